This is an optimization exercise on Yosys and OpenROAD, whose aim is small area, not a production implementation. Function was checked by simulation only, so behaviour that the tests miss may differ from the original. The runs stand in the order in which they began. Some may have run side by side, so a run need not build on the results above it, and the first need not be the original design. Not every run is shown, and edits may drop behaviour that the tests do not exercise. The flow treats the clock pin as an ideal source, which a real chip does not have.

--- flow/config.mk ---
export PLATFORM = sky130hd
export DESIGN_NAME = i2c_wrapper
export DESIGN_NICKNAME = i2c_wrapper
export VERILOG_FILES = /design/flow/design.v
export SDC_FILE = /design/flow/constraint.sdc
export NUM_CORES = 4
export LEC_CHECK = 0
export CAP_MARGIN = 20
export CORE_MARGIN = 2
export CORE_UTILIZATION = 40
export SLEW_MARGIN = 20
--- flow/constraint.sdc ---
create_clock -name core_clock -period 10.0 [get_ports {pclk}]
set_input_delay 2.0000 -clock core_clock [delete_from_list [all_inputs] [get_ports {pclk}]]
set_output_delay 2.0000 -clock core_clock [all_outputs]
set_load 0.01 [all_outputs]
--- flow/design.v ---
module i2c_master (
    input   clk,
    input   rst,
    input   newd,
    input  [6:0]  addr,
    input   op,          
    input   mode_sel,    
    input  [7:0]  reg_addr,    
    input  sda_in,
    output sda_out,
    output  scl,
    input  [31:0] din,
    output [31:0] dout,
    output reg busy,
    output reg ack_err,
    output reg done
);
    parameter  CLK_DIV1 = (40_000_000 / 100_000) / 4;   
parameter  [8:0] CLK1 = CLK_DIV1 - 1;    
parameter  [8:0] CLK2 = (CLK_DIV1 * 2) - 1;   
parameter  [8:0] CLK3 = (CLK_DIV1 * 3) - 1;   
parameter  [8:0] CLK4 = (CLK_DIV1 * 4) - 1;   
    reg [8:0] count1;
    reg [1:0] pulse;
    always @(posedge clk) begin
        if (rst || !busy) begin
            pulse  <= 2'd0;
            count1 <= 9'd0;
        end else begin
            if      (count1 == CLK1) begin pulse <= 2'd1; count1 <= count1 + 9'd1; end
            else if (count1 == CLK2) begin pulse <= 2'd2; count1 <= count1 + 9'd1; end
            else if (count1 == CLK3) begin pulse <= 2'd3; count1 <= count1 + 9'd1; end
            else if (count1 == CLK4) begin pulse <= 2'd0; count1 <= 9'd0;          end
            else                          count1 <= count1 + 9'd1;
        end
    end
parameter [3:0] IDLE       = 4'd0;
parameter [3:0] START      = 4'd1;
parameter [3:0] WR_SLVADDR = 4'd2;
parameter [3:0] ACK_SA     = 4'd3;
parameter [3:0] WR_REGADDR = 4'd4;
parameter [3:0] ACK_RA     = 4'd5;
parameter [3:0] WR_DATA    = 4'd6;
parameter [3:0] ACK_WR     = 4'd7;
parameter [3:0] RD_DATA    = 4'd8;
parameter [3:0] MSTR_ACK   = 4'd9;
parameter [3:0] MSTR_NACK  = 4'd10;
parameter [3:0] STOP       = 4'd11;
reg [3:0] state;
    reg        scl_t;
    reg        sda_t;
    reg        sda_en;
    reg [3:0]  bitcount;
    reg [1:0]  byte_idx;
    reg [7:0]  sh_addr_w;    
    reg [7:0]  sh_addr_r;    
    reg [7:0]  sh_regaddr;
    reg [31:0] sh_tx;
    reg [31:0] rx_data;
    reg [31:0] dout_r;       
    reg        r_ack;
    wire [7:0] tx_byte;
    assign tx_byte = (mode_sel == 1'b0) ? sh_tx[31:24]   :
                     (byte_idx == 2'd0) ? sh_tx[31:24]  :
                     (byte_idx == 2'd1) ? sh_tx[23:16]  :
                     (byte_idx == 2'd2) ? sh_tx[15:8]   :
                                          sh_tx[7:0];
    wire last_byte;
    assign last_byte = (mode_sel == 1'b0) ? (byte_idx == 2'd0)
                                          : (byte_idx == 2'd3);
    always @(posedge clk) begin
        if (rst) begin
            state      <= IDLE;
            scl_t      <= 1'b1;
            sda_t      <= 1'b1;
            sda_en     <= 1'b0;
            bitcount   <= 4'd0;
            byte_idx   <= 2'd0;
            sh_addr_w  <= 8'd0;
            sh_addr_r  <= 8'd0;
            sh_regaddr <= 8'd0;
            sh_tx      <= 32'd0;
            rx_data    <= 32'd0;
            dout_r     <= 32'd0;
            r_ack      <= 1'b0;
            busy       <= 1'b0;
            ack_err    <= 1'b0;
            done       <= 1'b0;
        end else begin
            case (state)
                IDLE: begin
                    ack_err <= 1'b0;
                    scl_t   <= 1'b1;
                    sda_t   <= 1'b1;
                    sda_en  <= 1'b0;
                    if (newd) begin
                        sh_addr_w  <= {addr, 1'b0};
                        sh_addr_r  <= {addr, 1'b1};
                        sh_regaddr <= reg_addr;
                        sh_tx      <= din;
                        rx_data    <= 32'd0;
                        byte_idx   <= 2'd0;
                        bitcount   <= 4'd0;
                        done    <= 1'b0;
                        busy       <= 1'b1;
                        state      <= START;
                    end else begin
                        busy <= 1'b0;
                    end
                end
                START: begin
                    sda_en <= 1'b1;
                    case (pulse)
                        2'd0: begin scl_t <= 1'b1; sda_t <= 1'b1; end
                        2'd1: begin scl_t <= 1'b1; sda_t <= 1'b1; end
                        2'd2: begin scl_t <= 1'b1; sda_t <= 1'b0; end   
                        2'd3: begin scl_t <= 1'b1; sda_t <= 1'b0; end
                        default: ;
                    endcase
                    if (count1 == CLK4) begin
                        scl_t    <= 1'b0;
                        bitcount <= 4'd0;
                        state    <= WR_SLVADDR;
                    end
                end
                WR_SLVADDR: begin
                    sda_en <= 1'b1;
                    if (bitcount <= 4'd7) begin
                        case (pulse)
                            2'd0: begin scl_t <= 1'b0; end
                            2'd1: begin
                                scl_t <= 1'b0;
                                sda_t <= (op == 1'b0)
       ? sh_addr_w[3'd7 - bitcount[2:0]]
       : sh_addr_r[3'd7 - bitcount[2:0]];
                            end
                            2'd2: begin scl_t <= 1'b1; end
                            2'd3: begin scl_t <= 1'b1; end
                            default: ;
                        endcase
                        if (count1 == CLK4) begin
                            scl_t    <= 1'b0;
                            bitcount <= bitcount + 4'd1;
                        end
                    end else begin
                        bitcount <= 4'd0;
                        sda_en   <= 1'b0;    
                        state    <= ACK_SA;
                    end
                end
                ACK_SA: begin
                    sda_en <= 1'b0;
                    case (pulse)
                        2'd0: begin scl_t <= 1'b0; end
                        2'd1: begin scl_t <= 1'b0; end
                        2'd2: begin scl_t <= 1'b1; r_ack <= sda_in; end   
                        2'd3: begin scl_t <= 1'b1; end
                        default: ;
                    endcase
                    if (count1 == CLK4) begin
                        scl_t <= 1'b0;
                        if (r_ack == 1'b0) begin         
                            bitcount <= 4'd0;
                            sda_en   <= 1'b1;
                            state    <= WR_REGADDR;
                        end else begin                   
                            ack_err <= 1'b1;
                            sda_en  <= 1'b1;
                            state   <= STOP;
                        end
                    end
                end
                WR_REGADDR: begin
                    sda_en <= 1'b1;
                    if (bitcount <= 4'd7) begin
                        case (pulse)
                            2'd0: begin scl_t <= 1'b0; end
                            2'd1: begin
                                scl_t <= 1'b0;
                                sda_t <= sh_regaddr[3'd7 - bitcount[2:0]];
                            end
                            2'd2: begin scl_t <= 1'b1; end
                            2'd3: begin scl_t <= 1'b1; end
                            default: ;
                        endcase
                        if (count1 == CLK4) begin
                            scl_t    <= 1'b0;
                            bitcount <= bitcount + 4'd1;
                        end
                    end else begin
                        bitcount <= 4'd0;
                        sda_en   <= 1'b0;    
                        state    <= ACK_RA;
                    end
                end
                ACK_RA: begin
                    sda_en <= 1'b0;
                    case (pulse)
                        2'd0: begin scl_t <= 1'b0; end
                        2'd1: begin scl_t <= 1'b0; end
                        2'd2: begin scl_t <= 1'b1; r_ack <= sda_in; end   
                        2'd3: begin scl_t <= 1'b1; end
                        default: ;
                    endcase
                    if (count1 == CLK4) begin
                        scl_t    <= 1'b0;
                        bitcount <= 4'd0;
                        if (r_ack == 1'b0) begin
                            if (op == 1'b0) begin
                                sda_en <= 1'b1;
                                state  <= WR_DATA;    
                            end else begin
                                sda_en <= 1'b0;       
                                state  <= RD_DATA;    
                            end
                        end else begin
                            ack_err <= 1'b1;
                            sda_en  <= 1'b1;
                            state   <= STOP;
                        end
                    end
                end
                WR_DATA: begin
                    sda_en <= 1'b1;
                    if (bitcount <= 4'd7) begin
                        case (pulse)
                            2'd0: begin scl_t <= 1'b0; end
                            2'd1: begin
                                scl_t <= 1'b0;
                                sda_t <= tx_byte[3'd7 - bitcount[2:0]];
                            end
                            2'd2: begin scl_t <= 1'b1; end
                            2'd3: begin scl_t <= 1'b1; end
                            default: ;
                        endcase
                        if (count1 == CLK4) begin
                            scl_t    <= 1'b0;
                            bitcount <= bitcount + 4'd1;
                        end
                    end else begin
                        bitcount <= 4'd0;
                        sda_en   <= 1'b0;    
                        state    <= ACK_WR;
                    end
                end
                ACK_WR: begin
                    sda_en <= 1'b0;
                    case (pulse)
                        2'd0: begin scl_t <= 1'b0; end
                        2'd1: begin scl_t <= 1'b0; end
                        2'd2: begin scl_t <= 1'b1; r_ack <= sda_in; end   
                        2'd3: begin scl_t <= 1'b1; end
                        default: ;
                    endcase
                    if (count1 == CLK4) begin
                        scl_t <= 1'b0;
                        if (r_ack == 1'b0) begin
                            if (last_byte) begin
                                sda_en <= 1'b1;
                                state  <= STOP;          
                            end else begin
                                byte_idx <= byte_idx + 2'd1;
                                bitcount <= 4'd0;
                                sda_en   <= 1'b1;
                                state    <= WR_DATA;     
                            end
                        end else begin
                            ack_err <= 1'b1;
                            sda_en  <= 1'b1;
                            state   <= STOP;
                        end
                    end
                end
                RD_DATA: begin
                    sda_en <= 1'b0;      
                    if (bitcount <= 4'd7) begin
                        case (pulse)
                            2'd0: begin scl_t <= 1'b0; end
                            2'd1: begin scl_t <= 1'b0; end
                            2'd2: begin
    scl_t <= 1'b1;
    if (count1 == CLK3) begin
        if(mode_sel == 1'b0)
            rx_data[7:0] <= {rx_data[6:0], sda_in};
        else begin
            case(byte_idx)
                2'd0: rx_data[31:24] <= {rx_data[30:24], sda_in};
                2'd1: rx_data[23:16] <= {rx_data[22:16], sda_in};
                2'd2: rx_data[15:8]  <= {rx_data[14:8],  sda_in};
                2'd3: rx_data[7:0]   <= {rx_data[6:0],   sda_in};
                default: ;
            endcase
        end
    end
end
                                                       2'd3: begin scl_t <= 1'b1; end
                            default: ;
                        endcase
                        if (count1 == CLK4) begin
                            scl_t    <= 1'b0;
                            bitcount <= bitcount + 4'd1;
                        end
                    end else begin
                        bitcount <= 4'd0;
                        sda_en   <= 1'b1;
                        state    <= last_byte ? MSTR_NACK : MSTR_ACK;
                    end
                end
                MSTR_ACK: begin
                    sda_en <= 1'b1;
                    case (pulse)
                        2'd0: begin scl_t <= 1'b0; sda_t <= 1'b0; end
                        2'd1: begin scl_t <= 1'b0; sda_t <= 1'b0; end
                        2'd2: begin scl_t <= 1'b1; sda_t <= 1'b0; end
                        2'd3: begin scl_t <= 1'b1; sda_t <= 1'b0; end
                        default: ;
                    endcase
                    if (count1 == CLK4) begin
                        scl_t    <= 1'b0;
                        byte_idx <= byte_idx + 2'd1;
                        bitcount <= 4'd0;
                        sda_en   <= 1'b0;
                        state    <= RD_DATA;
                    end
                end
                MSTR_NACK: begin
                    sda_en <= 1'b1;
                    case (pulse)
                        2'd0: begin scl_t <= 1'b0; sda_t <= 1'b1; end
                        2'd1: begin scl_t <= 1'b0; sda_t <= 1'b1; end
                        2'd2: begin scl_t <= 1'b1; sda_t <= 1'b1; end
                        2'd3: begin scl_t <= 1'b1; sda_t <= 1'b1; end
                        default: ;
                    endcase
                    if (count1 == CLK4) begin
                        dout_r <= rx_data;
                        scl_t  <= 1'b0;
                        sda_t  <= 1'b0;    
                        sda_en <= 1'b1;
                        state  <= STOP;
                    end
                end
                STOP: begin
                    sda_en <= 1'b1;
                    case (pulse)
                        2'd0: begin scl_t <= 1'b0; sda_t <= 1'b0; end
                        2'd1: begin scl_t <= 1'b1; sda_t <= 1'b0; end   
                        2'd2: begin scl_t <= 1'b1; sda_t <= 1'b1; end   
                        2'd3: begin scl_t <= 1'b1; sda_t <= 1'b1; end
                        default: ;
                    endcase
                    if (count1 == CLK4) begin
                        scl_t  <= 1'b1;
                        sda_t  <= 1'b1;
                        sda_en <= 1'b0;
                        busy   <= 1'b0;
                        done   <= 1'b1;
                       state  <= IDLE;
                    end
                end
                default: state <= IDLE;
            endcase
        end
    end
    assign sda_out  = (sda_en && (sda_t == 1'b0)) ? 1'b0 : 1'b1;
    assign scl  = scl_t;
    assign dout = dout_r;
endmodule
module i2c_register #(
parameter ADDR_WIDTH = 8,
parameter DATA_WIDTH = 32
)(
input  logic                    pclk,
input  logic                    presetn,
input  logic [ADDR_WIDTH-1:0]   paddr,
input  logic                    psel,
input  logic                    penable,
input  logic                    pwrite,
input  logic [DATA_WIDTH-1:0]   pwdata,
output logic [DATA_WIDTH-1:0]   prdata,
output logic                    pready,
output logic                    pslverr,
output logic [3:0]              control_reg,
output logic [6:0]              addr_reg,
output logic [31:0]             reg_addr_out,
output logic [31:0]             data_in_reg,
input  logic                    i2c_busy,
input  logic                    i2c_done,
input  logic                    i2c_ack_err,
input  logic [31:0]             i2c_rx_data
);
localparam CONTROL  = 8'h00;    
localparam ADDR     = 8'h04;    
localparam REG_ADDR = 8'h08;    
localparam DATA_IN  = 8'h0C;    
localparam DATA_OUT = 8'h10;    
localparam STATUS   = 8'h14;    
logic [31:0] slave_addr_reg;
logic [31:0] reg_addr_reg;
logic [31:0] data_reg;
logic [31:0] status_reg;
logic write_en;
logic read_en;
logic access_en;
logic addr_valid;
logic write_to_ro;
assign write_en  = psel & penable & pwrite;
assign read_en   = psel & penable & ~pwrite;
assign access_en = psel & penable;
assign pready = psel & penable;
always_comb begin
    case (paddr)
        CONTROL,
        ADDR,
        REG_ADDR,
        DATA_IN,
        DATA_OUT,
        STATUS : addr_valid = 1'b1;
        default  : addr_valid = 1'b0;
    endcase
end
assign write_to_ro =
    write_en &&
    ((paddr == STATUS) || (paddr == DATA_OUT));
assign pslverr =
    access_en &&
    (~addr_valid || write_to_ro);
always_ff @(posedge pclk or negedge presetn) begin
    if (!presetn) begin
        control_reg    <= 4'b0000;
        slave_addr_reg <= 32'd0;
        reg_addr_reg   <= 32'd0;
        data_reg       <= 32'd0;
        status_reg <= 32'd0;
    end
    else begin
        if (addr_valid ) begin 
            if( write_en) begin
            case (paddr)
                CONTROL  : control_reg    <= pwdata[3:0];
                ADDR     : slave_addr_reg <= pwdata;
                REG_ADDR : reg_addr_reg   <= pwdata;
                DATA_IN  : data_reg       <= pwdata;
                               default  : ;
            endcase
        end
            else begin
                status_reg <= {29'd0, i2c_ack_err,i2c_busy};
            end
        end
        if (control_reg[0])
            control_reg[0] <= 1'b0;
    end
end
assign addr_reg       = slave_addr_reg[6:0];
assign reg_addr_out   = reg_addr_reg;
assign data_in_reg    = data_reg;
logic [31:0] prdata_int;
always_comb begin
    prdata_int = 32'd0;
    if (addr_valid && penable && psel) begin
        case (paddr)
            CONTROL :
                prdata_int = {28'd0, control_reg};
            ADDR :
                prdata_int = slave_addr_reg;
            REG_ADDR :
                prdata_int = reg_addr_reg;
            DATA_IN :
                prdata_int = data_reg;
            DATA_OUT :
                prdata_int = i2c_rx_data;
            STATUS :
                prdata_int = status_reg; 
            default: prdata_int=32'h0;
        endcase
    end
end
assign prdata = (pwrite==0)?prdata_int:'h0;
endmodule
module i2c_wrapper #(
    parameter ADDR_WIDTH = 8,
    parameter DATA_WIDTH = 32
)(
    input  logic                    pclk,
    input  logic                    presetn,
    input  logic [ADDR_WIDTH-1:0]   paddr,
    input  logic                    psel,
    input  logic                    penable,
    input  logic                    pwrite,
    input  logic [DATA_WIDTH-1:0]   pwdata,
    output logic [DATA_WIDTH-1:0]   prdata,
    output logic                    pready,
    output logic                    pslverr,
    input  logic                     sda_in,
    output logic                     sda_out,
    output wire                     scl
);
wire [3:0]  control_reg_wire;
wire mode_sel;
assign mode_sel = control_reg_wire[2];
wire [6:0]  wire_addr;
wire [31:0] wire_reg_addr;
wire [31:0] wire_tx_data;
wire [31:0] wire_rx_data;
wire         wire_busy;
wire         wire_done;
wire         wire_error;
i2c_register #(
    .ADDR_WIDTH (ADDR_WIDTH),
    .DATA_WIDTH (DATA_WIDTH)
) i2c_reg (
    .pclk           (pclk),
    .presetn        (presetn),
    .paddr          (paddr),
    .psel           (psel),
    .penable        (penable),
    .pwrite         (pwrite),
    .pwdata         (pwdata),
    .prdata         (prdata),
    .pready         (pready),
    .pslverr        (pslverr),
    .control_reg    (control_reg_wire),
    .addr_reg       (wire_addr),
    .reg_addr_out   (wire_reg_addr),
    .data_in_reg    (wire_tx_data),
    .i2c_busy       (wire_busy),
    .i2c_done       (wire_done),
    .i2c_ack_err    (wire_error),
    .i2c_rx_data    (wire_rx_data)
);
i2c_master i2c (
    .clk            (pclk),
    .rst            (~presetn),
    .newd           (control_reg_wire[0]),
    .op             (control_reg_wire[1]),
    .mode_sel(mode_sel),
    .addr           (wire_addr),
    .reg_addr (wire_reg_addr[7:0]),
    .din       (wire_tx_data),
    .dout         (wire_rx_data),
    .sda_in           (sda_in),
    .sda_out           (sda_out),
    .scl            (scl),
    .busy           (wire_busy),
    .done           (wire_done),
    .ack_err        (wire_error)
);
endmodule
--- flow/run.sh ---
#!/bin/bash
# synth_recipe.tcl (not shown) runs the flow's synth.tcl, then flattens the netlist and writes it again
# the make line also repeats each setting of config.mk as NAME=value (left out here)
make -C /OpenROAD-flow-scripts/flow DESIGN_CONFIG=/design/flow/config.mk WORK_HOME=/design/flow/orfs CLKGATE_MAP_FILE= SYNTH_SCRIPT=/design/flow/synth_recipe.tcl finish
==> impl_metrics.env, run 1 <==
export IMPL_status="finished clean"
export IMPL_cp_cell_sequence="clkdlybuf4s50_1, or4_4, nor2_2, nand3b_2, nor2_2, buf_4, a22oi_1, a21oi_1, clkdlybuf4s50_1"
export IMPL_grt_pass1_vias=8234
export IMPL_grt_pass1_wl_microns=47300
export IMPL_drv_slew=0
export IMPL_core_area_sq_mm=0.0270
export IMPL_slew_headroom=0.377
export IMPL_synth_distinct_cells=68
export IMPL_finalSetupViolCount=0
export IMPL_syn_area_per_cell_sq_um=9.76
export IMPL_grt_max_degree=69
export IMPL_setup_tns_ps=0
export IMPL_crit_path_max_fanout=32
export IMPL_route_detailed_drc=0
export IMPL_cts_sinks=241
export IMPL_clock_skew_ps=25.8
export IMPL_synthFlopType="dfxtp_1"
export IMPL_clock_latency_ps=550
export IMPL_gp_congestion=0.858
export IMPL_yosysMostFrequentCell="nand2_1"
export IMPL_postCtsSetupRepairBufs=0
export IMPL_cap_viol_max_count=0
export IMPL_cts_buffers=27
export IMPL_netlist_instances=1128
export IMPL_fp_dieW_microns=170
export IMPL_syn_area_sq_mm=0.0110
export IMPL_drt_first_pass_iters=7
export IMPL_cp_buffers_inverters=3
export IMPL_initial_core_util=0.408
export IMPL_io_buffers=81
export IMPL_fmax_mhz=145
export IMPL_rows=60
export IMPL_grt_overflow=0
export IMPL_fin_crit_sh=0.690
export IMPL_cp_required_ps=8000
export IMPL_die_area_sq_mm=0.0289
export IMPL_syn_nets=1180
export IMPL_clkTransAtPathRegs_ps=60
export IMPL_end_kind="output port"
export IMPL_root_buffer="clkbuf_16"
export IMPL_ys_warn_count=2
export IMPL_place_hpwl_microns=20400
export IMPL_grt_setup_unrepaired="no"
export IMPL_ys_top_cells_by_count="nand2_1, dfxtp_1, a21oi_1"
export IMPL_crit_arrival_ps=4900
export IMPL_seq_area_frac_synth=0.485
export IMPL_regToRegSetupSlack_ps=7350
export IMPL_grtUsageTotal=0.207
export IMPL_ys_async_sr_fraction=0.423
export IMPL_syn_to_final_growth_pct=17.0
export IMPL_max_stage_delay_ps=630
export IMPL_finalNetCount=1227
export IMPL_synth_edf_count=0
export IMPL_synth_seq_cells=241
export IMPL_worstMarginPinSlew_ps=935
export IMPL_routedWlPerCell_microns=19.3
export IMPL_antenna_cells=0
export IMPL_drt_wl_total_microns=29600
export IMPL_worst_setup_path_start_kind="input port"
export IMPL_worst_hold_path_type="flip-flop to flip-flop"
export IMPL_synth_top_area_frac=0.253
export IMPL_vias=8599
export IMPL_drive_gt1_frac=0.159
export IMPL_htree_levels=1
export IMPL_ant_nets=0
export IMPL_yosys_area_top_type="dfxtp_1"
export IMPL_period_needed_ps=6900
export IMPL_synthTopCellsByArea="dfxtp_1, dfrtp_1, mux2_2"
export IMPL_cts_path_max_buffers=3
export IMPL_grt_antenna_before_repair=0
export IMPL_die_h_microns=170
export IMPL_slowest_stage="clkdlybuf4s50_1"
export IMPL_cts_repair_resized=0
export IMPL_cts_tree="yes"
export IMPL_hold_violations=0
export IMPL_viasPerCell=5.60
export IMPL_path_delay_family="buffers and inverters"
export IMPL_io_pins=82
export IMPL_path_class="input port to output port"
export IMPL_ctsHoldBuffers=0
export IMPL_drtIter0Drc=632
==> per-layer routing <==
| metal | wire, microns | part of all wire | up-vias | track usage |
|---|---|---|---|---|
| met2 | 13200 | 0.44 | 297 | 0.320 |
| li1 | - | - | 4100 | - |
| met4 | 309 | 0.010 | 0 | 0.0412 |
| met3 | 2030 | 0.068 | 31 | 0.0356 |
| met1 | 14100 | 0.48 | 4171 | 0.307 |
| met5 | 0 | 0 | - | 0 |
==> cells in the final DEF, fill, tap and decap left out, drive strengths merged, types with 3 or more instances in the layout <==
cell type,n
nand2,164
dfxtp,139
a21oi,125
mux2,109
dfrtp,102
nor2,83
clkdlybuf4s50,80
mux2i,48
clkbuf,40
nand2b,36
nand3,35
a222oi,28
o21ai,27
buf,19
inv,17
nor3,12
and3,11
a31oi,9
or3,9
clkinv,9
o211ai,8
a211oi,7
ha,6
a22oi,5
nor2b,5
xnor2,4
nand4,3
o22ai,3
o31ai,3
a211o,3
a2111oi,3
xor2,3
nor3b,3
or4,3
nor4,3
a21boi,3
==> cell families (layout without fill, tap and decap cells) <==
logic type      after synthesis  count (layout)  synth area share
xor+xnor                      7               7           0.00557
simple gates                381             381             0.169
flops                       241             241             0.485
compound gates              235             235             0.134
buf+inv                      99             166            0.0408
mux                         159             159             0.159
fa+ha+maj                     6               6           0.00682
==> path summary, 6_finish.rpt <==
path                                             from                                to  cells past startpoint
setup / recovery                             paddr[0]                         prdata[0]                      9
hold / removal             i2c.sh_tx[11]$_SDFFE_PN0P_        i2c.sh_tx[11]$_SDFFE_PN0P_                      2
setup reg to reg            i2c.state[0]$_SDFFE_PN0P_      i2c.byte_idx[0]$_SDFFE_PN0P_                      6
hold reg to reg            i2c.sh_tx[11]$_SDFFE_PN0P_        i2c.sh_tx[11]$_SDFFE_PN0P_                      2
max in group asynchronous                     presetn  i2c_reg.control_reg[0]$_DFF_PN0_                      3
min in group asynchronous                     presetn  i2c_reg.data_reg[18]$_DFFE_PN0P_                      2
==> area by class of cell <==
class                   count  area [sq um]
inverters                  18          68.8
fillers                  2543         14100
clock inverters             9          85.1
multi-input cells         788          5250
flip-flops and latches    241          5340
well taps                 341           427
repair buffers             99           963
clock buffers              40           756
==> worst register-to-register path: cells and delay by family, from the launching register on <==
| family | cells | cell delay (ps) |
|---|---|---|
| AND/OR/NAND/NOR | 3 | 1680 |
| AO/OA/AOI/OAI | 2 | 370 |
| flip-flops | 1 | 290 |
| buffers and inverters | 1 | 220 |
==> stage by stage <==
step / instance area, sq um / worst slack, ps / hold WS, ps / std cells / utilization
after floorplan: 11000 / 4340 / 430 / 1128 / -
after global placement: 12000 / 2790 / 442 / 1486 / 0.446
after detailed placement: 12000 / 3080 / 450 / 1486 / 0.446
after CTS: 12900 / 3070 / 458 / 1535 / 0.477
after global routing: 12900 / 2970 / 475 / 1536 / 0.478
final: 12900 / 3100 / 457 / 1536 / 0.478
Power of run 1 is not shown: the default activity estimate is doubtful for this run.
==> run 2, diff against run 1 <==
==> flow/design.v (replaced) <==
module i2c_wrapper #(
    parameter ADDR_WIDTH = 8,
    parameter DATA_WIDTH = 32
)(
    input  logic                    pclk,
    input  logic                    presetn,
    input  logic [ADDR_WIDTH-1:0]   paddr,
    input  logic                    psel,
    input  logic                    penable,
    input  logic                    pwrite,
    input  logic [DATA_WIDTH-1:0]   pwdata,
    output logic [DATA_WIDTH-1:0]   prdata,
    output logic                    pready,
    output logic                    pslverr,
    input  logic                    sda_in,
    output logic                    sda_out,
    output wire                     scl
);
    wire a_ctl = (paddr == 8'h00);
    wire a_adr = (paddr == 8'h04);
    wire a_reg = (paddr == 8'h08);
    wire a_din = (paddr == 8'h0C);
    wire a_out = (paddr == 8'h10);
    wire a_sts = (paddr == 8'h14);
    wire a_ok  = a_ctl | a_adr | a_reg | a_din | a_out | a_sts;
    wire acc = psel & penable;
    wire wr  = acc & pwrite;
    assign pready  = acc;
    assign pslverr = acc & (~a_ok | (pwrite & (a_out | a_sts)));
    reg  [3:0]  ctrl;                  
    reg  [31:0] r_adr, r_reg, r_din;   
    reg  [31:0] r_out;                 
    reg         v_adr, v_reg, v_din, v_out;
    reg         st_busy, st_err;       
    wire op   = ctrl[1];
    wire mode = ctrl[2];
    always @(posedge pclk or negedge presetn) begin
        if (!presetn) begin
            ctrl  <= 4'd0;
            v_adr <= 1'b0;
            v_reg <= 1'b0;
            v_din <= 1'b0;
        end else begin
            if (wr & a_ctl) ctrl[3:1] <= pwdata[3:1];
            ctrl[0] <= ~ctrl[0] & wr & a_ctl & pwdata[0];
            if (wr & a_adr) v_adr <= 1'b1;
            if (wr & a_reg) v_reg <= 1'b1;
            if (wr & a_din) v_din <= 1'b1;
        end
    end
    always @(posedge pclk) begin
        if (wr & a_adr) r_adr <= pwdata;
        if (wr & a_reg) r_reg <= pwdata;
        if (wr & a_din) r_din <= pwdata;
    end
    localparam [3:0] IDLE = 4'd0,  START = 4'd1,  SLV  = 4'd2,  ACK_SA = 4'd3,
                     REG  = 4'd4,  ACK_RA = 4'd5, WRD  = 4'd6,  ACK_WR = 4'd7,
                     RDD  = 4'd8,  MACK = 4'd9,   MNACK = 4'd10, STOP = 4'd11;
    reg [3:0] state;
    reg [3:0] bitcnt;
    reg [1:0] byte_idx;
    reg [1:0] q;           
    reg [6:0] s;           
    reg       scl_t, sda_t, sda_en;
    reg       r_ack, ack_err;
    reg [6:0] sa;          
    reg [7:0] sr;          
    reg [31:0] buf_q;      
    reg       sa_v, sr_v, tx_v;
    wire busy = (state != IDLE);
    wire term = s[6] & ~s[5] & s[4] & s[2] & s[0];    
    wire clk3 = (q == 2'd2) & term;
    wire clk4 = (q == 2'd3) & term;
    wire bit_last = bitcnt[3];
    always @(posedge pclk) begin
        if (!busy | term) s <= 7'd1;
        else              s <= {s[5:0], s[6] ^ s[5]};
        if (!busy)        q <= 2'd0;
        else if (term)    q <= q + 2'd1;
    end
    wire last_byte = mode ? (byte_idx == 2'd3) : (byte_idx == 2'd0);
    wire [1:0] tsel   = mode ? byte_idx : 2'd0;
    wire [2:0] bsel   = 3'd7 - bitcnt[2:0];
    wire [31:0] bufsw = buf_q;
    wire tx_bit  = bufsw[{~tsel, bsel}] & tx_v;
    wire sa_bit  = (bitcnt[2:0] == 3'd7) ? op : (sa[bsel - 3'd1] & sa_v);
    wire sr_bit  = sr[bsel] & sr_v;
    wire sample = (state == RDD) & ~bit_last & clk3;
    wire [3:0] sh;
    assign sh[0] = sample & (~mode | (byte_idx == 2'd3));    
    assign sh[1] = sample & mode & (byte_idx == 2'd2);
    assign sh[2] = sample & mode & (byte_idx == 2'd1);
    assign sh[3] = sample & mode & (byte_idx == 2'd0);
    wire rd_enter = (state == ACK_RA) & clk4 & ~r_ack & op;
    integer i;
    always @(posedge pclk) begin
        if (!busy) begin
            sa    <= r_adr[6:0];
            sr    <= r_reg[7:0];
            buf_q <= r_din;
            sa_v  <= v_adr;
            sr_v  <= v_reg;
            tx_v  <= v_din;
        end else if (rd_enter) begin
            buf_q <= 32'd0;
        end else begin
            for (i = 0; i < 4; i = i + 1)
                if (sh[i]) buf_q[8*i +: 8] <= {buf_q[8*i +: 7], sda_in};
        end
    end
    always @(posedge pclk or negedge presetn) begin
        if (!presetn) begin
            state    <= IDLE;
            scl_t    <= 1'b1;
            sda_t    <= 1'b1;
            sda_en   <= 1'b0;
            bitcnt   <= 4'd0;
            byte_idx <= 2'd0;
            r_ack    <= 1'b0;
            ack_err  <= 1'b0;
            v_out    <= 1'b0;
        end else begin
            case (state)
            IDLE: begin
                ack_err <= 1'b0;
                scl_t   <= 1'b1;
                sda_t   <= 1'b1;
                sda_en  <= 1'b0;
                bitcnt  <= 4'd0;
                byte_idx <= 2'd0;
                if (ctrl[0]) state <= START;
            end
            START: begin
                sda_en <= 1'b1;
                scl_t  <= ~clk4;
                sda_t  <= ~q[1];
                if (clk4) state <= SLV;
            end
            SLV, REG, WRD: begin
                if (!bit_last) begin
                    sda_en <= 1'b1;
                    scl_t  <= q[1] & ~clk4;
                    if (q == 2'd1)
                        sda_t <= (state == SLV) ? sa_bit : (state == REG) ? sr_bit : tx_bit;
                    if (clk4) bitcnt <= bitcnt + 4'd1;
                end else begin
                    bitcnt <= 4'd0;
                    sda_en <= 1'b0;
                    state  <= state + 4'd1;
                end
            end
            ACK_SA, ACK_RA, ACK_WR: begin
                sda_en <= 1'b0;
                scl_t  <= q[1] & ~clk4;
                if (clk3) r_ack <= sda_in;
                if (clk4) begin
                    sda_en <= 1'b1;
                    if (r_ack) begin
                        ack_err <= 1'b1;
                        state   <= STOP;
                    end else if (state == ACK_SA) begin
                        state <= REG;
                    end else if (state == ACK_RA) begin
                        if (op) begin sda_en <= 1'b0; state <= RDD; end
                        else state <= WRD;
                    end else begin
                        if (last_byte) state <= STOP;
                        else begin byte_idx <= byte_idx + 2'd1; state <= WRD; end
                    end
                end
            end
            RDD: begin
                if (!bit_last) begin
                    sda_en <= 1'b0;
                    scl_t  <= q[1] & ~clk4;
                    if (clk4) bitcnt <= bitcnt + 4'd1;
                end else begin
                    bitcnt <= 4'd0;
                    sda_en <= 1'b1;
                    state  <= last_byte ? MNACK : MACK;
                end
            end
            MACK: begin
                sda_en <= 1'b1;
                scl_t  <= q[1] & ~clk4;
                sda_t  <= 1'b0;
                if (clk4) begin
                    byte_idx <= byte_idx + 2'd1;
                    sda_en   <= 1'b0;
                    state    <= RDD;
                end
            end
            MNACK: begin
                sda_en <= 1'b1;
                scl_t  <= q[1] & ~clk4;
                sda_t  <= ~clk4;
                if (clk4) begin
                    v_out <= 1'b1;
                    state <= STOP;
                end
            end
            STOP: begin
                sda_en <= ~clk4;
                scl_t  <= (q != 2'd0);
                sda_t  <= q[1];
                if (clk4) state <= IDLE;
            end
            default: state <= IDLE;
            endcase
        end
    end
    always @(posedge pclk) begin
        if ((state == MNACK) & clk4) r_out <= buf_q;
        st_busy <= busy;
        st_err  <= ack_err;
    end
    assign scl     = scl_t;
    assign sda_out = ~sda_en | sda_t;
    always @(*) begin
        prdata = 32'd0;
        if (a_ctl) prdata = {28'd0, ctrl};
        if (a_adr & v_adr) prdata = r_adr;
        if (a_reg & v_reg) prdata = r_reg;
        if (a_din & v_din) prdata = r_din;
        if (a_out & v_out) prdata = r_out;
        if (a_sts) prdata = {30'd0, st_err, st_busy};
    end
endmodule
==> run 2 against run 1 <==
Against the previous run: count of clock-buffer cells in the layout decreased by 11; clock skew fell by 12 ps; critical path depth down 1; synthesized area decreased by 17%; still clean on timing, DRC and antenna; fmax is 0.21% lower; sequential share of layout area grew 14 points; wire length shrank 25%; register-to-register slack got worse by 400 ps; final area is 15% lower; sequential cell count decreased by 29; core utilization grew 0.94 points.
==> impl_metrics.env, run 2 <==
export IMPL_status="finished clean"
export IMPL_yosysMostFrequentCell="edfxtp_1"
export IMPL_finalNetCount=795
export IMPL_grt_antenna_before_repair=0
export IMPL_cp_required_ps=8000
export IMPL_fin_util=0.487
export IMPL_worst_setup_path_start_kind="input port"
export IMPL_viasPerCell=5.81
export IMPL_gp_congestion=0.826
export IMPL_route_detailed_drc=0
export IMPL_syn_nets=718
export IMPL_cts_sinks=212
export IMPL_fmax_mhz=145
export IMPL_rows=55
export IMPL_drtIter0Drc=637
export IMPL_fin_cells=1035
export IMPL_synthFlopType="edfxtp_1"
export IMPL_die_area_sq_mm=0.0241
export IMPL_grt_setup_unrepaired="no"
export IMPL_synth_distinct_cells=72
export IMPL_synth_seq_cells=212
export IMPL_cts_repair_resized=0
export IMPL_initial_core_util=0.405
export IMPL_grt_max_degree=54
export IMPL_fin_hold_ws_ps=375
export IMPL_reg2reg_depth=5
export IMPL_die_h_microns=155
export IMPL_ys_top_cells_by_count="edfxtp_1, nand2_1, a22o_1"
export IMPL_crit_path_max_fanout=16
export IMPL_hold_violations=0
export IMPL_ctsHoldBuffers=0
export IMPL_drt_wl_total_microns=22200
export IMPL_routedWlPerCell_microns=21.4
export IMPL_core_area_sq_mm=0.0226
export IMPL_grtUsageTotal=0.185
export IMPL_io_buffers=81
export IMPL_reg2reg_from="state[0]$_DFFE_PN0P_"
export IMPL_cts_buffers=23
export IMPL_ant_nets=0
export IMPL_layout_common_cells="edfxtp_1, nand2_1, clkdlybuf4s50_1, a22o_1, a222oi_1"
export IMPL_synth_top_area_frac=0.584
export IMPL_finalSetupViolCount=0
export IMPL_r2r_end="buf_q[8]$_DFFE_PP_"
export IMPL_clock_latency_ps=510
export IMPL_crit_arrival_ps=4910
export IMPL_grt_pass1_wl_microns=35000
export IMPL_hold_depth=0
export IMPL_worstHoldEndpoint="st_err$_DFF_P_"
export IMPL_hp_start="ack_err$_DFFE_PN0P_"
export IMPL_worst_hold_path_type="flip-flop to flip-flop"
export IMPL_period_needed_ps=6910
export IMPL_path_class="input port to output port"
export IMPL_placed_cells=992
export IMPL_seq_area_frac_synth=0.671
export IMPL_crit_start="paddr[0]"
export IMPL_slew_headroom=0.429
export IMPL_place_hpwl_microns=14000
export IMPL_setup_tns_ps=0
export IMPL_ys_async_sr_fraction=0.108
export IMPL_ys_warn_count=1
export IMPL_grt_overflow=0
export IMPL_end_kind="output port"
export IMPL_postCtsSetupRepairBufs=0
export IMPL_drv_slew=0
export IMPL_worstMarginPinSlew_ps=851
export IMPL_cts_tree="yes"
export IMPL_syn_area_per_cell_sq_um=13.9
export IMPL_synth_edf_count=178
export IMPL_fin_crit_sh=0.691
export IMPL_fp_dieW_microns=155
export IMPL_vias=6014
export IMPL_yosys_area_top_type="edfxtp_1"
export IMPL_synthTopCellsByArea="edfxtp_1, dfrtp_1, a22o_1"
export IMPL_final_common_cell="edfxtp_1"
export IMPL_cts_path_max_buffers=3
export IMPL_root_buffer="clkbuf_16"
export IMPL_cap_viol_max_count=0
export IMPL_syn_to_final_growth_pct=20.3
export IMPL_netlist_instances=656
export IMPL_clkTransAtPathRegs_ps=60
export IMPL_clock_skew_ps=13.4
export IMPL_htree_levels=1
export IMPL_regToRegSetupSlack_ps=6950
export IMPL_antenna_cells=0
export IMPL_syn_area_sq_mm=0.00915
export IMPL_drive_gt1_frac=0.116
export IMPL_grt_pass1_vias=6186
export IMPL_io_pins=82
export IMPL_drt_first_pass_iters=6
[run 2: cell count changes in the layout (fill, tap and decap cells not counted), moves of 37 or more]
cell      change
mux2_2       -92
dfxtp_1     -128
nand2_1      -79
mux2i_1      -41
nor2_1       -67
a22o_1       +37
edfxtp_1    +178
dfrtp_1      -81
a21oi_1     -109
[run 2: critical path, cell delays in order]
cell,delay (ps)
clkdlybuf4s50_1,410
nor4_2,400
nor4b_4,450
and3_1,610
buf_4,340
nand2_1,80
nand2_1,60
clkdlybuf4s50_1,550
[run 2: cell families (layout without fill, tap and decap cells)]
group / count (synthesis) / after routing / synth area share
multiplexers: 26 / 26 / 0.0360
AND/OR/NAND/NOR: 186 / 186 / 0.106
buffers and inverters: 63 / 157 / 0.0320
adder cells (fa/ha/maj): 16 / 16 / 0.0219
AO/OA/AOI/OAI: 152 / 152 / 0.132
flip-flops: 212 / 212 / 0.671
XOR/XNOR: 1 / 1 / 0.000958
[run 2: final cells by class]
class | instances | area [sq um]
fill | 1974 | 11600
sequential | 212 | 6140
multi-input combinational | 381 | 2740
timing repair buffer | 95 | 936
clock buffer | 29 | 651
tap | 285 | 357
clock inverter | 13 | 100
inverter | 20 | 75.1
[run 2: worst max-delay path by stage]
stage	slack, ps	to	cells past startpoint
floorplan	3800	r_adr[0]$_DFFE_PP_	3
global placement	3120	prdata[15]	8
detailed placement	3030	prdata[17]	8
CTS	3030	prdata[17]	8
global route	2820	prdata[19]	8
finish	3090	prdata[6]	8
[run 2: layer usage]
metal  GRT usage  wire length [microns]  part of all wire  vias up
met1       0.254                   9640              0.43     3027
met4      0.0419                    354             0.016        0
met5           0                      0                 0        -
met2       0.311                  10800              0.49      204
li1            -                      -                 -     2755
met3      0.0337                   1340             0.060       28
[run 2: through the flow]
step           worst slack, ps  cell area, sq um
2_1_floorplan             3800              9150
3_3_place_gp              3120             10200
3_5_place_dp              3030             10200
4_1_cts                   3030             11000
5_1_grt                   2820             11000
6_report                  3090             11000
Power of run 2 is not shown: the default activity estimate is doubtful for this run.
==> run 3, diff against run 2 <==
--- a/flow/config.mk
+++ b/flow/config.mk
@@ -5,6 +5,7 @@
 export SDC_FILE = /design/flow/constraint.sdc
 export NUM_CORES = 4
 export LEC_CHECK = 0
+export ABC_AREA = 1
 export CAP_MARGIN = 20
 export CORE_MARGIN = 2
 export CORE_UTILIZATION = 40
==> run 3 against run 2 <==
Against the previous run: still clean on timing, DRC and antenna; wire length rose by 0.65%; setup slack got worse by 140 ps; cell count grew 21%; synthesized cell count increased by 32%; clock skew fell by 3.8 ps; global-route usage rose by 0.068 points; count of clock-buffer cells in the layout stayed put; critical path type unchanged; critical endpoint is now prdata[3]; largest cell class unchanged.
==> impl_metrics.env, run 3 <==
export IMPL_netlist_instances=865
export IMPL_syn_to_final_growth_pct=21.4
export IMPL_routedWlPerCell_microns=17.8
export IMPL_grtUsageTotal=0.186
export IMPL_ys_async_sr_fraction=0.108
export IMPL_die_area_sq_mm=0.0244
export IMPL_ctsHoldBuffers=0
export IMPL_reg2reg_depth=7
export IMPL_cts_sinks=212
export IMPL_route_detailed_drc=0
export IMPL_fp_dieW_microns=156
export IMPL_crit_path_max_fanout=28
export IMPL_synthFlopType="edfxtp_1"
export IMPL_placed_cells=1211
export IMPL_vias=6571
export IMPL_cts_repair_resized=0
export IMPL_die_h_microns=156
export IMPL_yosysMostFrequentCell="nand2_1"
export IMPL_clock_latency_ps=500
export IMPL_synth_seq_cells=212
export IMPL_final_area_sq_mm=0.0112
export IMPL_end_kind="output port"
export IMPL_worstMarginPinSlew_ps=910
export IMPL_synth_distinct_cells=39
export IMPL_crit_arrival_ps=5050
export IMPL_cts_buffers=23
export IMPL_drt_wl_total_microns=22300
export IMPL_syn_area_sq_mm=0.00926
export IMPL_grt_overflow=0
export IMPL_finalSetupViolCount=0
export IMPL_worstHoldEndpoint="st_err$_DFF_P_"
export IMPL_worst_hold_path_type="flip-flop to flip-flop"
export IMPL_path_class="input port to output port"
export IMPL_grt_setup_unrepaired="no"
export IMPL_clkTransAtPathRegs_ps=60
export IMPL_syn_area_per_cell_sq_um=10.7
export IMPL_drive_gt1_frac=0.0804
export IMPL_antenna_cells=0
export IMPL_core_area_sq_mm=0.0227
export IMPL_grt_max_degree=60
export IMPL_slowest_stage="nor2_4"
export IMPL_ys_warn_count=1
export IMPL_max_stage_delay_ps=690
export IMPL_cts_path_max_buffers=3
export IMPL_synthTopCellsByArea="edfxtp_1, nand2_1, dfrtp_1"
export IMPL_cp_required_ps=8000
export IMPL_cts_tree="yes"
export IMPL_r2r_end="buf_q[22]$_DFFE_PP_"
export IMPL_drv_slew=0
export IMPL_io_buffers=81
export IMPL_layout_common_cells="nand2_1, edfxtp_1, inv_1, clkdlybuf4s50_1, nor2_1"
export IMPL_fmax_mhz=142
export IMPL_slew_headroom=0.392
export IMPL_reg2reg_from="state[3]$_DFFE_PN0P_"
export IMPL_grt_pass1_wl_microns=35100
export IMPL_worst_setup_path_start_kind="input port"
export IMPL_hold_depth=0
export IMPL_synth_edf_count=178
export IMPL_fin_crit_sh=0.705
export IMPL_yosys_area_top_type="edfxtp_1"
export IMPL_status="finished clean"
export IMPL_ant_nets=0
export IMPL_htree_levels=1
export IMPL_period_needed_ps=7050
export IMPL_clock_skew_ps=9.58
export IMPL_drt_first_pass_iters=5
export IMPL_place_hpwl_microns=14100
export IMPL_place_area_sq_mm=0.0104
export IMPL_grt_antenna_before_repair=0
export IMPL_hp_start="ack_err$_DFFE_PN0P_"
export IMPL_ys_top_cells_by_count="nand2_1, edfxtp_1, inv_1"
export IMPL_io_pins=82
export IMPL_drtIter0Drc=489
export IMPL_viasPerCell=5.24
export IMPL_root_buffer="clkbuf_16"
export IMPL_syn_nets=927
export IMPL_synth_top_area_frac=0.577
export IMPL_hold_violations=0
export IMPL_rows=55
export IMPL_finalNetCount=1016
export IMPL_initial_core_util=0.408
export IMPL_final_common_cell="nand2_1"
export IMPL_regToRegSetupSlack_ps=6870
export IMPL_setup_tns_ps=0
export IMPL_postCtsSetupRepairBufs=0
export IMPL_seq_area_frac_synth=0.663
export IMPL_gp_congestion=0.838
export IMPL_grt_pass1_vias=6303
export IMPL_cap_viol_max_count=0
export IMPL_cp_cell_sequence="clkdlybuf4s50_1, nor2_1, nand2_1, nor2_1, nand3_1, nor2_4, inv_1, o21ai_0, o22ai_1, inv_1, clkdlybuf4s50_1"
export IMPL_fin_cells=1255
==> run 3: cell count changes after synthesis, sizes merged, moves of 9 or more <==
cell	before	now
o21ai	20	61
nand3	10	39
a222oi	30	0
nor2b	9	0
nand2b	10	0
a22o	37	0
nand2	85	238
mux2	15	2
a41oi	0	27
inv	20	105
nor2	15	80
buf	30	17
==> run 3: layout make-up <==
cell class	count	area [sq um]
Clock buffer	29	629
Clock inverter	12	134
Fill cell	2045	11500
Inverter	105	394
Multi-Input combinational cell	520	2630
Sequential cell	212	6140
Tap cell	285	357
Timing Repair Buffer	92	953
==> run 3: cells by family (layout without fill, tap and decap cells) <==
logic type / after synthesis / after routing / share of synthesized area
and+or+nand+nor: 371 / 371 / 0.165
DFF: 212 / 212 / 0.663
buffers and inverters: 133 / 238 / 0.0559
AOI/OAI and AO/OA: 129 / 129 / 0.0893
adders and majority gates: 16 / 16 / 0.0216
xor gates and xnor gates: 2 / 2 / 0.00189
muxes: 2 / 2 / 0.00243
==> run 3: worst max-delay path: cells and delay by family <==
kind / cells / cell delay [ps]
AND/OR/NAND/NOR: 5 / 1310
AO/OA/AOI/OAI: 2 / 360
buffers and inverters: 4 / 1370
==> run 3: layer usage <==
metal / GRT usage / part of all wire / up-vias
li1: - / - / 3138
met1: 0.284 / 0.50 / 3211
met2: 0.283 / 0.44 / 194
met3: 0.0256 / 0.052 / 28
met4: 0.0415 / 0.016 / 0
met5: 0 / 0 / -
==> run 3: how the worst max path moves through the flow <==
stage | from | endpoint | slack (ps) | depth (start not counted)
finish | paddr[7] | prdata[3] | 2950 | 11
global route | paddr[1] | prdata[3] | 2690 | 11
CTS | paddr[7] | prdata[3] | 2950 | 11
detailed placement | paddr[6] | prdata[3] | 2950 | 11
global placement | paddr[7] | prdata[3] | 3030 | 11
floorplan | paddr[7] | prdata[17] | 4760 | 8
==> run 3: stage by stage <==
stage	hold slack (ps)	worst slack (ps)	util
3_5_place_dp	389	2950	0.458
2_1_floorplan	341	4760	-
5_1_grt	411	2690	0.495
3_3_place_gp	367	3030	0.458
4_1_cts	404	2950	0.491
6_report	387	2950	0.495
Power of run 3 is not shown: the default activity estimate is doubtful for this run.
==> run 4, diff against run 3 <==
--- a/flow/config.mk
+++ b/flow/config.mk
@@ -5,8 +5,8 @@
 export SDC_FILE = /design/flow/constraint.sdc
 export NUM_CORES = 4
 export LEC_CHECK = 0
-export ABC_AREA = 1
 export CAP_MARGIN = 20
 export CORE_MARGIN = 2
 export CORE_UTILIZATION = 40
+export CTS_BUF_LIST = sky130_fd_sc_hd__clkbuf_4
 export SLEW_MARGIN = 20
==> run 4 against run 3 <==
Against the previous run: hold slack lost 13 ps; wire length increased by 0.40%; via count decreased by 5.3%; register-to-register slack better by 50 ps; core utilization is 0.97 points lower; fmax increased by 2.0%; cell count down 13%; critical endpoint is now prdata[6]; largest cell class unchanged.
==> impl_metrics.env, run 4 <==
export IMPL_ys_top_cells_by_count="edfxtp_1, nand2_1, a22o_1"
export IMPL_clkTransAtPathRegs_ps=60
export IMPL_grtUsageTotal=0.190
export IMPL_finalSetupViolCount=0
export IMPL_cap_viol_max_count=0
export IMPL_ys_warn_count=1
export IMPL_grt_pass1_vias=6452
export IMPL_vias=6223
export IMPL_ant_nets=0
export IMPL_grt_overflow=0
export IMPL_layout_common_cells="edfxtp_1, nand2_1, clkbuf_4, clkdlybuf4s50_1, a22o_1"
export IMPL_status="finished clean"
export IMPL_cts_buffers=54
export IMPL_routedWlPerCell_microns=20.5
export IMPL_fmax_mhz=145
export IMPL_cts_repair_resized=0
export IMPL_slew_headroom=0.434
export IMPL_crit_path_max_fanout=16
export IMPL_fp_dieW_microns=155
export IMPL_yosys_area_top_type="edfxtp_1"
export IMPL_setup_tns_ps=0
export IMPL_io_pins=82
export IMPL_grt_antenna_before_repair=1
export IMPL_rows=55
export IMPL_final_area_sq_mm=0.0110
export IMPL_cts_sinks=212
export IMPL_io_buffers=81
export IMPL_grt_max_degree=54
export IMPL_ctsHoldBuffers=0
export IMPL_synth_top_area_frac=0.584
export IMPL_drt_first_pass_iters=5
export IMPL_worst_setup_path_start_kind="input port"
export IMPL_place_hpwl_microns=14000
export IMPL_grt_setup_unrepaired="no"
export IMPL_path_class="input port to output port"
export IMPL_drive_gt1_frac=0.170
export IMPL_cts_path_max_buffers=3
export IMPL_fin_cells=1091
export IMPL_seq_area_frac_synth=0.671
export IMPL_clock_latency_ps=640
export IMPL_postCtsSetupRepairBufs=0
export IMPL_drt_wl_total_microns=22400
export IMPL_pre_cts_slack_ps=3030
export IMPL_htree_levels=2
export IMPL_core_area_sq_mm=0.0226
export IMPL_cts_tree="yes"
export IMPL_syn_area_per_cell_sq_um=13.9
export IMPL_final_common_cell="edfxtp_1"
export IMPL_gp_congestion=0.826
export IMPL_syn_to_final_growth_pct=19.8
export IMPL_root_buffer="clkbuf_4"
export IMPL_synth_edf_count=178
export IMPL_clock_skew_ps=41.1
export IMPL_ys_async_sr_fraction=0.108
export IMPL_grt_pass1_wl_microns=35600
export IMPL_worstMarginPinSlew_ps=843
export IMPL_fin_crit_sh=0.691
export IMPL_route_detailed_drc=0
export IMPL_period_needed_ps=6910
export IMPL_initial_core_util=0.405
export IMPL_drv_slew=0
export IMPL_crit_arrival_ps=4910
export IMPL_syn_nets=718
export IMPL_syn_area_sq_mm=0.00915
export IMPL_die_h_microns=155
export IMPL_place_area_sq_mm=0.0102
export IMPL_end_kind="output port"
export IMPL_placed_cells=992
export IMPL_worst_hold_path_type="flip-flop to flip-flop"
export IMPL_synth_seq_cells=212
export IMPL_finalNetCount=826
export IMPL_cp_required_ps=8000
export IMPL_synthFlopType="edfxtp_1"
export IMPL_viasPerCell=5.70
export IMPL_die_area_sq_mm=0.0241
export IMPL_netlist_instances=656
export IMPL_setup_slack_ps=3090
export IMPL_n_fill_cell=2035
export IMPL_yosysMostFrequentCell="edfxtp_1"
export IMPL_synthTopCellsByArea="edfxtp_1, dfrtp_1, a22o_1"
export IMPL_hold_violations=0
export IMPL_drtIter0Drc=526
export IMPL_synth_distinct_cells=72
run 4: metal layers:
metal	share of wire	vias to the layer above	GRT usage	routed length [microns]
li1	-	2844	-	-
met1	0.44	3130	0.254	9810
met2	0.48	219	0.308	10900
met3	0.061	30	0.0487	1370
met4	0.017	0	0.0572	379
met5	0	-	0	0
run 4: final timing paths:
kind / cells past startpoint / to / slack, ps / from
setup / recovery: 8 / prdata[6] / 3090 / paddr[0]
hold / removal: 0 / st_err$_DFF_P_ / 370 / ack_err$_DFFE_PN0P_
setup reg to reg: 5 / buf_q[19]$_DFFE_PP_ / 6920 / state[0]$_DFFE_PN0P_
hold reg to reg: 0 / st_err$_DFF_P_ / 370 / ack_err$_DFFE_PN0P_
max in group asynchronous: 2 / sda_t$_DFFE_PN1P_ / 7950 / presetn
min in group asynchronous: 2 / r_ack$_DFFE_PN0P_ / 1750 / presetn
run 4: logic make-up (layout without fill, tap and decap cells):
| logic type | Yosys count | count (layout) | share of synthesized area |
|---|---|---|---|
| AO/OA/AOI/OAI | 152 | 152 | 0.132 |
| multiplexers | 26 | 26 | 0.0360 |
| buffers and inverters | 63 | 212 | 0.0320 |
| adder cells (fa/ha/maj) | 16 | 16 | 0.0219 |
| flip-flops | 212 | 212 | 0.671 |
| other | 0 | 1 | 0 |
| XOR/XNOR | 1 | 1 | 0.000958 |
| AND/OR/NAND/NOR | 186 | 186 | 0.106 |
run 4: critical path, stage by stage:
cell and delay, ps:
clkdlybuf4s50_1 410, nor4_2 400, nor4b_4 450, and3_1 620, buf_4 340, nand2_1 80
nand2_1 60, clkdlybuf4s50_1 540
run 4: metrics by stage:
step / hold slack [ps] / utilization
CTS: 380 / 0.484
detailed placement: 361 / 0.453
finish: 374 / 0.485
global placement: 365 / 0.453
floorplan: 341 / -
global route: 395 / 0.485
run 4: cell type report:
type | count | area, sq um | area share
Antenna cell | 1 | 2.50 | 0.000228
Clock inverter | 15 | 87.6 | 0.00799
Timing Repair Buffer | 95 | 936 | 0.0854
Clock buffer | 82 | 616 | 0.0562
Sequential cell | 212 | 6140 | 0.561
Inverter | 20 | 75.1 | 0.00685
Multi-Input combinational cell | 381 | 2740 | 0.250
Tap cell | 285 | 357 | 0.0325
Power of run 4 is not shown: the default activity estimate is doubtful for this run.
==> run 5, diff against run 4 <==
--- a/flow/config.mk
+++ b/flow/config.mk
@@ -8,5 +8,5 @@
 export CAP_MARGIN = 20
 export CORE_MARGIN = 2
 export CORE_UTILIZATION = 40
-export CTS_BUF_LIST = sky130_fd_sc_hd__clkbuf_4
+export CTS_BUF_LIST = sky130_fd_sc_hd__clkbuf_2
 export SLEW_MARGIN = 20
==> run 5 against run 4 <==
Against the previous run: count of clock-buffer cells in the layout increased by 1; largest cell class unchanged; critical path type unchanged; critical path depth unchanged; hold slack improved by 12 ps; still clean; sequential cell count unchanged; register-to-register slack about the same; wire length increased by 0.27%; die area unchanged; synthesized cell count unchanged.
==> impl_metrics.env, run 5 <==
export IMPL_status="finished clean"
export IMPL_drtIter0Drc=552
export IMPL_place_area_sq_mm=0.0102
export IMPL_synth_top_area_frac=0.584
export IMPL_cts_sinks=212
export IMPL_core_area_sq_mm=0.0226
export IMPL_gp_congestion=0.826
export IMPL_routedWlPerCell_microns=20.6
export IMPL_cp_required_ps=8000
export IMPL_syn_area_per_cell_sq_um=13.9
export IMPL_vias=6195
export IMPL_drt_first_pass_iters=5
export IMPL_clkTransAtPathRegs_ps=110
export IMPL_grt_overflow=0
export IMPL_path_class="input port to output port"
export IMPL_placed_cells=992
export IMPL_root_buffer="clkbuf_2"
export IMPL_syn_area_sq_mm=0.00915
export IMPL_fp_dieW_microns=155
export IMPL_finalNetCount=825
export IMPL_grt_pass1_wl_microns=35600
export IMPL_final_common_cell="edfxtp_1"
export IMPL_grt_setup_unrepaired="no"
export IMPL_end_kind="output port"
export IMPL_slew_headroom=0.429
export IMPL_postCtsSetupRepairBufs=0
export IMPL_clock_latency_ps=780
export IMPL_fin_crit_sh=0.690
export IMPL_grt_max_degree=54
export IMPL_setup_tns_ps=0
export IMPL_crit_arrival_ps=4900
export IMPL_rows=55
export IMPL_drive_gt1_frac=0.170
export IMPL_synth_edf_count=178
export IMPL_yosys_area_top_type="edfxtp_1"
export IMPL_seq_area_frac_synth=0.671
export IMPL_die_area_sq_mm=0.0241
export IMPL_syn_nets=718
export IMPL_fin_hold_ws_ps=386
export IMPL_worst_hold_path_type="flip-flop to flip-flop"
export IMPL_ys_async_sr_fraction=0.108
export IMPL_place_hpwl_microns=14000
export IMPL_fin_cells=1090
export IMPL_cts_buffers=53
export IMPL_cts_tree="yes"
export IMPL_synth_distinct_cells=72
export IMPL_cap_viol_max_count=0
export IMPL_clock_skew_ps=39.7
export IMPL_initial_core_util=0.405
export IMPL_synthFlopType="edfxtp_1"
export IMPL_drt_wl_total_microns=22500
export IMPL_fmax_mhz=145
export IMPL_synth_seq_cells=212
export IMPL_ys_top_cells_by_count="edfxtp_1, nand2_1, a22o_1"
export IMPL_synthTopCellsByArea="edfxtp_1, dfrtp_1, a22o_1"
export IMPL_worstMarginPinSlew_ps=851
export IMPL_viasPerCell=5.68
export IMPL_grt_pass1_vias=6428
export IMPL_layout_common_cells="edfxtp_1, nand2_1, clkbuf_2, clkdlybuf4s50_1, a22o_1"
export IMPL_crit_path_max_fanout=16
export IMPL_cts_path_max_buffers=3
export IMPL_yosysMostFrequentCell="edfxtp_1"
export IMPL_finalSetupViolCount=0
export IMPL_final_area_sq_mm=0.0107
export IMPL_die_h_microns=155
export IMPL_htree_levels=2
export IMPL_syn_to_final_growth_pct=17.2
export IMPL_n_fill_cell=2050
export IMPL_ctsHoldBuffers=0
export IMPL_io_buffers=81
export IMPL_cts_repair_resized=0
export IMPL_ant_nets=0
export IMPL_ys_warn_count=1
export IMPL_drv_slew=0
export IMPL_period_needed_ps=6900
export IMPL_io_pins=82
export IMPL_grt_antenna_before_repair=1
export IMPL_grtUsageTotal=0.190
export IMPL_route_detailed_drc=0
export IMPL_hold_violations=0
export IMPL_netlist_instances=656
export IMPL_worst_setup_path_start_kind="input port"
==> run 5: cell counts after synthesis <==
Identical to the previous run, type by type.
==> run 5: routing by layer <==
metal	GRT usage	vias up	routed length (microns)
met5	0	-	0
met4	0.0603	0	403
met3	0.0476	36	1440
met2	0.305	228	10800
met1	0.255	3081	9790
li1	-	2850	-
==> run 5: cell families after synthesis <==
kind of cell,after synthesis,share of synthesized area
AO/OA/AOI/OAI,152,0.132
buffers and inverters,63,0.0320
multiplexers,26,0.0360
AND/OR/NAND/NOR,186,0.106
flip-flops,212,0.671
XOR/XNOR,1,0.000958
adder cells (fa/ha/maj),16,0.0219
==> run 5: layout make-up <==
| class | instances | area (sq um) | share of cell area |
|---|---|---|---|
| diodes | 1 | 2.50 | 0.000233 |
| flip-flops and latches | 212 | 6140 | 0.573 |
| clock buffers | 83 | 415 | 0.0387 |
| multi-input cells | 381 | 2740 | 0.255 |
| repair buffers | 95 | 936 | 0.0873 |
| clock inverters | 13 | 56.3 | 0.00525 |
| inverters | 20 | 75.1 | 0.00700 |
| well taps | 285 | 357 | 0.0332 |
==> run 5: worst paths after layout <==
kind,startpoint,end,slack [ps],cells past startpoint
setup / recovery,paddr[0],prdata[6],3100,8
hold / removal,ack_err$_DFFE_PN0P_,st_err$_DFF_P_,390,0
setup reg to reg,state[0]$_DFFE_PN0P_,buf_q[13]$_DFFE_PP_,6920,5
hold reg to reg,ack_err$_DFFE_PN0P_,st_err$_DFF_P_,390,0
max in group asynchronous,presetn,sda_t$_DFFE_PN1P_,8060,2
min in group asynchronous,presetn,ctrl[0]$_DFF_PN0_,1600,2
==> run 5: worst max-delay path, cell delays in order <==
cell	delay [ps]
clkdlybuf4s50_1	410
nor4_2	400
nor4b_4	450
and3_1	600
buf_4	340
nand2_1	80
nand2_1	60
clkdlybuf4s50_1	540
==> run 5: stage by stage <==
step	util	setup WS [ps]
4_1_cts	0.474	3030
5_1_grt	0.475	2810
6_report	0.475	3100
3_3_place_gp	0.453	3120
2_1_floorplan	-	3800
3_5_place_dp	0.453	3030
Power of run 5 is not shown: the default activity estimate is doubtful for this run.
==> run 6, diff against run 5 <==
--- a/flow/design.v
+++ b/flow/design.v
@@ -61,7 +61,7 @@
     reg [1:0] byte_idx;
     reg [1:0] q;           
     reg [6:0] s;           
-    reg       scl_t, sda_t, sda_en;
+    reg       sda_t, sda_en;
     reg       r_ack, ack_err;
     reg [6:0] sa;          
     reg [7:0] sr;          
@@ -81,37 +81,44 @@
     wire last_byte = mode ? (byte_idx == 2'd3) : (byte_idx == 2'd0);
     wire [1:0] tsel   = mode ? byte_idx : 2'd0;
     wire [2:0] bsel   = 3'd7 - bitcnt[2:0];
-    wire [31:0] bufsw = buf_q;
-    wire tx_bit  = bufsw[{~tsel, bsel}] & tx_v;
+    wire tx_bit  = buf_q[{~tsel, 3'd7}] & tx_v;
     wire sa_bit  = (bitcnt[2:0] == 3'd7) ? op : (sa[bsel - 3'd1] & sa_v);
     wire sr_bit  = sr[bsel] & sr_v;
     wire sample = (state == RDD) & ~bit_last & clk3;
+    wire rot    = (state == WRD) & ~bit_last & clk4;
     wire [3:0] sh;
-    assign sh[0] = sample & (~mode | (byte_idx == 2'd3));    
-    assign sh[1] = sample & mode & (byte_idx == 2'd2);
-    assign sh[2] = sample & mode & (byte_idx == 2'd1);
-    assign sh[3] = sample & mode & (byte_idx == 2'd0);
+    assign sh[0] = rot | (sample & (~mode | (byte_idx == 2'd3)));    
+    assign sh[1] = rot | (sample & mode & (byte_idx == 2'd2));
+    assign sh[2] = rot | (sample & mode & (byte_idx == 2'd1));
+    assign sh[3] = rot | (sample & mode & (byte_idx == 2'd0));
     wire rd_enter = (state == ACK_RA) & clk4 & ~r_ack & op;
+    wire keep = busy & ~rd_enter;
+    wire [31:0] prev;
+    wire [31:0] buf_d;
+    wire [3:0]  buf_en;
+    genvar k;
+    generate
+        for (k = 0; k < 4; k = k + 1) begin : g_byte
+            assign prev[8*k +: 8] = {buf_q[8*k +: 7], rot ? buf_q[8*k+7] : sda_in};
+            assign buf_en[k] = ~busy | rd_enter | sh[k];
+        end
+    endgenerate
+    assign buf_d = ({32{keep}} & prev) | ({32{~busy}} & r_din);
     integer i;
     always @(posedge pclk) begin
+        for (i = 0; i < 4; i = i + 1)
+            if (buf_en[i]) buf_q[8*i +: 8] <= buf_d[8*i +: 8];
         if (!busy) begin
             sa    <= r_adr[6:0];
             sr    <= r_reg[7:0];
-            buf_q <= r_din;
             sa_v  <= v_adr;
             sr_v  <= v_reg;
             tx_v  <= v_din;
-        end else if (rd_enter) begin
-            buf_q <= 32'd0;
-        end else begin
-            for (i = 0; i < 4; i = i + 1)
-                if (sh[i]) buf_q[8*i +: 8] <= {buf_q[8*i +: 7], sda_in};
         end
     end
     always @(posedge pclk or negedge presetn) begin
         if (!presetn) begin
             state    <= IDLE;
-            scl_t    <= 1'b1;
             sda_t    <= 1'b1;
             sda_en   <= 1'b0;
             bitcnt   <= 4'd0;
@@ -123,7 +130,6 @@
             case (state)
             IDLE: begin
                 ack_err <= 1'b0;
-                scl_t   <= 1'b1;
                 sda_t   <= 1'b1;
                 sda_en  <= 1'b0;
                 bitcnt  <= 4'd0;
@@ -132,14 +138,12 @@
             end
             START: begin
                 sda_en <= 1'b1;
-                scl_t  <= ~clk4;
                 sda_t  <= ~q[1];
                 if (clk4) state <= SLV;
             end
             SLV, REG, WRD: begin
                 if (!bit_last) begin
                     sda_en <= 1'b1;
-                    scl_t  <= q[1] & ~clk4;
                     if (q == 2'd1)
                         sda_t <= (state == SLV) ? sa_bit : (state == REG) ? sr_bit : tx_bit;
                     if (clk4) bitcnt <= bitcnt + 4'd1;
@@ -151,7 +155,6 @@
             end
             ACK_SA, ACK_RA, ACK_WR: begin
                 sda_en <= 1'b0;
-                scl_t  <= q[1] & ~clk4;
                 if (clk3) r_ack <= sda_in;
                 if (clk4) begin
                     sda_en <= 1'b1;
@@ -172,7 +175,6 @@
             RDD: begin
                 if (!bit_last) begin
                     sda_en <= 1'b0;
-                    scl_t  <= q[1] & ~clk4;
                     if (clk4) bitcnt <= bitcnt + 4'd1;
                 end else begin
                     bitcnt <= 4'd0;
@@ -182,7 +184,6 @@
             end
             MACK: begin
                 sda_en <= 1'b1;
-                scl_t  <= q[1] & ~clk4;
                 sda_t  <= 1'b0;
                 if (clk4) begin
                     byte_idx <= byte_idx + 2'd1;
@@ -192,7 +193,6 @@
             end
             MNACK: begin
                 sda_en <= 1'b1;
-                scl_t  <= q[1] & ~clk4;
                 sda_t  <= ~clk4;
                 if (clk4) begin
                     v_out <= 1'b1;
@@ -201,7 +201,6 @@
             end
             STOP: begin
                 sda_en <= ~clk4;
-                scl_t  <= (q != 2'd0);
                 sda_t  <= q[1];
                 if (clk4) state <= IDLE;
             end
@@ -214,15 +213,16 @@
         st_busy <= busy;
         st_err  <= ack_err;
     end
-    assign scl     = scl_t;
+    wire s_first = (s == 7'd1);
+    assign scl = (state == IDLE) | (state == START) |
+                 ((state == STOP) ? (q[1] | (q[0] & ~s_first))
+                                  : (q[1] & (q[0] | ~s_first)));
     assign sda_out = ~sda_en | sda_t;
-    always @(*) begin
-        prdata = 32'd0;
-        if (a_ctl) prdata = {28'd0, ctrl};
-        if (a_adr & v_adr) prdata = r_adr;
-        if (a_reg & v_reg) prdata = r_reg;
-        if (a_din & v_din) prdata = r_din;
-        if (a_out & v_out) prdata = r_out;
-        if (a_sts) prdata = {30'd0, st_err, st_busy};
-    end
+    wire s_adr = a_adr & v_adr;
+    wire s_reg = a_reg & v_reg;
+    wire s_din = a_din & v_din;
+    wire s_out = a_out & v_out;
+    assign prdata = ({32{s_adr}} & r_adr) | ({32{s_reg}} & r_reg) |
+                    ({32{s_din}} & r_din) | ({32{s_out}} & r_out) |
+                    {28'd0, {4{a_ctl}} & ctrl} | {30'd0, {2{a_sts}} & {st_err, st_busy}};
 endmodule
==> flow/flow/run.sh (new file) <==
#!/bin/bash
set -euo pipefail
bash standard.sh 'BUFFER_PORTS_ARGS=-buffer_cell sky130_fd_sc_hd__buf_1' \
  'CTS_ARGS=-sink_clustering_enable -repair_clock_nets -dont_use_dummy_load -buf_list sky130_fd_sc_hd__clkbuf_2' finish > standard_flow.log 2>&1
==> flow/standard.sh (new file) <==
#!/bin/bash
# synth_recipe.tcl (not shown) runs the flow's synth.tcl, then flattens the netlist and writes it again
# the make line also repeats each setting of config.mk as NAME=value (left out here)
make -C /OpenROAD-flow-scripts/flow DESIGN_CONFIG=/design/flow/config.mk WORK_HOME=/design/flow/orfs CLKGATE_MAP_FILE= SYNTH_SCRIPT=/design/flow/synth_recipe.tcl "${@:-finish}"
--- a/flow/config.mk
+++ b/flow/config.mk
@@ -8,5 +8,4 @@
 export CAP_MARGIN = 20
 export CORE_MARGIN = 2
 export CORE_UTILIZATION = 40
-export CTS_BUF_LIST = sky130_fd_sc_hd__clkbuf_2
 export SLEW_MARGIN = 20
removed: flow/run.sh
==> run 6 against run 5 <==
Against the previous run: sequential cell count fell by 1; wire length fell by 4.7%; still clean on timing, DRC and antenna; setup slack improved by 460 ps; critical path depth fell by 1; largest cell class unchanged; die area fell by 3.1%; highest routed layer is now met5; hold slack improved by 35 ps; critical endpoint is now prdata[15]; fmax rose by 7.2%.
==> impl_metrics.env, run 6 <==
export IMPL_drt_wl_total_microns=21400
export IMPL_grt_antenna_before_repair=1
export IMPL_rows=54
export IMPL_clkTransAtPathRegs_ps=110
export IMPL_fp_dieW_microns=153
export IMPL_synth_edf_count=178
export IMPL_root_buffer="clkbuf_2"
export IMPL_synth_seq_cells=211
export IMPL_ctsHoldBuffers=0
export IMPL_r2r_end="state[0]$_DFFE_PN0P_"
export IMPL_antenna_cells=0
export IMPL_syn_nets=673
export IMPL_yosys_area_top_type="edfxtp_1"
export IMPL_crit_path_max_fanout=22
export IMPL_status="finished clean"
export IMPL_seq_area_frac_synth=0.691
export IMPL_slowest_stage="and4b_1"
export IMPL_crit_top_cell="buf_1"
export IMPL_netlist_instances=612
export IMPL_layout_common_cells="edfxtp_1, buf_1, clkbuf_2, nor2_1, a22oi_1"
export IMPL_io_buffers=81
export IMPL_clock_latency_ps=790
export IMPL_end_kind="output port"
export IMPL_routedWlPerCell_microns=21.5
export IMPL_synth_top_area_frac=0.604
export IMPL_grt_overflow=0
export IMPL_syn_to_final_growth_pct=9.69
export IMPL_setup_tns_ps=0
export IMPL_cap_viol_max_count=0
export IMPL_grt_max_degree=58
export IMPL_ys_async_sr_fraction=0.104
export IMPL_reg2reg_from="state[0]$_DFFE_PN0P_"
export IMPL_period_needed_ps=6430
export IMPL_cts_repair_resized=0
export IMPL_grt_pass1_vias=6082
export IMPL_drive_gt1_frac=0.130
export IMPL_synthFlopType="edfxtp_1"
export IMPL_vias=5764
export IMPL_crit_start="paddr[4]"
export IMPL_max_stage_delay_ps=650
export IMPL_core_area_sq_mm=0.0218
export IMPL_syn_area_per_cell_sq_um=14.5
export IMPL_ys_top_cells_by_count="edfxtp_1, nor2_1, a22oi_1"
export IMPL_htree_levels=2
export IMPL_drtIter0Drc=460
export IMPL_drv_slew=0
export IMPL_ys_warn_count=1
export IMPL_finalNetCount=778
export IMPL_drt_first_pass_iters=5
export IMPL_postCtsSetupRepairBufs=0
export IMPL_initial_core_util=0.407
export IMPL_place_hpwl_microns=13200
export IMPL_regToRegSetupSlack_ps=6840
export IMPL_grtUsageTotal=0.183
export IMPL_die_area_sq_mm=0.0233
export IMPL_gp_congestion=0.849
export IMPL_fin_crit_sh=0.643
export IMPL_worstMarginPinSlew_ps=1050
export IMPL_crit_arrival_ps=4430
export IMPL_cp_required_ps=8000
export IMPL_grt_pass1_wl_microns=33600
export IMPL_cts_sinks=211
export IMPL_cts_buffers=52
export IMPL_fmax_mhz=155
export IMPL_grt_setup_unrepaired="no"
export IMPL_worst_hold_path_type="flip-flop to flip-flop"
export IMPL_viasPerCell=5.79
export IMPL_worstSetupEndpoint="prdata[15]"
export IMPL_syn_area_sq_mm=0.00886
export IMPL_synthTopCellsByArea="edfxtp_1, dfrtp_1, a22o_1"
export IMPL_hold_violations=0
export IMPL_cp_cell_sequence="buf_1, nor4_4, nor3b_2, and4b_1, buf_4, a221o_1, buf_1"
export IMPL_cts_tree="yes"
export IMPL_synth_distinct_cells=62
export IMPL_reg2reg_depth=8
export IMPL_path_class="input port to output port"
export IMPL_die_h_microns=153
export IMPL_cts_path_max_buffers=3
export IMPL_io_pins=82
export IMPL_route_detailed_drc=0
export IMPL_finalSetupViolCount=0
export IMPL_slew_headroom=0.303
export IMPL_clock_skew_ps=128
export IMPL_ant_nets=0
export IMPL_worst_setup_path_start_kind="input port"
export IMPL_yosysMostFrequentCell="edfxtp_1"
export IMPL_final_common_cell="edfxtp_1"
-- run 6: cell types whose count changed after synthesis, sizes merged, moves of 16 or more --
cell and change:
nand2 -67, a221o +27, a222oi -29, buf -16
nor2 +38, a22oi +31
-- run 6: layout make-up --
type / count / area [sq um]
clock buffers: 52 / 260
fillers: 1998 / 12000
repair buffers: 92 / 399
well taps: 280 / 350
flip-flops and latches: 211 / 6120
inverters: 16 / 60.1
multi-input cells: 344 / 2530
-- run 6: kinds of logic after synthesis --
logic type	count (synthesis)	share of synthesized area
multiplexers	18	0.0263
flip-flops	211	0.691
AND/OR/NAND/NOR	143	0.0846
adder cells (fa/ha/maj)	15	0.0212
AO/OA/AOI/OAI	166	0.149
buffers and inverters	57	0.0264
XOR/XNOR	2	0.00198
-- run 6: metal layers --
layer / track usage / up-vias / routed length, microns / share of wire
met2: 0.292 / 244 / 9990 / 0.47
li1: - / 2606 / - / -
met4: 0.0564 / 2 / 348 / 0.016
met5: 0 / - / 13 / 0.00061
met3: 0.0455 / 37 / 1620 / 0.076
met1: 0.250 / 2875 / 9430 / 0.44
-- run 6: how the worst min path moves through the flow --
stage / to / startpoint / cells past startpoint
3_3_place_gp: st_err$_DFF_P_ / ack_err$_DFFE_PN0P_ / 0
6_report: r_out[26]$_DFFE_PP_ / buf_q[26]$_DFFE_PP_ / 0
3_5_place_dp: st_err$_DFF_P_ / ack_err$_DFFE_PN0P_ / 0
4_1_cts: r_out[26]$_DFFE_PP_ / buf_q[26]$_DFFE_PP_ / 0
5_1_grt: sr[6]$_DFFE_PP_ / r_reg[6]$_DFFE_PP_ / 0
2_1_floorplan: st_err$_DFF_P_ / ack_err$_DFFE_PN0P_ / 0
-- run 6: worst max-delay path: cells and delay by family --
kind	cells	cell delay, ps
compound gates	1	220
simple gates	3	1500
buf+inv	3	700
-- run 6: through the flow --
stage | instances | util | hold slack [ps] | setup slack, ps | cell area, sq um
floorplan | 612 | - | 347 | 4270 | 8860
global placement | 942 | 0.434 | 403 | 3690 | 9430
detailed placement | 942 | 0.434 | 403 | 3580 | 9430
CTS | 994 | 0.446 | 434 | 3580 | 9690
global route | 995 | 0.447 | 448 | 3390 | 9710
finish | 995 | 0.447 | 421 | 3570 | 9710
Power of run 6 is not shown: the default activity estimate is doubtful for this run.
==> run 7, diff against run 6 <==
==> flow/flow/run.sh (replaced) <==
#!/bin/bash
# Layout flow: the standard flow (standard.sh) with three changes.
#  1. After the standard synthesis, the combinational cells are mapped again
#     by ABC with an area-oriented script (flow/area.abc). The flip-flops
#     are black boxes in that step, so every register keeps its instance
#     name and cell type from the standard synthesis.
#  2. The ports are buffered with sky130_fd_sc_hd__buf_1.
#  3. Clock tree synthesis gets its own arguments (flow/cts_args.txt).
# Each tool's output goes to a log file of its own in this folder.
set -euo pipefail
LIB=$FLOW_HOME/platforms/sky130hd/lib/sky130_fd_sc_hd__tt_025C_1v80.lib
R=orfs/results/sky130hd/i2c_wrapper/base
DU=$(grep -A40 "DONT_USE_CELLS +=" $FLOW_HOME/platforms/sky130hd/config.mk | grep -oE "sky130_fd_sc_hd__[a-z0-9_]+" | sed 's/^/-dont_use /' | tr '\n' ' ')

bash standard.sh synth > 1_standard_synth.log 2>&1
cp $R/1_2_yosys.v std_synth.v
python3 flow/comb_lib.py $LIB comb.lib > 2_comb_lib.log 2>&1
yosys -p "read_liberty comb.lib; read_liberty -lib -nooverwrite $LIB; \
  read_verilog std_synth.v; hierarchy -check -top $FLOW_TOP; flatten; rename -hide w:*.*; hierarchy -top $FLOW_TOP; read_liberty -lib -nooverwrite $LIB; opt -purge; \
  abc -liberty $LIB $DU -script flow/area.abc; opt_clean -purge; \
  setundef -zero; \
  hilomap -singleton -hicell sky130_fd_sc_hd__conb_1 HI -locell sky130_fd_sc_hd__conb_1 LO; \
  insbuf -buf sky130_fd_sc_hd__buf_4 A X; opt_clean -purge; \
  check -assert -mapped; stat -liberty $LIB; \
  write_verilog -noattr -nohex -nodec reabc.v" > 3_reabc_yosys.log 2>&1
cp reabc.v $R/1_2_yosys.v
CTS=$(cat flow/cts_args.txt)
bash standard.sh 'BUFFER_PORTS_ARGS=-buffer_cell sky130_fd_sc_hd__buf_1' "CTS_ARGS=$CTS" finish > 4_standard_finish.log 2>&1
==> flow/flow/area.abc (new file) <==
&get -n
&st
&dc2
&dch -f
&nf -R 1000 -p -a
&put
topo
dnsize
==> flow/flow/comb_lib.py (new file) <==
# Writes a copy of a liberty file that keeps only the combinational cells
# (no ff, latch or statetable groups), so that yosys can read their functions
# while the sequential cells stay black boxes.
import re, sys
txt = open(sys.argv[1]).read()
starts = [m.start() for m in re.finditer(r'\n\s*cell \(', txt)]
head = txt[:starts[0]]
starts.append(txt.rindex('}'))
keep = []
for a, b in zip(starts, starts[1:]):
    seg = txt[a:b]
    if re.search(r'\b(ff|latch|statetable)\s*\(', seg):
        continue
    keep.append(seg)
open(sys.argv[2], 'w').write(head + ''.join(keep) + '\n}\n')
==> flow/flow/cts_args.txt (new file) <==
-sink_clustering_enable -repair_clock_nets -dont_use_dummy_load -buf_list sky130_fd_sc_hd__clkbuf_2
==> run 7 against run 6 <==
Against the previous run: still clean on timing, DRC and antenna; synthesized area shrank 7.1%; sequential cell count is the same; cell count shrank 1.7%; setup slack gained 350 ps; global-route usage grew 0.50 points; critical path depth grew 2; wire length shrank 5.6%; final area shrank 4.1%; die area shrank 6.9%; first-iteration DRC count grew 0.87%; synthesized cell count shrank 8.5%; sequential share of layout area grew 2.7 points.
==> impl_metrics.env, run 7 <==
export IMPL_reg2reg_from="s[5]$_SDFF_PP0_"
export IMPL_cp_required_ps=8000
export IMPL_final_common_cell="edfxtp_1"
export IMPL_cts_repair_resized=0
export IMPL_syn_nets=606
export IMPL_fp_dieW_microns=147
export IMPL_crit_path_max_fanout=32
export IMPL_ant_nets=0
export IMPL_clock_skew_ps=67.4
export IMPL_drt_first_pass_iters=6
export IMPL_syn_area_sq_mm=0.00823
export IMPL_hold_violations=0
export IMPL_io_pins=82
export IMPL_htree_levels=2
export IMPL_worstMarginPinSlew_ps=1050
export IMPL_netlist_instances=560
export IMPL_hp_start="ack_err$_DFFE_PN0P_"
export IMPL_routedWlPerCell_microns=20.7
export IMPL_clock_latency_ps=770
export IMPL_viasPerCell=5.69
export IMPL_grt_pass1_wl_microns=31900
export IMPL_drive_gt1_frac=0.106
export IMPL_cts_buffers=52
export IMPL_cts_path_max_buffers=3
export IMPL_grt_max_degree=56
export IMPL_place_area_sq_mm=0.00905
export IMPL_place_hpwl_microns=12400
export IMPL_root_buffer="clkbuf_2"
export IMPL_die_area_sq_mm=0.0217
export IMPL_end_kind="output port"
export IMPL_initial_core_util=0.407
export IMPL_worst_hold_path_type="flip-flop to flip-flop"
export IMPL_crit_arrival_ps=4090
export IMPL_final_area_sq_mm=0.00932
export IMPL_grt_antenna_before_repair=1
export IMPL_rows=52
export IMPL_grt_setup_unrepaired="no"
export IMPL_slew_headroom=0.301
export IMPL_fin_hold_ws_ps=383
export IMPL_worstHoldEndpoint="st_err$_DFF_P_"
export IMPL_fmax_mhz=164
export IMPL_regToRegSetupSlack_ps=6800
export IMPL_fin_crit_sh=0.609
export IMPL_grt_pass1_vias=5782
export IMPL_hold_depth=0
export IMPL_setup_tns_ps=0
export IMPL_drt_wl_total_microns=20200
export IMPL_drv_slew=0
export IMPL_layout_common_cells="edfxtp_1, buf_1, a22oi_1, o21ai_0, clkbuf_2"
export IMPL_cts_sinks=211
export IMPL_drtIter0Drc=464
export IMPL_grt_overflow=0
export IMPL_grtUsageTotal=0.188
export IMPL_ys_warn_count=1
export IMPL_syn_area_per_cell_sq_um=14.7
export IMPL_reg2reg_depth=7
export IMPL_clkTransAtPathRegs_ps=70
export IMPL_cts_tree="yes"
export IMPL_postCtsSetupRepairBufs=0
export IMPL_io_buffers=81
export IMPL_die_h_microns=147
export IMPL_finalSetupViolCount=0
export IMPL_status="finished clean"
export IMPL_route_detailed_drc=0
export IMPL_syn_to_final_growth_pct=13.3
export IMPL_vias=5560
export IMPL_gp_congestion=0.879
export IMPL_finalNetCount=754
export IMPL_worst_setup_path_start_kind="input port"
export IMPL_ctsHoldBuffers=0
export IMPL_core_area_sq_mm=0.0202
export IMPL_path_class="input port to output port"
export IMPL_cap_viol_max_count=0
export IMPL_r2r_end="buf_q[0]$_DFFE_PP_"
export IMPL_period_needed_ps=6090
## run 7: changes by cell type in the layout (fill, tap and decap cells not counted), moves of 7 or more
cell / before / now
nand2_1: 16 / 43
ha_1: 15 / 0
a221o_1: 28 / 2
and2_1: 11 / 1
a22o_1: 35 / 28
inv_1: 15 / 0
nand3_1: 9 / 17
nor2_1: 50 / 20
o21ai_0: 12 / 56
mux2_2: 7 / 0
a22oi_1: 37 / 65
a21oi_1: 10 / 19
## run 7: worst max path at each step
stage          cells past startpoint  slack [ps]                   to            startpoint
2_1_floorplan                      3        2570  buf_q[10]$_DFFE_PP_  state[0]$_DFFE_PN0P_
3_3_place_gp                       9        4000           prdata[31]              paddr[0]
3_5_place_dp                       9        3930           prdata[31]              paddr[0]
4_1_cts                            9        3900           prdata[31]              paddr[0]
5_1_grt                            9        3790           prdata[24]              paddr[0]
6_report                           9        3910           prdata[24]              paddr[0]
## run 7: area by class of cell
| type | count | area (sq um) |
|---|---|---|
| timing repair buffer | 94 | 434 |
| inverter | 5 | 18.8 |
| antenna | 2 | 5.00 |
| fill | 1825 | 10900 |
| tap | 270 | 338 |
| clock buffer | 52 | 260 |
| multi-input combinational | 344 | 2150 |
| sequential | 211 | 6120 |
## run 7: per-stage QoR
stage               instances  utilization  worst slack (ps)
floorplan                 560            -              2570
global placement          922        0.445              4000
detailed placement        924        0.448              3930
CTS                       976        0.460              3900
global route              978        0.461              3790
finish                    978        0.461              3910
## run 7: per-layer routing
metal	vias up	wire length, microns	track usage
met5	-	0	0
met4	0	523	0.0736
met3	43	1280	0.0410
met2	235	9770	0.312
met1	2723	8620	0.244
li1	2559	-	-
## run 7: critical path: stages
cell      delay, ps
buf_1            70
or3_1           450
nand2b_1        200
or2_0           300
nor2b_2         130
buf_4           410
a22oi_1         150
o21ai_0         170
buf_1           200
Power of run 7 is not shown: the default activity estimate is doubtful for this run.
==> run 8, diff against run 7 <==
==> flow/flow/cts_args.txt (replaced) <==
-sink_clustering_enable -repair_clock_nets -dont_use_dummy_load -buf_list sky130_fd_sc_hd__clkbuf_4 -sink_clustering_size 10 -sink_clustering_max_diameter 40
--- a/flow/config.mk
+++ b/flow/config.mk
@@ -5,7 +5,7 @@
 export SDC_FILE = /design/flow/constraint.sdc
 export NUM_CORES = 4
 export LEC_CHECK = 0
-export CAP_MARGIN = 20
+export CAP_MARGIN = 0
 export CORE_MARGIN = 2
 export CORE_UTILIZATION = 40
-export SLEW_MARGIN = 20
+export SLEW_MARGIN = 0
==> run 8 against run 7 <==
Against the previous run: still clean; sequential share of layout area is 0.60 points higher; first-iteration DRC count decreased by 17%; via count fell by 2.3%; die area unchanged; hold slack got worse by 12 ps; register-to-register slack gained 70 ps; synthesized cell count stayed put; cell count down 2.6%; fmax decreased by 0.14%; wire length is 1.4% lower; critical endpoint is now prdata[31].
==> impl_metrics.env, run 8 <==
export IMPL_finalSetupViolCount=0
export IMPL_end_kind="output port"
export IMPL_slowest_stage="or3_1"
export IMPL_syn_area_sq_mm=0.00823
export IMPL_ys_warn_count=1
export IMPL_layout_common_cells="edfxtp_1, buf_1, a22oi_1, o21ai_0, nand2_1"
export IMPL_cap_viol_max_count=0
export IMPL_period_needed_ps=6100
export IMPL_fin_crit_sh=0.610
export IMPL_die_h_microns=147
export IMPL_multi_input_area_sq_mm=0.00215
export IMPL_drt_wl_total_microns=19900
export IMPL_grt_pass1_wl_microns=31600
export IMPL_cts_buffers=30
export IMPL_syn_area_per_cell_sq_um=14.7
export IMPL_max_stage_delay_ps=440
export IMPL_worstMarginPinSlew_ps=1150
export IMPL_cp_cell_sequence="buf_1, or3_1, nand2b_1, or2_0, nor2b_2, buf_4, a22oi_1, o21ai_0, buf_1"
export IMPL_clock_latency_ps=660
export IMPL_cts_repair_resized=0
export IMPL_grt_pass1_vias=5628
export IMPL_drv_slew=0
export IMPL_fp_dieW_microns=147
export IMPL_crit_arrival_ps=4100
export IMPL_drtIter0Drc=384
export IMPL_io_buffers=81
export IMPL_regArea_sq_mm=0.00612
export IMPL_n_fill_cell=1831
export IMPL_hold_violations=0
export IMPL_final_common_cell="edfxtp_1"
export IMPL_io_pins=82
export IMPL_slew_headroom=0.230
export IMPL_path_class="input port to output port"
export IMPL_postCtsSetupRepairBufs=0
export IMPL_crit_top_cell="buf_1"
export IMPL_route_detailed_drc=0
export IMPL_root_buffer="clkbuf_4"
export IMPL_fmax_mhz=164
export IMPL_finalNetCount=730
export IMPL_vias=5432
export IMPL_place_area_sq_mm=0.00901
export IMPL_grt_setup_unrepaired="no"
export IMPL_clock_skew_ps=53.7
export IMPL_htree_levels=1
export IMPL_grt_overflow=0
export IMPL_cts_path_max_buffers=3
export IMPL_core_area_sq_mm=0.0202
export IMPL_clkTransAtPathRegs_ps=70
export IMPL_syn_nets=606
export IMPL_die_area_sq_mm=0.0217
export IMPL_gp_congestion=0.879
export IMPL_fin_cells=953
export IMPL_worst_hold_path_type="flip-flop to flip-flop"
export IMPL_netlist_instances=560
export IMPL_drive_gt1_frac=0.0748
export IMPL_setup_tns_ps=0
export IMPL_drt_first_pass_iters=6
export IMPL_place_hpwl_microns=12000
export IMPL_syn_to_final_growth_pct=12.3
export IMPL_grtUsageTotal=0.185
export IMPL_cts_sinks=211
export IMPL_status="finished clean"
export IMPL_fin_hold_ws_ps=371
export IMPL_grt_antenna_before_repair=1
export IMPL_rows=52
export IMPL_ant_nets=0
export IMPL_initial_core_util=0.407
export IMPL_placed_cells=922
export IMPL_final_area_sq_mm=0.00924
export IMPL_crit_path_max_fanout=32
export IMPL_routedWlPerCell_microns=20.9
export IMPL_grt_max_degree=56
export IMPL_viasPerCell=5.70
export IMPL_cp_required_ps=8000
export IMPL_cts_tree="yes"
export IMPL_ctsHoldBuffers=0
export IMPL_worst_setup_path_start_kind="input port"
[run 8: cell types whose count changed in the layout (fill, tap and decap cells not counted)]
cell | before | now
clkbuf_2 | 52 | 0
diode_2 | 2 | 1
buf_16 | 1 | 0
clkbuf_4 | 0 | 30
buf_12 | 1 | 0
[run 8: critical path: cells and delay by family]
family	cells	cell delay (ps)
simple gates	4	1060
buf+inv	3	680
compound gates	2	350
[run 8: worst paths after layout]
check,from,endpoint,slack [ps],depth (start not counted)
min,ack_err$_DFFE_PN0P_,st_err$_DFF_P_,370,0
min in group asynchronous,presetn,byte_idx[1]$_DFFE_PN0P_,1320,2
min reg2reg,ack_err$_DFFE_PN0P_,st_err$_DFF_P_,370,0
max,paddr[0],prdata[31],3900,9
max reg2reg,s[5]$_SDFF_PP0_,buf_q[6]$_DFFE_PP_,6870,7
max in group asynchronous,presetn,sda_t$_DFFE_PN1P_,8330,2
[run 8: metrics by stage]
step,util,worst slack [ps]
global route,0.456,3790
floorplan,-,2570
finish,0.456,3900
detailed placement,0.445,3920
global placement,0.445,4000
CTS,0.456,3910
[run 8: layer usage]
| layer | GRT usage | routed length (microns) | vias to the layer above |
|---|---|---|---|
| li1 | - | - | 2520 |
| met1 | 0.247 | 8710 | 2706 |
| met2 | 0.315 | 9720 | 175 |
| met3 | 0.0318 | 1120 | 31 |
| met4 | 0.0524 | 367 | 0 |
| met5 | 0 | 0 | - |
[run 8: cell type report]
type                    instances  area share
multi-input cells             344       0.232
diodes                          1    0.000271
well taps                     270      0.0366
flip-flops and latches        211       0.662
clock buffers                  30      0.0244
inverters                       5     0.00203
repair buffers                 92      0.0419
Power of run 8 is not shown: the default activity estimate is doubtful for this run.
==> run 9, diff against run 8 <==
==> flow/flow/cts_args.txt (replaced) <==
-sink_clustering_enable -repair_clock_nets -dont_use_dummy_load -buf_list sky130_fd_sc_hd__clkbuf_1 sky130_fd_sc_hd__clkbuf_2
==> flow/config.mk (replaced) <==
export PLATFORM = sky130hd
export DESIGN_NAME = i2c_wrapper
export DESIGN_NICKNAME = i2c_wrapper
export VERILOG_FILES = /design/flow/design.v
export SDC_FILE = /design/flow/constraint.sdc
export NUM_CORES = 4
export LEC_CHECK = 0
export CAP_MARGIN = 20
export CORE_MARGIN = 2
export CORE_UTILIZATION = 55
export SLEW_MARGIN = 20
==> run 9 against run 8 <==
Against the previous run: the flow now stops in clock tree synthesis (4_1_cts); synthesized area is the same; synthesized cell count is the same.
==> impl_metrics.env, run 9 <==
export IMPL_syn_area_per_cell_sq_um=14.7
export IMPL_stop_stage="clock tree synthesis (4_1_cts)"
export IMPL_syn_nets=606
export IMPL_gp_congestion=0.917
export IMPL_io_buffers=81
export IMPL_place_hpwl_microns=11300
export IMPL_die_h_microns=126
export IMPL_status="stopped before the end"
export IMPL_fp_dieW_microns=126
export IMPL_error="[ERROR STA-0564] clock_tree_synthesis positional arguments not supported."
export IMPL_initial_core_util=0.564
export IMPL_syn_area_sq_mm=0.00823
export IMPL_netlist_instances=560
export IMPL_io_pins=82
export IMPL_ys_warn_count=1
export IMPL_rows=44
## run 9: worst max-delay path by stage
stage	from	end	slack, ps	cells after the start
after detailed placement	paddr[0]	prdata[15]	3990	9
after global placement	paddr[0]	prdata[15]	4030	9
after floorplan	state[0]$_DFFE_PN0P_	buf_q[10]$_DFFE_PP_	2570	3
## run 9: per-stage QoR
step | utilization | hold WS, ps | setup slack (ps) | area, sq um | std cells
after detailed placement | 0.611 | 400 | 3990 | 8910 | 838
after global placement | 0.611 | 397 | 4030 | 8910 | 838
after floorplan | - | 347 | 2570 | 8230 | 560
==> run 10, diff against run 9 <==
==> flow/flow/cts_args.txt (replaced) <==
-sink_clustering_enable -repair_clock_nets -dont_use_dummy_load -buf_list sky130_fd_sc_hd__clkbuf_4 -sink_clustering_size 10 -sink_clustering_max_diameter 40
--- a/flow/config.mk
+++ b/flow/config.mk
@@ -5,7 +5,7 @@
 export SDC_FILE = /design/flow/constraint.sdc
 export NUM_CORES = 4
 export LEC_CHECK = 0
-export CAP_MARGIN = 20
+export CAP_MARGIN = 0
 export CORE_MARGIN = 2
 export CORE_UTILIZATION = 55
-export SLEW_MARGIN = 20
+export SLEW_MARGIN = 0
==> run 10 against run 9 <==
Against the previous run: the run now finishes clean; synthesized cell count unchanged; synthesized area is the same.
==> impl_metrics.env, run 10 <==
export IMPL_final_area_sq_mm=0.00913
export IMPL_drv_slew=0
export IMPL_end_kind="output port"
export IMPL_cp_cell_sequence="buf_1, or3_1, nand2b_1, or2_0, nor2b_2, buf_4, a22oi_1, o21ai_0, buf_1"
export IMPL_gp_congestion=0.917
export IMPL_cts_repair_resized=0
export IMPL_worst_hold_path_type="flip-flop to flip-flop"
export IMPL_grt_antenna_before_repair=0
export IMPL_drt_wl_total_microns=19400
export IMPL_ctsHoldBuffers=0
export IMPL_ant_nets=0
export IMPL_layout_common_cells="edfxtp_1, buf_1, a22oi_1, o21ai_0, nand2_1"
export IMPL_clkTransAtPathRegs_ps=100
export IMPL_crit_arrival_ps=4010
export IMPL_slew_headroom=0.295
export IMPL_worstHoldEndpoint="st_err$_DFF_P_"
export IMPL_antenna_cells=0
export IMPL_period_needed_ps=6010
export IMPL_ys_warn_count=1
export IMPL_drtIter0Drc=462
export IMPL_fin_hold_ws_ps=428
export IMPL_root_buffer="clkbuf_4"
export IMPL_final_common_cell="edfxtp_1"
export IMPL_finalNetCount=731
export IMPL_io_buffers=81
export IMPL_cp_required_ps=8000
export IMPL_cts_path_max_buffers=3
export IMPL_grtUsageTotal=0.245
export IMPL_r2r_end="buf_q[6]$_DFFE_PP_"
export IMPL_syn_area_per_cell_sq_um=14.7
export IMPL_cts_sinks=211
export IMPL_initial_core_util=0.564
export IMPL_die_h_microns=126
export IMPL_htree_levels=1
export IMPL_io_pins=82
export IMPL_postCtsSetupRepairBufs=0
export IMPL_fp_dieW_microns=126
export IMPL_die_area_sq_mm=0.0160
export IMPL_worst_setup_path_start_kind="input port"
export IMPL_cap_viol_max_count=0
export IMPL_fmax_mhz=166
export IMPL_hp_start="ack_err$_DFFE_PN0P_"
export IMPL_slowest_stage="or3_1"
export IMPL_grt_pass1_vias=5458
export IMPL_routedWlPerCell_microns=22.4
export IMPL_grt_max_degree=55
export IMPL_drt_first_pass_iters=5
export IMPL_netlist_instances=560
export IMPL_grt_pass1_wl_microns=30500
export IMPL_clock_skew_ps=80.0
export IMPL_rows=44
export IMPL_multi_input_area_sq_mm=0.00215
export IMPL_syn_nets=606
export IMPL_cts_buffers=29
export IMPL_grt_setup_unrepaired="no"
export IMPL_status="finished clean"
export IMPL_syn_to_final_growth_pct=11.0
export IMPL_fin_util=0.626
export IMPL_route_detailed_drc=0
export IMPL_path_class="input port to output port"
export IMPL_vias=5554
export IMPL_fin_crit_sh=0.601
export IMPL_drive_gt1_frac=0.0761
export IMPL_syn_area_sq_mm=0.00823
export IMPL_clock_latency_ps=670
export IMPL_regToRegSetupSlack_ps=7060
export IMPL_place_area_sq_mm=0.00891
export IMPL_crit_path_max_fanout=32
export IMPL_grt_overflow=0
export IMPL_reg2reg_depth=7
export IMPL_crit_top_cell="buf_1"
export IMPL_max_stage_delay_ps=430
export IMPL_viasPerCell=6.41
export IMPL_cts_tree="yes"
export IMPL_place_hpwl_microns=11300
export IMPL_reg2reg_from="s[5]$_SDFF_PP0_"
export IMPL_worstMarginPinSlew_ps=1060
export IMPL_regArea_sq_mm=0.00612
export IMPL_n_fill_cell=1155
export IMPL_core_area_sq_mm=0.0146
export IMPL_hold_depth=0
export IMPL_finalSetupViolCount=0
export IMPL_hold_violations=0
export IMPL_setup_tns_ps=0
-- run 10: worst max path at each step --
stage                     endpoint            startpoint  cells past startpoint  slack [ps]
3_5_place_dp            prdata[15]              paddr[0]                      9        3990
4_1_cts                 prdata[15]              paddr[0]                      9        3980
5_1_grt                 prdata[15]              paddr[0]                      9        3820
3_3_place_gp            prdata[15]              paddr[0]                      9        4030
6_report                prdata[15]              paddr[0]                      9        3990
2_1_floorplan  buf_q[10]$_DFFE_PP_  state[0]$_DFFE_PN0P_                      3        2570
-- run 10: cell type report --
class                   count  share of cell area
clock buffers              29              0.0238
inverters                   5             0.00206
multi-input cells         344               0.235
flip-flops and latches    211               0.670
well taps                 184              0.0252
repair buffers             94              0.0440
-- run 10: critical path: cells and delay by family --
family / cells / cell delay (ps)
AOI/OAI and AO/OA: 2 / 280
and+or+nand+nor: 4 / 1040
buffers and inverters: 3 / 680
-- run 10: metrics by stage --
step | worst slack [ps] | std cells
global route | 3820 | 867
detailed placement | 3990 | 838
finish | 3990 | 867
floorplan | 2570 | 560
global placement | 4030 | 838
CTS | 3980 | 867
-- run 10: layer usage --
layer / global-route usage / up-vias / wire, microns
li1: - / 2514 / -
met3: 0.0456 / 32 / 1520
met1: 0.351 / 2742 / 8450
met4: 0.0633 / 0 / 383
met2: 0.395 / 266 / 9030
met5: 0 / - / 0
Power of run 10 is not shown: the default activity estimate is doubtful for this run.
==> run 11, diff against run 10 <==
--- a/flow/design.v
+++ b/flow/design.v
@@ -27,7 +27,7 @@
     wire wr  = acc & pwrite;
     assign pready  = acc;
     assign pslverr = acc & (~a_ok | (pwrite & (a_out | a_sts)));
-    reg  [3:0]  ctrl;                  
+    reg  [3:1]  ctrl;                  
     reg  [31:0] r_adr, r_reg, r_din;   
     reg  [31:0] r_out;                 
     reg         v_adr, v_reg, v_din, v_out;
@@ -36,13 +36,12 @@
     wire mode = ctrl[2];
     always @(posedge pclk or negedge presetn) begin
         if (!presetn) begin
-            ctrl  <= 4'd0;
+            ctrl  <= 3'd0;
             v_adr <= 1'b0;
             v_reg <= 1'b0;
             v_din <= 1'b0;
         end else begin
             if (wr & a_ctl) ctrl[3:1] <= pwdata[3:1];
-            ctrl[0] <= ~ctrl[0] & wr & a_ctl & pwdata[0];
             if (wr & a_adr) v_adr <= 1'b1;
             if (wr & a_reg) v_reg <= 1'b1;
             if (wr & a_din) v_din <= 1'b1;
@@ -55,19 +54,22 @@
     end
     localparam [3:0] IDLE = 4'd0,  START = 4'd1,  SLV  = 4'd2,  ACK_SA = 4'd3,
                      REG  = 4'd4,  ACK_RA = 4'd5, WRD  = 4'd6,  ACK_WR = 4'd7,
-                     RDD  = 4'd8,  MACK = 4'd9,   MNACK = 4'd10, STOP = 4'd11;
+                     RDD  = 4'd8,  MACK = 4'd9,   MNACK = 4'd10, STOP = 4'd11,
+                     ACK_N = 4'd12,    
+                     PRE = 4'd13;      
     reg [3:0] state;
     reg [3:0] bitcnt;
     reg [1:0] byte_idx;
     reg [1:0] q;           
     reg [6:0] s;           
-    reg       sda_t, sda_en;
-    reg       r_ack, ack_err;
+    reg       sda_t;
+    reg       ack_err;
     reg [6:0] sa;          
     reg [7:0] sr;          
     reg [31:0] buf_q;      
-    reg       sa_v, sr_v, tx_v;
-    wire busy = (state != IDLE);
+    reg       sa_v, sr_v;
+    wire busy = (state != IDLE) & (state != PRE);
+    wire start_wr = wr & a_ctl & pwdata[0];
     wire term = s[6] & ~s[5] & s[4] & s[2] & s[0];    
     wire clk3 = (q == 2'd2) & term;
     wire clk4 = (q == 2'd3) & term;
@@ -81,7 +83,7 @@
     wire last_byte = mode ? (byte_idx == 2'd3) : (byte_idx == 2'd0);
     wire [1:0] tsel   = mode ? byte_idx : 2'd0;
     wire [2:0] bsel   = 3'd7 - bitcnt[2:0];
-    wire tx_bit  = buf_q[{~tsel, 3'd7}] & tx_v;
+    wire tx_bit  = buf_q[{~tsel, 3'd7}];
     wire sa_bit  = (bitcnt[2:0] == 3'd7) ? op : (sa[bsel - 3'd1] & sa_v);
     wire sr_bit  = sr[bsel] & sr_v;
     wire sample = (state == RDD) & ~bit_last & clk3;
@@ -91,7 +93,7 @@
     assign sh[1] = rot | (sample & mode & (byte_idx == 2'd2));
     assign sh[2] = rot | (sample & mode & (byte_idx == 2'd1));
     assign sh[3] = rot | (sample & mode & (byte_idx == 2'd0));
-    wire rd_enter = (state == ACK_RA) & clk4 & ~r_ack & op;
+    wire rd_enter = (state == ACK_RA) & clk4 & op;
     wire keep = busy & ~rd_enter;
     wire [31:0] prev;
     wire [31:0] buf_d;
@@ -103,7 +105,7 @@
             assign buf_en[k] = ~busy | rd_enter | sh[k];
         end
     endgenerate
-    assign buf_d = ({32{keep}} & prev) | ({32{~busy}} & r_din);
+    assign buf_d = ({32{keep}} & prev) | ({32{~busy & v_din}} & r_din);
     integer i;
     always @(posedge pclk) begin
         for (i = 0; i < 4; i = i + 1)
@@ -113,86 +115,74 @@
             sr    <= r_reg[7:0];
             sa_v  <= v_adr;
             sr_v  <= v_reg;
-            tx_v  <= v_din;
         end
     end
     always @(posedge pclk or negedge presetn) begin
         if (!presetn) begin
             state    <= IDLE;
             sda_t    <= 1'b1;
-            sda_en   <= 1'b0;
             bitcnt   <= 4'd0;
             byte_idx <= 2'd0;
-            r_ack    <= 1'b0;
             ack_err  <= 1'b0;
             v_out    <= 1'b0;
         end else begin
             case (state)
-            IDLE: begin
+            IDLE, PRE: begin
                 ack_err <= 1'b0;
                 sda_t   <= 1'b1;
-                sda_en  <= 1'b0;
                 bitcnt  <= 4'd0;
                 byte_idx <= 2'd0;
-                if (ctrl[0]) state <= START;
+                state   <= (state == PRE) ? START : start_wr ? PRE : IDLE;
             end
             START: begin
-                sda_en <= 1'b1;
                 sda_t  <= ~q[1];
                 if (clk4) state <= SLV;
             end
             SLV, REG, WRD: begin
                 if (!bit_last) begin
-                    sda_en <= 1'b1;
                     if (q == 2'd1)
                         sda_t <= (state == SLV) ? sa_bit : (state == REG) ? sr_bit : tx_bit;
                     if (clk4) bitcnt <= bitcnt + 4'd1;
                 end else begin
                     bitcnt <= 4'd0;
-                    sda_en <= 1'b0;
                     state  <= state + 4'd1;
                 end
             end
             ACK_SA, ACK_RA, ACK_WR: begin
-                sda_en <= 1'b0;
-                if (clk3) r_ack <= sda_in;
-                if (clk4) begin
-                    sda_en <= 1'b1;
-                    if (r_ack) begin
-                        ack_err <= 1'b1;
-                        state   <= STOP;
-                    end else if (state == ACK_SA) begin
+                if (clk3 & sda_in) state <= ACK_N;
+                if (clk4) begin
+                    if (state == ACK_SA) begin
                         state <= REG;
                     end else if (state == ACK_RA) begin
-                        if (op) begin sda_en <= 1'b0; state <= RDD; end
-                        else state <= WRD;
+                        state <= op ? RDD : WRD;
                     end else begin
                         if (last_byte) state <= STOP;
                         else begin byte_idx <= byte_idx + 2'd1; state <= WRD; end
                     end
                 end
             end
+            ACK_N: begin
+                if (clk4) begin
+                    ack_err <= 1'b1;
+                    state   <= STOP;
+                end
+            end
             RDD: begin
                 if (!bit_last) begin
-                    sda_en <= 1'b0;
                     if (clk4) bitcnt <= bitcnt + 4'd1;
                 end else begin
                     bitcnt <= 4'd0;
-                    sda_en <= 1'b1;
                     state  <= last_byte ? MNACK : MACK;
                 end
             end
             MACK: begin
-                sda_en <= 1'b1;
                 sda_t  <= 1'b0;
                 if (clk4) begin
                     byte_idx <= byte_idx + 2'd1;
-                    sda_en   <= 1'b0;
                     state    <= RDD;
                 end
             end
             MNACK: begin
-                sda_en <= 1'b1;
                 sda_t  <= ~clk4;
                 if (clk4) begin
                     v_out <= 1'b1;
@@ -200,9 +190,8 @@
                 end
             end
             STOP: begin
-                sda_en <= ~clk4;
                 sda_t  <= q[1];
-                if (clk4) state <= IDLE;
+                if (clk4) state <= start_wr ? PRE : IDLE;
             end
             default: state <= IDLE;
             endcase
@@ -214,9 +203,12 @@
         st_err  <= ack_err;
     end
     wire s_first = (s == 7'd1);
-    assign scl = (state == IDLE) | (state == START) |
+    assign scl = ~busy | (state == START) |
                  ((state == STOP) ? (q[1] | (q[0] & ~s_first))
                                   : (q[1] & (q[0] | ~s_first)));
+    wire sda_en = ~(~busy | (state == ACK_SA) | (state == ACK_RA) |
+                    (state == ACK_WR) | (state == ACK_N) | (state == RDD) |
+                    ((state == START) & (q == 2'd0) & s_first));
     assign sda_out = ~sda_en | sda_t;
     wire s_adr = a_adr & v_adr;
     wire s_reg = a_reg & v_reg;
@@ -224,5 +216,5 @@
     wire s_out = a_out & v_out;
     assign prdata = ({32{s_adr}} & r_adr) | ({32{s_reg}} & r_reg) |
                     ({32{s_din}} & r_din) | ({32{s_out}} & r_out) |
-                    {28'd0, {4{a_ctl}} & ctrl} | {30'd0, {2{a_sts}} & {st_err, st_busy}};
+                    {28'd0, {3{a_ctl}} & ctrl, 1'b0} | {30'd0, {2{a_sts}} & {st_err, st_busy}};
 endmodule
==> flow/flow/area.abc (replaced) <==
&get -n
&st
&dc2
&dch -f
&nf -R 1000 -p -a
&st
&dc2
&dch -f
&nf -R 1000 -p -a
&put
topo
dnsize
--- a/flow/config.mk
+++ b/flow/config.mk
@@ -7,5 +7,5 @@
 export LEC_CHECK = 0
 export CAP_MARGIN = 0
 export CORE_MARGIN = 2
-export CORE_UTILIZATION = 55
+export CORE_UTILIZATION = 40
 export SLEW_MARGIN = 0
==> run 11 against run 10 <==
Against the previous run: cell count is 8.1% higher; count of clock-buffer cells in the layout is 2 higher; core utilization is 16 points lower; highest routed layer is now met5; sequential share of layout area is 0.83 points lower; still clean on timing, DRC and antenna; synthesized area is 1.9% lower; fmax is 1.6% lower; first-iteration DRC count is 31% higher; setup slack worse by 96 ps; global-route usage is 6.6 points lower; final area is 0.48% lower.
==> impl_metrics.env, run 11 <==
export IMPL_status="finished clean"
export IMPL_drt_first_pass_iters=6
export IMPL_vias=5343
export IMPL_cts_buffers=31
export IMPL_n_fill_cell=1817
export IMPL_clock_skew_ps=109
export IMPL_place_hpwl_microns=12000
export IMPL_core_area_sq_mm=0.0197
export IMPL_hold_violations=0
export IMPL_rows=51
export IMPL_io_pins=82
export IMPL_reg2reg_from="state[0]$_DFFE_PN0P_"
export IMPL_antenna_cells=0
export IMPL_period_needed_ps=6110
export IMPL_crit_arrival_ps=4110
export IMPL_reg2reg_depth=7
export IMPL_cts_sinks=207
export IMPL_gp_congestion=0.861
export IMPL_cp_required_ps=8000
export IMPL_initial_core_util=0.411
export IMPL_slew_headroom=0.154
export IMPL_regToRegSetupSlack_ps=6720
export IMPL_path_class="input port to output port"
export IMPL_clkTransAtPathRegs_ps=70
export IMPL_fin_crit_sh=0.611
export IMPL_fmax_mhz=164
export IMPL_worstHoldEndpoint="st_err$_DFF_P_"
export IMPL_hold_depth=0
export IMPL_cts_tree="yes"
export IMPL_netlist_instances=547
export IMPL_finalNetCount=720
export IMPL_r2r_end="buf_q[17]$_DFFE_PP_"
export IMPL_route_detailed_drc=0
export IMPL_die_h_microns=146
export IMPL_die_area_sq_mm=0.0213
export IMPL_drtIter0Drc=604
export IMPL_grt_max_degree=34
export IMPL_grt_pass1_vias=5309
export IMPL_layout_common_cells="edfxtp_1, nand2_1, buf_1, clkbuf_4, a222oi_1"
export IMPL_syn_nets=593
export IMPL_hp_start="ack_err$_DFFE_PN0P_"
export IMPL_ctsHoldBuffers=0
export IMPL_drv_slew=0
export IMPL_cts_path_max_buffers=3
export IMPL_io_buffers=81
export IMPL_crit_path_max_fanout=31
export IMPL_cts_repair_resized=0
export IMPL_end_kind="output port"
export IMPL_worst_setup_path_start_kind="input port"
export IMPL_grtUsageTotal=0.179
export IMPL_ys_warn_count=1
export IMPL_syn_area_per_cell_sq_um=14.8
export IMPL_fp_dieW_microns=146
export IMPL_cap_viol_max_count=0
export IMPL_final_common_cell="edfxtp_1"
export IMPL_clock_latency_ps=720
export IMPL_worst_hold_path_type="flip-flop to flip-flop"
export IMPL_grt_overflow=0
export IMPL_grt_setup_unrepaired="no"
export IMPL_worstMarginPinSlew_ps=1260
export IMPL_drive_gt1_frac=0.0833
export IMPL_routedWlPerCell_microns=20.7
export IMPL_syn_area_sq_mm=0.00807
export IMPL_root_buffer="clkbuf_4"
export IMPL_postCtsSetupRepairBufs=0
export IMPL_ant_nets=0
export IMPL_syn_to_final_growth_pct=12.6
export IMPL_setup_tns_ps=0
export IMPL_grt_pass1_wl_microns=30100
export IMPL_htree_levels=1
export IMPL_finalSetupViolCount=0
export IMPL_drt_wl_total_microns=19400
export IMPL_viasPerCell=5.70
export IMPL_grt_antenna_before_repair=1
[run 11: worst max path at each step]
stage / start / endpoint / slack (ps)
floorplan: paddr[1] / prdata[10] / 3150
global placement: paddr[1] / prdata[18] / 3900
detailed placement: paddr[1] / prdata[18] / 3940
CTS: paddr[1] / prdata[18] / 3920
global route: paddr[1] / prdata[17] / 3700
finish: paddr[1] / prdata[18] / 3890
[run 11: final cells by class]
class	count	area, sq um	area share
multi-input cells	335	2090	0.230
clock buffers	31	233	0.0256
repair buffers	94	402	0.0442
flip-flops and latches	207	6010	0.661
inverters	5	18.8	0.00206
well taps	265	332	0.0365
[run 11: per-stage QoR]
stage | std cells | util | instance area [sq um] | hold WS, ps | setup slack [ps]
final | 937 | 0.462 | 9090 | 384 | 3890
after global routing | 937 | 0.462 | 9090 | 401 | 3700
after CTS | 937 | 0.462 | 9090 | 386 | 3920
after detailed placement | 906 | 0.451 | 8860 | 368 | 3940
after global placement | 906 | 0.451 | 8860 | 364 | 3900
after floorplan | 547 | - | 8070 | 348 | 3150
[run 11: critical path, cell delays in order]
cell      delay (ps)
buf_1             70
nor3_1           170
nand2_1          130
or2_0            400
nor2_4           740
a222oi_1         300
nand2_1          120
buf_1            150
[run 11: layer usage]
layer | global-route usage | wire length, microns | vias up
met1 | 0.264 | 8980 | 2618
li1 | - | - | 2452
met3 | 0.0356 | 1370 | 40
met4 | 0.0539 | 449 | 2
met2 | 0.270 | 8550 | 231
met5 | 0 | 13 | -
Power of run 11 is not shown: the default activity estimate is doubtful for this run.
==> run 12, diff against run 11 <==
==> flow/flow/cts_args.txt (replaced) <==
-sink_clustering_enable -repair_clock_nets -dont_use_dummy_load -buf_list sky130_fd_sc_hd__clkbuf_8 -sink_clustering_size 16 -sink_clustering_max_diameter 30
==> run 12 against run 11 <==
Against the previous run: via count hardly changed; sequential share of layout area fell by 2.1 points; wire length increased by 0.82%; sequential cell count is the same; setup slack lost 6.1 ps; count of clock-buffer cells in the layout grew 8; critical path type unchanged; critical endpoint unchanged.
==> impl_metrics.env, run 12 <==
export IMPL_route_detailed_drc=0
export IMPL_root_buffer="clkbuf_8"
export IMPL_ant_nets=0
export IMPL_grt_pass1_wl_microns=30500
export IMPL_core_area_sq_mm=0.0197
export IMPL_syn_to_final_growth_pct=16.4
export IMPL_syn_area_sq_mm=0.00807
export IMPL_syn_nets=593
export IMPL_drv_slew=0
export IMPL_postCtsSetupRepairBufs=0
export IMPL_max_stage_delay_ps=750
export IMPL_clkTransAtPathRegs_ps=40
export IMPL_drtIter0Drc=589
export IMPL_io_buffers=81
export IMPL_routedWlPerCell_microns=20.7
export IMPL_drt_wl_total_microns=19500
export IMPL_drive_gt1_frac=0.0941
export IMPL_ys_warn_count=1
export IMPL_finalSetupViolCount=0
export IMPL_io_pins=82
export IMPL_routed_wl_met3_microns=1620
export IMPL_grt_max_degree=34
export IMPL_path_class="input port to output port"
export IMPL_setup_tns_ps=0
export IMPL_cts_repair_resized=0
export IMPL_hold_violations=0
export IMPL_grtUsageTotal=0.182
export IMPL_period_needed_ps=6110
export IMPL_wl_met2_microns=8630
export IMPL_netlist_instances=547
export IMPL_ctsHoldBuffers=0
export IMPL_gp_congestion=0.861
export IMPL_worst_hold_path_type="flip-flop to flip-flop"
export IMPL_wl_met1_microns=8830
export IMPL_cp_cell_sequence="buf_1, nor3_1, nand2_1, or2_0, nor2_4, a222oi_1, nand2_1, buf_1"
export IMPL_worstMarginPinSlew_ps=1250
export IMPL_grt_pass1_vias=5389
export IMPL_worst_setup_path_start_kind="input port"
export IMPL_grt_setup_unrepaired="no"
export IMPL_highest_layer="met5"
export IMPL_initial_core_util=0.411
export IMPL_die_area_sq_mm=0.0213
export IMPL_grt_antenna_before_repair=1
export IMPL_cap_viol_max_count=0
export IMPL_fmax_mhz=164
export IMPL_vias=5348
export IMPL_cts_tree="yes"
export IMPL_final_common_cell="edfxtp_1"
export IMPL_htree_levels=2
export IMPL_crit_arrival_ps=4110
export IMPL_fin_crit_sh=0.611
export IMPL_path_delay_family="simple AND/OR/NAND/NOR gates"
export IMPL_fp_dieW_microns=146
export IMPL_end_kind="output port"
export IMPL_cts_sinks=207
export IMPL_clock_skew_ps=71.4
export IMPL_finalNetCount=728
export IMPL_place_hpwl_microns=12000
export IMPL_slowest_stage="nor2_4"
export IMPL_cts_path_max_buffers=3
export IMPL_layout_common_cells="edfxtp_1, nand2_1, buf_1, clkbuf_8, a222oi_1"
export IMPL_viasPerCell=5.66
export IMPL_slew_headroom=0.161
export IMPL_antenna_cells=0
export IMPL_syn_area_per_cell_sq_um=14.8
export IMPL_die_h_microns=146
export IMPL_grt_overflow=0
export IMPL_drt_first_pass_iters=5
export IMPL_cp_required_ps=8000
export IMPL_status="finished clean"
export IMPL_rows=51
export IMPL_cp_buffers_inverters=2
export IMPL_clock_latency_ps=540
export IMPL_crit_path_max_fanout=31
export IMPL_cts_buffers=39
## run 12: final timing paths
| check | start | end | slack, ps | cells after the start |
|---|---|---|---|---|
| setup reg to reg | state[0]$_DFFE_PN0P_ | buf_q[16]$_DFFE_PP_ | 6680 | 7 |
| hold reg to reg | ack_err$_DFFE_PN0P_ | st_err$_DFF_P_ | 380 | 0 |
| setup / recovery | paddr[1] | prdata[18] | 3890 | 8 |
| min in group asynchronous | presetn | byte_idx[0]$_DFFE_PN0P_ | 1450 | 2 |
| hold / removal | ack_err$_DFFE_PN0P_ | st_err$_DFF_P_ | 380 | 0 |
| max in group asynchronous | presetn | sda_t$_DFFE_PN1P_ | 8230 | 2 |
## run 12: layer usage
layer / global-route usage / vias to the layer above
li1: - / 2454
met4: 0.0612 / 2
met3: 0.0425 / 40
met2: 0.270 / 255
met1: 0.266 / 2597
met5: 0 / -
## run 12: cell type report
cell class,instances,area (sq um)
Fill cell,1795,10300
Sequential cell,207,6010
Multi-Input combinational cell,335,2090
Clock buffer,39,537
Timing Repair Buffer,94,402
Tap cell,265,332
Inverter,5,18.8
## run 12: metrics by stage
stage                     std cells  area (sq um)  hold slack [ps]  setup WS (ps)  utilization
final                           945          9390              375           3890        0.478
after global routing            945          9390              395           3690        0.478
after CTS                       945          9390              380           3920        0.478
after detailed placement        906          8860              368           3940        0.451
after global placement          906          8860              364           3900        0.451
after floorplan                 547          8070              348           3150            -
## run 12: worst reg2reg max path, stage by stage (launching register included)
cell and delay [ps]:
dfrtp_1 660, nand2b_1 370, o22ai_2 240, buf_4 360, clkinv_1 340, o21ai_0 330
nor2_1 180, o21ai_0 510
Power of run 12 is not shown: the default activity estimate is doubtful for this run.
==> run 13, diff against run 12 <==
==> flow/flow/cts_args.txt (replaced) <==
-sink_clustering_enable -repair_clock_nets -dont_use_dummy_load -buf_list sky130_fd_sc_hd__clkbuf_4 -sink_clustering_size 10 -sink_clustering_max_diameter 40
--- a/flow/config.mk
+++ b/flow/config.mk
@@ -8,4 +8,5 @@
 export CAP_MARGIN = 0
 export CORE_MARGIN = 2
 export CORE_UTILIZATION = 40
+export GPL_TIMING_DRIVEN = 0
 export SLEW_MARGIN = 0
==> run 13 against run 12 <==
Against the previous run: still clean; count of clock-buffer cells in the layout fell by 11; critical endpoint unchanged; fmax fell by 2.2%; non-clock buffer count rose by 4; synthesized cell count did not move; register-to-register slack got worse by 270 ps.
==> impl_metrics.env, run 13 <==
export IMPL_drv_slew=0
export IMPL_fp_dieW_microns=146
export IMPL_place_hpwl_microns=12700
export IMPL_wl_met2_microns=9080
export IMPL_die_h_microns=146
export IMPL_grtUsageTotal=0.179
export IMPL_core_area_sq_mm=0.0197
export IMPL_netlist_instances=547
export IMPL_worst_setup_path_start_kind="input port"
export IMPL_ant_nets=0
export IMPL_io_pins=82
export IMPL_clkTransAtPathRegs_ps=80
export IMPL_syn_area_per_cell_sq_um=14.8
export IMPL_n_fill_cell=1841
export IMPL_grt_pass1_vias=5374
export IMPL_syn_to_final_growth_pct=14.1
export IMPL_antenna_cells=0
export IMPL_grt_antenna_before_repair=1
export IMPL_cts_buffers=28
export IMPL_htree_levels=1
export IMPL_status="finished clean"
export IMPL_cts_path_max_buffers=3
export IMPL_worst_hold_path_type="flip-flop to flip-flop"
export IMPL_gp_congestion=0.883
export IMPL_layout_common_cells="edfxtp_1, nand2_1, buf_1, a222oi_1, clkbuf_4"
export IMPL_fmax_mhz=160
export IMPL_fin_crit_sh=0.625
export IMPL_wl_met1_microns=8440
export IMPL_io_buffers=81
export IMPL_viasPerCell=5.65
export IMPL_finalSetupViolCount=0
export IMPL_worstMarginPinSlew_ps=1300
export IMPL_cts_repair_resized=0
export IMPL_period_needed_ps=6250
export IMPL_drive_gt1_frac=0.0877
export IMPL_drtIter0Drc=608
export IMPL_ys_warn_count=1
export IMPL_rows=51
export IMPL_grt_max_degree=34
export IMPL_vias=5296
export IMPL_grt_setup_unrepaired="no"
export IMPL_crit_arrival_ps=4250
export IMPL_syn_area_sq_mm=0.00807
export IMPL_highest_layer="met5"
export IMPL_initial_core_util=0.411
export IMPL_route_detailed_drc=0
export IMPL_crit_path_max_fanout=13
export IMPL_grt_pass1_wl_microns=30300
export IMPL_drt_wl_total_microns=19300
export IMPL_cts_tree="yes"
export IMPL_die_area_sq_mm=0.0213
export IMPL_path_class="input port to output port"
export IMPL_ctsHoldBuffers=0
export IMPL_clock_skew_ps=54.3
export IMPL_hold_violations=0
export IMPL_drt_first_pass_iters=6
export IMPL_cp_required_ps=8000
export IMPL_cts_sinks=207
export IMPL_root_buffer="clkbuf_4"
export IMPL_slew_headroom=0.122
export IMPL_routedWlPerCell_microns=20.6
export IMPL_finalNetCount=721
export IMPL_end_kind="output port"
export IMPL_final_common_cell="edfxtp_1"
export IMPL_postCtsSetupRepairBufs=0
export IMPL_cap_viol_max_count=0
export IMPL_grt_overflow=0
export IMPL_clock_latency_ps=650
export IMPL_routed_wl_met3_microns=1470
export IMPL_setup_tns_ps=0
export IMPL_syn_nets=593
[run 13: worst max-delay path, stage by stage]
cell	delay [ps]
buf_1	70
nor3_1	170
nand2_1	130
or2_0	420
nor3b_2	520
buf_6	220
buf_6	160
buf_8	160
a222oi_1	100
nand2_1	140
buf_1	160
[run 13: cell type report]
class | count | area (sq um) | area share
clock buffer | 28 | 210 | 0.0228
tap | 265 | 332 | 0.0360
timing repair buffer | 98 | 541 | 0.0587
sequential | 207 | 6010 | 0.653
inverter | 5 | 18.8 | 0.00204
multi-input combinational | 335 | 2100 | 0.228
[run 13: metal layers]
metal  vias to the layer above  global-route usage
li1                       2447                   -
met1                      2592               0.252
met4                         2              0.0345
met5                         -                   0
met2                       219               0.292
met3                        36              0.0353
[run 13: through the flow]
stage / setup slack [ps] / utilization / instances / hold WS, ps / instance area (sq um)
global placement: 588 / 0.443 / 893 / 369 / 8700
finish: 3750 / 0.469 / 938 / 411 / 9210
CTS: 3730 / 0.468 / 937 / 401 / 9200
detailed placement: 3750 / 0.458 / 909 / 380 / 8990
floorplan: 3150 / - / 547 / 348 / 8070
global route: 3560 / 0.469 / 938 / 413 / 9210
[run 13: worst paths after layout]
| check | from | to | slack [ps] | depth (start not counted) |
|---|---|---|---|---|
| worst max-delay path | paddr[1] | prdata[18] | 3750 | 11 |
| worst min-delay path | ack_err$_DFFE_PN0P_ | st_err$_DFF_P_ | 410 | 0 |
| worst max register to register | state[0]$_DFFE_PN0P_ | buf_q[24]$_DFFE_PP_ | 6410 | 6 |
| worst min register to register | ack_err$_DFFE_PN0P_ | st_err$_DFF_P_ | 410 | 0 |
| max in group asynchronous | presetn | state[3]$_DFFE_PN0P_ | 7660 | 1 |
| min in group asynchronous | presetn | v_din$_DFFE_PN0P_ | 1590 | 1 |
Power of run 13 is not shown: the default activity estimate is doubtful for this run.
==> run 14, diff against run 13 <==
==> flow/flow/cts_args.txt (replaced) <==
-sink_clustering_enable -repair_clock_nets -dont_use_dummy_load -buf_list sky130_fd_sc_hd__clkbuf_4 -sink_clustering_size 12 -sink_clustering_max_diameter 30
--- a/flow/config.mk
+++ b/flow/config.mk
@@ -8,5 +8,4 @@
 export CAP_MARGIN = 0
 export CORE_MARGIN = 2
 export CORE_UTILIZATION = 40
-export GPL_TIMING_DRIVEN = 0
 export SLEW_MARGIN = 0
==> run 14 against run 13 <==
Against the previous run: setup slack better by 160 ps; highest routed layer unchanged; cell count is 0.75% higher; count of clock-buffer cells in the layout is 11 higher; non-clock buffer count is 4 lower; synthesized area stayed put; sequential cell count stayed put; final area is 0.67% lower; via count hardly changed; global-route usage is 0.30 points higher; still clean; synthesized cell count stayed put; critical path depth is 3 lower; critical endpoint unchanged.
==> impl_metrics.env, run 14 <==
export IMPL_grt_overflow=0
export IMPL_drt_wl_total_microns=19300
export IMPL_initial_core_util=0.411
export IMPL_fmax_mhz=164
export IMPL_cts_sinks=207
export IMPL_cts_tree="yes"
export IMPL_io_pins=82
export IMPL_gr_usage_met1=0.265
export IMPL_drive_gt1_frac=0.0941
export IMPL_worst_hold_path_type="flip-flop to flip-flop"
export IMPL_hold_violations=0
export IMPL_finalNetCount=728
export IMPL_cp_required_ps=8000
export IMPL_cp_cell_sequence="buf_1, nor3_1, nand2_1, or2_0, nor2_4, a222oi_1, nand2_1, buf_1"
export IMPL_antenna_cells=0
export IMPL_ctsHoldBuffers=0
export IMPL_cts_buffers=39
export IMPL_die_h_microns=146
export IMPL_core_area_sq_mm=0.0197
export IMPL_cts_path_max_buffers=3
export IMPL_slowest_stage="nor2_4"
export IMPL_ys_warn_count=1
export IMPL_grtUsageTotal=0.182
export IMPL_path_delay_family="simple AND/OR/NAND/NOR gates"
export IMPL_gr_usage_met3=0.0406
export IMPL_vias=5299
export IMPL_rows=51
export IMPL_setup_tns_ps=0
export IMPL_postCtsSetupRepairBufs=0
export IMPL_status="finished clean"
export IMPL_drv_slew=0
export IMPL_end_kind="output port"
export IMPL_cts_repair_resized=0
export IMPL_gp_congestion=0.861
export IMPL_finalSetupViolCount=0
export IMPL_grt_pass1_vias=5364
export IMPL_fin_crit_sh=0.610
export IMPL_grt_setup_unrepaired="no"
export IMPL_die_area_sq_mm=0.0213
export IMPL_grt_max_degree=34
export IMPL_clkTransAtPathRegs_ps=60
export IMPL_fp_dieW_microns=146
export IMPL_max_stage_delay_ps=730
export IMPL_worst_setup_path_start_kind="input port"
export IMPL_drt_first_pass_iters=8
export IMPL_busiest_layer="met2"
export IMPL_crit_path_max_fanout=31
export IMPL_worstMarginPinSlew_ps=1190
export IMPL_syn_area_sq_mm=0.00807
export IMPL_place_hpwl_microns=12000
export IMPL_final_common_cell="edfxtp_1"
export IMPL_ant_nets=0
export IMPL_grt_pass1_wl_microns=30300
export IMPL_syn_nets=593
export IMPL_htree_levels=2
export IMPL_clock_latency_ps=660
export IMPL_cap_viol_max_count=0
export IMPL_io_buffers=81
export IMPL_crit_arrival_ps=4100
export IMPL_root_buffer="clkbuf_4"
export IMPL_layout_common_cells="edfxtp_1, nand2_1, buf_1, clkbuf_4, a222oi_1"
export IMPL_grt_antenna_before_repair=1
export IMPL_cp_buffers_inverters=2
export IMPL_route_detailed_drc=0
export IMPL_clock_skew_ps=110
export IMPL_period_needed_ps=6100
export IMPL_syn_area_per_cell_sq_um=14.8
export IMPL_viasPerCell=5.61
export IMPL_gr_usage_met2=0.269
export IMPL_routedWlPerCell_microns=20.5
export IMPL_slew_headroom=0.197
export IMPL_netlist_instances=547
export IMPL_syn_to_final_growth_pct=13.4
export IMPL_path_class="input port to output port"
export IMPL_drtIter0Drc=629
run 14: stage by stage:
stage               cells  worst slack (ps)   util  instance area [sq um]  hold slack [ps]
finish                945              3900  0.465                   9150              384
CTS                   945              3920  0.465                   9150              385
detailed placement    906              3940  0.451                   8860              368
global placement      906              3900  0.451                   8860              364
global route          945              3700  0.465                   9150              400
floorplan             547              3150      -                   8070              348
run 14: worst paths after layout:
path                            cells past startpoint  slack (ps)                  end                  from
worst max-delay path                                8        3900           prdata[18]              paddr[1]
worst min-delay path                                0         380       st_err$_DFF_P_   ack_err$_DFFE_PN0P_
max in group asynchronous                           2        8330    sda_t$_DFFE_PN1P_               presetn
min in group asynchronous                           2        1340  ctrl[3]$_DFFE_PN0N_               presetn
worst max register to register                      7        6720  buf_q[21]$_DFFE_PP_  state[0]$_DFFE_PN0P_
worst min register to register                      0         380       st_err$_DFF_P_   ack_err$_DFFE_PN0P_
run 14: worst register-to-register path, cell delays in order (launching register included):
cell,delay (ps)
dfrtp_1,660
nand2b_1,370
o22ai_2,240
buf_4,350
clkinv_1,330
o21ai_0,320
nor2_1,180
o21ai_0,490
run 14: cell type report:
type                       count  area, sq um
clock buffer                  39          293
sequential                   207         6010
multi-input combinational    335         2090
timing repair buffer          94          402
inverter                       5         18.8
tap                          265          332
fill                        1814        10500
run 14: layer usage:
layer / share of wire / routed length (microns)
met1: 0.45 / 8760
met2: 0.44 / 8580
met3: 0.080 / 1540
met4: 0.023 / 444
met5: 0.00083 / 16
Power of run 14 is not shown: the default activity estimate is doubtful for this run.
==> run 15, diff against run 14 <==
==> flow/flow/cts_args.txt (replaced) <==
-sink_clustering_enable -repair_clock_nets -dont_use_dummy_load -buf_list sky130_fd_sc_hd__clkbuf_4 -sink_clustering_size 12 -sink_clustering_max_diameter 40
==> run 15 against run 14 <==
Against the previous run: highest routed layer unchanged; clock skew down 13 ps; non-clock buffer count unchanged; core utilization down 0.34 points; setup slack worse by 7.3 ps; largest cell class unchanged; via count about the same; critical endpoint unchanged; still clean; sequential cell count unchanged.
==> impl_metrics.env, run 15 <==
export IMPL_setup_tns_ps=0
export IMPL_io_buffers=81
export IMPL_drt_wl_total_microns=19200
export IMPL_fp_dieW_microns=146
export IMPL_clock_skew_ps=97.4
export IMPL_grt_setup_unrepaired="no"
export IMPL_htree_levels=1
export IMPL_die_area_sq_mm=0.0213
export IMPL_postCtsSetupRepairBufs=0
export IMPL_finalSetupViolCount=0
export IMPL_route_detailed_drc=0
export IMPL_syn_nets=593
export IMPL_grt_pass1_vias=5318
export IMPL_clock_latency_ps=690
export IMPL_grt_overflow=0
export IMPL_grtUsageTotal=0.178
export IMPL_clkTransAtPathRegs_ps=70
export IMPL_ant_nets=0
export IMPL_io_pins=82
export IMPL_max_stage_delay_ps=740
export IMPL_finalNetCount=719
export IMPL_slew_headroom=0.160
export IMPL_cts_sinks=207
export IMPL_drt_first_pass_iters=6
export IMPL_fmax_mhz=164
export IMPL_die_h_microns=146
export IMPL_ys_warn_count=1
export IMPL_worst_hold_path_type="flip-flop to flip-flop"
export IMPL_grt_pass1_wl_microns=30000
export IMPL_antenna_cells=0
export IMPL_grt_antenna_before_repair=1
export IMPL_vias=5304
export IMPL_core_area_sq_mm=0.0197
export IMPL_worst_setup_path_start_kind="input port"
export IMPL_place_hpwl_microns=12000
export IMPL_fin_crit_sh=0.610
export IMPL_crit_arrival_ps=4100
export IMPL_syn_to_final_growth_pct=12.5
export IMPL_initial_core_util=0.411
export IMPL_cp_cell_sequence="buf_1, nor3_1, nand2_1, or2_0, nor2_4, a222oi_1, nand2_1, buf_1"
export IMPL_layout_common_cells="edfxtp_1, nand2_1, buf_1, a222oi_1, clkbuf_4"
export IMPL_hold_violations=0
export IMPL_syn_area_per_cell_sq_um=14.8
export IMPL_root_buffer="clkbuf_4"
export IMPL_cp_required_ps=8000
export IMPL_slowest_stage="nor2_4"
export IMPL_netlist_instances=547
export IMPL_worstMarginPinSlew_ps=1250
export IMPL_cts_path_max_buffers=3
export IMPL_crit_path_max_fanout=31
export IMPL_final_common_cell="edfxtp_1"
export IMPL_period_needed_ps=6100
export IMPL_cts_buffers=30
export IMPL_drtIter0Drc=614
export IMPL_ctsHoldBuffers=0
export IMPL_routedWlPerCell_microns=20.6
export IMPL_drive_gt1_frac=0.0820
export IMPL_viasPerCell=5.67
export IMPL_gp_congestion=0.861
export IMPL_syn_area_sq_mm=0.00807
export IMPL_path_class="input port to output port"
export IMPL_rows=51
export IMPL_end_kind="output port"
export IMPL_cap_viol_max_count=0
export IMPL_grt_max_degree=34
export IMPL_drv_slew=0
export IMPL_cts_tree="yes"
export IMPL_cts_repair_resized=0
export IMPL_status="finished clean"
## run 15: cell count changes in the layout (fill, tap and decap cells not counted)
cell,change
clkbuf_4,-9
## run 15: worst paths after layout
check	startpoint	endpoint	cells after the start	slack, ps
hold reg to reg	ack_err$_DFFE_PN0P_	st_err$_DFF_P_	0	390
hold / removal	ack_err$_DFFE_PN0P_	st_err$_DFF_P_	0	390
setup / recovery	paddr[1]	prdata[18]	8	3900
min in group asynchronous	presetn	byte_idx[1]$_DFFE_PN0P_	2	1280
setup reg to reg	state[0]$_DFFE_PN0P_	buf_q[18]$_DFFE_PP_	7	6680
max in group asynchronous	presetn	sda_t$_DFFE_PN1P_	2	8390
## run 15: cell type report
type | instances | area (sq um)
well taps | 265 | 332
repair buffers | 94 | 402
multi-input cells | 335 | 2090
flip-flops and latches | 207 | 6010
fillers | 1811 | 10600
clock buffers | 30 | 225
inverters | 5 | 18.8
## run 15: routing by layer
layer	track usage	vias to the layer above	wire length (microns)
met1	0.263	2602	8810
met2	0.270	222	8600
li1	-	2443	-
met3	0.0359	35	1420
met5	0	-	13
met4	0.0490	2	398
## run 15: critical path, delay by kind of cell
kind	cells	cell delay, ps
buffers and inverters	2	220
AOI/OAI and AO/OA	1	300
and+or+nand+nor	5	1560
## run 15: metrics by stage
| stage | hold slack [ps] | util | worst slack (ps) | std cells | instance area, sq um |
|---|---|---|---|---|---|
| 5_1_grt | 400 | 0.462 | 3700 | 936 | 9080 |
| 4_1_cts | 386 | 0.462 | 3920 | 936 | 9080 |
| 3_3_place_gp | 364 | 0.451 | 3900 | 906 | 8860 |
| 3_5_place_dp | 368 | 0.451 | 3940 | 906 | 8860 |
| 6_report | 386 | 0.462 | 3900 | 936 | 9080 |
| 2_1_floorplan | 348 | - | 3150 | 547 | 8070 |
Power of run 15 is not shown: the default activity estimate is doubtful for this run.
==> run 16, diff against run 15 <==
==> flow/flow/cts_args.txt (replaced) <==
-sink_clustering_enable -repair_clock_nets -dont_use_dummy_load -buf_list sky130_fd_sc_hd__clkbuf_4 -sink_clustering_size 10 -sink_clustering_max_diameter 40
--- a/flow/config.mk
+++ b/flow/config.mk
@@ -7,5 +7,5 @@
 export LEC_CHECK = 0
 export CAP_MARGIN = 0
 export CORE_MARGIN = 2
-export CORE_UTILIZATION = 40
+export CORE_UTILIZATION = 50
 export SLEW_MARGIN = 0
==> run 16 against run 15 <==
Against the previous run: still clean on timing, DRC and antenna; global-route usage is 5.5 points higher; clock skew is 36 ps higher; hold slack lost 4.1 ps; cell count down 4.9%; register-to-register slack about the same; non-clock buffer count increased by 2; via count rose by 1.2%; count of clock-buffer cells in the layout unchanged; synthesized cell count did not move; sequential share of layout area increased by 0.37 points; fmax is 5.1% lower; die area decreased by 19%; critical path type unchanged.
==> impl_metrics.env, run 16 <==
export IMPL_status="finished clean"
export IMPL_syn_to_final_growth_pct=11.9
export IMPL_drt_wl_total_microns=19500
export IMPL_path_class="input port to output port"
export IMPL_final_common_cell="edfxtp_1"
export IMPL_r2r_end="buf_q[3]$_DFFE_PP_"
export IMPL_drive_gt1_frac=0.0847
export IMPL_netlist_instances=547
export IMPL_grt_pass1_vias=5236
export IMPL_clkTransAtPathRegs_ps=100
export IMPL_ctsHoldBuffers=0
export IMPL_setup_tns_ps=0
export IMPL_reg2reg_depth=6
export IMPL_root_buffer="clkbuf_4"
export IMPL_reg2reg_from="s[2]$_SDFF_PP0_"
export IMPL_worst_setup_path_start_kind="input port"
export IMPL_rows=46
export IMPL_ant_nets=0
export IMPL_grt_pass1_wl_microns=29800
export IMPL_postCtsSetupRepairBufs=0
export IMPL_syn_nets=593
export IMPL_hp_start="ack_err$_DFFE_PN0P_"
export IMPL_cts_buffers=30
export IMPL_period_needed_ps=6430
export IMPL_slew_headroom=0.252
export IMPL_clock_latency_ps=700
export IMPL_gp_congestion=0.872
export IMPL_place_hpwl_microns=11700
export IMPL_grtUsageTotal=0.233
export IMPL_finalNetCount=721
export IMPL_cts_sinks=207
export IMPL_slowest_stage="nor3b_2"
export IMPL_cts_tree="yes"
export IMPL_path_delay_family="simple AND/OR/NAND/NOR gates"
export IMPL_syn_area_per_cell_sq_um=14.8
export IMPL_vias=5365
export IMPL_path_depth=9
export IMPL_cts_path_max_buffers=3
export IMPL_io_buffers=81
export IMPL_worstSetupEndpoint="prdata[31]"
export IMPL_worst_hold_path_type="flip-flop to flip-flop"
export IMPL_finalSetupViolCount=0
export IMPL_worstMarginPinSlew_ps=1110
export IMPL_cp_cell_sequence="buf_1, nor3_1, nand2_1, or2_0, nor3b_2, buf_4, a222oi_1, nand2_1, buf_1"
export IMPL_cp_required_ps=8000
export IMPL_grt_antenna_before_repair=1
export IMPL_crit_path_max_fanout=22
export IMPL_ys_warn_count=1
export IMPL_hold_violations=0
export IMPL_fin_crit_sh=0.643
export IMPL_grt_overflow=0
export IMPL_place_area_sq_mm=0.00880
export IMPL_grt_max_degree=34
export IMPL_viasPerCell=6.03
export IMPL_core_area_sq_mm=0.0158
export IMPL_routedWlPerCell_microns=21.9
export IMPL_cap_viol_max_count=0
export IMPL_drtIter0Drc=575
export IMPL_die_area_sq_mm=0.0172
export IMPL_final_area_sq_mm=0.00903
export IMPL_initial_core_util=0.510
export IMPL_htree_levels=1
export IMPL_syn_area_sq_mm=0.00807
export IMPL_max_stage_delay_ps=730
export IMPL_io_pins=82
export IMPL_cp_buffers_inverters=3
export IMPL_route_detailed_drc=0
export IMPL_die_h_microns=131
export IMPL_drt_first_pass_iters=6
export IMPL_end_kind="output port"
export IMPL_n_fill_cell=1312
export IMPL_drv_slew=0
export IMPL_fmax_mhz=156
export IMPL_cts_repair_resized=0
export IMPL_crit_arrival_ps=4430
export IMPL_grt_setup_unrepaired="no"
export IMPL_crit_start="paddr[1]"
export IMPL_layout_common_cells="edfxtp_1, nand2_1, buf_1, a222oi_1, clkbuf_4"
export IMPL_fp_dieW_microns=131
export IMPL_clock_skew_ps=134
export IMPL_regToRegSetupSlack_ps=6680
-- run 16: cell count changes in the layout (fill, tap and decap cells not counted), sizes merged --
cell,before,now
diode,0,1
buf,94,96
-- run 16: cell type report --
| type | count | area (sq um) | area share |
|---|---|---|---|
| Sequential cell | 207 | 6010 | 0.666 |
| Multi-Input combinational cell | 335 | 2090 | 0.231 |
| Timing Repair Buffer | 96 | 417 | 0.0461 |
| Tap cell | 216 | 270 | 0.0299 |
| Clock buffer | 30 | 225 | 0.0249 |
| Inverter | 5 | 18.8 | 0.00208 |
| Antenna cell | 1 | 2.50 | 0.000277 |
-- run 16: routing by layer --
metal  up-vias  GRT usage  wire length (microns)
met5         -          0                      0
met4         0     0.0607                    423
met3        34     0.0407                   1570
met2       233      0.362                   8880
met1      2651      0.344                   8600
li1       2447          -                      -
-- run 16: worst register-to-register path, cell delays in order (launching register included) --
cell and delay (ps):
dfxtp_1 360, nand3_1 70, nor3b_1 560, nand3_1 400, nor4_1 1030, nor2_1 180
nand2_1 370
-- run 16: per-stage QoR --
stage / cells / worst slack, ps / hold slack [ps] / util
6_report: 890 / 3570 / 382 / 0.571
3_3_place_gp: 859 / 3550 / 363 / 0.556
4_1_cts: 889 / 3540 / 380 / 0.570
2_1_floorplan: 547 / 3150 / 348 / -
5_1_grt: 890 / 3380 / 400 / 0.571
3_5_place_dp: 859 / 3520 / 357 / 0.556
-- run 16: worst min-delay path by stage --
stage                                 to  slack (ps)  cells past startpoint
after floorplan           st_err$_DFF_P_         350                      0
after CTS                 st_err$_DFF_P_         380                      0
after global placement    st_err$_DFF_P_         360                      0
after global routing      st_err$_DFF_P_         400                      0
after detailed placement  st_err$_DFF_P_         360                      0
final                     st_err$_DFF_P_         380                      0
Power of run 16 is not shown: the default activity estimate is doubtful for this run.
==> run 17, diff against run 16 <==
--- a/flow/design.v
+++ b/flow/design.v
@@ -121,17 +121,11 @@
         if (!presetn) begin
             state    <= IDLE;
             sda_t    <= 1'b1;
-            bitcnt   <= 4'd0;
-            byte_idx <= 2'd0;
-            ack_err  <= 1'b0;
             v_out    <= 1'b0;
         end else begin
             case (state)
             IDLE, PRE: begin
-                ack_err <= 1'b0;
                 sda_t   <= 1'b1;
-                bitcnt  <= 4'd0;
-                byte_idx <= 2'd0;
                 state   <= (state == PRE) ? START : start_wr ? PRE : IDLE;
             end
             START: begin
@@ -142,9 +136,7 @@
                 if (!bit_last) begin
                     if (q == 2'd1)
                         sda_t <= (state == SLV) ? sa_bit : (state == REG) ? sr_bit : tx_bit;
-                    if (clk4) bitcnt <= bitcnt + 4'd1;
                 end else begin
-                    bitcnt <= 4'd0;
                     state  <= state + 4'd1;
                 end
             end
@@ -157,28 +149,24 @@
                         state <= op ? RDD : WRD;
                     end else begin
                         if (last_byte) state <= STOP;
-                        else begin byte_idx <= byte_idx + 2'd1; state <= WRD; end
+                        else state <= WRD;
                     end
                 end
             end
             ACK_N: begin
                 if (clk4) begin
-                    ack_err <= 1'b1;
                     state   <= STOP;
                 end
             end
             RDD: begin
                 if (!bit_last) begin
-                    if (clk4) bitcnt <= bitcnt + 4'd1;
                 end else begin
-                    bitcnt <= 4'd0;
                     state  <= last_byte ? MNACK : MACK;
                 end
             end
             MACK: begin
                 sda_t  <= 1'b0;
                 if (clk4) begin
-                    byte_idx <= byte_idx + 2'd1;
                     state    <= RDD;
                 end
             end
@@ -196,6 +184,16 @@
             default: state <= IDLE;
             endcase
         end
+    end
+    wire idle_like = ~busy;
+    wire in_data   = (state == SLV) | (state == REG) | (state == WRD) | (state == RDD);
+    wire bc_inc    = in_data & ~bit_last & clk4;
+    wire bc_clr    = idle_like | (in_data & bit_last);
+    wire bi_inc    = ((state == ACK_WR) & clk4 & ~last_byte) | ((state == MACK) & clk4);
+    always @(posedge pclk) begin
+        bitcnt   <= (bitcnt + {3'd0, bc_inc}) & {4{~bc_clr}};
+        byte_idx <= (byte_idx + {1'b0, bi_inc}) & {2{~idle_like}};
+        ack_err  <= (ack_err | ((state == ACK_N) & clk4)) & ~idle_like;
     end
     always @(posedge pclk) begin
         if ((state == MNACK) & clk4) r_out <= buf_q;
--- a/flow/config.mk
+++ b/flow/config.mk
@@ -7,5 +7,5 @@
 export LEC_CHECK = 0
 export CAP_MARGIN = 0
 export CORE_MARGIN = 2
-export CORE_UTILIZATION = 50
+export CORE_UTILIZATION = 40
 export SLEW_MARGIN = 0
==> run 17 against run 16 <==
Against the previous run: global-route usage is 4.8 points lower; cell count rose by 6.2%; via count rose by 0.52%; non-clock buffer count shrank 2; final area rose by 0.30%; setup slack got worse by 250 ps; hold slack got worse by 27 ps; first-iteration DRC count down 22%; core utilization shrank 11 points; clock skew is 12 ps lower; sequential cell count stayed put.
==> impl_metrics.env, run 17 <==
export IMPL_routed_wl_met3_microns=1420
export IMPL_cts_sinks=207
export IMPL_reg2reg_depth=7
export IMPL_cp_required_ps=8000
export IMPL_wl_met2_microns=9490
export IMPL_fp_dieW_microns=146
export IMPL_place_hpwl_microns=12200
export IMPL_grt_setup_unrepaired="no"
export IMPL_grt_antenna_before_repair=0
export IMPL_route_detailed_drc=0
export IMPL_htree_levels=2
export IMPL_syn_nets=597
export IMPL_postCtsSetupRepairBufs=0
export IMPL_ys_warn_count=1
export IMPL_core_area_sq_mm=0.0196
export IMPL_setup_tns_ps=0
export IMPL_grt_pass1_vias=5535
export IMPL_worstHoldEndpoint="st_err$_DFF_P_"
export IMPL_regToRegSetupSlack_ps=6120
export IMPL_path_class="input port to output port"
export IMPL_hp_start="ack_err$_DFF_P_"
export IMPL_crit_arrival_ps=4680
export IMPL_clock_latency_ps=650
export IMPL_slew_headroom=0.172
export IMPL_fmax_mhz=150
export IMPL_io_buffers=81
export IMPL_rows=51
export IMPL_finalNetCount=728
export IMPL_n_fill_cell=1773
export IMPL_worst_setup_path_start_kind="input port"
export IMPL_grt_pass1_wl_microns=30500
export IMPL_cts_path_max_buffers=3
export IMPL_grtUsageTotal=0.184
export IMPL_cts_buffers=35
export IMPL_highest_layer="met4"
export IMPL_drive_gt1_frac=0.0824
export IMPL_syn_area_per_cell_sq_um=14.6
export IMPL_ant_nets=0
export IMPL_drt_wl_total_microns=19600
export IMPL_crit_path_max_fanout=21
export IMPL_syn_area_sq_mm=0.00803
export IMPL_layout_common_cells="edfxtp_1, nand2_1, buf_1, clkbuf_4"
export IMPL_hold_violations=0
export IMPL_cts_tree="yes"
export IMPL_viasPerCell=5.71
export IMPL_ctsHoldBuffers=0
export IMPL_clock_skew_ps=122
export IMPL_clkTransAtPathRegs_ps=40
export IMPL_period_needed_ps=6680
export IMPL_grt_overflow=0
export IMPL_fin_hold_ws_ps=354
export IMPL_syn_to_final_growth_pct=12.9
export IMPL_netlist_instances=551
export IMPL_worst_hold_path_type="flip-flop to flip-flop"
export IMPL_finalSetupViolCount=0
export IMPL_final_common_cell="edfxtp_1"
export IMPL_reg2reg_from="state[2]$_DFFE_PN0P_"
export IMPL_gp_congestion=0.891
export IMPL_die_h_microns=146
export IMPL_die_area_sq_mm=0.0212
export IMPL_root_buffer="clkbuf_4"
export IMPL_antenna_cells=0
export IMPL_wl_met1_microns=8150
export IMPL_cap_viol_max_count=0
export IMPL_end_kind="output port"
export IMPL_worstMarginPinSlew_ps=1230
export IMPL_initial_core_util=0.410
export IMPL_vias=5393
export IMPL_drtIter0Drc=451
export IMPL_io_pins=82
export IMPL_grt_max_degree=34
export IMPL_r2r_end="buf_q[2]$_DFFE_PP_"
export IMPL_cts_repair_resized=0
export IMPL_drt_first_pass_iters=5
export IMPL_routedWlPerCell_microns=20.8
export IMPL_fin_crit_sh=0.668
export IMPL_drv_slew=0
export IMPL_status="finished clean"
export IMPL_hold_depth=0
-- run 17: cell count changes in the layout (fill, tap and decap cells not counted), sizes merged, moves of 5 or more --
| cell | change |
|---|---|
| dfxtp | +7 |
| nor2 | +9 |
| and3 | +7 |
| and2 | -5 |
| clkbuf | +5 |
| dfrtp | -7 |
| nand2 | -20 |
| a21oi | +6 |
-- run 17: area by class of cell --
| type | count | area, sq um | share of cell area |
|---|---|---|---|
| inverter | 5 | 18.8 | 0.00207 |
| multi-input combinational | 339 | 2070 | 0.228 |
| tap | 265 | 332 | 0.0366 |
| timing repair buffer | 94 | 402 | 0.0443 |
| clock buffer | 35 | 263 | 0.0290 |
| sequential | 207 | 5980 | 0.660 |
-- run 17: routing by layer --
metal	global-route usage	up-vias
met5	0	-
met4	0.0686	0
met3	0.0420	47
met2	0.307	213
met1	0.238	2648
li1	-	2485
-- run 17: how the worst max path moves through the flow --
stage | start | cells past startpoint | to
after floorplan | paddr[7] | 6 | prdata[10]
after global placement | paddr[7] | 9 | prdata[8]
after detailed placement | paddr[7] | 9 | prdata[14]
after CTS | paddr[7] | 9 | prdata[14]
after global routing | paddr[7] | 9 | prdata[10]
final | paddr[7] | 9 | prdata[8]
-- run 17: critical path: stages --
cell      delay [ps]
buf_1             60
or3_1            390
nor4_1           340
nand2_1          210
nor3b_2          820
buf_4            430
a222oi_1         160
nand2_1          110
buf_1            160
-- run 17: per-stage QoR --
stage          cell area, sq um  setup WS [ps]   util  instances
3_3_place_gp               8800           3390  0.449        910
4_1_cts                    9060           3300  0.462        945
2_1_floorplan              8030           2850      -        551
3_5_place_dp               8800           3300  0.449        910
6_report                   9060           3320  0.462        945
5_1_grt                    9060           3110  0.462        945
Power of run 17 is not shown: the default activity estimate is doubtful for this run.
==> run 18, diff against run 17 <==
==> flow/flow/cts_args.txt (replaced) <==
-sink_clustering_enable -repair_clock_nets -dont_use_dummy_load -buf_list sky130_fd_sc_hd__clkbuf_8 -sink_clustering_size 14 -sink_clustering_max_diameter 50
==> run 18 against run 17 <==
Against the previous run: still clean; setup slack improved by 6.9 ps; synthesized area is the same; via count shrank 1.3%; critical path type unchanged; critical endpoint unchanged.
==> impl_metrics.env, run 18 <==
export IMPL_grt_max_degree=34
export IMPL_gr_usage_met2=0.307
export IMPL_htree_levels=1
export IMPL_cap_viol_max_count=0
export IMPL_clock_latency_ps=540
export IMPL_place_hpwl_microns=12200
export IMPL_cp_buffers_inverters=3
export IMPL_max_stage_delay_ps=810
export IMPL_final_common_cell="edfxtp_1"
export IMPL_core_area_sq_mm=0.0196
export IMPL_syn_area_sq_mm=0.00803
export IMPL_root_buffer="clkbuf_8"
export IMPL_worstMarginPinSlew_ps=1240
export IMPL_cp_required_ps=8000
export IMPL_period_needed_ps=6680
export IMPL_drive_gt1_frac=0.0687
export IMPL_io_buffers=81
export IMPL_gr_usage_met3=0.0313
export IMPL_busiest_layer="met2"
export IMPL_clkTransAtPathRegs_ps=50
export IMPL_rows=51
export IMPL_drv_slew=0
export IMPL_routedWlPerCell_microns=20.8
export IMPL_fp_dieW_microns=146
export IMPL_crit_path_max_fanout=21
export IMPL_end_kind="output port"
export IMPL_ctsHoldBuffers=0
export IMPL_gp_congestion=0.891
export IMPL_syn_area_per_cell_sq_um=14.6
export IMPL_crit_arrival_ps=4680
export IMPL_viasPerCell=5.69
export IMPL_cts_tree="yes"
export IMPL_drtIter0Drc=445
export IMPL_ys_warn_count=1
export IMPL_die_h_microns=146
export IMPL_ant_nets=0
export IMPL_worst_setup_path_start_kind="input port"
export IMPL_drt_first_pass_iters=7
export IMPL_drt_wl_total_microns=19400
export IMPL_cts_path_max_buffers=3
export IMPL_clock_skew_ps=39.5
export IMPL_grt_setup_unrepaired="no"
export IMPL_placed_cells=910
export IMPL_postCtsSetupRepairBufs=0
export IMPL_cts_repair_resized=0
export IMPL_path_class="input port to output port"
export IMPL_antenna_cells=0
export IMPL_worst_hold_path_type="flip-flop to flip-flop"
export IMPL_hold_violations=0
export IMPL_grtUsageTotal=0.182
export IMPL_netlist_instances=551
export IMPL_initial_core_util=0.410
export IMPL_io_pins=82
export IMPL_route_detailed_drc=0
export IMPL_layout_common_cells="edfxtp_1, nand2_1, buf_1, nor2_1, a22o_1"
export IMPL_syn_to_final_growth_pct=13.9
export IMPL_fin_crit_sh=0.668
export IMPL_finalSetupViolCount=0
export IMPL_status="finished clean"
export IMPL_grt_antenna_before_repair=0
export IMPL_cp_cell_sequence="buf_1, or3_1, nor4_1, nand2_1, nor3b_2, buf_4, a222oi_1, nand2_1, buf_1"
export IMPL_vias=5324
export IMPL_slowest_stage="nor3b_2"
export IMPL_gr_usage_met1=0.241
export IMPL_grt_pass1_vias=5478
export IMPL_fin_util=0.467
export IMPL_grt_pass1_wl_microns=30400
export IMPL_grt_overflow=0
export IMPL_slew_headroom=0.163
export IMPL_die_area_sq_mm=0.0212
export IMPL_fin_cells=935
export IMPL_fmax_mhz=150
export IMPL_setup_tns_ps=0
export IMPL_cts_sinks=207
export IMPL_path_delay_family="simple AND/OR/NAND/NOR gates"
export IMPL_syn_nets=597
export IMPL_finalNetCount=718
export IMPL_cts_buffers=25
run 18: cell type report:
class,count,area [sq um]
Multi-Input combinational cell,339,2070
Timing Repair Buffer,94,402
Sequential cell,207,5980
Inverter,5,18.8
Clock buffer,25,344
Tap cell,265,332
Fill cell,1759,10500
run 18: worst reg2reg max path: stages, from the launching register on:
cell and delay, ps:
dfrtp_1 750, nand2_1 210, nor2_1 270, a21o_1 780, clkinv_1 520, o21ai_0 400
nor2_1 160, o21ai_0 500
run 18: per-layer routing:
metal / wire length (microns) / vias up
met5: 0 / -
met4: 546 / 0
met3: 1270 / 48
met2: 9450 / 195
met1: 8160 / 2625
li1: - / 2456
run 18: metrics by stage:
step | instance area [sq um] | setup WS, ps | hold WS (ps)
global route | 9140 | 3120 | 365
global placement | 8800 | 3390 | 355
floorplan | 8030 | 2850 | 331
CTS | 9140 | 3300 | 356
finish | 9140 | 3320 | 357
detailed placement | 8800 | 3300 | 342
run 18: path summary, 6_finish.rpt:
check	from	to	slack [ps]	cells after the start
min in group asynchronous	presetn	ctrl[3]$_DFFE_PN0N_	1540	1
setup reg to reg	state[2]$_DFFE_PN0P_	buf_q[2]$_DFFE_PP_	6020	7
setup / recovery	paddr[7]	prdata[8]	3320	9
hold reg to reg	ack_err$_DFF_P_	st_err$_DFF_P_	360	0
hold / removal	ack_err$_DFF_P_	st_err$_DFF_P_	360	0
max in group asynchronous	presetn	ctrl[1]$_DFFE_PN0N_	7880	1
Power of run 18 is not shown: the default activity estimate is doubtful for this run.
==> run 19, diff against run 18 <==
==> flow/flow/cts_args.txt (replaced) <==
-sink_clustering_enable -repair_clock_nets -dont_use_dummy_load -buf_list sky130_fd_sc_hd__clkbuf_4
==> run 19 against run 18 <==
Against the previous run: via count rose by 3.7%; non-clock buffer count did not move; first-iteration DRC count rose by 1.8%; critical path depth did not move.
==> impl_metrics.env, run 19 <==
export IMPL_vias=5523
export IMPL_core_area_sq_mm=0.0196
export IMPL_grt_antenna_before_repair=0
export IMPL_drt_wl_total_microns=19700
export IMPL_clock_skew_ps=99.4
export IMPL_fin_crit_sh=0.667
export IMPL_layout_common_cells="edfxtp_1, nand2_1, buf_1, clkbuf_4"
export IMPL_hold_violations=0
export IMPL_grt_pass1_vias=5701
export IMPL_route_detailed_drc=0
export IMPL_drt_first_pass_iters=5
export IMPL_cts_repair_resized=0
export IMPL_status="finished clean"
export IMPL_grt_max_degree=34
export IMPL_syn_nets=597
export IMPL_fp_dieW_microns=146
export IMPL_root_buffer="clkbuf_4"
export IMPL_finalNetCount=748
export IMPL_grtUsageTotal=0.186
export IMPL_final_common_cell="edfxtp_1"
export IMPL_syn_to_final_growth_pct=14.7
export IMPL_cp_cell_sequence="buf_1, or3_1, nor4_1, nand2_1, nor3b_2, buf_4, a222oi_1, nand2_1, buf_1"
export IMPL_crit_arrival_ps=4670
export IMPL_finalSetupViolCount=0
export IMPL_drive_gt1_frac=0.109
export IMPL_grt_pass1_wl_microns=30800
export IMPL_cts_buffers=55
export IMPL_die_h_microns=146
export IMPL_crit_start="paddr[7]"
export IMPL_crit_path_max_fanout=21
export IMPL_worstSetupEndpoint="prdata[14]"
export IMPL_setup_tns_ps=0
export IMPL_drv_slew=0
export IMPL_netlist_instances=551
export IMPL_io_buffers=81
export IMPL_htree_levels=2
export IMPL_clkTransAtPathRegs_ps=50
export IMPL_slew_headroom=0.149
export IMPL_viasPerCell=5.72
export IMPL_reg2reg_from="state[2]$_DFFE_PN0P_"
export IMPL_regToRegSetupSlack_ps=6060
export IMPL_syn_area_sq_mm=0.00803
export IMPL_end_kind="output port"
export IMPL_fmax_mhz=150
export IMPL_clock_latency_ps=660
export IMPL_grt_overflow=0
export IMPL_worstMarginPinSlew_ps=1260
export IMPL_gp_congestion=0.891
export IMPL_worst_hold_path_type="flip-flop to flip-flop"
export IMPL_slowest_stage="nor3b_2"
export IMPL_reg2reg_depth=7
export IMPL_initial_core_util=0.410
export IMPL_ctsHoldBuffers=0
export IMPL_postCtsSetupRepairBufs=0
export IMPL_cts_tree="yes"
export IMPL_syn_area_per_cell_sq_um=14.6
export IMPL_routedWlPerCell_microns=20.4
export IMPL_drtIter0Drc=453
export IMPL_path_class="input port to output port"
export IMPL_cts_path_max_buffers=3
export IMPL_r2r_end="buf_q[7]$_DFFE_PP_"
export IMPL_worst_setup_path_start_kind="input port"
export IMPL_ys_warn_count=1
export IMPL_cap_viol_max_count=0
export IMPL_n_fill_cell=1791
export IMPL_max_stage_delay_ps=820
export IMPL_cts_sinks=207
export IMPL_period_needed_ps=6670
export IMPL_antenna_cells=0
export IMPL_rows=51
export IMPL_ant_nets=0
export IMPL_io_pins=82
export IMPL_die_area_sq_mm=0.0212
export IMPL_place_hpwl_microns=12200
export IMPL_grt_setup_unrepaired="no"
export IMPL_cp_required_ps=8000
-- run 19: layout make-up --
| cell class | count | area, sq um | area share |
|---|---|---|---|
| flip-flops and latches | 207 | 5980 | 0.649 |
| clock buffers | 55 | 413 | 0.0448 |
| inverters | 5 | 18.8 | 0.00204 |
| multi-input cells | 339 | 2070 | 0.224 |
| well taps | 265 | 332 | 0.0360 |
| repair buffers | 94 | 402 | 0.0436 |
-- run 19: worst min-delay path by stage --
stage | start | endpoint | slack, ps | cells past startpoint
final | ack_err$_DFF_P_ | st_err$_DFF_P_ | 350 | 0
after global routing | ack_err$_DFF_P_ | st_err$_DFF_P_ | 360 | 0
after CTS | ack_err$_DFF_P_ | st_err$_DFF_P_ | 360 | 0
after detailed placement | ack_err$_DFF_P_ | st_err$_DFF_P_ | 340 | 0
after global placement | ack_err$_DFF_P_ | st_err$_DFF_P_ | 350 | 0
after floorplan | ack_err$_DFF_P_ | st_err$_DFF_P_ | 330 | 0
-- run 19: critical path, delay by kind of cell --
| family | cells | cell delay, ps |
|---|---|---|
| buffers and inverters | 3 | 640 |
| AND/OR/NAND/NOR | 5 | 1850 |
| AO/OA/AOI/OAI | 1 | 150 |
-- run 19: per-stage QoR --
| step | hold slack [ps] | util | instances | instance area [sq um] | worst slack [ps] |
|---|---|---|---|---|---|
| final | 353 | 0.470 | 965 | 9210 | 3330 |
| after global placement | 355 | 0.449 | 910 | 8800 | 3390 |
| after CTS | 356 | 0.470 | 965 | 9210 | 3300 |
| after detailed placement | 342 | 0.449 | 910 | 8800 | 3300 |
| after global routing | 365 | 0.470 | 965 | 9210 | 3120 |
| after floorplan | 331 | - | 551 | 8030 | 2850 |
-- run 19: layer usage --
metal  track usage  wire length, microns
met5             0                     0
met4        0.0765                   559
met1         0.237                  7840
met3        0.0429                  1730
met2         0.307                  9550
Power of run 19 is not shown: the default activity estimate is doubtful for this run.
==> run 20, diff against run 19 <==
==> flow/flow/cts_args.txt (replaced) <==
-sink_clustering_enable -repair_clock_nets -dont_use_dummy_load -buf_list sky130_fd_sc_hd__clkbuf_8
==> run 20 against run 19 <==
Against the previous run: count of clock-buffer cells in the layout fell by 18; clock skew fell by 61 ps; global-route usage fell by 0.091 points; register-to-register slack got worse by 30 ps; still clean; synthesized area did not move; die area did not move; setup slack improved by 1.6 ps; sequential cell count did not move; via count fell by 2.4%; core utilization rose by 0.49 points.
==> impl_metrics.env, run 20 <==
export IMPL_fp_dieW_microns=146
export IMPL_syn_area_sq_mm=0.00803
export IMPL_grt_overflow=0
export IMPL_syn_nets=597
export IMPL_period_needed_ps=6670
export IMPL_fin_crit_sh=0.667
export IMPL_layout_common_cells="edfxtp_1, nand2_1, buf_1, clkbuf_8"
export IMPL_path_delay_family="simple AND/OR/NAND/NOR gates"
export IMPL_regToRegSetupSlack_ps=6030
export IMPL_gr_usage_met2=0.308
export IMPL_io_pins=82
export IMPL_end_kind="output port"
export IMPL_grt_antenna_before_repair=0
export IMPL_placed_cells=910
export IMPL_vias=5393
export IMPL_viasPerCell=5.69
export IMPL_route_detailed_drc=0
export IMPL_rows=51
export IMPL_r2r_end="buf_q[5]$_DFFE_PP_"
export IMPL_gp_congestion=0.891
export IMPL_crit_arrival_ps=4670
export IMPL_max_stage_delay_ps=810
export IMPL_crit_path_max_fanout=21
export IMPL_final_common_cell="edfxtp_1"
export IMPL_routedWlPerCell_microns=20.7
export IMPL_cp_buffers_inverters=3
export IMPL_root_buffer="clkbuf_8"
export IMPL_busiest_layer="met2"
export IMPL_antenna_cells=0
export IMPL_worstSetupEndpoint="prdata[8]"
export IMPL_slowest_stage="nor3b_2"
export IMPL_drive_gt1_frac=0.0850
export IMPL_grt_max_degree=34
export IMPL_slew_headroom=0.156
export IMPL_drt_first_pass_iters=8
export IMPL_reg2reg_from="state[2]$_DFFE_PN0P_"
export IMPL_clock_latency_ps=510
export IMPL_drv_slew=0
export IMPL_worstMarginPinSlew_ps=1250
export IMPL_cp_cell_sequence="buf_1, or3_1, nor4_1, nand2_1, nor3b_2, buf_4, a222oi_1, nand2_1, buf_1"
export IMPL_cp_required_ps=8000
export IMPL_fin_util=0.475
export IMPL_cts_path_max_buffers=3
export IMPL_die_area_sq_mm=0.0212
export IMPL_clock_skew_ps=38.0
export IMPL_worst_hold_path_type="flip-flop to flip-flop"
export IMPL_grtUsageTotal=0.185
export IMPL_place_hpwl_microns=12200
export IMPL_syn_to_final_growth_pct=15.9
export IMPL_fin_cells=947
export IMPL_die_h_microns=146
export IMPL_gr_usage_met3=0.0451
export IMPL_fmax_mhz=150
export IMPL_pre_cts_slack_ps=3300
export IMPL_initial_core_util=0.410
export IMPL_grt_setup_unrepaired="no"
export IMPL_drt_wl_total_microns=19600
export IMPL_setup_tns_ps=0
export IMPL_netlist_instances=551
export IMPL_syn_area_per_cell_sq_um=14.6
export IMPL_clkTransAtPathRegs_ps=50
export IMPL_path_class="input port to output port"
export IMPL_grt_pass1_vias=5574
export IMPL_htree_levels=2
export IMPL_gr_usage_met1=0.239
export IMPL_ctsHoldBuffers=0
export IMPL_io_buffers=81
export IMPL_cts_buffers=37
export IMPL_cts_sinks=207
export IMPL_ant_nets=0
export IMPL_grt_pass1_wl_microns=30600
export IMPL_worst_setup_path_start_kind="input port"
export IMPL_finalNetCount=730
export IMPL_cts_tree="yes"
export IMPL_crit_start="paddr[7]"
export IMPL_cap_viol_max_count=0
export IMPL_path_depth=9
export IMPL_drtIter0Drc=420
export IMPL_cts_repair_resized=0
export IMPL_hold_violations=0
export IMPL_setup_slack_ps=3330
export IMPL_status="finished clean"
export IMPL_postCtsSetupRepairBufs=0
export IMPL_core_area_sq_mm=0.0196
export IMPL_reg2reg_depth=7
export IMPL_ys_warn_count=1
export IMPL_finalSetupViolCount=0
-- run 20: cell count changes in the layout (fill, tap and decap cells not counted), sizes merged --
cell | previous run | this run
clkbuf | 55 | 37
-- run 20: cell type report --
| type | instances | area (sq um) |
|---|---|---|
| tap | 265 | 332 |
| inverter | 5 | 18.8 |
| multi-input combinational | 339 | 2070 |
| sequential | 207 | 5980 |
| fill | 1753 | 10300 |
| timing repair buffer | 94 | 402 |
| clock buffer | 37 | 509 |
-- run 20: layer usage --
layer  wire length [microns]  up-vias
met5                       0        -
met4                     434        0
met3                    1500       39
met2                    9600      236
met1                    8050     2641
li1                        -     2477
-- run 20: stage by stage --
stage               hold slack, ps  cell area, sq um
global route                   364              9310
global placement               355              8800
finish                         353              9310
floorplan                      331              8030
CTS                            356              9310
detailed placement             342              8800
-- run 20: worst reg2reg max path, cell delays in order, from the launching register on --
cell      delay (ps)
dfrtp_1          740
nand2_1          200
nor2_1           270
a21o_1           780
clkinv_1         530
o21ai_0          400
nor2_1           160
o21ai_0          510
-- run 20: worst min path at each step --
| stage | start | end | cells past startpoint |
|---|---|---|---|
| floorplan | ack_err$_DFF_P_ | st_err$_DFF_P_ | 0 |
| global placement | ack_err$_DFF_P_ | st_err$_DFF_P_ | 0 |
| detailed placement | ack_err$_DFF_P_ | st_err$_DFF_P_ | 0 |
| CTS | ack_err$_DFF_P_ | st_err$_DFF_P_ | 0 |
| global route | ack_err$_DFF_P_ | st_err$_DFF_P_ | 0 |
| finish | ack_err$_DFF_P_ | st_err$_DFF_P_ | 0 |
Power of run 20 is not shown: the default activity estimate is doubtful for this run.
==> run 21, diff against run 20 <==
==> flow/flow/cts_args.txt (replaced) <==
-sink_clustering_enable -repair_clock_nets -dont_use_dummy_load -buf_list sky130_fd_sc_hd__clkbuf_4 -sink_clustering_size 10 -sink_clustering_max_diameter 40 -num_static_layers 1
==> run 21 against run 20 <==
Against the previous run: final area is 2.6% lower; critical path type unchanged; register-to-register slack better by 80 ps; largest cell class unchanged; count of clock-buffer cells in the layout decreased by 2; setup slack better by 16 ps; global-route usage is essentially flat; non-clock buffer count unchanged; synthesized cell count did not move.
==> impl_metrics.env, run 21 <==
export IMPL_n_fill_cell=1774
export IMPL_vias=5387
export IMPL_die_h_microns=146
export IMPL_path_delay_family="simple AND/OR/NAND/NOR gates"
export IMPL_cts_repair_resized=0
export IMPL_rows=51
export IMPL_syn_to_final_growth_pct=12.9
export IMPL_io_pins=82
export IMPL_routedWlPerCell_microns=20.8
export IMPL_grt_max_degree=34
export IMPL_clock_skew_ps=107
export IMPL_die_area_sq_mm=0.0212
export IMPL_final_area_sq_mm=0.00906
export IMPL_finalSetupViolCount=0
export IMPL_place_hpwl_microns=12200
export IMPL_drive_gt1_frac=0.0824
export IMPL_end_kind="output port"
export IMPL_drtIter0Drc=386
export IMPL_cap_viol_max_count=0
export IMPL_path_class="input port to output port"
export IMPL_clock_latency_ps=630
export IMPL_setup_slack_ps=3340
export IMPL_netlist_instances=551
export IMPL_cts_buffers=35
export IMPL_hold_violations=0
export IMPL_cts_sinks=207
export IMPL_cts_tree="yes"
export IMPL_antenna_cells=0
export IMPL_core_area_sq_mm=0.0196
export IMPL_fp_dieW_microns=146
export IMPL_htree_levels=2
export IMPL_fin_crit_sh=0.666
export IMPL_fmax_mhz=150
export IMPL_initial_core_util=0.410
export IMPL_grt_setup_unrepaired="no"
export IMPL_root_buffer="clkbuf_4"
export IMPL_slew_headroom=0.179
export IMPL_grt_antenna_before_repair=0
export IMPL_status="finished clean"
export IMPL_gp_congestion=0.891
export IMPL_worstMarginPinSlew_ps=1220
export IMPL_drt_wl_total_microns=19600
export IMPL_pre_cts_slack_ps=3300
export IMPL_syn_area_per_cell_sq_um=14.6
export IMPL_drt_first_pass_iters=5
export IMPL_grtUsageTotal=0.185
export IMPL_cts_path_max_buffers=3
export IMPL_crit_arrival_ps=4660
export IMPL_layout_common_cells="edfxtp_1, nand2_1, buf_1, clkbuf_4"
export IMPL_clkTransAtPathRegs_ps=40
export IMPL_syn_nets=597
export IMPL_syn_area_sq_mm=0.00803
export IMPL_cp_cell_sequence="buf_1, or3_1, nor4_1, nand2_1, nor3b_2, buf_4, a222oi_1, nand2_1, buf_1"
export IMPL_slowest_stage="nor3b_2"
export IMPL_grt_pass1_vias=5557
export IMPL_drv_slew=0
export IMPL_cp_buffers_inverters=3
export IMPL_ant_nets=0
export IMPL_place_area_sq_mm=0.00880
export IMPL_grt_overflow=0
export IMPL_crit_path_max_fanout=21
export IMPL_ys_warn_count=1
export IMPL_worst_hold_path_type="flip-flop to flip-flop"
export IMPL_max_stage_delay_ps=810
export IMPL_postCtsSetupRepairBufs=0
export IMPL_grt_pass1_wl_microns=30500
export IMPL_worst_setup_path_start_kind="input port"
export IMPL_route_detailed_drc=0
export IMPL_setup_tns_ps=0
export IMPL_final_common_cell="edfxtp_1"
export IMPL_finalNetCount=728
export IMPL_io_buffers=81
export IMPL_cp_required_ps=8000
export IMPL_period_needed_ps=6660
export IMPL_ctsHoldBuffers=0
export IMPL_viasPerCell=5.70
## run 21: cell types whose count changed in the layout (fill, tap and decap cells not counted)
cell | before | now
clkbuf_4 | 0 | 35
clkbuf_8 | 37 | 0
## run 21: worst paths after layout
check                                startpoint              endpoint  slack, ps  cells past startpoint
hold reg to reg                 ack_err$_DFF_P_        st_err$_DFF_P_        360                      0
setup / recovery                       paddr[7]            prdata[14]       3340                      9
max in group asynchronous               presetn  state[0]$_DFFE_PN0P_       7910                      1
hold / removal                  ack_err$_DFF_P_        st_err$_DFF_P_        360                      0
setup reg to reg           state[2]$_DFFE_PN0P_    buf_q[2]$_DFFE_PP_       6110                      7
min in group asynchronous               presetn   ctrl[3]$_DFFE_PN0N_       1450                      1
## run 21: final cells by class
cell class | count | area, sq um | area share
Tap cell | 265 | 332 | 0.0366
Multi-Input combinational cell | 339 | 2070 | 0.228
Clock buffer | 35 | 263 | 0.0290
Inverter | 5 | 18.8 | 0.00207
Timing Repair Buffer | 94 | 402 | 0.0443
Sequential cell | 207 | 5980 | 0.660
## run 21: worst register-to-register path: cells and delay by family, from the launching register on
kind	cells	cell delay [ps]
buffers and inverters	1	520
DFF	1	750
and+or+nand+nor	3	630
AOI/OAI and AO/OA	3	1680
## run 21: routing by layer
metal,wire [microns],up-vias,GRT usage
li1,-,2493,-
met1,7980,2605,0.237
met2,9580,242,0.307
met3,1530,47,0.0420
met4,532,0,0.0721
met5,0,-,0
## run 21: metrics by stage
| step | cells | hold slack, ps | util |
|---|---|---|---|
| after floorplan | 551 | 331 | - |
| after global placement | 910 | 355 | 0.449 |
| after detailed placement | 910 | 342 | 0.449 |
| after CTS | 945 | 355 | 0.462 |
| after global routing | 945 | 371 | 0.462 |
| final | 945 | 355 | 0.462 |
Power of run 21 is not shown: the default activity estimate is doubtful for this run.
==> run 22, diff against run 21 <==
==> flow/flow/cts_args.txt (replaced) <==
-sink_clustering_enable -repair_clock_nets -dont_use_dummy_load -buf_list sky130_fd_sc_hd__clkbuf_4 -root_buf sky130_fd_sc_hd__clkbuf_8 -sink_clustering_size 10 -sink_clustering_max_diameter 40 -sink_clustering_levels 1
==> run 22 against run 21 <==
Against the previous run: die area unchanged; critical path depth is the same; fmax shrank 0.21%; critical endpoint unchanged; hold slack improved by 0.66 ps; count of clock-buffer cells in the layout unchanged; synthesized area did not move.
==> impl_metrics.env, run 22 <==
export IMPL_fmax_mhz=150
export IMPL_worst_setup_path_start_kind="input port"
export IMPL_syn_area_sq_mm=0.00803
export IMPL_setup_tns_ps=0
export IMPL_cts_path_max_buffers=3
export IMPL_io_pins=82
export IMPL_crit_path_max_fanout=21
export IMPL_viasPerCell=5.71
export IMPL_end_kind="output port"
export IMPL_finalSetupViolCount=0
export IMPL_netlist_instances=551
export IMPL_postCtsSetupRepairBufs=0
export IMPL_rows=51
export IMPL_cts_repair_resized=0
export IMPL_drt_first_pass_iters=7
export IMPL_layout_common_cells="edfxtp_1, nand2_1, buf_1, nor2_1, a22o_1"
export IMPL_drtIter0Drc=438
export IMPL_fin_crit_sh=0.667
export IMPL_vias=5395
export IMPL_antenna_cells=0
export IMPL_drt_wl_total_microns=19600
export IMPL_grt_overflow=0
export IMPL_ant_nets=0
export IMPL_ctsHoldBuffers=0
export IMPL_die_h_microns=146
export IMPL_clkTransAtPathRegs_ps=40
export IMPL_cp_cell_sequence="buf_1, or3_1, nor4_1, nand2_1, nor3b_2, buf_4, a222oi_1, nand2_1, buf_1"
export IMPL_grt_setup_unrepaired="no"
export IMPL_root_buffer="clkbuf_8"
export IMPL_syn_to_final_growth_pct=13.3
export IMPL_r2r_end="buf_q[2]$_DFFE_PP_"
export IMPL_fin_util=0.464
export IMPL_crit_start="paddr[7]"
export IMPL_reg2reg_depth=7
export IMPL_routedWlPerCell_microns=20.7
export IMPL_max_stage_delay_ps=820
export IMPL_path_delay_family="simple AND/OR/NAND/NOR gates"
export IMPL_grt_antenna_before_repair=0
export IMPL_path_class="input port to output port"
export IMPL_initial_core_util=0.410
export IMPL_path_depth=9
export IMPL_cts_tree="yes"
export IMPL_htree_levels=2
export IMPL_regToRegSetupSlack_ps=6050
export IMPL_grt_pass1_wl_microns=30400
export IMPL_crit_arrival_ps=4670
export IMPL_clock_skew_ps=95.4
export IMPL_reg2reg_from="state[2]$_DFFE_PN0P_"
export IMPL_period_needed_ps=6670
export IMPL_status="finished clean"
export IMPL_grtUsageTotal=0.184
export IMPL_syn_area_per_cell_sq_um=14.6
export IMPL_drv_slew=0
export IMPL_cts_sinks=207
export IMPL_core_area_sq_mm=0.0196
export IMPL_cp_required_ps=8000
export IMPL_grt_max_degree=34
export IMPL_place_hpwl_microns=12200
export IMPL_grt_pass1_vias=5556
export IMPL_drive_gt1_frac=0.0824
export IMPL_worstMarginPinSlew_ps=1240
export IMPL_cp_buffers_inverters=3
export IMPL_finalNetCount=728
export IMPL_worstSetupEndpoint="prdata[14]"
export IMPL_ys_warn_count=1
export IMPL_slowest_stage="nor3b_2"
export IMPL_syn_nets=597
export IMPL_worst_hold_path_type="flip-flop to flip-flop"
export IMPL_die_area_sq_mm=0.0212
export IMPL_cap_viol_max_count=0
export IMPL_slew_headroom=0.165
export IMPL_io_buffers=81
export IMPL_cts_buffers=35
export IMPL_hold_violations=0
export IMPL_final_common_cell="edfxtp_1"
export IMPL_n_fill_cell=1767
export IMPL_fp_dieW_microns=146
export IMPL_route_detailed_drc=0
export IMPL_clock_latency_ps=530
export IMPL_gp_congestion=0.891
-- run 22: layer usage --
layer  track usage  share of wire  vias up
met1         0.237           0.42     2640
met5             0              0        -
met4        0.0706          0.028        0
met2         0.307           0.48      217
li1              -              -     2490
met3        0.0404          0.073       48
-- run 22: stage by stage --
step / cell area (sq um) / cells / hold slack, ps / setup WS (ps)
2_1_floorplan: 8030 / 551 / 331 / 2850
3_3_place_gp: 8800 / 910 / 355 / 3390
3_5_place_dp: 8800 / 910 / 342 / 3300
4_1_cts: 9090 / 945 / 355 / 3300
5_1_grt: 9090 / 945 / 370 / 3110
6_report: 9090 / 945 / 356 / 3330
-- run 22: cell type report --
cell class	instances	area, sq um	share of cell area
timing repair buffer	94	402	0.0442
multi-input combinational	339	2070	0.227
clock buffer	35	294	0.0323
inverter	5	18.8	0.00206
tap	265	332	0.0365
sequential	207	5980	0.658
-- run 22: worst min path at each step --
stage,depth (start not counted),from,slack (ps),end
after global placement,0,ack_err$_DFF_P_,350,st_err$_DFF_P_
after floorplan,0,ack_err$_DFF_P_,330,st_err$_DFF_P_
after detailed placement,0,ack_err$_DFF_P_,340,st_err$_DFF_P_
final,0,ack_err$_DFF_P_,360,st_err$_DFF_P_
after global routing,0,ack_err$_DFF_P_,370,st_err$_DFF_P_
after CTS,0,ack_err$_DFF_P_,360,st_err$_DFF_P_
Power of run 22 is not shown: the default activity estimate is doubtful for this run.
==> run 23, diff against run 22 <==
==> flow/flow/run.sh (replaced) <==
#!/bin/bash
# Layout flow: the standard flow (standard.sh) with these changes.
#  1. After the standard synthesis, the combinational cells are mapped again
#     by ABC with an area-oriented script (flow/area.abc). The flip-flops
#     are black boxes in that step, so every register keeps its instance
#     name and cell type from the standard synthesis.
#  2. The ports are buffered with sky130_fd_sc_hd__buf_1.
#  3. The clock tree is built by flow/clock_tree.tcl (two balanced buffer
#     levels: one root buffer fed by the clock port, one leaf buffer per
#     group of nearby flip-flops), sourced at the start of ORFS's CTS step;
#     TritonCTS is then pointed at the clock port net only, which now has a
#     single sink, so it adds nothing. The rest of the CTS step (placement
#     legalisation, timing repair) runs as usual.
# Each tool's output goes to a log file of its own in this folder.
set -euo pipefail
LIB=$FLOW_HOME/platforms/sky130hd/lib/sky130_fd_sc_hd__tt_025C_1v80.lib
R=orfs/results/sky130hd/i2c_wrapper/base
DU=$(grep -A40 "DONT_USE_CELLS +=" $FLOW_HOME/platforms/sky130hd/config.mk | grep -oE "sky130_fd_sc_hd__[a-z0-9_]+" | sed 's/^/-dont_use /' | tr '\n' ' ')
export CLK_PORT=$(sed -n 's/.*create_clock.*get_ports {*\([A-Za-z0-9_]*\)}*.*/\1/p' constraint.sdc | head -1)

bash standard.sh synth > 1_standard_synth.log 2>&1
cp $R/1_2_yosys.v std_synth.v
python3 flow/comb_lib.py $LIB comb.lib > 2_comb_lib.log 2>&1
yosys -p "read_liberty comb.lib; read_liberty -lib -nooverwrite $LIB; \
  read_verilog std_synth.v; hierarchy -check -top $FLOW_TOP; flatten; rename -hide w:*.*; \
  hierarchy -top $FLOW_TOP; read_liberty -lib -nooverwrite $LIB; opt -purge; \
  abc -liberty $LIB $DU -script flow/area.abc; opt_clean -purge; \
  setundef -zero; \
  hilomap -singleton -hicell sky130_fd_sc_hd__conb_1 HI -locell sky130_fd_sc_hd__conb_1 LO; \
  insbuf -buf sky130_fd_sc_hd__buf_4 A X; opt_clean -purge; \
  check -assert -mapped; stat -liberty $LIB; \
  write_verilog -noattr -nohex -nodec reabc.v" > 3_reabc_yosys.log 2>&1
cp reabc.v $R/1_2_yosys.v
bash standard.sh 'BUFFER_PORTS_ARGS=-buffer_cell sky130_fd_sc_hd__buf_1' \
  "PRE_CTS_TCL=$PWD/flow/clock_tree.tcl" \
  "CTS_ARGS=-clk_nets $CLK_PORT -buf_list sky130_fd_sc_hd__clkbuf_4" \
  finish > 4_standard_finish.log 2>&1
==> flow/flow/clock_tree.tcl (new file) <==
# Builds the clock tree by hand before ORFS's CTS step (sourced as
# PRE_CTS_TCL): the flip-flops are split into groups of at most
# CLK_GROUP by recursive median cuts of their placement, each group gets
# one leaf buffer at its centre, and one root buffer at the centre of the
# leaf buffers is driven by the clock port. Every flip-flop sees the same
# two buffer levels.
set leaf_cell sky130_fd_sc_hd__clkbuf_4
set root_cell sky130_fd_sc_hd__clkbuf_16
set group_max 10
if { [info exists ::env(CLK_GROUP)] } { set group_max $::env(CLK_GROUP) }
if { [info exists ::env(CLK_LEAF)] } { set leaf_cell $::env(CLK_LEAF) }
if { [info exists ::env(CLK_ROOT)] } { set root_cell $::env(CLK_ROOT) }

set db [ord::get_db]
set block [ord::get_db_block]
set clk_net [$block findNet $::env(CLK_PORT)]

set pts {}
foreach it [$clk_net getITerms] {
  set inst [$it getInst]
  set bb [$inst getBBox]
  set x [expr { ([$bb xMin] + [$bb xMax]) / 2 }]
  set y [expr { ([$bb yMin] + [$bb yMax]) / 2 }]
  lappend pts [list $x $y $it]
}
puts "clock_tree: [llength $pts] clock sinks"

proc split_groups { pts gmax } {
  set n [llength $pts]
  set g [expr { int(ceil(double($n) / $gmax)) }]
  if { $g <= 1 } { return [list $pts] }
  set xs [lmap p $pts { lindex $p 0 }]
  set ys [lmap p $pts { lindex $p 1 }]
  set dx [expr { [tcl::mathfunc::max {*}$xs] - [tcl::mathfunc::min {*}$xs] }]
  set dy [expr { [tcl::mathfunc::max {*}$ys] - [tcl::mathfunc::min {*}$ys] }]
  set k [expr { $dx >= $dy ? 0 : 1 }]
  set s [lsort -integer -index $k $pts]
  set g1 [expr { $g / 2 }]
  set n1 [expr { int(round(double($n) * $g1 / $g)) }]
  return [concat [split_groups [lrange $s 0 [expr { $n1 - 1 }]] $gmax] \
                 [split_groups [lrange $s $n1 end] $gmax]]
}

set groups [split_groups $pts $group_max]
puts "clock_tree: [llength $groups] groups"

set leaf_master [$db findMaster $leaf_cell]
set root_master [$db findMaster $root_cell]
set root [odb::dbInst_create $block $root_master clk_root_buf]
set root_net [odb::dbNet_create $block clk_root_net]
$root_net setSigType CLOCK
[$root findITerm X] connect $root_net

set i 0
set sx 0
set sy 0
foreach grp $groups {
  set leaf [odb::dbInst_create $block $leaf_master clk_leaf_buf_$i]
  set net [odb::dbNet_create $block clk_leaf_net_$i]
  $net setSigType CLOCK
  set cx 0
  set cy 0
  foreach p $grp {
    set it [lindex $p 2]
    $it disconnect
    $it connect $net
    set cx [expr { $cx + [lindex $p 0] }]
    set cy [expr { $cy + [lindex $p 1] }]
  }
  set cx [expr { $cx / [llength $grp] }]
  set cy [expr { $cy / [llength $grp] }]
  [$leaf findITerm X] connect $net
  [$leaf findITerm A] connect $root_net
  $leaf setLocation $cx $cy
  $leaf setPlacementStatus PLACED
  set sx [expr { $sx + $cx }]
  set sy [expr { $sy + $cy }]
  incr i
}
[$root findITerm A] connect $clk_net
$root setLocation [expr { $sx / $i }] [expr { $sy / $i }]
$root setPlacementStatus PLACED
global_connect
detailed_placement
puts "clock_tree: $i leaf buffers of $leaf_cell, root $root_cell"
removed: flow/flow/cts_args.txt
==> run 23 against run 22 <==
Against the previous run: still clean on timing, DRC and antenna; synthesized cell count stayed put; highest routed layer unchanged; critical path depth stayed put; first-iteration DRC count is 4.8% lower; largest cell class unchanged; sequential cell count stayed put.
==> impl_metrics.env, run 23 <==
export IMPL_cp_buffers_inverters=3
export IMPL_rows=51
export IMPL_grt_pass1_wl_microns=30100
export IMPL_layout_common_cells="edfxtp_1, nand2_1, buf_1, nor2_1, a22o_1"
export IMPL_end_kind="output port"
export IMPL_place_hpwl_microns=12200
export IMPL_syn_to_final_growth_pct=11.9
export IMPL_path_delay_family="simple AND/OR/NAND/NOR gates"
export IMPL_grt_max_degree=34
export IMPL_crit_arrival_ps=4670
export IMPL_status="finished clean"
export IMPL_clkTransAtPathRegs_ps=120
export IMPL_clock_latency_ps=420
export IMPL_drt_first_pass_iters=5
export IMPL_worst_setup_path_start_kind="input port"
export IMPL_setup_tns_ps=0
export IMPL_syn_area_sq_mm=0.00803
export IMPL_max_stage_delay_ps=820
export IMPL_drt_wl_total_microns=19300
export IMPL_die_h_microns=146
export IMPL_vias=5348
export IMPL_worstHoldEndpoint="st_err$_DFF_P_"
export IMPL_hold_violations=0
export IMPL_period_needed_ps=6670
export IMPL_cp_required_ps=8000
export IMPL_viasPerCell=5.73
export IMPL_slowest_stage="nor3b_2"
export IMPL_syn_area_per_cell_sq_um=14.6
export IMPL_clock_skew_ps=27.4
export IMPL_grt_pass1_vias=5409
export IMPL_worst_hold_path_type="flip-flop to flip-flop"
export IMPL_reg2reg_depth=7
export IMPL_drv_slew=0
export IMPL_fin_crit_sh=0.667
export IMPL_routedWlPerCell_microns=20.7
export IMPL_finalNetCount=715
export IMPL_reg2reg_from="state[2]$_DFFE_PN0P_"
export IMPL_regToRegSetupSlack_ps=6000
export IMPL_route_detailed_drc=0
export IMPL_worstMarginPinSlew_ps=1280
export IMPL_ctsHoldBuffers=0
export IMPL_fp_dieW_microns=146
export IMPL_cp_cell_sequence="buf_1, or3_1, nor4_1, nand2_1, nor3b_2, buf_4, a222oi_1, nand2_1, buf_1"
export IMPL_die_area_sq_mm=0.0212
export IMPL_cts_repair_resized=0
export IMPL_initial_core_util=0.410
export IMPL_grt_overflow=0
export IMPL_finalSetupViolCount=0
export IMPL_syn_nets=597
export IMPL_ant_nets=0
export IMPL_ys_warn_count=1
export IMPL_postCtsSetupRepairBufs=0
export IMPL_cap_viol_max_count=0
export IMPL_slew_headroom=0.141
export IMPL_hold_depth=0
export IMPL_grt_antenna_before_repair=0
export IMPL_r2r_end="buf_q[7]$_DFFE_PP_"
export IMPL_netlist_instances=551
export IMPL_io_buffers=81
export IMPL_grt_setup_unrepaired="no"
export IMPL_grtUsageTotal=0.177
export IMPL_fmax_mhz=150
export IMPL_drtIter0Drc=417
export IMPL_crit_path_max_fanout=21
export IMPL_core_area_sq_mm=0.0196
export IMPL_final_common_cell="edfxtp_1"
export IMPL_drive_gt1_frac=0.0645
export IMPL_hp_start="ack_err$_DFF_P_"
export IMPL_path_class="input port to output port"
export IMPL_gp_congestion=0.891
export IMPL_io_pins=82
-- run 23: worst max-delay path by stage --
stage	endpoint	cells after the start	startpoint	slack [ps]
global placement	prdata[8]	9	paddr[7]	3390
global route	prdata[10]	9	paddr[7]	3120
floorplan	prdata[10]	6	paddr[7]	2850
finish	prdata[14]	9	paddr[7]	3330
CTS	prdata[14]	9	paddr[7]	3300
detailed placement	prdata[14]	9	paddr[7]	3300
-- run 23: cell type report --
type                    count  area, sq um
flip-flops and latches    207         5980
plain buffers              22          183
diodes                      1         2.50
inverters                   5         18.8
repair buffers             94          402
fillers                  1779        10600
well taps                 265          332
multi-input cells         339         2070
-- run 23: per-stage QoR --
step / cell area, sq um / util / hold slack [ps] / cells / setup slack, ps
floorplan: 8030 / - / 331 / 551 / 2850
global placement: 8800 / 0.449 / 355 / 910 / 3390
detailed placement: 8800 / 0.449 / 342 / 910 / 3300
CTS: 8980 / 0.458 / 348 / 932 / 3300
global route: 8980 / 0.458 / 391 / 932 / 3120
finish: 8980 / 0.458 / 390 / 933 / 3330
-- run 23: worst reg2reg max path: cells and delay by family (launching register included) --
family	cells	cell delay, ps
AND/OR/NAND/NOR	3	620
buffers and inverters	1	520
flip-flops	1	770
AO/OA/AOI/OAI	3	1710
-- run 23: metal layers --
metal	routed length, microns	track usage	part of all wire	vias up
met4	420	0.0382	0.022	0
met5	0	0	0	-
met1	7900	0.240	0.41	2611
met2	9480	0.308	0.49	243
li1	-	-	-	2460
met3	1500	0.0207	0.078	34
Power of run 23 is not shown: the default activity estimate is doubtful for this run.
==> run 24, diff against run 23 <==
--- a/flow/flow/clock_tree.tcl
+++ b/flow/flow/clock_tree.tcl
@@ -6,7 +6,7 @@
 # two buffer levels.
 set leaf_cell sky130_fd_sc_hd__clkbuf_4
 set root_cell sky130_fd_sc_hd__clkbuf_16
-set group_max 10
+set group_max 8
 if { [info exists ::env(CLK_GROUP)] } { set group_max $::env(CLK_GROUP) }
 if { [info exists ::env(CLK_LEAF)] } { set leaf_cell $::env(CLK_LEAF) }
 if { [info exists ::env(CLK_ROOT)] } { set root_cell $::env(CLK_ROOT) }
==> run 24 against run 23 <==
Against the previous run: final area rose by 0.39%; critical endpoint unchanged; critical path type unchanged; register-to-register slack barely moved; wire length is essentially flat; highest routed layer unchanged; hold slack worse by 29 ps.
==> impl_metrics.env, run 24 <==
export IMPL_fp_dieW_microns=146
export IMPL_grt_max_degree=34
export IMPL_route_detailed_drc=0
export IMPL_place_hpwl_microns=12200
export IMPL_netlist_instances=551
export IMPL_cp_buffers_inverters=3
export IMPL_drive_gt1_frac=0.0714
export IMPL_syn_area_per_cell_sq_um=14.6
export IMPL_cp_cell_sequence="buf_1, or3_1, nor4_1, nand2_1, nor3b_2, buf_4, a222oi_1, nand2_1, buf_1"
export IMPL_clkTransAtPathRegs_ps=100
export IMPL_crit_path_max_fanout=21
export IMPL_worstMarginPinSlew_ps=1260
export IMPL_path_depth=9
export IMPL_fin_crit_sh=0.666
export IMPL_end_kind="output port"
export IMPL_regToRegSetupSlack_ps=5990
export IMPL_initial_core_util=0.410
export IMPL_crit_arrival_ps=4660
export IMPL_n_fill_cell=1778
export IMPL_crit_start="paddr[7]"
export IMPL_ys_warn_count=1
export IMPL_grt_setup_unrepaired="no"
export IMPL_clock_latency_ps=430
export IMPL_rows=51
export IMPL_cp_required_ps=8000
export IMPL_worst_hold_path_type="flip-flop to flip-flop"
export IMPL_cts_repair_resized=0
export IMPL_drt_wl_total_microns=19300
export IMPL_syn_nets=597
export IMPL_worst_setup_path_start_kind="input port"
export IMPL_slowest_stage="nor3b_2"
export IMPL_grt_pass1_wl_microns=30100
export IMPL_grt_overflow=0
export IMPL_syn_to_final_growth_pct=12.3
export IMPL_drv_slew=0
export IMPL_gp_congestion=0.891
export IMPL_drtIter0Drc=391
export IMPL_reg2reg_depth=7
export IMPL_grt_antenna_before_repair=0
export IMPL_max_stage_delay_ps=810
export IMPL_ctsHoldBuffers=0
export IMPL_ant_nets=0
export IMPL_die_h_microns=146
export IMPL_core_area_sq_mm=0.0196
export IMPL_cap_viol_max_count=0
export IMPL_hold_violations=0
export IMPL_setup_tns_ps=0
export IMPL_path_delay_family="simple AND/OR/NAND/NOR gates"
export IMPL_syn_area_sq_mm=0.00803
export IMPL_fmax_mhz=150
export IMPL_final_common_cell="edfxtp_1"
export IMPL_die_area_sq_mm=0.0212
export IMPL_antenna_cells=0
export IMPL_r2r_end="buf_q[4]$_DFFE_PP_"
export IMPL_io_buffers=81
export IMPL_layout_common_cells="edfxtp_1, nand2_1, buf_1, nor2_1, a22o_1"
export IMPL_postCtsSetupRepairBufs=0
export IMPL_grt_pass1_vias=5451
export IMPL_viasPerCell=5.69
export IMPL_status="finished clean"
export IMPL_period_needed_ps=6660
export IMPL_slew_headroom=0.151
export IMPL_grtUsageTotal=0.176
export IMPL_worstSetupEndpoint="prdata[14]"
export IMPL_reg2reg_from="state[2]$_DFFE_PN0P_"
export IMPL_clock_skew_ps=22.3
export IMPL_finalSetupViolCount=0
export IMPL_drt_first_pass_iters=9
export IMPL_path_class="input port to output port"
export IMPL_io_pins=82
export IMPL_finalNetCount=720
export IMPL_routedWlPerCell_microns=20.6
export IMPL_vias=5334
[run 24: per-layer routing]
metal	wire, microns	global-route usage
met4	381	0.0402
met3	1430	0.0229
met2	9570	0.306
met1	7920	0.238
met5	0	0
[run 24: stage by stage]
step                hold WS [ps]  setup slack [ps]  cell area, sq um  std cells   util
floorplan                    331              2850              8030        551      -
global placement             355              3390              8800        910  0.449
detailed placement           342              3300              8800        910  0.449
CTS                          348              3300              9020        937  0.460
global route                 374              3120              9020        937  0.460
finish                       361              3340              9020        937  0.460
[run 24: final cells by class]
class                           count  area (sq um)  area share
Multi-Input combinational cell    339          2070       0.229
Buffer                             27           220      0.0244
Tap cell                          265           332      0.0368
Inverter                            5          18.8     0.00208
Timing Repair Buffer               94           402      0.0445
Sequential cell                   207          5980       0.663
[run 24: worst min path at each step]
stage	startpoint	end	slack [ps]	cells after the start
after floorplan	ack_err$_DFF_P_	st_err$_DFF_P_	330	0
after global placement	ack_err$_DFF_P_	st_err$_DFF_P_	350	0
after detailed placement	ack_err$_DFF_P_	st_err$_DFF_P_	340	0
after CTS	ack_err$_DFF_P_	st_err$_DFF_P_	350	0
final	ack_err$_DFF_P_	st_err$_DFF_P_	360	0
after global routing	ack_err$_DFF_P_	st_err$_DFF_P_	370	0
Power of run 24 is not shown: the default activity estimate is doubtful for this run.
==> run 25, diff against run 24 <==
--- a/flow/flow/clock_tree.tcl
+++ b/flow/flow/clock_tree.tcl
@@ -6,7 +6,7 @@
 # two buffer levels.
 set leaf_cell sky130_fd_sc_hd__clkbuf_4
 set root_cell sky130_fd_sc_hd__clkbuf_16
-set group_max 8
+set group_max 9
 if { [info exists ::env(CLK_GROUP)] } { set group_max $::env(CLK_GROUP) }
 if { [info exists ::env(CLK_LEAF)] } { set leaf_cell $::env(CLK_LEAF) }
 if { [info exists ::env(CLK_ROOT)] } { set root_cell $::env(CLK_ROOT) }
==> run 25 against run 24 <==
Against the previous run: critical path depth unchanged; final area decreased by 0.25%; die area unchanged; cell count decreased by 0.32%; clock skew increased by 5.6 ps; critical path type unchanged; largest cell class unchanged; highest routed layer unchanged.
==> impl_metrics.env, run 25 <==
export IMPL_status="finished clean"
export IMPL_routedWlPerCell_microns=20.7
export IMPL_end_kind="output port"
export IMPL_place_hpwl_microns=12200
export IMPL_crit_path_max_fanout=21
export IMPL_finalSetupViolCount=0
export IMPL_final_area_sq_mm=0.00899
export IMPL_cp_cell_sequence="buf_1, or3_1, nor4_1, nand2_1, nor3b_2, buf_4, a222oi_1, nand2_1, buf_1"
export IMPL_ant_nets=0
export IMPL_syn_area_per_cell_sq_um=14.6
export IMPL_period_needed_ps=6700
export IMPL_vias=5341
export IMPL_worstMarginPinSlew_ps=1250
export IMPL_fin_util=0.459
export IMPL_slew_headroom=0.159
export IMPL_fmax_mhz=149
export IMPL_clock_latency_ps=430
export IMPL_viasPerCell=5.72
export IMPL_routed_wl_met3_microns=1410
export IMPL_clock_skew_ps=27.9
export IMPL_netlist_instances=551
export IMPL_wl_met1_microns=8010
export IMPL_hold_violations=0
export IMPL_fp_dieW_microns=146
export IMPL_postCtsSetupRepairBufs=0
export IMPL_crit_arrival_ps=4700
export IMPL_final_common_cell="edfxtp_1"
export IMPL_syn_nets=597
export IMPL_grt_antenna_before_repair=0
export IMPL_io_buffers=81
export IMPL_setup_tns_ps=0
export IMPL_grt_pass1_wl_microns=30100
export IMPL_io_pins=82
export IMPL_syn_area_sq_mm=0.00803
export IMPL_clkTransAtPathRegs_ps=80
export IMPL_ctsHoldBuffers=0
export IMPL_layout_common_cells="edfxtp_1, nand2_1, buf_1, nor2_1, a22o_1"
export IMPL_initial_core_util=0.410
export IMPL_highest_layer="met4"
export IMPL_cap_viol_max_count=0
export IMPL_die_area_sq_mm=0.0212
export IMPL_finalNetCount=717
export IMPL_wl_met2_microns=9450
export IMPL_path_class="input port to output port"
export IMPL_drtIter0Drc=418
export IMPL_grt_max_degree=34
export IMPL_antenna_cells=0
export IMPL_drt_wl_total_microns=19300
export IMPL_drv_slew=0
export IMPL_grt_overflow=0
export IMPL_worst_setup_path_start_kind="input port"
export IMPL_die_h_microns=146
export IMPL_worst_hold_path_type="flip-flop to flip-flop"
export IMPL_slowest_stage="nor3b_2"
export IMPL_ys_warn_count=1
export IMPL_grt_setup_unrepaired="no"
export IMPL_rows=51
export IMPL_route_detailed_drc=0
export IMPL_max_stage_delay_ps=830
export IMPL_drt_first_pass_iters=5
export IMPL_cp_required_ps=8000
export IMPL_syn_to_final_growth_pct=12.0
export IMPL_grtUsageTotal=0.177
export IMPL_place_area_sq_mm=0.00880
export IMPL_cts_repair_resized=0
export IMPL_drive_gt1_frac=0.0673
export IMPL_fin_crit_sh=0.670
export IMPL_grt_pass1_vias=5408
export IMPL_gp_congestion=0.891
export IMPL_core_area_sq_mm=0.0196
run 25: metrics by stage:
stage               instances  hold WS, ps  setup slack [ps]
finish                    934          359              3300
global route              934          371              3120
CTS                       934          348              3300
detailed placement        910          342              3300
global placement          910          355              3390
floorplan                 551          331              2850
run 25: cell type report:
| cell class | count | area [sq um] |
|---|---|---|
| buffer | 24 | 198 |
| tap | 265 | 332 |
| timing repair buffer | 94 | 402 |
| multi-input combinational | 339 | 2070 |
| sequential | 207 | 5980 |
| fill | 1779 | 10600 |
| inverter | 5 | 18.8 |
run 25: path summary, 6_finish.rpt:
path / from / to / slack (ps) / depth (start not counted)
setup / recovery: paddr[7] / prdata[8] / 3300 / 9
hold / removal: ack_err$_DFF_P_ / st_err$_DFF_P_ / 360 / 0
max in group asynchronous: presetn / ctrl[3]$_DFFE_PN0N_ / 7830 / 1
setup reg to reg: state[2]$_DFFE_PN0P_ / buf_q[4]$_DFFE_PP_ / 5990 / 7
min in group asynchronous: presetn / state[2]$_DFFE_PN0P_ / 1630 / 1
hold reg to reg: ack_err$_DFF_P_ / st_err$_DFF_P_ / 360 / 0
run 25: metal layers:
metal  global-route usage  up-vias
li1                     -     2464
met1                0.239     2611
met2                0.308      229
met3               0.0201       37
met4               0.0392        0
met5                    0        -
run 25: critical path: cells and delay by family:
family | cells | cell delay (ps)
AOI/OAI and AO/OA | 1 | 160
and+or+nand+nor | 5 | 1870
buffers and inverters | 3 | 650
Power of run 25 is not shown: the default activity estimate is doubtful for this run.
==> run 26, diff against run 25 <==
--- a/flow/flow/run.sh
+++ b/flow/flow/run.sh
@@ -31,7 +31,10 @@
   check -assert -mapped; stat -liberty $LIB; \
   write_verilog -noattr -nohex -nodec reabc.v" > 3_reabc_yosys.log 2>&1
 cp reabc.v $R/1_2_yosys.v
+DU_NAMES=$(grep -A40 "DONT_USE_CELLS +=" $FLOW_HOME/platforms/sky130hd/config.mk | grep -oE "sky130_fd_sc_hd__[a-z0-9_]+" | tr '\n' ' ')
+BIGBUF="sky130_fd_sc_hd__buf_4 sky130_fd_sc_hd__buf_6 sky130_fd_sc_hd__buf_8 sky130_fd_sc_hd__buf_12 sky130_fd_sc_hd__buf_16"
 bash standard.sh 'BUFFER_PORTS_ARGS=-buffer_cell sky130_fd_sc_hd__buf_1' \
+  "DONT_USE_CELLS=$DU_NAMES $BIGBUF" \
   "PRE_CTS_TCL=$PWD/flow/clock_tree.tcl" \
   "CTS_ARGS=-clk_nets $CLK_PORT -buf_list sky130_fd_sc_hd__clkbuf_4" \
   finish > 4_standard_finish.log 2>&1
--- a/flow/flow/clock_tree.tcl
+++ b/flow/flow/clock_tree.tcl
@@ -6,7 +6,7 @@
 # two buffer levels.
 set leaf_cell sky130_fd_sc_hd__clkbuf_4
 set root_cell sky130_fd_sc_hd__clkbuf_16
-set group_max 9
+set group_max 10
 if { [info exists ::env(CLK_GROUP)] } { set group_max $::env(CLK_GROUP) }
 if { [info exists ::env(CLK_LEAF)] } { set leaf_cell $::env(CLK_LEAF) }
 if { [info exists ::env(CLK_ROOT)] } { set root_cell $::env(CLK_ROOT) }
==> run 26 against run 25 <==
Against the previous run: global-route usage about the same; clock skew up 0.57 ps; first-iteration DRC count up 13%; cell count down 0.11%; sequential share of layout area down 0.12 points; sequential cell count unchanged; still clean on timing, DRC and antenna; core utilization up 0.083 points; critical endpoint is now prdata[30]; setup slack worse by 390 ps; via count down 0.26%; highest routed layer unchanged; wire length down 1.1%; final area up 0.18%.
==> impl_metrics.env, run 26 <==
export IMPL_status="finished clean"
export IMPL_worst_setup_path_start_kind="input port"
export IMPL_reg2reg_from="state[2]$_DFFE_PN0P_"
export IMPL_ys_warn_count=1
export IMPL_antenna_cells=0
export IMPL_postCtsSetupRepairBufs=0
export IMPL_layout_common_cells="edfxtp_1, nand2_1, buf_1, nor2_1, a22o_1"
export IMPL_clkTransAtPathRegs_ps=110
export IMPL_fmax_mhz=141
export IMPL_fp_dieW_microns=146
export IMPL_drt_first_pass_iters=7
export IMPL_syn_to_final_growth_pct=12.3
export IMPL_crit_arrival_ps=5090
export IMPL_reg2reg_depth=7
export IMPL_worstMarginPinSlew_ps=1200
export IMPL_die_h_microns=146
export IMPL_setup_tns_ps=0
export IMPL_clock_skew_ps=28.5
export IMPL_syn_area_per_cell_sq_um=14.6
export IMPL_hold_violations=0
export IMPL_place_hpwl_microns=12400
export IMPL_grt_setup_unrepaired="no"
export IMPL_drtIter0Drc=473
export IMPL_slew_headroom=0.193
export IMPL_ctsHoldBuffers=0
export IMPL_grt_pass1_wl_microns=30400
export IMPL_netlist_instances=551
export IMPL_grt_pass1_vias=5445
export IMPL_io_buffers=81
export IMPL_fin_crit_sh=0.709
export IMPL_worstHoldEndpoint="st_err$_DFF_P_"
export IMPL_n_fill_cell=1759
export IMPL_viasPerCell=5.71
export IMPL_syn_nets=597
export IMPL_gr_usage_met3=0.0235
export IMPL_finalSetupViolCount=0
export IMPL_regToRegSetupSlack_ps=6100
export IMPL_routedWlPerCell_microns=20.5
export IMPL_clock_latency_ps=430
export IMPL_busiest_layer="met2"
export IMPL_grt_antenna_before_repair=0
export IMPL_fin_cells=933
export IMPL_cap_viol_max_count=0
export IMPL_gr_usage_met2=0.295
export IMPL_ant_nets=0
export IMPL_grt_max_degree=34
export IMPL_crit_path_max_fanout=22
export IMPL_gr_usage_met1=0.249
export IMPL_rows=51
export IMPL_vias=5327
export IMPL_die_area_sq_mm=0.0212
export IMPL_io_pins=82
export IMPL_drt_wl_total_microns=19100
export IMPL_period_needed_ps=7090
export IMPL_drive_gt1_frac=0.0524
export IMPL_end_kind="output port"
export IMPL_placed_cells=911
export IMPL_path_class="input port to output port"
export IMPL_cts_repair_resized=0
export IMPL_finalNetCount=716
export IMPL_route_detailed_drc=0
export IMPL_final_common_cell="edfxtp_1"
export IMPL_r2r_end="buf_q[7]$_DFFE_PP_"
export IMPL_grtUsageTotal=0.176
export IMPL_grt_overflow=0
export IMPL_worst_hold_path_type="flip-flop to flip-flop"
export IMPL_gp_congestion=0.834
export IMPL_drv_slew=0
export IMPL_initial_core_util=0.410
export IMPL_syn_area_sq_mm=0.00803
export IMPL_hp_start="ack_err$_DFF_P_"
export IMPL_cp_required_ps=8000
export IMPL_hold_depth=0
export IMPL_core_area_sq_mm=0.0196
## run 26: final cells by class
type	instances	area [sq um]	area share
Inverter	5	18.8	0.00208
Sequential cell	207	5980	0.663
Timing Repair Buffer	95	433	0.0480
Multi-Input combinational cell	339	2070	0.229
Buffer	22	183	0.0203
Tap cell	265	332	0.0368
## run 26: worst max path at each step
stage              from    endpoint  slack [ps]  cells past startpoint
3_3_place_gp   paddr[7]   prdata[8]        2910                      9
4_1_cts        paddr[7]  prdata[27]        2840                      9
3_5_place_dp   paddr[7]  prdata[27]        2870                      9
5_1_grt        paddr[7]  prdata[14]        2590                      9
2_1_floorplan  paddr[7]  prdata[10]        2850                      6
6_report       paddr[7]  prdata[30]        2910                      8
## run 26: layer usage
metal,up-vias,share of wire
met1,2619,0.43
met2,218,0.48
met5,-,0
met3,29,0.068
met4,0,0.019
li1,2461,-
## run 26: stage by stage
| stage | area (sq um) | utilization | setup slack, ps | hold slack [ps] |
|---|---|---|---|---|
| global route | 9010 | 0.460 | 2590 | 350 |
| finish | 9010 | 0.460 | 2910 | 350 |
| CTS | 9010 | 0.460 | 2840 | 358 |
| global placement | 8830 | 0.451 | 2910 | 352 |
| floorplan | 8030 | - | 2850 | 331 |
| detailed placement | 8830 | 0.451 | 2870 | 350 |
## run 26: critical path, cell delays in order
cell           delay, ps
buf_1                 70
or3_1                390
or4_1                570
and4b_1             1040
dlygate4sd1_1        530
a222oi_1             180
nand2_1              140
buf_1                160
Power of run 26 is not shown: the default activity estimate is doubtful for this run.
==> run 27, diff against run 26 <==
--- a/flow/flow/run.sh
+++ b/flow/flow/run.sh
@@ -31,10 +31,7 @@
   check -assert -mapped; stat -liberty $LIB; \
   write_verilog -noattr -nohex -nodec reabc.v" > 3_reabc_yosys.log 2>&1
 cp reabc.v $R/1_2_yosys.v
-DU_NAMES=$(grep -A40 "DONT_USE_CELLS +=" $FLOW_HOME/platforms/sky130hd/config.mk | grep -oE "sky130_fd_sc_hd__[a-z0-9_]+" | tr '\n' ' ')
-BIGBUF="sky130_fd_sc_hd__buf_4 sky130_fd_sc_hd__buf_6 sky130_fd_sc_hd__buf_8 sky130_fd_sc_hd__buf_12 sky130_fd_sc_hd__buf_16"
 bash standard.sh 'BUFFER_PORTS_ARGS=-buffer_cell sky130_fd_sc_hd__buf_1' \
-  "DONT_USE_CELLS=$DU_NAMES $BIGBUF" \
   "PRE_CTS_TCL=$PWD/flow/clock_tree.tcl" \
   "CTS_ARGS=-clk_nets $CLK_PORT -buf_list sky130_fd_sc_hd__clkbuf_4" \
   finish > 4_standard_finish.log 2>&1
--- a/flow/flow/clock_tree.tcl
+++ b/flow/flow/clock_tree.tcl
@@ -3,10 +3,14 @@
 # CLK_GROUP by recursive median cuts of their placement, each group gets
 # one leaf buffer at its centre, and one root buffer at the centre of the
 # leaf buffers is driven by the clock port. Every flip-flop sees the same
-# two buffer levels.
+# two buffer levels. A group whose estimated load (pins plus half-perimeter
+# wire) is large gets the stronger leaf buffer, to keep its clock slew low.
 set leaf_cell sky130_fd_sc_hd__clkbuf_4
 set root_cell sky130_fd_sc_hd__clkbuf_16
 set group_max 10
+set big_leaf_cell sky130_fd_sc_hd__clkbuf_8
+# estimated leaf load in fF: 1.75 per clock pin + 0.3 per um of half-perimeter
+set big_load_ff 36.5
 if { [info exists ::env(CLK_GROUP)] } { set group_max $::env(CLK_GROUP) }
 if { [info exists ::env(CLK_LEAF)] } { set leaf_cell $::env(CLK_LEAF) }
 if { [info exists ::env(CLK_ROOT)] } { set root_cell $::env(CLK_ROOT) }
@@ -45,6 +49,9 @@
 puts "clock_tree: [llength $groups] groups"
 
 set leaf_master [$db findMaster $leaf_cell]
+set big_master [$db findMaster $big_leaf_cell]
+set dbu [$block getDbUnitsPerMicron]
+set nbig 0
 set root_master [$db findMaster $root_cell]
 set root [odb::dbInst_create $block $root_master clk_root_buf]
 set root_net [odb::dbNet_create $block clk_root_net]
@@ -55,7 +62,18 @@
 set sx 0
 set sy 0
 foreach grp $groups {
-  set leaf [odb::dbInst_create $block $leaf_master clk_leaf_buf_$i]
+  set xs [lmap p $grp { lindex $p 0 }]
+  set ys [lmap p $grp { lindex $p 1 }]
+  set hp [expr { double([tcl::mathfunc::max {*}$xs] - [tcl::mathfunc::min {*}$xs] + \
+                        [tcl::mathfunc::max {*}$ys] - [tcl::mathfunc::min {*}$ys]) / $dbu }]
+  set load [expr { 1.75 * [llength $grp] + 0.3 * $hp }]
+  if { $load > $big_load_ff } {
+    set m $big_master
+    incr nbig
+  } else {
+    set m $leaf_master
+  }
+  set leaf [odb::dbInst_create $block $m clk_leaf_buf_$i]
   set net [odb::dbNet_create $block clk_leaf_net_$i]
   $net setSigType CLOCK
   set cx 0
@@ -82,4 +100,4 @@
 $root setPlacementStatus PLACED
 global_connect
 detailed_placement
-puts "clock_tree: $i leaf buffers of $leaf_cell, root $root_cell"
+puts "clock_tree: $i leaf buffers ($nbig of them $big_leaf_cell, the rest $leaf_cell), root $root_cell"
==> run 27 against run 26 <==
Against the previous run: fmax increased by 5.9%; final area fell by 0.18%; highest routed layer unchanged; cell count is the same; hold slack lost 18 ps; die area unchanged; still clean; critical path depth increased by 1; synthesized area did not move; global-route usage about the same; first-iteration DRC count fell by 11%; register-to-register slack got worse by 60 ps.
==> impl_metrics.env, run 27 <==
export IMPL_grt_overflow=0
export IMPL_syn_nets=597
export IMPL_reg2reg_from="state[2]$_DFFE_PN0P_"
export IMPL_placed_cells=910
export IMPL_period_needed_ps=6700
export IMPL_initial_core_util=0.410
export IMPL_die_area_sq_mm=0.0212
export IMPL_final_common_cell="edfxtp_1"
export IMPL_worstMarginPinSlew_ps=1250
export IMPL_fin_cells=933
export IMPL_layout_common_cells="edfxtp_1, nand2_1, buf_1, nor2_1, a22o_1"
export IMPL_n_fill_cell=1775
export IMPL_core_area_sq_mm=0.0196
export IMPL_end_kind="output port"
export IMPL_grt_pass1_wl_microns=30100
export IMPL_io_pins=82
export IMPL_ys_warn_count=1
export IMPL_status="finished clean"
export IMPL_slew_headroom=0.160
export IMPL_pre_cts_slack_ps=3300
export IMPL_cap_viol_max_count=0
export IMPL_setup_tns_ps=0
export IMPL_fin_crit_sh=0.670
export IMPL_hold_violations=0
export IMPL_crit_start="paddr[7]"
export IMPL_setup_slack_ps=3300
export IMPL_syn_to_final_growth_pct=12.0
export IMPL_routedWlPerCell_microns=20.7
export IMPL_clkTransAtPathRegs_ps=100
export IMPL_viasPerCell=5.76
export IMPL_drt_first_pass_iters=8
export IMPL_io_buffers=81
export IMPL_worst_setup_path_start_kind="input port"
export IMPL_ant_nets=0
export IMPL_fmax_mhz=149
export IMPL_gp_congestion=0.891
export IMPL_route_detailed_drc=0
export IMPL_place_hpwl_microns=12200
export IMPL_clock_latency_ps=420
export IMPL_die_h_microns=146
export IMPL_syn_area_sq_mm=0.00803
export IMPL_vias=5375
export IMPL_drv_slew=0
export IMPL_grtUsageTotal=0.177
export IMPL_postCtsSetupRepairBufs=0
export IMPL_grt_antenna_before_repair=0
export IMPL_drt_wl_total_microns=19300
export IMPL_grt_setup_unrepaired="no"
export IMPL_worst_hold_path_type="flip-flop to flip-flop"
export IMPL_syn_area_per_cell_sq_um=14.6
export IMPL_path_class="input port to output port"
export IMPL_grt_max_degree=34
export IMPL_cts_repair_resized=0
export IMPL_clock_skew_ps=36.8
export IMPL_netlist_instances=551
export IMPL_finalNetCount=715
export IMPL_place_area_sq_mm=0.00880
export IMPL_fp_dieW_microns=146
export IMPL_hp_start="ack_err$_DFF_P_"
export IMPL_drive_gt1_frac=0.0645
export IMPL_drtIter0Drc=423
export IMPL_cp_required_ps=8000
export IMPL_final_area_sq_mm=0.00899
export IMPL_grt_pass1_vias=5412
export IMPL_ctsHoldBuffers=0
export IMPL_rows=51
export IMPL_finalSetupViolCount=0
export IMPL_crit_path_max_fanout=21
export IMPL_crit_arrival_ps=4700
run 27: critical path, cell delays in order:
cell and delay, ps:
buf_1 60, or3_1 390, nor4_1 340, nand2_1 200, nor3b_2 830, buf_4 430, a222oi_1 150, nand2_1 110
buf_1 160
run 27: path summary, 6_finish.rpt:
check / endpoint / cells past startpoint / slack, ps
max: prdata[14] / 9 / 3300
min: st_err$_DFF_P_ / 0 / 330
max reg2reg: buf_q[7]$_DFFE_PP_ / 7 / 6040
min reg2reg: st_err$_DFF_P_ / 0 / 330
max in group asynchronous: state[0]$_DFFE_PN0P_ / 1 / 7760
min in group asynchronous: ctrl[2]$_DFFE_PN0N_ / 1 / 1660
run 27: final cells by class:
| cell class | count | area (sq um) | share of cell area |
|---|---|---|---|
| sequential | 207 | 5980 | 0.665 |
| multi-input combinational | 339 | 2070 | 0.230 |
| timing repair buffer | 94 | 402 | 0.0447 |
| buffer | 22 | 195 | 0.0217 |
| tap | 265 | 332 | 0.0369 |
| inverter | 5 | 18.8 | 0.00209 |
| antenna | 1 | 2.50 | 0.000278 |
run 27: routing by layer:
metal / routed length [microns] / GRT usage / part of all wire
met4: 419 / 0.0382 / 0.022
met5: 0 / 0 / 0
met1: 7830 / 0.240 / 0.40
met3: 1540 / 0.0207 / 0.080
met2: 9540 / 0.308 / 0.49
run 27: metrics by stage:
step / utilization / hold slack [ps]
floorplan: - / 331
global placement: 0.449 / 355
detailed placement: 0.449 / 342
CTS: 0.459 / 348
global route: 0.459 / 330
finish: 0.459 / 332
Power of run 27 is not shown: the default activity estimate is doubtful for this run.
==> run 28, diff against run 27 <==
--- a/flow/flow/clock_tree.tcl
+++ b/flow/flow/clock_tree.tcl
@@ -7,7 +7,7 @@
 # wire) is large gets the stronger leaf buffer, to keep its clock slew low.
 set leaf_cell sky130_fd_sc_hd__clkbuf_4
 set root_cell sky130_fd_sc_hd__clkbuf_16
-set group_max 10
+set group_max 12
 set big_leaf_cell sky130_fd_sc_hd__clkbuf_8
 # estimated leaf load in fF: 1.75 per clock pin + 0.3 per um of half-perimeter
 set big_load_ff 36.5
--- a/flow/config.mk
+++ b/flow/config.mk
@@ -7,5 +7,5 @@
 export LEC_CHECK = 0
 export CAP_MARGIN = 0
 export CORE_MARGIN = 2
-export CORE_UTILIZATION = 40
+export CORE_UTILIZATION = 60
 export SLEW_MARGIN = 0
==> run 28 against run 27 <==
Against the previous run: largest cell class unchanged; synthesized cell count stayed put; core utilization grew 21 points; fmax grew 1.9%; final area fell by 1.6%; hold slack improved by 24 ps; critical endpoint is now prdata[13]; synthesized area stayed put; critical path depth stayed put.
==> impl_metrics.env, run 28 <==
export IMPL_reg2reg_depth=7
export IMPL_cap_viol_max_count=0
export IMPL_cp_cell_sequence="buf_1, or3_1, nor4_1, nand2_1, nor3b_2, buf_4, a222oi_1, nand2_1, buf_1"
export IMPL_die_h_microns=120
export IMPL_hold_depth=0
export IMPL_worstSetupEndpoint="prdata[13]"
export IMPL_cts_repair_resized=0
export IMPL_drt_first_pass_iters=8
export IMPL_clock_skew_ps=38.4
export IMPL_syn_area_per_cell_sq_um=14.6
export IMPL_grt_setup_unrepaired="no"
export IMPL_fp_dieW_microns=120
export IMPL_layout_common_cells="edfxtp_1, nand2_1, buf_1, nor2_1, a22o_1"
export IMPL_postCtsSetupRepairBufs=0
export IMPL_slew_headroom=0.0776
export IMPL_route_detailed_drc=0
export IMPL_end_kind="output port"
export IMPL_grt_overflow=0
export IMPL_worst_setup_path_start_kind="input port"
export IMPL_fin_hold_ws_ps=356
export IMPL_r2r_end="buf_q[0]$_DFFE_PP_"
export IMPL_gp_congestion=0.901
export IMPL_die_area_sq_mm=0.0143
export IMPL_rows=42
export IMPL_vias=5291
export IMPL_setup_tns_ps=0
export IMPL_drive_gt1_frac=0.0589
export IMPL_grt_antenna_before_repair=0
export IMPL_worst_hold_path_type="flip-flop to flip-flop"
export IMPL_period_needed_ps=6570
export IMPL_grt_max_degree=34
export IMPL_netlist_instances=551
export IMPL_path_depth=9
export IMPL_final_common_cell="edfxtp_1"
export IMPL_drt_wl_total_microns=18100
export IMPL_ys_warn_count=1
export IMPL_core_area_sq_mm=0.0131
export IMPL_ctsHoldBuffers=0
export IMPL_reg2reg_from="state[2]$_DFFE_PN0P_"
export IMPL_crit_arrival_ps=4570
export IMPL_cp_buffers_inverters=3
export IMPL_clkTransAtPathRegs_ps=80
export IMPL_place_hpwl_microns=11200
export IMPL_crit_path_max_fanout=23
export IMPL_status="finished clean"
export IMPL_syn_nets=597
export IMPL_ant_nets=0
export IMPL_max_stage_delay_ps=600
export IMPL_grt_pass1_vias=5130
export IMPL_antenna_cells=0
export IMPL_drv_slew=0
export IMPL_initial_core_util=0.611
export IMPL_routedWlPerCell_microns=21.6
export IMPL_finalNetCount=710
export IMPL_regToRegSetupSlack_ps=5950
export IMPL_io_buffers=81
export IMPL_grtUsageTotal=0.252
export IMPL_io_pins=82
export IMPL_drtIter0Drc=627
export IMPL_cp_required_ps=8000
export IMPL_viasPerCell=6.31
export IMPL_fin_crit_sh=0.657
export IMPL_worstMarginPinSlew_ps=1370
export IMPL_path_class="input port to output port"
export IMPL_syn_area_sq_mm=0.00803
export IMPL_slowest_stage="nor3b_2"
export IMPL_syn_to_final_growth_pct=10.3
export IMPL_fmax_mhz=152
export IMPL_crit_start="paddr[7]"
export IMPL_clock_latency_ps=410
export IMPL_grt_pass1_wl_microns=28300
export IMPL_hold_violations=0
export IMPL_finalSetupViolCount=0
export IMPL_path_delay_family="simple AND/OR/NAND/NOR gates"
-- run 28: stage by stage --
step / util / std cells / setup slack [ps] / instance area (sq um)
final: 0.674 / 838 / 3430 / 8850
after global routing: 0.674 / 838 / 3170 / 8850
after CTS: 0.674 / 838 / 3410 / 8850
after detailed placement: 0.660 / 819 / 3420 / 8670
after global placement: 0.660 / 819 / 3600 / 8670
after floorplan: - / 551 / 2850 / 8030
-- run 28: layer usage --
metal	track usage	up-vias	routed length, microns
li1	-	2447	-
met1	0.376	2604	7810
met2	0.418	215	8720
met3	0.0261	25	1240
met4	0.0412	0	329
met5	0	-	0
-- run 28: cell type report --
type                       count  area (sq um)
inverter                       5          18.8
fill                         972          4290
buffer                        19           179
timing repair buffer          92           387
tap                          176           220
sequential                   207          5980
multi-input combinational    339          2070
-- run 28: worst min-delay path by stage --
stage / to / startpoint / slack, ps
2_1_floorplan: st_err$_DFF_P_ / ack_err$_DFF_P_ / 330
3_3_place_gp: st_err$_DFF_P_ / ack_err$_DFF_P_ / 340
3_5_place_dp: st_err$_DFF_P_ / ack_err$_DFF_P_ / 340
4_1_cts: st_err$_DFF_P_ / ack_err$_DFF_P_ / 340
5_1_grt: st_err$_DFF_P_ / ack_err$_DFF_P_ / 370
6_report: st_err$_DFF_P_ / ack_err$_DFF_P_ / 360
Power of run 28 is not shown: the default activity estimate is doubtful for this run.
==> run 29, diff against run 28 <==
--- a/flow/flow/clock_tree.tcl
+++ b/flow/flow/clock_tree.tcl
@@ -10,7 +10,7 @@
 set group_max 12
 set big_leaf_cell sky130_fd_sc_hd__clkbuf_8
 # estimated leaf load in fF: 1.75 per clock pin + 0.3 per um of half-perimeter
-set big_load_ff 36.5
+set big_load_ff 33
 if { [info exists ::env(CLK_GROUP)] } { set group_max $::env(CLK_GROUP) }
 if { [info exists ::env(CLK_LEAF)] } { set leaf_cell $::env(CLK_LEAF) }
 if { [info exists ::env(CLK_ROOT)] } { set root_cell $::env(CLK_ROOT) }
==> run 29 against run 28 <==
Against the previous run: still clean; core utilization up 0.38 points; critical path depth unchanged; global-route usage up 0.060 points; fmax up 0.23%; setup slack better by 15 ps; die area unchanged; cell count unchanged; first-iteration DRC count down 4.5%; synthesized area unchanged; via count about the same; final area up 0.57%.
==> impl_metrics.env, run 29 <==
export IMPL_status="finished clean"
export IMPL_clkTransAtPathRegs_ps=80
export IMPL_initial_core_util=0.611
export IMPL_crit_path_max_fanout=23
export IMPL_max_stage_delay_ps=600
export IMPL_hold_depth=0
export IMPL_grt_pass1_wl_microns=28300
export IMPL_worstMarginPinSlew_ps=1290
export IMPL_drt_wl_total_microns=18100
export IMPL_cts_repair_resized=0
export IMPL_fin_util=0.677
export IMPL_antenna_cells=0
export IMPL_core_area_sq_mm=0.0131
export IMPL_syn_area_per_cell_sq_um=14.6
export IMPL_finalSetupViolCount=0
export IMPL_path_class="input port to output port"
export IMPL_period_needed_ps=6560
export IMPL_path_depth=9
export IMPL_slew_headroom=0.132
export IMPL_clock_skew_ps=41.5
export IMPL_drv_slew=0
export IMPL_grt_antenna_before_repair=0
export IMPL_cp_buffers_inverters=3
export IMPL_n_fill_cell=959
export IMPL_routedWlPerCell_microns=21.6
export IMPL_place_hpwl_microns=11200
export IMPL_netlist_instances=551
export IMPL_ys_warn_count=1
export IMPL_postCtsSetupRepairBufs=0
export IMPL_gp_congestion=0.901
export IMPL_worst_setup_path_start_kind="input port"
export IMPL_clock_latency_ps=420
export IMPL_drive_gt1_frac=0.0589
export IMPL_drt_first_pass_iters=5
export IMPL_ctsHoldBuffers=0
export IMPL_viasPerCell=6.31
export IMPL_die_area_sq_mm=0.0143
export IMPL_drtIter0Drc=599
export IMPL_rows=42
export IMPL_end_kind="output port"
export IMPL_syn_nets=597
export IMPL_fin_crit_sh=0.656
export IMPL_reg2reg_depth=7
export IMPL_fmax_mhz=152
export IMPL_grt_setup_unrepaired="no"
export IMPL_finalNetCount=710
export IMPL_grt_overflow=0
export IMPL_crit_arrival_ps=4560
export IMPL_setup_tns_ps=0
export IMPL_cp_cell_sequence="buf_1, or3_1, nor4_1, nand2_1, nor3b_2, buf_4, a222oi_1, nand2_1, buf_1"
export IMPL_route_detailed_drc=0
export IMPL_die_h_microns=120
export IMPL_final_common_cell="edfxtp_1"
export IMPL_cp_required_ps=8000
export IMPL_syn_area_sq_mm=0.00803
export IMPL_syn_to_final_growth_pct=10.9
export IMPL_path_delay_family="simple AND/OR/NAND/NOR gates"
export IMPL_hold_violations=0
export IMPL_place_area_sq_mm=0.00867
export IMPL_layout_common_cells="edfxtp_1, nand2_1, buf_1, nor2_1, a22o_1"
export IMPL_final_area_sq_mm=0.00890
export IMPL_fp_dieW_microns=120
export IMPL_cap_viol_max_count=0
export IMPL_worst_hold_path_type="flip-flop to flip-flop"
export IMPL_io_pins=82
export IMPL_ant_nets=0
export IMPL_grtUsageTotal=0.253
export IMPL_grt_pass1_vias=5146
export IMPL_slowest_stage="nor3b_2"
export IMPL_vias=5290
export IMPL_io_buffers=81
export IMPL_grt_max_degree=34
run 29: changes by cell type in the layout (fill, tap and decap cells not counted):
cell      change
clkbuf_4      -8
clkbuf_8      +8
run 29: cell type report:
type,instances,area (sq um),area share
flip-flops and latches,207,5980,0.672
multi-input cells,339,2070,0.232
repair buffers,92,387,0.0434
plain buffers,19,229,0.0257
well taps,176,220,0.0247
inverters,5,18.8,0.00211
run 29: final timing paths:
kind	startpoint	end	slack, ps
worst max-delay path	paddr[7]	prdata[8]	3440
worst min-delay path	ack_err$_DFF_P_	st_err$_DFF_P_	360
worst max register to register	state[2]$_DFFE_PN0P_	buf_q[7]$_DFFE_PP_	6000
worst min register to register	ack_err$_DFF_P_	st_err$_DFF_P_	360
max in group asynchronous	presetn	v_reg$_DFFE_PN0P_	7770
min in group asynchronous	presetn	v_din$_DFFE_PN0P_	1660
run 29: stage by stage:
stage               instances  hold slack (ps)  worst slack [ps]
floorplan                 551              331              2850
global placement          819              343              3600
detailed placement        819              341              3420
CTS                       838              343              3440
global route              838              373              3170
finish                    838              356              3440
run 29: per-layer routing:
metal,GRT usage,share of wire,up-vias
met5,0,0,-
met4,0.0390,0.017,0
met3,0.0295,0.072,24
met2,0.419,0.49,220
met1,0.375,0.42,2606
li1,-,-,2440
Power of run 29 is not shown: the default activity estimate is doubtful for this run.
==> run 30, diff against run 29 <==
--- a/flow/flow/clock_tree.tcl
+++ b/flow/flow/clock_tree.tcl
@@ -7,10 +7,10 @@
 # wire) is large gets the stronger leaf buffer, to keep its clock slew low.
 set leaf_cell sky130_fd_sc_hd__clkbuf_4
 set root_cell sky130_fd_sc_hd__clkbuf_16
-set group_max 12
+set group_max 11
 set big_leaf_cell sky130_fd_sc_hd__clkbuf_8
 # estimated leaf load in fF: 1.75 per clock pin + 0.3 per um of half-perimeter
-set big_load_ff 33
+set big_load_ff 36.5
 if { [info exists ::env(CLK_GROUP)] } { set group_max $::env(CLK_GROUP) }
 if { [info exists ::env(CLK_LEAF)] } { set leaf_cell $::env(CLK_LEAF) }
 if { [info exists ::env(CLK_ROOT)] } { set root_cell $::env(CLK_ROOT) }
==> run 30 against run 29 <==
Against the previous run: clock skew shrank 6.0 ps; register-to-register slack lost 70 ps; cell count grew 0.12%; via count grew 1.4%; synthesized cell count is the same; still clean; largest cell class unchanged; critical path type unchanged; critical path depth is the same; final area shrank 0.48%.
==> impl_metrics.env, run 30 <==
export IMPL_layout_common_cells="edfxtp_1, nand2_1, buf_1, nor2_1, a22o_1"
export IMPL_drive_gt1_frac=0.0603
export IMPL_syn_to_final_growth_pct=10.4
export IMPL_crit_arrival_ps=4570
export IMPL_status="finished clean"
export IMPL_syn_area_sq_mm=0.00803
export IMPL_final_common_cell="edfxtp_1"
export IMPL_ys_warn_count=1
export IMPL_slew_headroom=0.0927
export IMPL_crit_path_max_fanout=23
export IMPL_drt_first_pass_iters=5
export IMPL_ant_nets=0
export IMPL_grt_pass1_wl_microns=28200
export IMPL_drtIter0Drc=602
export IMPL_die_area_sq_mm=0.0143
export IMPL_worstMarginPinSlew_ps=1350
export IMPL_routedWlPerCell_microns=21.6
export IMPL_grt_max_degree=34
export IMPL_drt_wl_total_microns=18100
export IMPL_period_needed_ps=6570
export IMPL_fmax_mhz=152
export IMPL_worst_setup_path_start_kind="input port"
export IMPL_setup_tns_ps=0
export IMPL_grtUsageTotal=0.252
export IMPL_gp_congestion=0.901
export IMPL_grt_overflow=0
export IMPL_grt_antenna_before_repair=0
export IMPL_drv_slew=0
export IMPL_syn_area_per_cell_sq_um=14.6
export IMPL_cp_required_ps=8000
export IMPL_io_pins=82
export IMPL_regToRegSetupSlack_ps=5930
export IMPL_end_kind="output port"
export IMPL_vias=5362
export IMPL_grt_setup_unrepaired="no"
export IMPL_die_h_microns=120
export IMPL_clkTransAtPathRegs_ps=80
export IMPL_hold_violations=0
export IMPL_finalSetupViolCount=0
export IMPL_place_hpwl_microns=11200
export IMPL_viasPerCell=6.39
export IMPL_io_buffers=81
export IMPL_cts_repair_resized=0
export IMPL_initial_core_util=0.611
export IMPL_core_area_sq_mm=0.0131
export IMPL_postCtsSetupRepairBufs=0
export IMPL_netlist_instances=551
export IMPL_syn_nets=597
export IMPL_finalNetCount=711
export IMPL_grt_pass1_vias=5131
export IMPL_fin_crit_sh=0.657
export IMPL_route_detailed_drc=0
export IMPL_ctsHoldBuffers=0
export IMPL_clock_latency_ps=410
export IMPL_fp_dieW_microns=120
export IMPL_path_class="input port to output port"
export IMPL_worst_hold_path_type="flip-flop to flip-flop"
export IMPL_antenna_cells=0
export IMPL_cap_viol_max_count=0
export IMPL_rows=42
export IMPL_clock_skew_ps=35.5
==> run 30: worst max-delay path, stage by stage <==
cell and delay (ps):
buf_1 70, or3_1 410, nor4_1 420, nand2_1 230
nor3b_2 590, buf_4 410, a222oi_1 160, nand2_1 100
buf_1 150
==> run 30: worst paths after layout <==
check	from	to	cells after the start
worst max register to register	state[2]$_DFFE_PN0P_	buf_q[1]$_DFFE_PP_	7
worst min-delay path	ack_err$_DFF_P_	st_err$_DFF_P_	0
worst min register to register	ack_err$_DFF_P_	st_err$_DFF_P_	0
max in group asynchronous	presetn	state[0]$_DFFE_PN0P_	1
worst max-delay path	paddr[7]	prdata[13]	9
min in group asynchronous	presetn	ctrl[3]$_DFFE_PN0N_	1
==> run 30: layer usage <==
layer	GRT usage	routed length (microns)	up-vias	part of all wire
li1	-	-	2447	-
met1	0.375	7780	2657	0.43
met2	0.416	8760	231	0.48
met3	0.0214	1180	27	0.065
met4	0.0500	415	0	0.023
met5	0	0	-	0
==> run 30: per-stage QoR <==
step | cells | hold slack (ps) | setup slack, ps | area, sq um | utilization
CTS | 839 | 343 | 3410 | 8860 | 0.674
global route | 839 | 377 | 3170 | 8860 | 0.674
floorplan | 551 | 331 | 2850 | 8030 | -
global placement | 819 | 343 | 3600 | 8670 | 0.660
finish | 839 | 351 | 3430 | 8860 | 0.674
detailed placement | 819 | 341 | 3420 | 8670 | 0.660
==> run 30: area by class of cell <==
class | count | area (sq um)
Sequential cell | 207 | 5980
Fill cell | 971 | 4280
Multi-Input combinational cell | 339 | 2070
Timing Repair Buffer | 92 | 387
Tap cell | 176 | 220
Buffer | 20 | 186
Inverter | 5 | 18.8
Power of run 30 is not shown: the default activity estimate is doubtful for this run.
==> run 31, diff against run 30 <==
--- a/flow/design.v
+++ b/flow/design.v
@@ -31,7 +31,7 @@
     reg  [31:0] r_adr, r_reg, r_din;   
     reg  [31:0] r_out;                 
     reg         v_adr, v_reg, v_din, v_out;
-    reg         st_busy, st_err;       
+    reg         st_err;                
     wire op   = ctrl[1];
     wire mode = ctrl[2];
     always @(posedge pclk or negedge presetn) begin
@@ -75,7 +75,7 @@
     wire clk4 = (q == 2'd3) & term;
     wire bit_last = bitcnt[3];
     always @(posedge pclk) begin
-        if (!busy | term) s <= 7'd1;
+        if (!busy | (term & ~((state == STOP) & (q == 2'd3)))) s <= 7'd1;
         else              s <= {s[5:0], s[6] ^ s[5]};
         if (!busy)        q <= 2'd0;
         else if (term)    q <= q + 2'd1;
@@ -197,17 +197,18 @@
     end
     always @(posedge pclk) begin
         if ((state == MNACK) & clk4) r_out <= buf_q;
-        st_busy <= busy;
         st_err  <= ack_err;
     end
     wire s_first = (s == 7'd1);
     assign scl = ~busy | (state == START) |
                  ((state == STOP) ? (q[1] | (q[0] & ~s_first))
                                   : (q[1] & (q[0] | ~s_first)));
+    wire first  = (q == 2'd0) & s_first;
     wire sda_en = ~(~busy | (state == ACK_SA) | (state == ACK_RA) |
                     (state == ACK_WR) | (state == ACK_N) | (state == RDD) |
-                    ((state == START) & (q == 2'd0) & s_first));
+                    ((state == START) & first));
     assign sda_out = ~sda_en | sda_t;
+    wire st_busy = busy ? ~((state == START) & first) : s[1];
     wire s_adr = a_adr & v_adr;
     wire s_reg = a_reg & v_reg;
     wire s_din = a_din & v_din;
==> run 31 against run 30 <==
Against the previous run: critical path depth is 1 higher; core utilization up 0.092 points; fmax up 5.7%; wire length shrank 0.14%; synthesized cell count shrank 2.0%; global-route usage barely moved; register-to-register slack better by 890 ps; highest routed layer unchanged.
==> impl_metrics.env, run 31 <==
export IMPL_status="finished clean"
export IMPL_grt_overflow=0
export IMPL_finalSetupViolCount=0
export IMPL_cp_buffers_inverters=3
export IMPL_syn_nets=586
export IMPL_drt_wl_total_microns=18100
export IMPL_grt_pass1_vias=5163
export IMPL_netlist_instances=540
export IMPL_gp_congestion=0.976
export IMPL_worst_hold_path_type="flip-flop to flip-flop"
export IMPL_hold_violations=0
export IMPL_antenna_cells=0
export IMPL_slew_headroom=0.406
export IMPL_place_hpwl_microns=11400
export IMPL_n_fill_cell=964
export IMPL_finalNetCount=702
export IMPL_crit_path_max_fanout=28
export IMPL_syn_area_sq_mm=0.00807
export IMPL_drtIter0Drc=492
export IMPL_fin_util=0.675
export IMPL_postCtsSetupRepairBufs=0
export IMPL_drt_first_pass_iters=4
export IMPL_grt_pass1_wl_microns=28200
export IMPL_regArea_sq_mm=0.00596
export IMPL_initial_core_util=0.612
export IMPL_layout_common_cells="edfxtp_1, buf_1, nor2_1, a22oi_1, nand2_1"
export IMPL_grtUsageTotal=0.252
export IMPL_clock_latency_ps=420
export IMPL_die_h_microns=120
export IMPL_grt_setup_unrepaired="no"
export IMPL_worst_setup_path_start_kind="input port"
export IMPL_fin_crit_sh=0.621
export IMPL_rows=42
export IMPL_vias=5301
export IMPL_end_kind="output port"
export IMPL_setup_tns_ps=0
export IMPL_ctsHoldBuffers=0
export IMPL_clkTransAtPathRegs_ps=80
export IMPL_io_buffers=81
export IMPL_setup_slack_ps=3790
export IMPL_grt_max_degree=34
export IMPL_io_pins=82
export IMPL_fp_dieW_microns=120
export IMPL_cap_viol_max_count=0
export IMPL_drv_slew=0
export IMPL_fin_hold_ws_ps=358
export IMPL_path_delay_family="simple AND/OR/NAND/NOR gates"
export IMPL_max_stage_delay_ps=450
export IMPL_syn_area_per_cell_sq_um=14.9
export IMPL_pre_cts_slack_ps=3820
export IMPL_clock_skew_ps=41.0
export IMPL_path_class="input port to output port"
export IMPL_viasPerCell=6.39
export IMPL_multi_input_area_sq_mm=0.00213
export IMPL_worstMarginPinSlew_ps=887
export IMPL_crit_arrival_ps=4210
export IMPL_ant_nets=0
export IMPL_drive_gt1_frac=0.0734
export IMPL_cts_repair_resized=0
export IMPL_ys_warn_count=1
export IMPL_grt_antenna_before_repair=0
export IMPL_die_area_sq_mm=0.0144
export IMPL_fmax_mhz=161
export IMPL_cp_cell_sequence="buf_1, nor3_1, nand2_1, nor2_1, nand2_1, nor3b_2, buf_4, a222oi_1, nand2_1, buf_1"
export IMPL_syn_to_final_growth_pct=10.4
export IMPL_core_area_sq_mm=0.0132
export IMPL_routedWlPerCell_microns=21.8
export IMPL_slowest_stage="buf_4"
export IMPL_period_needed_ps=6210
export IMPL_crit_top_cell="nand2_1"
export IMPL_final_common_cell="edfxtp_1"
export IMPL_route_detailed_drc=0
export IMPL_cp_required_ps=8000
==> run 31: changes by cell type in the layout (fill, tap and decap cells not counted), sizes merged, moves of 4 or more <==
| cell | change |
|---|---|
| nand2 | -45 |
| a22oi | +40 |
| a222oi | -28 |
| a221o | +18 |
| nor2 | +16 |
| o21ai | +10 |
| and3 | -9 |
| a21oi | -7 |
| and2 | +5 |
| a22o | -4 |
| nand4 | +4 |
==> run 31: final timing paths <==
kind	startpoint	to	slack (ps)	cells after the start
worst max-delay path	paddr[5]	prdata[3]	3790	10
worst min-delay path	ack_err$_DFF_P_	st_err$_DFF_P_	360	0
worst max register to register	s[4]$_SDFF_PP0_	buf_q[2]$_DFFE_PP_	6820	7
worst min register to register	ack_err$_DFF_P_	st_err$_DFF_P_	360	0
max in group asynchronous	presetn	ctrl[1]$_DFFE_PN0N_	7840	1
min in group asynchronous	presetn	state[3]$_DFFE_PN0P_	1630	1
==> run 31: cell type report <==
type / instances / area share
buffer: 20 / 0.0195
multi-input combinational: 329 / 0.240
sequential: 206 / 0.669
tap: 176 / 0.0247
timing repair buffer: 94 / 0.0451
inverter: 5 / 0.00211
==> run 31: per-layer routing <==
metal,track usage,routed length [microns],vias up
met3,0.0309,1390,33
met4,0.0728,452,0
met5,0,0,-
met1,0.371,7670,2609
met2,0.402,8600,235
li1,-,-,2424
==> run 31: stage by stage <==
step / std cells / area (sq um)
floorplan: 540 / 8070
global placement: 810 / 8730
detailed placement: 810 / 8730
CTS: 830 / 8900
global route: 830 / 8900
finish: 830 / 8900
==> run 31: worst reg2reg max path, delay by kind of cell (launching register included) <==
| family | cells | cell delay (ps) |
|---|---|---|
| flops | 1 | 380 |
| simple gates | 7 | 2470 |
Power of run 31 is not shown: the default activity estimate is doubtful for this run.
==> run 32, diff against run 31 <==
--- a/flow/design.v
+++ b/flow/design.v
@@ -56,6 +56,7 @@
                      REG  = 4'd4,  ACK_RA = 4'd5, WRD  = 4'd6,  ACK_WR = 4'd7,
                      RDD  = 4'd8,  MACK = 4'd9,   MNACK = 4'd10, STOP = 4'd11,
                      ACK_N = 4'd12,    
+                     STOP_E = 4'd14,   
                      PRE = 4'd13;      
     reg [3:0] state;
     reg [3:0] bitcnt;
@@ -63,7 +64,6 @@
     reg [1:0] q;           
     reg [6:0] s;           
     reg       sda_t;
-    reg       ack_err;
     reg [6:0] sa;          
     reg [7:0] sr;          
     reg [31:0] buf_q;      
@@ -75,7 +75,7 @@
     wire clk4 = (q == 2'd3) & term;
     wire bit_last = bitcnt[3];
     always @(posedge pclk) begin
-        if (!busy | (term & ~((state == STOP) & (q == 2'd3)))) s <= 7'd1;
+        if (!busy | (term & ~(((state == STOP) | (state == STOP_E)) & (q == 2'd3)))) s <= 7'd1;
         else              s <= {s[5:0], s[6] ^ s[5]};
         if (!busy)        q <= 2'd0;
         else if (term)    q <= q + 2'd1;
@@ -155,7 +155,7 @@
             end
             ACK_N: begin
                 if (clk4) begin
-                    state   <= STOP;
+                    state   <= STOP_E;
                 end
             end
             RDD: begin
@@ -177,7 +177,7 @@
                     state <= STOP;
                 end
             end
-            STOP: begin
+            STOP, STOP_E: begin
                 sda_t  <= q[1];
                 if (clk4) state <= start_wr ? PRE : IDLE;
             end
@@ -193,15 +193,14 @@
     always @(posedge pclk) begin
         bitcnt   <= (bitcnt + {3'd0, bc_inc}) & {4{~bc_clr}};
         byte_idx <= (byte_idx + {1'b0, bi_inc}) & {2{~idle_like}};
-        ack_err  <= (ack_err | ((state == ACK_N) & clk4)) & ~idle_like;
     end
     always @(posedge pclk) begin
         if ((state == MNACK) & clk4) r_out <= buf_q;
-        st_err  <= ack_err;
+        st_err  <= (state == STOP_E) | (st_err & ~busy & s[1]);
     end
     wire s_first = (s == 7'd1);
     assign scl = ~busy | (state == START) |
-                 ((state == STOP) ? (q[1] | (q[0] & ~s_first))
+                 ((state == STOP) | (state == STOP_E) ? (q[1] | (q[0] & ~s_first))
                                   : (q[1] & (q[0] | ~s_first)));
     wire first  = (q == 2'd0) & s_first;
     wire sda_en = ~(~busy | (state == ACK_SA) | (state == ACK_RA) |
==> flow/flow/run.sh (replaced) <==
#!/bin/bash
# Layout flow: the standard flow (standard.sh) with these changes.
#  1. After the standard synthesis, the combinational cells are mapped again
#     by ABC with area-oriented scripts (flow/area*.abc); the smallest result
#     is kept. The flip-flops are black boxes in that step, so every register
#     keeps its instance name and cell type from the standard synthesis.
#  2. The ports are buffered with sky130_fd_sc_hd__buf_1.
#  3. The clock tree is built by flow/clock_tree.tcl (two balanced buffer
#     levels: one root buffer fed by the clock port, one leaf buffer per
#     group of nearby flip-flops), sourced at the start of ORFS's CTS step;
#     TritonCTS is then pointed at the clock port net only, which now has a
#     single sink, so it adds nothing. The rest of the CTS step (placement
#     legalisation, timing repair) runs as usual.
# Each tool's output goes to a log file of its own in this folder.
set -euo pipefail
LIB=$FLOW_HOME/platforms/sky130hd/lib/sky130_fd_sc_hd__tt_025C_1v80.lib
R=orfs/results/sky130hd/i2c_wrapper/base
DU=$(grep -A40 "DONT_USE_CELLS +=" $FLOW_HOME/platforms/sky130hd/config.mk | grep -oE "sky130_fd_sc_hd__[a-z0-9_]+" | sed 's/^/-dont_use /' | tr '\n' ' ')
export CLK_PORT=$(sed -n 's/.*create_clock.*get_ports {*\([A-Za-z0-9_]*\)}*.*/\1/p' constraint.sdc | head -1)

bash standard.sh synth > 1_standard_synth.log 2>&1
cp $R/1_2_yosys.v std_synth.v
python3 flow/comb_lib.py $LIB comb.lib > 2_comb_lib.log 2>&1
best=""
best_area=""
for s in flow/area*.abc; do
  n=$(basename $s .abc)
  yosys -p "read_liberty comb.lib; read_liberty -lib -nooverwrite $LIB; \
    read_verilog std_synth.v; hierarchy -check -top $FLOW_TOP; flatten; rename -hide w:*.*; \
    hierarchy -top $FLOW_TOP; read_liberty -lib -nooverwrite $LIB; opt -purge; \
    abc -liberty $LIB $DU -script $s; opt_clean -purge; \
    setundef -zero; \
    hilomap -singleton -hicell sky130_fd_sc_hd__conb_1 HI -locell sky130_fd_sc_hd__conb_1 LO; \
    insbuf -buf sky130_fd_sc_hd__buf_4 A X; opt_clean -purge; \
    check -assert -mapped; tee -o reabc_$n.stat stat -liberty $LIB; \
    write_verilog -noattr -nohex -nodec reabc_$n.v" > 3_reabc_yosys_$n.log 2>&1
  a=$(sed -n "s/.*Chip area for module .*: \([0-9.]*\).*/\1/p" reabc_$n.stat | tail -1)
  echo "$n $a" >> 3_reabc_areas.txt
  if [[ -z "$best" ]] || awk -v a="$a" -v b="$best_area" 'BEGIN { exit !(a < b) }'; then
    best=$n
    best_area=$a
  fi
done
echo "kept $best $best_area" >> 3_reabc_areas.txt
cp reabc_$best.v reabc.v
cp reabc.v $R/1_2_yosys.v
bash standard.sh 'BUFFER_PORTS_ARGS=-buffer_cell sky130_fd_sc_hd__buf_1' \
  "PRE_CTS_TCL=$PWD/flow/clock_tree.tcl" \
  "CTS_ARGS=-clk_nets $CLK_PORT -buf_list sky130_fd_sc_hd__clkbuf_4" \
  finish > 4_standard_finish.log 2>&1
==> flow/flow/area1.abc (new file) <==
&get -n
&st
&dc2
&dch -f
&nf -R 1000 -p -a
&put
topo
dnsize
==> flow/flow/area2.abc (new file) <==
&get -n
&st
&dc2
&dch -f
&nf -R 1000 -p -a
&st
&dc2
&dch -f
&nf -R 1000 -p -a
&put
topo
dnsize
==> flow/flow/area3.abc (new file) <==
&get -n
&st
&dc2
&dch -f
&nf -R 1000 -p -a -C 32 -F 8 -A 8
&put
topo
dnsize
==> flow/flow/area4.abc (new file) <==
&get -n
&st
&dc2
&dch -f
&nf -R 1000 -p -a -E 10
&put
topo
dnsize
==> flow/flow/area5.abc (new file) <==
&get -n
&st
&dch -f
&nf -R 1000 -p
&put
topo
dnsize
==> flow/flow/area6.abc (new file) <==
&get -n
&st
&syn2
&dc2
&dch -f
&nf -R 1000 -p -a -F 8 -A 8
&put
topo
dnsize
==> flow/flow/area7.abc (new file) <==
&get -n
&st
&dc2
&dch -f
&nf -R 1000 -p -a
&st
&dc2
&dch -f
&nf -R 1000 -p -a
&st
&dc2
&dch -f
&nf -R 1000 -p -a -C 32
&put
topo
dnsize
==> flow/flow/area8.abc (new file) <==
&get -n
&st
&b
&dc2
&dch -f
&nf -R 1000 -p -a
&st
&dc2
&dch -f
&nf -R 1000 -p -a
&put
topo
dnsize
removed: flow/flow/area.abc
==> run 32 against run 31 <==
Against the previous run: wire length shrank 2.0%; sequential share of layout area grew 0.68 points; global-route usage shrank 0.29 points; final area shrank 1.3%; still clean on timing, DRC and antenna; highest routed layer unchanged; hold slack gained 69 ps; synthesized cell count grew 1.3%.
==> impl_metrics.env, run 32 <==
export IMPL_end_kind="output port"
export IMPL_route_detailed_drc=0
export IMPL_grt_pass1_wl_microns=27800
export IMPL_clock_latency_ps=410
export IMPL_hold_violations=0
export IMPL_drive_gt1_frac=0.0623
export IMPL_viasPerCell=6.32
export IMPL_hp_start="buf_q[8]$_DFFE_PP_"
export IMPL_core_area_sq_mm=0.0131
export IMPL_syn_to_final_growth_pct=10.4
export IMPL_die_h_microns=119
export IMPL_crit_arrival_ps=4810
export IMPL_syn_area_per_cell_sq_um=14.6
export IMPL_routedWlPerCell_microns=21.3
export IMPL_rows=42
export IMPL_ys_warn_count=1
export IMPL_layout_common_cells="edfxtp_1, nand2_1, buf_1, a222oi_1, a22o_1"
export IMPL_fp_dieW_microns=119
export IMPL_die_area_sq_mm=0.0142
export IMPL_grtUsageTotal=0.249
export IMPL_grt_setup_unrepaired="no"
export IMPL_place_hpwl_microns=10900
export IMPL_cp_required_ps=8000
export IMPL_postCtsSetupRepairBufs=0
export IMPL_clock_skew_ps=34.8
export IMPL_path_class="input port to output port"
export IMPL_syn_area_sq_mm=0.00796
export IMPL_worst_hold_path_type="flip-flop to flip-flop"
export IMPL_fmax_mhz=147
export IMPL_setup_tns_ps=0
export IMPL_io_pins=82
export IMPL_finalSetupViolCount=0
export IMPL_drt_wl_total_microns=17700
export IMPL_grt_max_degree=34
export IMPL_vias=5274
export IMPL_antenna_cells=0
export IMPL_ant_nets=0
export IMPL_crit_start="paddr[6]"
export IMPL_cts_repair_resized=0
export IMPL_crit_path_max_fanout=21
export IMPL_drv_slew=0
export IMPL_drtIter0Drc=618
export IMPL_gp_congestion=0.869
export IMPL_finalNetCount=706
export IMPL_drt_first_pass_iters=5
export IMPL_ctsHoldBuffers=0
export IMPL_grt_overflow=0
export IMPL_final_common_cell="edfxtp_1"
export IMPL_initial_core_util=0.608
export IMPL_slew_headroom=0.283
export IMPL_regToRegSetupSlack_ps=6160
export IMPL_grt_pass1_vias=5107
export IMPL_grt_antenna_before_repair=0
export IMPL_clkTransAtPathRegs_ps=110
export IMPL_period_needed_ps=6810
export IMPL_fin_crit_sh=0.681
export IMPL_syn_nets=593
export IMPL_reg2reg_from="state[1]$_DFFE_PN0P_"
export IMPL_io_buffers=81
export IMPL_worstMarginPinSlew_ps=1070
export IMPL_cap_viol_max_count=0
export IMPL_netlist_instances=547
export IMPL_worst_setup_path_start_kind="input port"
export IMPL_status="finished clean"
[run 32: layout make-up]
class / instances / area [sq um]
buffer: 20 / 180
timing repair buffer: 91 / 379
fill: 973 / 4300
inverter: 5 / 18.8
tap: 176 / 220
multi-input combinational: 337 / 2050
sequential: 205 / 5940
[run 32: final timing paths]
kind                                   endpoint  cells past startpoint
max reg2reg                 buf_q[15]$_DFFE_PP_                      6
min in group asynchronous   ctrl[2]$_DFFE_PN0N_                      1
max in group asynchronous  state[1]$_DFFE_PN0P_                      1
min reg2reg                  r_out[8]$_DFFE_PP_                      0
min                          r_out[8]$_DFFE_PP_                      0
max                                  prdata[18]                      9
[run 32: metal layers]
layer,track usage,vias up,part of all wire
li1,-,2411,-
met1,0.373,2581,0.42
met2,0.403,253,0.48
met3,0.0283,29,0.082
met4,0.0528,0,0.018
met5,0,-,0
[run 32: per-stage QoR]
step | util | hold WS [ps] | cell area, sq um | cells | setup slack (ps)
after floorplan | - | 425 | 7960 | 547 | 2820
after global placement | 0.658 | 432 | 8610 | 814 | 3370
after detailed placement | 0.658 | 433 | 8610 | 814 | 3220
after CTS | 0.671 | 435 | 8790 | 834 | 3200
after global routing | 0.671 | 438 | 8790 | 834 | 2940
final | 0.671 | 427 | 8790 | 834 | 3190
[run 32: critical path, stage by stage]
cell and delay [ps]:
buf_1 70, nor3_1 280, nor4b_1 580, nand2_1 240, nor3b_2 800, buf_4 420
a222oi_1 160, nand2_1 100, buf_1 160
Power of run 32 is not shown: the default activity estimate is doubtful for this run.
==> run 33, diff against run 32 <==
--- a/flow/flow/clock_tree.tcl
+++ b/flow/flow/clock_tree.tcl
@@ -7,7 +7,7 @@
 # wire) is large gets the stronger leaf buffer, to keep its clock slew low.
 set leaf_cell sky130_fd_sc_hd__clkbuf_4
 set root_cell sky130_fd_sc_hd__clkbuf_16
-set group_max 11
+set group_max 12
 set big_leaf_cell sky130_fd_sc_hd__clkbuf_8
 # estimated leaf load in fF: 1.75 per clock pin + 0.3 per um of half-perimeter
 set big_load_ff 36.5
--- a/flow/config.mk
+++ b/flow/config.mk
@@ -7,5 +7,5 @@
 export LEC_CHECK = 0
 export CAP_MARGIN = 0
 export CORE_MARGIN = 2
-export CORE_UTILIZATION = 60
+export CORE_UTILIZATION = 70
 export SLEW_MARGIN = 0
==> run 33 against run 32 <==
Against the previous run: sequential share of layout area up 0.40 points; cell count fell by 4.3%; register-to-register slack worse by 270 ps; global-route usage increased by 3.9 points; clock skew decreased by 13 ps; setup slack got worse by 36 ps; synthesized cell count unchanged.
==> impl_metrics.env, run 33 <==
export IMPL_grt_overflow=0
export IMPL_slew_headroom=0.254
export IMPL_clkTransAtPathRegs_ps=110
export IMPL_fmax_mhz=146
export IMPL_busiest_layer="met2"
export IMPL_core_area_sq_mm=0.0110
export IMPL_cp_required_ps=8000
export IMPL_die_area_sq_mm=0.0122
export IMPL_multi_input_area_sq_mm=0.00205
export IMPL_path_class="input port to output port"
export IMPL_drtIter0Drc=800
export IMPL_ys_warn_count=1
export IMPL_crit_path_max_fanout=20
export IMPL_setup_tns_ps=0
export IMPL_fp_dieW_microns=111
export IMPL_netlist_instances=547
export IMPL_layout_common_cells="edfxtp_1, nand2_1, buf_1, a222oi_1, a22o_1"
export IMPL_regArea_sq_mm=0.00594
export IMPL_grt_antenna_before_repair=0
export IMPL_vias=5381
export IMPL_clock_skew_ps=22.1
export IMPL_crit_arrival_ps=4850
export IMPL_n_fill_cell=608
export IMPL_die_h_microns=111
export IMPL_drt_wl_total_microns=18000
export IMPL_rows=38
export IMPL_finalSetupViolCount=0
export IMPL_gr_usage_met3=0.0318
export IMPL_viasPerCell=6.74
export IMPL_drive_gt1_frac=0.0623
export IMPL_clock_latency_ps=400
export IMPL_status="finished clean"
export IMPL_gp_congestion=0.896
export IMPL_cts_repair_resized=0
export IMPL_period_needed_ps=6850
export IMPL_place_hpwl_microns=11500
export IMPL_routedWlPerCell_microns=22.6
export IMPL_route_detailed_drc=0
export IMPL_io_buffers=81
export IMPL_hold_depth=0
export IMPL_ant_nets=0
export IMPL_grt_pass1_wl_microns=28200
export IMPL_final_common_cell="edfxtp_1"
export IMPL_hold_violations=0
export IMPL_gr_usage_met1=0.390
export IMPL_grt_max_degree=34
export IMPL_reg2reg_depth=7
export IMPL_finalNetCount=706
export IMPL_worstMarginPinSlew_ps=1120
export IMPL_grt_setup_unrepaired="no"
export IMPL_postCtsSetupRepairBufs=0
export IMPL_syn_nets=593
export IMPL_drt_first_pass_iters=7
export IMPL_initial_core_util=0.725
export IMPL_drv_slew=0
export IMPL_cap_viol_max_count=0
export IMPL_end_kind="output port"
export IMPL_antenna_cells=0
export IMPL_fin_crit_sh=0.685
export IMPL_grt_pass1_vias=5489
export IMPL_ctsHoldBuffers=0
export IMPL_syn_to_final_growth_pct=9.71
export IMPL_io_pins=82
export IMPL_worst_setup_path_start_kind="input port"
export IMPL_syn_area_sq_mm=0.00796
export IMPL_syn_area_per_cell_sq_um=14.6
export IMPL_worst_hold_path_type="flip-flop to flip-flop"
export IMPL_gr_usage_met2=0.506
export IMPL_grtUsageTotal=0.289
[run 33: cell types whose count changed in the layout (fill, tap and decap cells not counted), sizes merged]
cell and delta:
clkbuf -1, buf +1
[run 33: cell type report]
| cell class | count | area share |
|---|---|---|
| sequential | 205 | 0.680 |
| multi-input combinational | 337 | 0.235 |
| tap | 140 | 0.0201 |
| inverter | 5 | 0.00215 |
| buffer | 19 | 0.0191 |
| timing repair buffer | 92 | 0.0443 |
[run 33: critical path: stages]
cell and delay [ps]:
buf_1 70, nor3_1 320, nor4b_1 520, nand2_1 230, nor3b_2 870, buf_4 430
a222oi_1 170, nand2_1 100, buf_1 150
[run 33: stage by stage]
| stage | setup WS, ps | hold WS, ps | std cells | utilization | cell area [sq um] |
|---|---|---|---|---|---|
| 2_1_floorplan | 2820 | 425 | 547 | - | 7960 |
| 4_1_cts | 3140 | 437 | 798 | 0.795 | 8730 |
| 5_1_grt | 2900 | 472 | 798 | 0.795 | 8730 |
| 6_report | 3150 | 465 | 798 | 0.795 | 8730 |
| 3_3_place_gp | 3410 | 434 | 779 | 0.780 | 8570 |
| 3_5_place_dp | 3150 | 437 | 779 | 0.780 | 8570 |
[run 33: final timing paths]
path	slack, ps	to	from
max	3150	prdata[17]	paddr[6]
min	470	sr[1]$_DFFE_PP_	r_reg[1]$_DFFE_PP_
max reg2reg	5890	buf_q[29]$_DFFE_PP_	state[1]$_DFFE_PN0P_
min reg2reg	470	sr[1]$_DFFE_PP_	r_reg[1]$_DFFE_PP_
max in group asynchronous	7820	state[0]$_DFFE_PN0P_	presetn
min in group asynchronous	1660	v_adr$_DFFE_PN0P_	presetn
[run 33: metal layers]
| metal | vias to the layer above | share of wire |
|---|---|---|
| met3 | 31 | 0.098 |
| li1 | 2406 | - |
| met4 | 0 | 0.021 |
| met2 | 351 | 0.51 |
| met1 | 2593 | 0.38 |
| met5 | - | 0 |
Power of run 33 is not shown: the default activity estimate is doubtful for this run.
==> run 34, diff against run 33 <==
--- a/flow/flow/clock_tree.tcl
+++ b/flow/flow/clock_tree.tcl
@@ -7,7 +7,7 @@
 # wire) is large gets the stronger leaf buffer, to keep its clock slew low.
 set leaf_cell sky130_fd_sc_hd__clkbuf_4
 set root_cell sky130_fd_sc_hd__clkbuf_16
-set group_max 12
+set group_max 14
 set big_leaf_cell sky130_fd_sc_hd__clkbuf_8
 # estimated leaf load in fF: 1.75 per clock pin + 0.3 per um of half-perimeter
 set big_load_ff 36.5
==> run 34 against run 33 <==
Against the previous run: still clean on timing, DRC and antenna; sequential share of layout area is 0.36 points lower; clock skew is 16 ps higher; critical path depth stayed put; die area stayed put; critical path type unchanged; largest cell class unchanged.
==> impl_metrics.env, run 34 <==
export IMPL_cp_required_ps=8000
export IMPL_slowest_stage="nor3b_2"
export IMPL_cp_buffers_inverters=3
export IMPL_grtUsageTotal=0.290
export IMPL_grt_max_degree=34
export IMPL_drive_gt1_frac=0.0580
export IMPL_finalSetupViolCount=0
export IMPL_ant_nets=0
export IMPL_worst_hold_path_type="flip-flop to flip-flop"
export IMPL_fin_crit_sh=0.682
export IMPL_setup_tns_ps=0
export IMPL_vias=5411
export IMPL_grt_overflow=0
export IMPL_fmax_mhz=147
export IMPL_reg2reg_from="state[1]$_DFFE_PN0P_"
export IMPL_path_class="input port to output port"
export IMPL_ctsHoldBuffers=0
export IMPL_status="finished clean"
export IMPL_clock_latency_ps=420
export IMPL_grt_pass1_wl_microns=28200
export IMPL_die_h_microns=111
export IMPL_syn_to_final_growth_pct=10.3
export IMPL_clock_skew_ps=38.4
export IMPL_die_area_sq_mm=0.0122
export IMPL_io_buffers=81
export IMPL_hold_violations=0
export IMPL_crit_arrival_ps=4820
export IMPL_syn_area_per_cell_sq_um=14.6
export IMPL_end_kind="output port"
export IMPL_drt_first_pass_iters=6
export IMPL_syn_nets=593
export IMPL_crit_start="paddr[6]"
export IMPL_worstMarginPinSlew_ps=1150
export IMPL_path_delay_family="simple AND/OR/NAND/NOR gates"
export IMPL_place_area_sq_mm=0.00857
export IMPL_period_needed_ps=6820
export IMPL_placed_cells=779
export IMPL_finalNetCount=703
export IMPL_grt_pass1_vias=5470
export IMPL_initial_core_util=0.725
export IMPL_rows=38
export IMPL_worst_setup_path_start_kind="input port"
export IMPL_layout_common_cells="edfxtp_1, nand2_1, buf_1, a222oi_1, a22o_1"
export IMPL_io_pins=82
export IMPL_routedWlPerCell_microns=22.9
export IMPL_syn_area_sq_mm=0.00796
export IMPL_cap_viol_max_count=0
export IMPL_crit_path_max_fanout=20
export IMPL_drt_wl_total_microns=18200
export IMPL_fp_dieW_microns=111
export IMPL_hp_start="buf_q[30]$_DFFE_PP_"
export IMPL_place_hpwl_microns=11500
export IMPL_final_area_sq_mm=0.00878
export IMPL_core_area_sq_mm=0.0110
export IMPL_grt_setup_unrepaired="no"
export IMPL_drtIter0Drc=936
export IMPL_ys_warn_count=1
export IMPL_gp_congestion=0.896
export IMPL_grt_antenna_before_repair=0
export IMPL_slew_headroom=0.232
export IMPL_postCtsSetupRepairBufs=0
export IMPL_cts_repair_resized=0
export IMPL_cp_cell_sequence="buf_1, nor3_1, nor4b_1, nand2_1, nor3b_2, buf_4, a222oi_1, nand2_1, buf_1"
export IMPL_final_common_cell="edfxtp_1"
export IMPL_clkTransAtPathRegs_ps=110
export IMPL_drv_slew=0
export IMPL_antenna_cells=0
export IMPL_fin_cells=795
export IMPL_netlist_instances=547
export IMPL_viasPerCell=6.81
export IMPL_max_stage_delay_ps=830
export IMPL_route_detailed_drc=0
run 34: per-stage QoR:
| stage | hold WS [ps] | worst slack [ps] | util |
|---|---|---|---|
| 2_1_floorplan | 425 | 2820 | - |
| 3_3_place_gp | 434 | 3410 | 0.780 |
| 3_5_place_dp | 437 | 3150 | 0.780 |
| 4_1_cts | 437 | 3150 | 0.799 |
| 5_1_grt | 431 | 2910 | 0.799 |
| 6_report | 425 | 3180 | 0.799 |
run 34: final cells by class:
cell class                      count  area [sq um]
Tap cell                          140           175
Multi-Input combinational cell    337          2050
Sequential cell                   205          5940
Buffer                             16           213
Fill cell                         589          2200
Inverter                            5          18.8
Timing Repair Buffer               92           387
run 34: routing by layer:
metal | part of all wire | routed length [microns] | up-vias | global-route usage
met3 | 0.11 | 1970 | 36 | 0.0423
met5 | 0 | 0 | - | 0
met2 | 0.50 | 9130 | 391 | 0.502
met1 | 0.37 | 6740 | 2586 | 0.390
met4 | 0.021 | 378 | 0 | 0.0808
li1 | - | - | 2398 | -
run 34: final timing paths:
path | endpoint | slack, ps | cells after the start
max in group asynchronous | state[2]$_DFFE_PN0P_ | 7790 | 1
hold reg to reg | r_out[30]$_DFFE_PP_ | 430 | 0
min in group asynchronous | v_adr$_DFFE_PN0P_ | 1640 | 1
setup / recovery | prdata[17] | 3180 | 9
hold / removal | r_out[30]$_DFFE_PP_ | 430 | 0
setup reg to reg | buf_q[29]$_DFFE_PP_ | 5850 | 7
Power of run 34 is not shown: the default activity estimate is doubtful for this run.
==> run 35, diff against run 34 <==
--- a/flow/flow/clock_tree.tcl
+++ b/flow/flow/clock_tree.tcl
@@ -7,7 +7,7 @@
 # wire) is large gets the stronger leaf buffer, to keep its clock slew low.
 set leaf_cell sky130_fd_sc_hd__clkbuf_4
 set root_cell sky130_fd_sc_hd__clkbuf_16
-set group_max 14
+set group_max 11
 set big_leaf_cell sky130_fd_sc_hd__clkbuf_8
 # estimated leaf load in fF: 1.75 per clock pin + 0.3 per um of half-perimeter
 set big_load_ff 36.5
==> run 35 against run 34 <==
Against the previous run: still clean; hold slack improved by 15 ps; wire length is the same; via count is 0.18% lower; setup slack got worse by 26 ps; synthesized cell count did not move; synthesized area did not move.
==> impl_metrics.env, run 35 <==
export IMPL_slowest_stage="nor3b_2"
export IMPL_regToRegSetupSlack_ps=5910
export IMPL_grt_pass1_wl_microns=28400
export IMPL_finalSetupViolCount=0
export IMPL_ys_warn_count=1
export IMPL_cp_buffers_inverters=3
export IMPL_setup_slack_ps=3150
export IMPL_place_hpwl_microns=11500
export IMPL_setup_tns_ps=0
export IMPL_path_delay_family="simple AND/OR/NAND/NOR gates"
export IMPL_hp_start="v_reg$_DFFE_PN0P_"
export IMPL_io_pins=82
export IMPL_antenna_cells=0
export IMPL_end_kind="output port"
export IMPL_fin_cells=799
export IMPL_drt_first_pass_iters=8
export IMPL_syn_to_final_growth_pct=9.81
export IMPL_grt_overflow=0
export IMPL_slew_headroom=0.219
export IMPL_viasPerCell=6.76
export IMPL_die_h_microns=111
export IMPL_clkTransAtPathRegs_ps=120
export IMPL_fin_hold_ws_ps=441
export IMPL_drtIter0Drc=760
export IMPL_clock_latency_ps=410
export IMPL_core_area_sq_mm=0.0110
export IMPL_rows=38
export IMPL_ant_nets=0
export IMPL_io_buffers=81
export IMPL_initial_core_util=0.725
export IMPL_syn_nets=593
export IMPL_hold_violations=0
export IMPL_fmax_mhz=146
export IMPL_drt_wl_total_microns=18200
export IMPL_fin_crit_sh=0.685
export IMPL_n_fill_cell=598
export IMPL_cp_required_ps=8000
export IMPL_drv_slew=0
export IMPL_finalNetCount=707
export IMPL_regArea_sq_mm=0.00594
export IMPL_path_class="input port to output port"
export IMPL_r2r_end="buf_q[29]$_DFFE_PP_"
export IMPL_pre_cts_slack_ps=3150
export IMPL_routedWlPerCell_microns=22.8
export IMPL_reg2reg_from="state[1]$_DFFE_PN0P_"
export IMPL_layout_common_cells="edfxtp_1, nand2_1, buf_1, a222oi_1, a22o_1"
export IMPL_reg2reg_depth=7
export IMPL_die_area_sq_mm=0.0122
export IMPL_drive_gt1_frac=0.0637
export IMPL_route_detailed_drc=0
export IMPL_max_stage_delay_ps=850
export IMPL_crit_arrival_ps=4850
export IMPL_postCtsSetupRepairBufs=0
export IMPL_crit_path_max_fanout=20
export IMPL_cp_cell_sequence="buf_1, nor3_1, nor4b_1, nand2_1, nor3b_2, buf_4, a222oi_1, nand2_1, buf_1"
export IMPL_netlist_instances=547
export IMPL_ctsHoldBuffers=0
export IMPL_worst_setup_path_start_kind="input port"
export IMPL_grt_antenna_before_repair=0
export IMPL_multi_input_area_sq_mm=0.00205
export IMPL_grt_pass1_vias=5546
export IMPL_grt_setup_unrepaired="no"
export IMPL_worstHoldEndpoint="sr_v$_DFFE_PP_"
export IMPL_final_common_cell="edfxtp_1"
export IMPL_syn_area_sq_mm=0.00796
export IMPL_period_needed_ps=6850
export IMPL_worst_hold_path_type="flip-flop to flip-flop"
export IMPL_cts_repair_resized=0
export IMPL_worstMarginPinSlew_ps=1170
export IMPL_hold_depth=0
export IMPL_path_depth=9
export IMPL_grtUsageTotal=0.292
export IMPL_placed_cells=779
export IMPL_grt_max_degree=34
export IMPL_clock_skew_ps=39.8
export IMPL_gp_congestion=0.896
export IMPL_fp_dieW_microns=111
export IMPL_cap_viol_max_count=0
export IMPL_vias=5401
export IMPL_syn_area_per_cell_sq_um=14.6
export IMPL_status="finished clean"
==> run 35: cell count changes in the layout (fill, tap and decap cells not counted), sizes merged <==
cell / previous run / this run
clkbuf: 16 / 20
==> run 35: worst reg2reg max path, cell delays in order, from the launching register on <==
cell	delay [ps]
dfrtp_1	690
clkinv_1	270
nand2_1	190
o21a_1	410
clkinv_1	830
and2_0	810
buf_4	390
a22o_1	280
==> run 35: cell type report <==
| class | instances | share of cell area |
|---|---|---|
| multi-input cells | 337 | 0.235 |
| inverters | 5 | 0.00215 |
| flip-flops and latches | 205 | 0.679 |
| plain buffers | 20 | 0.0199 |
| well taps | 140 | 0.0200 |
| repair buffers | 92 | 0.0442 |
==> run 35: routing by layer <==
| layer | up-vias | wire length, microns | GRT usage |
|---|---|---|---|
| li1 | 2407 | - | - |
| met1 | 2579 | 6700 | 0.393 |
| met2 | 384 | 9320 | 0.500 |
| met3 | 31 | 1890 | 0.0395 |
| met4 | 0 | 313 | 0.0983 |
| met5 | - | 0 | 0 |
==> run 35: per-stage QoR <==
step	cell area (sq um)	util
2_1_floorplan	7960	-
3_3_place_gp	8570	0.780
3_5_place_dp	8570	0.780
4_1_cts	8740	0.796
5_1_grt	8740	0.796
6_report	8740	0.796
==> run 35: worst max path at each step <==
| stage | endpoint | from |
|---|---|---|
| after floorplan | prdata[17] | paddr[6] |
| after global placement | prdata[30] | paddr[6] |
| after detailed placement | prdata[17] | paddr[6] |
| after CTS | prdata[12] | paddr[6] |
| after global routing | prdata[18] | paddr[6] |
| final | prdata[12] | paddr[6] |
Power of run 35 is not shown: the default activity estimate is doubtful for this run.
==> run 36, diff against run 35 <==
--- a/flow/flow/clock_tree.tcl
+++ b/flow/flow/clock_tree.tcl
@@ -6,8 +6,8 @@
 # two buffer levels. A group whose estimated load (pins plus half-perimeter
 # wire) is large gets the stronger leaf buffer, to keep its clock slew low.
 set leaf_cell sky130_fd_sc_hd__clkbuf_4
-set root_cell sky130_fd_sc_hd__clkbuf_16
-set group_max 11
+set root_cell sky130_fd_sc_hd__clkbuf_8
+set group_max 12
 set big_leaf_cell sky130_fd_sc_hd__clkbuf_8
 # estimated leaf load in fF: 1.75 per clock pin + 0.3 per um of half-perimeter
 set big_load_ff 36.5
==> run 36 against run 35 <==
Against the previous run: still clean on timing, DRC and antenna; die area did not move; register-to-register slack got worse by 40 ps; cell count fell by 0.13%; setup slack improved by 25 ps; critical endpoint is now prdata[17].
==> impl_metrics.env, run 36 <==
export IMPL_worst_hold_path_type="flip-flop to flip-flop"
export IMPL_crit_arrival_ps=4820
export IMPL_period_needed_ps=6820
export IMPL_grt_pass1_wl_microns=28100
export IMPL_postCtsSetupRepairBufs=0
export IMPL_placed_cells=779
export IMPL_route_detailed_drc=0
export IMPL_io_pins=82
export IMPL_antenna_cells=0
export IMPL_cap_viol_max_count=0
export IMPL_final_common_cell="edfxtp_1"
export IMPL_drive_gt1_frac=0.0623
export IMPL_cts_repair_resized=0
export IMPL_crit_path_max_fanout=20
export IMPL_syn_nets=593
export IMPL_layout_common_cells="edfxtp_1, nand2_1, buf_1, a222oi_1, a22o_1"
export IMPL_syn_area_sq_mm=0.00796
export IMPL_drt_first_pass_iters=7
export IMPL_ctsHoldBuffers=0
export IMPL_core_area_sq_mm=0.0110
export IMPL_grt_antenna_before_repair=0
export IMPL_fin_crit_sh=0.682
export IMPL_grt_pass1_vias=5485
export IMPL_clkTransAtPathRegs_ps=120
export IMPL_worst_setup_path_start_kind="input port"
export IMPL_gp_congestion=0.896
export IMPL_fin_cells=798
export IMPL_rows=38
export IMPL_grtUsageTotal=0.288
export IMPL_place_hpwl_microns=11500
export IMPL_ys_warn_count=1
export IMPL_cp_required_ps=8000
export IMPL_clock_skew_ps=26.7
export IMPL_reg2reg_depth=7
export IMPL_drv_slew=0
export IMPL_netlist_instances=547
export IMPL_n_fill_cell=609
export IMPL_vias=5347
export IMPL_syn_area_per_cell_sq_um=14.6
export IMPL_grt_setup_unrepaired="no"
export IMPL_grt_overflow=0
export IMPL_finalSetupViolCount=0
export IMPL_clock_latency_ps=470
export IMPL_routedWlPerCell_microns=22.6
export IMPL_grt_max_degree=34
export IMPL_end_kind="output port"
export IMPL_hold_depth=0
export IMPL_drtIter0Drc=689
export IMPL_drt_wl_total_microns=18000
export IMPL_finalNetCount=706
export IMPL_fmax_mhz=147
export IMPL_status="finished clean"
export IMPL_die_area_sq_mm=0.0122
export IMPL_fp_dieW_microns=111
export IMPL_ant_nets=0
export IMPL_worstMarginPinSlew_ps=1120
export IMPL_slew_headroom=0.250
export IMPL_path_class="input port to output port"
export IMPL_hold_violations=0
export IMPL_initial_core_util=0.725
export IMPL_viasPerCell=6.70
export IMPL_io_buffers=81
export IMPL_die_h_microns=111
export IMPL_setup_tns_ps=0
export IMPL_syn_to_final_growth_pct=9.57
## run 36: area by class of cell
type,count,area (sq um),area share
buffer,19,155,0.0178
inverter,5,18.8,0.00215
multi-input combinational,337,2050,0.235
sequential,205,5940,0.681
tap,140,175,0.0201
timing repair buffer,92,387,0.0443
## run 36: worst max-delay path: stages
cell and delay [ps]:
buf_1 70, nor3_1 310, nor4b_1 520, nand2_1 230
nor3b_2 840, buf_4 420, a222oi_1 170, nand2_1 100
buf_1 150
## run 36: metal layers
layer / vias to the layer above / part of all wire / GRT usage / wire (microns)
li1: 2410 / - / - / -
met1: 2590 / 0.38 / 0.389 / 6840
met2: 319 / 0.51 / 0.503 / 9240
met3: 28 / 0.090 / 0.0329 / 1610
met4: 0 / 0.017 / 0.0850 / 309
met5: - / 0 / 0 / 0
## run 36: path summary, 6_finish.rpt
kind | startpoint | to | slack (ps)
max in group asynchronous | presetn | state[0]$_DFFE_PN0P_ | 7870
setup reg to reg | state[1]$_DFFE_PN0P_ | buf_q[29]$_DFFE_PP_ | 5870
min in group asynchronous | presetn | v_out$_DFFE_PN0P_ | 1590
setup / recovery | paddr[6] | prdata[17] | 3180
hold reg to reg | v_reg$_DFFE_PN0P_ | sr_v$_DFFE_PP_ | 460
hold / removal | v_reg$_DFFE_PN0P_ | sr_v$_DFFE_PP_ | 460
## run 36: metrics by stage
stage / instance area, sq um / setup WS, ps / utilization / hold WS, ps
detailed placement: 8570 / 3150 / 0.780 / 437
floorplan: 7960 / 2820 / - / 425
CTS: 8720 / 3140 / 0.794 / 437
finish: 8720 / 3180 / 0.794 / 460
global placement: 8570 / 3410 / 0.780 / 434
global route: 8720 / 2900 / 0.794 / 471
Power of run 36 is not shown: the default activity estimate is doubtful for this run.
==> run 37, diff against run 36 <==
--- a/flow/config.mk
+++ b/flow/config.mk
@@ -7,5 +7,5 @@
 export LEC_CHECK = 0
 export CAP_MARGIN = 0
 export CORE_MARGIN = 2
-export CORE_UTILIZATION = 70
+export CORE_UTILIZATION = 65
 export SLEW_MARGIN = 0
==> run 37 against run 36 <==
Against the previous run: first-iteration DRC count grew 5.4%; largest cell class unchanged; setup slack gained 490 ps; wire length shrank 2.9%; clock skew shrank 0.53 ps; sequential share of layout area is essentially flat; synthesized area is the same; critical path depth is the same; critical path type unchanged.
==> impl_metrics.env, run 37 <==
export IMPL_cp_cell_sequence="buf_1, nor3_1, nor4b_1, nor2b_1, and3_1, buf_4, a222oi_1, nand2_1, buf_1"
export IMPL_status="finished clean"
export IMPL_core_area_sq_mm=0.0120
export IMPL_crit_start="paddr[6]"
export IMPL_reg2reg_depth=6
export IMPL_ant_nets=0
export IMPL_vias=5259
export IMPL_rows=40
export IMPL_path_class="input port to output port"
export IMPL_final_area_sq_mm=0.00872
export IMPL_drv_slew=0
export IMPL_worst_setup_path_start_kind="input port"
export IMPL_period_needed_ps=6330
export IMPL_worst_hold_path_type="flip-flop to flip-flop"
export IMPL_fin_crit_sh=0.633
export IMPL_crit_arrival_ps=4330
export IMPL_layout_common_cells="edfxtp_1, nand2_1, buf_1, a222oi_1, a22o_1"
export IMPL_hp_start="r_reg[1]$_DFFE_PP_"
export IMPL_clock_skew_ps=26.2
export IMPL_clkTransAtPathRegs_ps=120
export IMPL_setup_tns_ps=0
export IMPL_place_area_sq_mm=0.00857
export IMPL_final_common_cell="edfxtp_1"
export IMPL_syn_area_per_cell_sq_um=14.6
export IMPL_max_stage_delay_ps=580
export IMPL_slowest_stage="nor4b_1"
export IMPL_ys_warn_count=1
export IMPL_fin_cells=804
export IMPL_placed_cells=785
export IMPL_path_depth=9
export IMPL_io_pins=82
export IMPL_path_delay_family="simple AND/OR/NAND/NOR gates"
export IMPL_grt_pass1_vias=5116
export IMPL_finalNetCount=705
export IMPL_postCtsSetupRepairBufs=0
export IMPL_grt_antenna_before_repair=0
export IMPL_syn_to_final_growth_pct=9.59
export IMPL_ctsHoldBuffers=0
export IMPL_grt_setup_unrepaired="no"
export IMPL_antenna_cells=0
export IMPL_die_h_microns=115
export IMPL_regToRegSetupSlack_ps=6240
export IMPL_die_area_sq_mm=0.0131
export IMPL_drive_gt1_frac=0.0609
export IMPL_grtUsageTotal=0.269
export IMPL_fmax_mhz=158
export IMPL_cap_viol_max_count=0
export IMPL_worstSetupEndpoint="prdata[23]"
export IMPL_io_buffers=81
export IMPL_worstMarginPinSlew_ps=1150
export IMPL_end_kind="output port"
export IMPL_grt_overflow=0
export IMPL_cp_required_ps=8000
export IMPL_drtIter0Drc=726
export IMPL_netlist_instances=547
export IMPL_r2r_end="buf_q[12]$_DFFE_PP_"
export IMPL_hold_violations=0
export IMPL_grt_max_degree=34
export IMPL_slew_headroom=0.226
export IMPL_reg2reg_from="state[1]$_DFFE_PN0P_"
export IMPL_clock_latency_ps=480
export IMPL_crit_top_cell="buf_1"
export IMPL_syn_nets=593
export IMPL_cts_repair_resized=0
export IMPL_syn_area_sq_mm=0.00796
export IMPL_place_hpwl_microns=10700
export IMPL_grt_pass1_wl_microns=27300
export IMPL_fin_hold_ws_ps=446
export IMPL_drt_first_pass_iters=6
export IMPL_n_fill_cell=813
export IMPL_gp_congestion=0.889
export IMPL_route_detailed_drc=0
export IMPL_drt_wl_total_microns=17500
export IMPL_fp_dieW_microns=115
export IMPL_cp_buffers_inverters=3
export IMPL_viasPerCell=6.54
export IMPL_routedWlPerCell_microns=21.7
export IMPL_crit_path_max_fanout=32
export IMPL_finalSetupViolCount=0
export IMPL_initial_core_util=0.666
-- run 37: cell type report --
cell class | instances | area [sq um] | share of cell area
Buffer | 19 | 155 | 0.0178
Tap cell | 147 | 184 | 0.0211
Multi-Input combinational cell | 337 | 2050 | 0.235
Sequential cell | 205 | 5940 | 0.680
Timing Repair Buffer | 91 | 379 | 0.0435
Inverter | 5 | 18.8 | 0.00215
-- run 37: worst reg2reg max path, delay by kind of cell, from the launching register on --
kind | cells | cell delay (ps)
AOI/OAI and AO/OA | 3 | 1660
buffers and inverters | 2 | 1070
DFF | 1 | 720
and+or+nand+nor | 1 | 210
-- run 37: worst min path at each step --
stage / to / cells past startpoint / slack, ps
3_3_place_gp: r_out[0]$_DFFE_PP_ / 0 / 430
2_1_floorplan: sr[4]$_DFFE_PP_ / 0 / 430
4_1_cts: sr[1]$_DFFE_PP_ / 0 / 440
3_5_place_dp: sr[1]$_DFFE_PP_ / 0 / 440
6_report: sr[1]$_DFFE_PP_ / 0 / 450
5_1_grt: r_out[29]$_DFFE_PP_ / 0 / 470
-- run 37: stage by stage --
stage / utilization / worst slack [ps]
after floorplan: - / 2820
after global placement: 0.716 / 3910
after detailed placement: 0.716 / 3790
after CTS: 0.729 / 3770
after global routing: 0.729 / 3490
final: 0.729 / 3670
-- run 37: layer usage --
metal | wire (microns) | part of all wire | vias up | track usage
met4 | 234 | 0.013 | 0 | 0.0577
li1 | - | - | 2413 | -
met5 | 0 | 0 | - | 0
met3 | 1590 | 0.091 | 22 | 0.0323
met2 | 8370 | 0.48 | 267 | 0.427
met1 | 7280 | 0.42 | 2557 | 0.410
Power of run 37 is not shown: the default activity estimate is doubtful for this run.

[port drivers added, routing unchanged]
In the flow no input, the clock included, has a driving cell. The finished layouts below were timed again as built, in two steps.
Step 1 sets driving cells, clkbuf_16 on the clock port and buf_2 on the other inputs (assumed; they add their load-dependent delay and slew).
Step 2, shift: input delay + t, output delay - t, t = (earliest + latest rising clock arrival at the registers) / 2. This alone moves slack from input paths to output paths.
a / b / c = ideal ports / drivers / drivers and shift; a / b = the first two.
run	t (ns)	setup WS [ns]	worst register clock-pin slew, ns
run 1	0.584	3.104 / 3.081 / 3.081	0.06 / 0.06
run 2	0.545	3.089 / 3.067 / 3.067	0.07 / 0.07
run 3	0.542	2.946 / 2.922 / 2.922	0.07 / 0.07
run 4	0.657	3.086 / 3.063 / 3.063	0.07 / 0.07
run 5	0.800	3.104 / 3.082 / 3.082	0.12 / 0.12
run 6	0.763	3.566 / 3.541 / 3.541	0.13 / 0.13
run 7	0.773	3.914 / 3.894 / 3.894	0.11 / 0.11
run 8	0.671	3.905 / 3.874 / 3.874	0.11 / 0.11
run 10	0.666	3.989 / 3.964 / 3.964	0.11 / 0.11
run 11	0.700	3.893 / 3.872 / 3.872	0.11 / 0.11
run 12	0.541	3.887 / 3.866 / 3.866	0.07 / 0.07
run 13	0.655	3.748 / 3.726 / 3.726	0.11 / 0.11
run 14	0.635	3.905 / 3.884 / 3.884	0.11 / 0.11
run 15	0.682	3.898 / 3.877 / 3.877	0.12 / 0.12
run 16	0.672	3.571 / 3.549 / 3.549	0.10 / 0.10
run 17	0.630	3.318 / 3.291 / 3.291	0.10 / 0.10
run 18	0.556	3.325 / 3.298 / 3.298	0.09 / 0.09
run 19	0.647	3.326 / 3.299 / 3.299	0.07 / 0.07
run 20	0.528	3.328 / 3.301 / 3.301	0.06 / 0.06
run 21	0.617	3.344 / 3.317 / 3.317	0.10 / 0.10
run 22	0.525	3.330 / 3.303 / 3.303	0.10 / 0.10
run 23	0.448	3.327 / 3.300 / 3.300	0.12 / 0.12
run 24	0.463	3.340 / 3.313 / 3.313	0.10 / 0.10
run 25	0.452	3.302 / 3.276 / 3.276	0.12 / 0.12
run 26	0.452	2.909 / 2.888 / 2.888	0.12 / 0.12
run 27	0.441	3.304 / 3.277 / 3.277	0.11 / 0.11
run 28	0.431	3.427 / 3.407 / 3.407	0.12 / 0.12
run 29	0.443	3.443 / 3.422 / 3.422	0.12 / 0.12
run 30	0.436	3.433 / 3.413 / 3.413	0.11 / 0.11
run 31	0.446	3.790 / 3.763 / 3.763	0.12 / 0.12
run 32	0.436	3.186 / 3.165 / 3.165	0.11 / 0.11
run 33	0.425	3.150 / 3.130 / 3.130	0.11 / 0.11
run 34	0.440	3.177 / 3.157 / 3.157	0.12 / 0.12
run 35	0.432	3.151 / 3.131 / 3.131	0.12 / 0.12
run 36	0.494	3.176 / 3.156 / 3.156	0.12 / 0.12
run 37	0.507	3.666 / 3.645 / 3.645	0.12 / 0.12
After both steps setup and hold are still met in every run listed. The setup slack of run 8, which loses most, moves by -0.031 ns with the drivers and by -0.031 ns with both steps.
